What follows belongs to an exercise in optimizing a design on an open flow for small area, a short achievable clock period and few clock cycles; a production flow would make more cautious choices.
At most, simulation tests tie the RTL to the original design; equivalence was not proved.
The runs stand in the order in which they began. Some may have run side by side, so a run need not build on the results above it, and the first need not be the original design.
Some runs may be left out. An edit can pass the tests and still lose a function that they never use.
Only the layout flow was run in run 5; the RTL was not checked for function there.

`design/flow/design.v`:
```
`timescale 1ns / 1ps
module checkfr_fsm(
    input [31:0] num_in,
    input clk, rst, r_i,
    output res,
    output reg r_o
    );
    reg [4:0] lst;
    reg [4:0] iter;
    reg res_rg;
    reg [1:0] state;
    reg [31:0] num;
    always@(posedge clk)
    begin
        if(rst)
            state <= 2'b00;
        else
        case(state)
        2'b00: if(r_i)
            begin
                lst <= 5'b11111;
                iter <= 0;
                res_rg <= 0;
                num <= num_in;
                state <= 2'b01;
            end
        2'b01:
            begin
                for(iter = 0; iter <= 22; iter = iter + 1)
                begin
                    if (lst == 5'b11111 && num[iter])
                        lst = iter;
                    else
                        lst = lst;
                end
                state <= 2'b10;
            end
        2'b10:
            begin
                if (num[30:23] > 7'b1111111)
                begin
                   res_rg = num[31] || ((22-(num[30:23]-7'b1111111)) >= lst) && (lst!=5'b11111);
                end
                else
                begin
                    res_rg = 1;
                end
                state <= 2'b00;
            end
        default:
            state <= 2'b00;
        endcase
    end
    always@(posedge clk)
    begin
        if(rst)
            r_o <= 0;
        else if(state == 2'b10)
            r_o <= 1;
        else
            r_o <= 0;
    end
    assign res = res_rg;
endmodule
`timescale 1ns / 1ps
module sum_fsm(
    input clk, rst, r_i,
    input [31:0] a, b,
    output [31:0] res,
    output reg r_o
    );
    reg [3:0] state;
    reg [31:0] mx;
    reg [31:0] mn;
    reg [24:0] mant;
    reg [22:0] mant_res;
    reg [8:0] exp;
    reg [4:0] carry;
    reg [4:0] iter;
    reg [31:0] res_reg;
    always@(posedge clk)
    begin
        if(rst)
            state <= 3'b000;
        else
        case(state)
            3'b000:
            begin
                state <= 3'b001;
                mx <= 0;
                mn <= 0;
                mant_res <= 0;
                mant <= 0;
                exp <= 0;
                carry <= 0;
                iter <= 0;
                res_reg <= 0;
            end
            3'b001: if(r_i)
            begin
                mx = (a[30:23] > b[30:23]) ? a : (((a[30:23] == b[30:23])) ? (a[22:0] > b[22:0] ? a : b) : b );
                mn = (a == mx) ? b : a;
                state <= 3'b010;
            end
            3'b010:
            begin
                mant <= (mx[31]^mn[31]) ? {1'b1, mx[22:0]} - ({1'b1, mn[22:0]} >> (mx[30:23]-mn[30:23])): {1'b1, mx[22:0]}+({1'b1, mn[22:0]} >> (mx[30:23]-mn[30:23]));
                state <= 3'b011;
            end
            3'b011:
            begin
                for(iter = 0; iter <= 24; iter = iter + 1)
                begin
                    if(mant[iter])
                        carry = iter;
                    else
                        carry = carry;
                end
                state <= 3'b100;
            end
            3'b100:
            begin
                mant_res <= mant[24] ? (mant >> 1) : (mant << (23-carry)); 
                state <= 3'b101;
            end
            3'b101:
            begin
                exp <= mx[30:23]+carry-5'b10111;
                state <= 3'b110;
            end
            3'b110:
            begin
                res_reg <= mx[31] ? {1'b1, exp[7:0], mant_res} : {1'b0, exp[7:0], mant_res};
                state <= 3'b111;
            end
            3'b111:
                state <= 3'b000;
            default:
                state <= 3'b000;
        endcase
    end
    always@(posedge clk)
    begin
        if(rst)
            r_o <= 0;
        else
        case(state)
            3'b000: r_o <= 0;
            3'b111: r_o <= 1;
        endcase
    end
    assign res = res_reg;
endmodule
`timescale 1ns / 1ps
module del_fsm(
    input [31:0] n, x,
    input clk, rst, r_i,
    output [31:0] res,
    output reg r_o
    );
    reg [24:0] divisible;
    reg [24:0] divider;
    reg [7:0] divs_exp;
    reg [7:0] divd_exp;
    reg divd_fb;
    reg divs_fb;
    reg [4:0] state;
    reg [4:0] iter;
    reg [23:0] mant_res;
    reg [24:0] reminder;
    reg [4:0] carry;
    reg [4:0] carry_sh;
    reg [8:0] exp;
    reg [31:0] res_reg;
    always@(posedge clk)
    begin
        if(rst)
            state <= 5'b00000;
        else
        case(state)
            5'b00000:
            begin
                divisible <= 0;
                divider <= 0;
                divs_exp <= 0;
                divd_exp <= 0;
                divd_fb <= 0;
                divs_fb <= 0;
                iter <= 0;
                mant_res <= 0;
                reminder <= 0;
                carry <= 0;
                res_reg <= 0;
                state <= 5'b00001;
            end
            5'b00001: if(r_i)
            begin
                divisible <= {1'b1, n[22:0]};
                divider <= {1'b1, x[22:0]};
                divs_exp <= n[30:23];
                divd_exp <= x[30:23];
                divd_fb <= n[31];
                divs_fb <= x[31];
                state <= 5'b00010;
            end
            5'b00010:
            begin
                if(divisible >= divider)
                begin
                    divisible <= divisible-divider;
                    mant_res <= mant_res +1'b1;
                    state <= 5'b00010;
                end
                else
                begin
                    reminder <= divisible;
                    state <= 5'b00011;
                end
            end
            5'b00011:
            begin
                reminder <= reminder << 1;
                state <= 5'b00100;
            end
            5'b00100:
            begin
                if(!mant_res[23])
                    state <= 5'b00101;
                else
                    state <= 5'b01010;  
            end
            5'b00101:
            begin
                if(reminder < divider)
                begin
                    mant_res <= mant_res << 1;
                    reminder <= reminder << 1;
                    state <= 5'b01001;
                end
                else
                    state <= 5'b00110;
            end
            5'b00110:
            begin
                mant_res <= (mant_res << 1) + 1'b1;
                state <= 5'b00111;
            end
            5'b00111:
            begin
                reminder <= reminder - divider;
                state <= 5'b01000;
            end
            5'b01000:
            begin
                reminder <= reminder << 1;
                state <= 5'b01001;
            end
            5'b01001:
            begin
                if(iter < 22)
                begin
                    iter <= iter + 1;
                    state <= 5'b00100;
                end
                else
                begin
                    state <= 5'b01010;
                    iter <= 0;
                end
            end
            5'b01010:  
            begin
                if(iter <= 23)
                    state <= 5'b01011;
                else
                    state <= 5'b01100;
            end
            5'b01011:
            begin
                if(mant_res[iter])
                begin
                    carry <= iter;
                    state <= 5'b01101;
                end
                else
                    state <= 5'b01101;
            end
            5'b01101:
            begin
                iter <= iter + 1;
                state <= 5'b01010;
            end
            5'b01100:
            begin
                carry_sh <= 23 - carry;
                state <= 5'b01110;
            end
            5'b01110:
            begin
                mant_res <= mant_res << carry_sh;
                state <= 5'b01111;
            end
            5'b01111:
            begin
                exp <= {1'b0,divs_exp}+7'b1111111-{1'b0,divd_exp};
                state <= 5'b10000;
            end
            5'b10000:
            begin
                res_reg <= {divs_fb^divd_fb, exp[7:0]-5'b10111+carry, mant_res[22:0]};
                state <= 5'b10001;
            end
            5'b10001:
            begin
                state <= 5'b00000;
            end
            default:
                state <= 5'b00000;
        endcase
    end
    always@(posedge clk)
    begin
        if(rst)
            r_o <= 0;
        else if(state == 5'b10001)
            r_o <= 1;
        else
            r_o <= 0;
    end    
    assign res = res_reg;
endmodule
`timescale 1ns / 1ps
module pow2_fsm(
    input [31:0] x,  
    input clk,
    input rst,
    input r_i,
    output [31:0] res,
    output err,
    output reg r_o
    );
    reg [8:0] exp_in;
    reg [22:0] mant_in;
    reg fb;
    reg [8:0] exp;
    reg [47:0] mant;
    reg [22:0] mant_res;
    reg [2:0] state;
    reg [31:0] res_reg;
    reg over;
    always@(posedge clk)
    begin
        if(rst)
            state <= 3'b000;
        else
        case(state)
        3'b000: if(r_i)
        begin
            exp_in <= x[30:23];
            mant_in <= x[22:0];
            fb <= x[31];
            exp <= 0;
            mant <= 0;
            mant_res <= 0;
            over <= 0;
            res_reg <= 0;
            state <= 3'b001;
        end
        3'b001:
        begin
            mant <= {1'b1,mant_in}*{1'b1,mant_in};
            state <= 3'b010;
        end
        3'b010:
        begin
            mant_res <= mant[47] ? mant[46:24] : mant[45:23];  
            state <= 3'b011;
        end
        3'b011:
        begin
            exp <= {1'b0,exp_in}+{1'b0,exp_in}-9'b001111111+mant[47];
            state <= 3'b100;
        end
        3'b100:
        begin
            res_reg = {1'b0, exp[7:0], mant_res};
            over = exp_in[7] ? {exp_in, mant_in} > res_reg[30:0] : {exp_in, mant_in} < res_reg[30:0];
            state <= 3'b101;
        end
        3'b101:
        begin
            state <= 3'b000;
        end
        default:
            state <= 3'b000;
        endcase
    end
    always@(posedge clk)
    begin
        if(rst)
            r_o <= 0;
        else if(state == 3'b101)
            r_o <= 1;
        else
            r_o <= 0;
    end
    assign res = res_reg;
    assign err = over;
endmodule
`timescale 1ns / 1ps
module fsm(
    input [15:0] dataIn,
    input R_I,
    input reset,
    input clk,
    output reg r_o,
    output reg [1:0] err,
    output [31:0] dataOut,
    output ready
    );
    reg [3:0] state;
    reg [31:0] reg_x;
    reg [31:0] reg_n;
    reg [31:0] counter;
    reg [31:0] step1;
    reg [31:0] step2;
    reg fr_i;
    reg fr_flag;
    wire fr_o;
    wire fr_res;
    reg incr_i;
    reg incr_flag;
    wire incr_o;
    wire [31:0] inc_res;
    reg sm_ri;
    reg sm_flag;
    wire sm_ro;
    wire [31:0] sm_res;
    reg dl_ri;
    reg dl_flag;
    wire dl_ro;
    wire [31:0] dl_res;
    reg pw_ri;
    reg pw_flag;
    wire pw_ro;
    wire pw_err;
    wire [31:0] pw_res;
    always@(posedge clk)
    begin
        if(reset)
        begin
            state <= 0;
            fr_i <= 0;
            incr_i <= 0;
            sm_ri <= 0;
            dl_ri <= 0;
            pw_ri <= 0;
        end
        else
        begin
            case(state)
                4'b0000:
                begin
                    reg_x <= 0;
                    reg_n <= 0;
                    counter <= 0;
                    err <= 0;
                    state <= 4'b0001;
                    fr_i <= 0;
                    fr_flag <= 1;
                    incr_i <= 0;
                    incr_flag <= 1;
                    sm_ri <= 0;
                    sm_flag <= 1;
                    dl_ri <= 0;
                    dl_flag <= 1;
                    pw_ri <= 0;
                    pw_flag <= 1;
                end
                4'b0001: if(R_I)
                begin
                    reg_x[31:16] <= dataIn;
                    state <= 4'b0010;
                end
                4'b0010: if(R_I)
                begin
                    reg_x[15:0] <= dataIn;
                    if ({reg_x[31:16], dataIn} == 0)
                    begin 
                        err <= 2'b11;
                        state <= 4'b1110;
                    end
                    else
                        state <= 4'b0011;    
                end
                4'b0011: if(R_I)
                begin
                    reg_n[31:16] <= dataIn;
                    state <= 4'b0100;
                end
                4'b0100: if(R_I)
                begin
                    reg_n[15:0] <= dataIn;
                    state <= 4'b1100;
                end
                4'b1100:  
                begin
                    if(fr_o)
                    begin
                        if(fr_res)
                        begin
                            err <= 2'b10;
                            reg_x <= 0;
                            fr_flag <= 1;
                            state <= 4'b1110;
                        end
                        else
                        begin
                            fr_flag <= 1;
                            state <= 4'b1101;
                        end
                    end
                    else
                    begin
                        if(fr_flag)
                        begin
                            fr_i <= 1;
                            fr_flag <= 0;
                        end
                        else
                            fr_i <= 0;
                   end
                end
                4'b1101:
                begin
                    state <= 4'b0101;
                end
                4'b0101:  
                begin
                    if(incr_o)
                    begin
                        counter <= inc_res;
                        if (inc_res[30:23]>reg_n[30:23] ? 1 : (inc_res[30:23]==reg_n[30:23] ? inc_res[22:0]>=reg_n[22:0] : 0))
                        begin
                            state <= 4'b0000;
                            incr_flag <= 1;
                        end
                        else
                        begin
                            incr_flag <= 1;
                            state <= 4'b0110;
                        end
                    end
                    else
                    begin
                        if(incr_flag)
                        begin
                            incr_i <= 1;
                            incr_flag <= 0;
                        end
                        else
                            incr_i <= 0;
                    end    
                end
                4'b0110:  
                begin
                    if(pw_ro)
                    begin
                        if (pw_err)
                        begin
                            err <= 2'b01;
                            reg_x <= 0;
                            state <= 4'b1110;
                            pw_flag <= 1;
                        end
                        else
                        begin
                            pw_flag <= 1;
                            step1 <= pw_res;
                            state <= 4'b0111;
                        end
                    end
                    else
                    begin
                        if(pw_flag)
                        begin
                            pw_ri <= 1;
                            pw_flag <= 0;
                        end
                        else
                            pw_ri <= 0;
                    end
                end
                4'b0111:  
                begin
                    if(dl_ro)
                    begin
                        dl_flag <= 1;
                        step2 <= dl_res;
                        state <= 4'b1000;
                    end
                    else
                    begin
                        if(dl_flag)
                        begin
                            dl_ri <= 1;
                            dl_flag <= 0;
                        end
                        else
                            dl_ri <= 0;
                   end
                end
                4'b1000:  
                begin
                    if(sm_ro)
                    begin
                        sm_flag <= 1;
                        reg_x <= sm_res;
                        state <= 4'b1110;
                    end
                    else
                    begin
                        if(sm_flag)
                        begin
                            sm_ri <= 1;
                            sm_flag <= 0;
                        end
                        else
                            sm_ri <= 0;
                    end
                end
                4'b1110:  
                begin
                    if(err==0)
                        state <= 4'b0101;
                    else
                        state <= 4'b0000;
                end
            endcase 
        end
    end
    always@(posedge clk)
    begin
        if(reset)
            r_o <= 0;
        else
        case(state)
            4'b0000: r_o <= 0;
            4'b0101: r_o <= 0;
            4'b1110: r_o <= 1;
            4'b1101: r_o <= 1;
        endcase
    end
    assign dataOut = reg_x;
    assign ready = (state == 4'b0001) || (state == 4'b0010) ||
                   (state == 4'b0011) || (state == 4'b0100);
    checkfr_fsm FR(
        .clk(clk),
        .rst(reset),
        .r_i(fr_i),
        .num_in(reg_n),
        .res(fr_res),
        .r_o(fr_o)
    );
    sum_fsm INCR(
        .clk(clk),
        .rst(reset),
        .r_i(incr_i),
        .r_o(incr_o),
        .a(counter),
        .b(32'b00111111100000000000000000000000),
        .res(inc_res)
    );
    sum_fsm SM(
        .clk(clk),
        .rst(reset),
        .r_i(sm_ri),
        .r_o(sm_ro),
        .a(step1),
        .b(step2),
        .res(sm_res)
    );
    pow2_fsm PW(
        .clk(clk),
        .rst(reset),
        .r_i(pw_ri),
        .r_o(pw_ro),
        .x(reg_x),
        .err(pw_err),
        .res(pw_res)
    );
    del_fsm DL(
        .clk(clk),
        .rst(reset),
        .r_i(dl_ri),
        .r_o(dl_ro),
        .n(reg_n),
        .x(reg_x),
        .res(dl_res)
    );
endmodule
```
`design/flow/run.sh`:
```
#!/bin/bash
# synth_recipe.tcl (not shown) runs the flow's synth.tcl, then flattens the netlist and writes it again
# the make line also repeats each setting of config.mk as NAME=value (left out here)
make -C /OpenROAD-flow-scripts/flow DESIGN_CONFIG=/design/flow/config.mk WORK_HOME=/design/flow/orfs CLKGATE_MAP_FILE= SYNTH_SCRIPT=/design/flow/synth_recipe.tcl finish
```
`design/flow/config.mk`:
```
export PLATFORM = sky130hd
export DESIGN_NAME = fsm
export DESIGN_NICKNAME = fsm
export VERILOG_FILES = /design/flow/design.v
export SDC_FILE = /design/flow/constraint.sdc
export NUM_CORES = 4
export LEC_CHECK = 0
export CAP_MARGIN = 20
export CORE_MARGIN = 2
export CORE_UTILIZATION = 40
export SLEW_MARGIN = 20
```
`design/flow/constraint.sdc`:
```
create_clock -name core_clock -period 10.0 [get_ports {clk}]
set_input_delay 2.0000 -clock core_clock [delete_from_list [all_inputs] [get_ports {clk}]]
set_output_delay 2.0000 -clock core_clock [all_outputs]
set_load 0.01 [all_outputs]
```
==> reports/metrics.yaml, run 1 <==
status: "no timing/DRC/antenna violations"
finClkSkew_ns: 0.0389
cp_max_fo: 17
dieArea_um2: 168000
synthCells: 6424
grt_pass1_wl_um: 282000
grt_pass1_vias: 47800
grt_max_degree: 95
slew_headroom_pct: 29.6
worstSkewPairLatency_ns: 0.73
yosysUniqueCellTypes: 101
fmax_mhz: 107
clkTransAtPathRegs_ns: 0.06
final-seq-area_um2: 24900
routed_via_density: 5.53
most-common-layout-cells: "edfxtp_1 (808), inv_1 (793), nor2_1 (532), nand2_1 (461), ha_1 (455)"
drive_gt1_share_pct: 6.70
cts_tree: "yes"
clock_path_buffers: 3
dpl_cell_area_um2: 68900
port_buffers: 54
drt-initial-drc-count: 4598
areaGrowthSynthToFinish_pct: 9.76
postCtsHoldBufs: 0
tightest_slew_ns: 1.06
antenna_found_initial: 20
synth_edf_count: 808
hpwl_um: 140000
drc: 0
core_um2: 164000
drtPass1Iterations: 8
async_flop_share_pct: 0
ctsRootBufferMaster: "clkbuf_16"
h-tree-depth: 3
cts-buffers-inserted: 97
fin_tns_setup_ns: 0
wl_um: 182000
hp-class: "flop to flop"
fillCellCount: 15500
slew_violations: 0
syn_area_um2: 66000
timing.hold.ws_ns: 0.408
multi_input_area_um2: 37000
endpoint_kind: "flop"
vias: 47900
synthFlopType: "edfxtp_1"
seq_area_frac_synth_pct: 37.7
num_rows: 149
die_width_um: 410
antenna_left: 0
gr-total-overflow: 0
gp_congestion: 0.920
syn-num-nets: 7333
pre_cts_slack_ns: 0.834
wl_per_cell_um: 21.0
rsz0062_at_grt: "no"
stdcell_area_um2: 72400
cts_resized: 0
cts_sinks: 839
worst_slack_ns: 0.681
grtUsageTotal_pct: 21.6
nets: 7291
period_needed_ns: 9.32
hold_viol_final: 0
setup_viol_count_final: 0
start_util_pct: 40.1
critPathKind: "flop to flop"
syn_area_per_cell_um2: 10.3
final_common_cell: "edfxtp_1"
drv_cap: 0
cp-start-kind: "flop"
post_cts_buffers: 0
finalCritPeriodShare_pct: 93.2
ys_ff_latch: 839
required_ns: 10.44
die_h_um: 410
crit_arrival_ns: 9.76
pin_count: 55
ys_warn_count: 5
routing by layer:
layer / share of wire, % / track usage [%]
met1: 43 / 29.3
met2: 47 / 34.9
met3: 7.4 / 3.82
met4: 3.1 / 7.00
met5: 0.042 / 0
cell type report:
class                   count  area share, %
flip-flops and latches    839           34.4
well taps                2189           3.78
multi-input cells        4483           51.1
clock inverters            60           1.11
diodes                      6         0.0207
repair buffers            156           1.82
clock buffers             124           3.60
inverters                 805           4.17
cell usage after synthesis (all sizes together) (50+ instances only):
library cell	number	area share, %
mux4	59	2.0
nand3	129	0.98
a22oi	60	0.68
nand4	53	0.53
nand2b	68	0.64
and3	220	2.1
xnor2	152	2.0
nand2	462	2.6
o21ai	261	2.0
ha	457	8.7
mux2i	157	2.4
clkbuf	254	1.5
o21a	50	0.57
and2	187	1.8
nor2b	60	0.57
fa	433	13
nor3	124	0.96
edfxtp	808	37
a211oi	63	0.72
xor2	89	1.2
inv	797	4.5
a21o	66	0.75
a21oi	271	2.1
nor2	534	3.0
final timing paths:
check,slack (ns),depth (start not counted),to,from
worst max register to register,0.68,25,PW.mant[37],PW.mant_in[9]
worst max-delay path,0.68,25,PW.mant[37],PW.mant_in[9]
worst min register to register,0.41,0,step2[2],DL.res_reg[2]
worst min-delay path,0.41,0,step2[2],DL.res_reg[2]
cell families (layout without fill, tap and decap cells):
group           after synthesis  in the layout  synth area share [%]
mux                         240            240                  4.84
flops                       839            839                  37.7
simple gates               1992           1992                  14.8
buf+inv                    1102           1145                  6.41
other cells                   1              7               0.00568
xor+xnor                    241            241                  3.21
compound gates             1119           1119                  11.2
fa+ha+maj                   890            890                  21.8
metrics by stage:
stage,util [%],cells
4_1_cts,44.0,8653
3_5_place_dp,41.9,8469
2_1_floorplan,-,6424
3_3_place_gp,41.9,8468
5_1_grt,44.0,8657
6_report,44.1,8662
worst max-delay path: stages (launching register included):
cell	delay (ns)
edfxtp_1	0.89
clkinv_1	0.74
nor2_1	0.41
ha_1	0.30
xnor2_1	0.23
fa_1	0.45
fa_1	0.50
fa_1	0.56
inv_1	0.05
fa_1	0.39
fa_1	0.57
inv_1	0.06
fa_1	0.37
ha_1	0.33
a2111oi_0	0.42
o21ai_0	0.17
a22oi_1	0.36
a21oi_1	0.34
o2111ai_1	0.43
a21oi_1	0.16
or3b_2	0.51
a21o_1	0.21
a21o_1	0.20
a21oi_1	0.17
xnor2_1	0.13
nor2_1	0.06
Testbench counts, summed over its fixed seeds: cycles 273,764.
Power of run 1 is not shown: the default activity estimate is doubtful for this run.
==> inputs of run 2 (changes only) <==
==> design/flow/design.v (replaced) <==
`timescale 1ns / 1ps
module checkfr_fsm(
    input  [31:0] num_in,
    output        res,
    output        inf,
    output [24:0] inc
    );
    wire [7:0]  e = num_in[30:23];
    wire [22:0] m = num_in[22:0];
    wire        in_rng = (e[7:5] == 3'b100) && (e[4:0] <= 5'd23);    
    wire [4:0]  t = 5'd23 - e[4:0];                                    
    genvar i;
    generate
        for (i = 0; i < 25; i = i + 1) begin : g_inc
            assign inc[i] = (t == i);
        end
    endgenerate
    wire [22:0] fmask;
    generate
        for (i = 0; i < 23; i = i + 1) begin : g_mask
            assign fmask[i] = (e >= 8'd150) || ({1'b0, e} + i <= 9'd149);
        end
    endgenerate
    assign res = num_in[31] || (e <= 8'd127) || ((m & fmask) != 23'd0);
    assign inf = !in_rng;
endmodule
`timescale 1ns / 1ps
module sum_align(
    input  [31:0] a, b,
    output        mx_s,
    output [7:0]  mx_e,
    output [22:0] mx_m,
    output        sub,
    output [23:0] sh
    );
    wire       a_gt = a[30:0] > b[30:0];
    wire [31:0] mx = a_gt ? a : b;
    wire [31:0] mn = a_gt ? b : a;
    wire [7:0]  d  = mx[30:23] - mn[30:23];
    assign sh   = (d >= 8'd24) ? 24'd0 : ({1'b1, mn[22:0]} >> d[4:0]);
    assign mx_s = mx[31];
    assign mx_e = mx[30:23];
    assign mx_m = mx[22:0];
    assign sub  = a[31] ^ b[31];
endmodule
module sum_add(
    input  [22:0] mx_m,
    input  [23:0] sh,
    input         sub,
    output [24:0] mant
    );
    assign mant = sub ? ({1'b0, 1'b1, mx_m} - {1'b0, sh}) : ({1'b0, 1'b1, mx_m} + {1'b0, sh});
endmodule
module sum_norm(
    input  [24:0] mant,
    input  [7:0]  mx_e,
    output [30:0] res
    );
    reg [4:0] carry;
    integer i;
    always @(*) begin
        carry = 5'd0;
        for (i = 0; i <= 24; i = i + 1)
            if (mant[i]) carry = i;
    end
    wire [24:0] shl = mant << (5'd23 - carry);
    wire [22:0] m_res = mant[24] ? mant[23:1] : shl[22:0];
    wire [7:0]  e_res = mx_e + {3'b000, carry} - 8'd23;
    assign res = {e_res, m_res};
endmodule
`timescale 1ns / 1ps
module del_fsm(
    input  [24:0] r,
    input  [23:0] d,
    output [24:0] r_nx,
    output [1:0]  q
    );
    wire [25:0] t1 = {1'b0, r} - {2'b00, d};
    wire        b1 = !t1[25];
    wire [24:0] r1 = {(b1 ? t1[23:0] : r[23:0]), 1'b0};
    wire [25:0] t2 = {1'b0, r1} - {2'b00, d};
    wire        b2 = !t2[25];
    assign r_nx = {(b2 ? t2[23:0] : r1[23:0]), 1'b0};
    assign q = {b1, b2};
endmodule
`timescale 1ns / 1ps
module pow2_fsm(
    input  [23:0] m,
    input  [24:0] acc,
    input  [1:0]  pair,
    input         last,
    output [24:0] acc_nx
    );
    wire [25:0] s = {1'b0, acc} + (pair[0] ? {2'b00, m} : 26'd0)
                                + (pair[1] ? {1'b0, m, 1'b0} : 26'd0);
    assign acc_nx = last ? s[25:1] : {1'b0, s[25:2]};
endmodule
`timescale 1ns / 1ps
module fsm(
    input [15:0] dataIn,
    input R_I,
    input reset,
    input clk,
    output reg r_o,
    output reg [1:0] err,
    output [31:0] dataOut,
    output ready
    );
    localparam [3:0] W1 = 4'd0, W2 = 4'd1, W3 = 4'd2, W4 = 4'd3,
                     CHK = 4'd4, MD = 4'd5, S1 = 4'd6, S2 = 4'd7, S3 = 4'd8;
    reg [3:0]  state;
    reg        rdy;
    reg [31:0] reg_x;
    reg [31:0] reg_n;
    reg [24:0] cnt;         
    reg        last;        
    reg [3:0]  it;
    reg [24:0] acc;         
    reg [24:0] rem;         
    reg [23:0] quo;
    reg [7:0]  mx_e;
    reg        mx_s;
    reg        sub;
    wire take = rdy & R_I;
    wire        fr_err, fr_inf;
    wire [24:0] fr_inc;
    checkfr_fsm FR(.num_in(reg_n), .res(fr_err), .inf(fr_inf), .inc(fr_inc));
    wire [24:0] tgt = {1'b1, reg_n[22:0], 1'b0};
    wire [23:0] xm = {1'b1, reg_x[22:0]};
    wire [1:0]  pair = xm[{it[3:0], 1'b0} +: 2];
    wire [24:0] acc_nx;
    pow2_fsm PW(.m(xm), .acc(acc), .pair(pair), .last(it == 4'd11), .acc_nx(acc_nx));
    wire [24:0] rem_nx;
    wire [1:0]  qb;
    del_fsm DL(.r(rem), .d(xm), .r_nx(rem_nx), .q(qb));
    wire [7:0]  xe   = reg_x[30:23];
    wire [7:0]  sq_e = {xe[6:0], 1'b0} + 8'd129 + {7'd0, acc[24]};
    wire [22:0] sq_m = acc[24] ? acc[23:1] : acc[22:0];
    wire [30:0] sq   = {sq_e, sq_m};
    wire        over = xe[7] ? (reg_x[30:0] > sq) : (reg_x[30:0] < sq);
    wire [7:0]  qt_e = reg_n[30:23] - xe + 8'd127 - {7'd0, !quo[23]};
    wire [22:0] qt_m = quo[23] ? quo[22:0] : {quo[21:0], 1'b0};
    wire [31:0] qt   = {reg_n[31] ^ reg_x[31], qt_e, qt_m};
    wire        al_s, al_sub;
    wire [7:0]  al_e;
    wire [22:0] al_m;
    wire [23:0] al_sh;
    sum_align SA(.a({1'b0, sq}), .b(qt), .mx_s(al_s), .mx_e(al_e), .mx_m(al_m),
                 .sub(al_sub), .sh(al_sh));
    wire [24:0] mant;
    sum_add SD(.mx_m(acc[22:0]), .sh(rem[23:0]), .sub(sub), .mant(mant));
    wire [30:0] nres;
    sum_norm SN(.mant(rem), .mx_e(mx_e), .res(nres));
    always @(posedge clk) begin
        if (reset) begin
            state <= W1;
            rdy <= 1'b1;
            r_o <= 1'b0;
        end else begin
            r_o <= 1'b0;
            case (state)
                W1: if (take) begin
                    reg_x[31:16] <= dataIn;
                    state <= W2;
                end
                W2: if (take) begin
                    reg_x[15:0] <= dataIn;
                    if ({reg_x[31:16], dataIn} == 32'd0) begin
                        err <= 2'b11;
                        r_o <= 1'b1;
                        state <= W1;
                    end else
                        state <= W3;
                end
                W3: if (take) begin
                    reg_n[31:16] <= dataIn;
                    state <= W4;
                end
                W4: if (take) begin
                    reg_n[15:0] <= dataIn;
                    rdy <= 1'b0;
                    state <= CHK;
                end
                CHK: begin
                    r_o <= 1'b1;
                    if (fr_err) begin
                        err <= 2'b10;
                        reg_x <= 32'd0;
                        rdy <= 1'b1;
                        state <= W1;
                    end else begin
                        err <= 2'b00;
                        cnt <= fr_inc;
                        acc <= 25'd0;
                        rem <= {1'b0, 1'b1, reg_n[22:0]};
                        it <= 4'd0;
                        state <= MD;
                    end
                end
                MD: begin
                    acc <= acc_nx;
                    rem <= rem_nx;
                    quo <= {quo[21:0], qb};
                    it <= it + 4'd1;
                    if (it == 4'd0) cnt <= cnt + fr_inc;
                    if (it == 4'd1) last <= !fr_inf && (cnt == tgt);
                    if (it == 4'd11) state <= S1;
                end
                S1: begin
                    if (over) begin
                        err <= 2'b01;
                        reg_x <= 32'd0;
                        r_o <= 1'b1;
                        rdy <= 1'b1;
                        state <= W1;
                    end else begin
                        acc[22:0] <= al_m;
                        rem[23:0] <= al_sh;
                        mx_e <= al_e;
                        mx_s <= al_s;
                        sub <= al_sub;
                        state <= S2;
                    end
                end
                S2: begin
                    rem <= mant;
                    state <= S3;
                end
                S3: begin
                    reg_x <= {mx_s, nres};
                    r_o <= 1'b1;
                    acc <= 25'd0;
                    rem <= {1'b0, 1'b1, reg_n[22:0]};
                    it <= 4'd0;
                    if (last) begin
                        rdy <= 1'b1;
                        state <= W1;
                    end else
                        state <= MD;
                end
                default: begin
                    state <= W1;
                    rdy <= 1'b1;
                end
            endcase
        end
    end
    assign dataOut = reg_x;
    assign ready = rdy;
endmodule
==> run 2 against run 1 <==
Effect of this change: design area shrank 64%; fmax grew 1.5%; still clean on timing, DRC and antenna; sequential share of layout area shrank 13 points; utilization shrank 0.054 points; critical endpoint is now rem[7]; clock skew shrank 0.024 ns.
==> reports/metrics.yaml, run 2 <==
critPathKind: "flop to flop"
synth_common_cells: "nand2_1 (299), nor2_1 (237), a21oi_1 (236), ha_1 (231), inv_1 (231)"
hpwl_um: 73600
cts-buffers-inserted: 17
timing.hold.ws_ns: 0.488
clkTransAtPathRegs_ns: 0.08
top_regs: "reg_n (32), reg_x (32)"
pin_count: 55
grt_pass1_wl_um: 143000
grtUsageTotal_pct: 30.2
final_common_cell: "nand2_1"
ctsRootBufferMaster: "clkbuf_16"
nets: 3172
die_h_um: 249
routed_via_density: 6.35
synth.most_common_cell: "nand2_1"
yosysUniqueCellTypes: 97
syn_area_per_cell_um2: 8.19
post_cts_buffers: 0
finalCritPeriodShare_pct: 91.8
drive_gt1_share_pct: 6.78
ys_top_cells_by_area: "edfxtp_1 (23%), ha_1 (12%), xnor2_1 (5.1%), a21oi_1 (4.9%), mux2i_1 (4.8%)"
vias: 23300
port_buffers: 54
postCtsHoldBufs: 0
slew_headroom_pct: 27.6
num_rows: 89
min_path_cells: 0
crit_arrival_ns: 9.41
wl_per_cell_um: 26.1
synthCells: 2919
cts_tree: "yes"
grt_max_degree: 66
yosysTopAreaCell: "edfxtp_1"
gr-total-overflow: 0
synth_top_area_share_pct: 22.6
final_cell_count_no_fill: 3678
clock_path_buffers: 2
syn-num-nets: 3199
synthFlopType: "edfxtp_1"
drtPass1Iterations: 8
syn_area_um2: 23900
fmax_mhz: 109
period_needed_ns: 9.18
wl_um: 96100
r2r_cells: 24
ys_warn_count: 2
cts_resized: 0
slew_violations: 0
h-tree-depth: 4
diodes: 0
hp-class: "flop to flop"
hold_viol_final: 0
cp-start-kind: "flop"
grt_pass1_vias: 22600
die_width_um: 249
synth_edf_count: 180
areaGrowthSynthToFinish_pct: 8.59
drc: 0
drv_cap: 0
dieArea_um2: 61800
fillCellCount: 5934
drt-initial-drc-count: 2658
core_um2: 59000
endpoint_kind: "flop"
most-common-layout-cells: "nand2_1 (298), a21oi_1 (236), nor2_1 (235), inv_1 (231), ha_1 (231)"
cts_sinks: 186
dpl_cell_area_um2: 25300
dp.cells: 3646
start_util_pct: 40.5
seq_area_frac_synth_pct: 23.1
antenna_found_initial: 2
stdcell_area_um2: 26000
antenna_left: 0
finClkSkew_ns: 0.0149
tightest_slew_ns: 1.08
rsz0062_at_grt: "no"
setup_viol_count_final: 0
ys_ff_latch: 186
gp_congestion: 1.09
async_flop_share_pct: 0
worstSkewPairLatency_ns: 0.50
required_ns: 10.23
cp_max_fo: 30
fin_tns_setup_ns: 0
status: "no timing/DRC/antenna violations"
-- run 2: critical path, cell delays in order, from the launching register on --
cell	delay [ns]
edfxtp_1	0.99
clkinv_1	0.73
ha_1	0.51
inv_1	0.04
ha_1	0.28
ha_1	0.39
xnor2_1	0.43
ha_1	0.33
nand4_1	0.22
nor4_1	0.78
nand3_1	0.49
nor4_4	0.57
a21o_1	0.19
mux2i_2	0.26
ha_1	0.27
nor3_1	0.08
a221oi_1	0.28
and3_1	0.74
buf_4	0.31
mux2i_1	0.26
nand2_1	0.08
o2111ai_1	0.15
o31ai_1	0.10
a21oi_1	0.26
o221ai_1	0.16
-- run 2: routing by layer --
metal	track usage (%)	vias up	wire (um)
met5	0	-	13
li1	-	10600	-
met2	49.3	1188	44100
met3	6.26	241	8530
met1	38.4	11300	38800
met4	13.2	2	4660
-- run 2: cells by family (layout without fill, tap and decap cells) --
group | count (synthesis) | in the layout | share of synthesized area [%]
fa+ha+maj | 266 | 266 | 14.8
xor+xnor | 200 | 200 | 7.51
compound gates | 852 | 852 | 22.9
flops | 186 | 186 | 23.1
buf+inv | 388 | 374 | 6.20
simple gates | 843 | 843 | 16.2
mux | 184 | 184 | 9.27
-- run 2: cell type report --
| cell class | instances | area (um^2) | area share, % |
|---|---|---|---|
| Timing Repair Buffer | 103 | 923 | 3.56 |
| Tap cell | 773 | 967 | 3.72 |
| Clock buffer | 19 | 433 | 1.67 |
| Multi-Input combinational cell | 2345 | 17000 | 65.4 |
| Sequential cell | 186 | 5530 | 21.3 |
| Clock inverter | 13 | 240 | 0.925 |
| Inverter | 239 | 897 | 3.45 |
-- run 2: per-stage QoR --
stage | setup WS [ns] | utilization [%]
floorplan | 2.32 | -
global placement | 0.911 | 42.8
detailed placement | 0.926 | 42.8
CTS | 0.911 | 44.0
global route | 0.333 | 44.0
finish | 0.820 | 44.0
-- run 2: worst paths after layout --
kind                                 from  slack, ns      end
worst min-delay path              quo[14]       0.49  quo[16]
worst min register to register    quo[14]       0.49  quo[16]
worst max-delay path            reg_n[26]       0.82   rem[7]
worst max register to register  reg_n[26]       0.82   rem[7]
Testbench counts for the RTL of run 2, summed over its fixed seeds: cycles 23,218.
Power of run 2 is not shown: the default activity estimate is doubtful for this run.
==> inputs of run 3 (changes only) <==
--- a/design/flow/design.v
+++ b/design/flow/design.v
@@ -8,39 +8,38 @@
     wire [7:0]  e = num_in[30:23];
     wire [22:0] m = num_in[22:0];
-    wire        in_rng = (e[7:5] == 3'b100) && (e[4:0] <= 5'd23);    
-    wire [4:0]  t = 5'd23 - e[4:0];                                    
+    wire [4:0]  u = e[4:0];
+    wire        ge150 = e[7] & ((e[6:5] != 2'b00) | (u >= 5'd22));
+    wire [22:0] fmask;
     genvar i;
     generate
+        for (i = 0; i < 23; i = i + 1) begin : g_mask
+            if (i <= 21) begin : g_lo
+                assign fmask[i] = ge150 | (u <= 5'd21 - i);
+            end else begin : g_hi
+                assign fmask[i] = ge150;
+            end
+        end
         for (i = 0; i < 25; i = i + 1) begin : g_inc
-            assign inc[i] = (t == i);
+            assign inc[i] = (u == 5'd23 - i);
         end
     endgenerate
-    wire [22:0] fmask;
-    generate
-        for (i = 0; i < 23; i = i + 1) begin : g_mask
-            assign fmask[i] = (e >= 8'd150) || ({1'b0, e} + i <= 9'd149);
-        end
-    endgenerate
-    assign res = num_in[31] || (e <= 8'd127) || ((m & fmask) != 23'd0);
-    assign inf = !in_rng;
+    assign res = num_in[31] | !e[7] | ((m & fmask) != 23'd0);
+    assign inf = !(e[7:5] == 3'b100 && u <= 5'd23);
 endmodule
 `timescale 1ns / 1ps
 module sum_align(
-    input  [31:0] a, b,
-    output        mx_s,
-    output [7:0]  mx_e,
+    input  [22:0] am, bm,
+    input         e_gt, e_eq,
+    input  [7:0]  ad,
+    output        a_gt,
     output [22:0] mx_m,
-    output        sub,
     output [23:0] sh
     );
-    wire       a_gt = a[30:0] > b[30:0];
-    wire [31:0] mx = a_gt ? a : b;
-    wire [31:0] mn = a_gt ? b : a;
-    wire [7:0]  d  = mx[30:23] - mn[30:23];
-    assign sh   = (d >= 8'd24) ? 24'd0 : ({1'b1, mn[22:0]} >> d[4:0]);
-    assign mx_s = mx[31];
-    assign mx_e = mx[30:23];
-    assign mx_m = mx[22:0];
-    assign sub  = a[31] ^ b[31];
+    wire        m_gt = am > bm;
+    assign a_gt = e_gt | (e_eq & m_gt);
+    wire [22:0] mn_e = e_gt ? bm : am;       
+    wire [23:0] shd  = (ad >= 8'd24) ? 24'd0 : ({1'b1, mn_e} >> ad[4:0]);
+    assign sh   = e_eq ? {1'b1, (m_gt ? bm : am)} : shd;
+    assign mx_m = a_gt ? am : bm;
 endmodule
 module sum_add(
@@ -119,5 +118,8 @@
     reg [24:0] rem;         
     reg [23:0] quo;
-    reg [7:0]  mx_e;
+    reg [7:0]  mx_e;        
+    reg [7:0]  sqe;         
+    reg [7:0]  ad;          
+    reg        e_gt, e_eq;  
     reg        mx_s;
     reg        sub;
@@ -135,17 +137,19 @@
     del_fsm DL(.r(rem), .d(xm), .r_nx(rem_nx), .q(qb));
     wire [7:0]  xe   = reg_x[30:23];
-    wire [7:0]  sq_e = {xe[6:0], 1'b0} + 8'd129 + {7'd0, acc[24]};
+    wire        f24  = xm >= 24'hB504F4;           
+    wire [7:0]  sq_e = {xe[6:0], 1'b0} + 8'd129 + {7'd0, f24};
+    wire [7:0]  qt_e = reg_n[30:23] - xe + 8'd127 - {7'd0, !quo[1]};
+    wire [8:0]  dsq  = {1'b0, sq_e} - {1'b0, qt_e};
+    wire [8:0]  dqt  = {1'b0, qt_e} - {1'b0, sq_e};
+    wire        qs   = reg_n[31] ^ reg_x[31];
     wire [22:0] sq_m = acc[24] ? acc[23:1] : acc[22:0];
-    wire [30:0] sq   = {sq_e, sq_m};
+    wire [30:0] sq   = {sqe, sq_m};
     wire        over = xe[7] ? (reg_x[30:0] > sq) : (reg_x[30:0] < sq);
-    wire [7:0]  qt_e = reg_n[30:23] - xe + 8'd127 - {7'd0, !quo[23]};
     wire [22:0] qt_m = quo[23] ? quo[22:0] : {quo[21:0], 1'b0};
-    wire [31:0] qt   = {reg_n[31] ^ reg_x[31], qt_e, qt_m};
-    wire        al_s, al_sub;
-    wire [7:0]  al_e;
+    wire        al_agt;
     wire [22:0] al_m;
     wire [23:0] al_sh;
-    sum_align SA(.a({1'b0, sq}), .b(qt), .mx_s(al_s), .mx_e(al_e), .mx_m(al_m),
-                 .sub(al_sub), .sh(al_sh));
+    sum_align SA(.am(sq_m), .bm(qt_m), .e_gt(e_gt), .e_eq(e_eq), .ad(ad),
+                 .a_gt(al_agt), .mx_m(al_m), .sh(al_sh));
     wire [24:0] mant;
     sum_add SD(.mx_m(acc[22:0]), .sh(rem[23:0]), .sub(sub), .mant(mant));
@@ -204,5 +208,13 @@
                     it <= it + 4'd1;
                     if (it == 4'd0) cnt <= cnt + fr_inc;
-                    if (it == 4'd1) last <= !fr_inf && (cnt == tgt);
+                    if (it == 4'd1) begin
+                        last <= !fr_inf && (cnt == tgt);
+                        sqe  <= sq_e;
+                        e_gt <= dqt[8];
+                        e_eq <= (dsq == 9'd0);
+                        ad   <= dsq[8] ? dqt[7:0] : dsq[7:0];
+                        mx_e <= dsq[8] ? qt_e : sq_e;
+                        sub  <= qs;
+                    end
                     if (it == 4'd11) state <= S1;
                 end
@@ -217,7 +229,5 @@
                         acc[22:0] <= al_m;
                         rem[23:0] <= al_sh;
-                        mx_e <= al_e;
-                        mx_s <= al_s;
-                        sub <= al_sub;
+                        mx_s <= al_agt ? 1'b0 : sub;
                         state <= S2;
                     end
==> run 3 against run 2 <==
Effect of this change: utilization barely moved; fmax is 27% higher; still clean; cell count fell by 3.6%; non-clock buffer count fell by 21; critical endpoint is now rem[6]; critical path depth fell by 2; worst hold slack worse by 0.017 ns; flip-flop and latch count grew 18; sequential share of layout area rose by 2.1 points.
==> reports/metrics.yaml, run 3 <==
antenna_left: 0
core_um2: 59000
diodes: 0
timing.hold.ws_ns: 0.471
grtUsageTotal_pct: 30.8
synth_top_area_share_pct: 24.9
synth.most_common_cell: "inv_1"
synth_compound_area_share_pct: 22.1
die_h_um: 248
drtPass1Iterations: 12
gr-total-overflow: 0
synthCells: 2784
finClkSkew_ns: 0.0243
num_rows: 89
synth.mux.area_fraction_pct: 10.5
synth_edf_count: 198
seq_area_frac_synth_pct: 25.4
port_buffers: 54
cp-start-kind: "flop"
path_buf_inv: 3
cp_max_fo: 24
hp-class: "flop to flop"
drc: 0
h-tree-depth: 1
drt-initial-drc-count: 2689
drv_cap: 0
synthFlopType: "edfxtp_1"
cp_slowest_stage_delay_ns: 0.75
yosysUniqueCellTypes: 92
synth_common_cells: "inv_1 (248), nand2_1 (235), ha_1 (223), nor2_1 (223), a21oi_1 (207)"
routed_via_density: 6.42
synthAdderAreaFrac_pct: 14.4
crit_chain: "inv_1 -> ha_1 -> nand4_1 -> or2_1 -> a211oi_1 -> o311a_1 -> o21a_4 -> nor2_8 -> inv_2 -> a21oi_1 -> ha_1 -> nor2b_1 -> o31ai_1 -> nand3b_1 -> a41o_1 -> a41oi_1 -> o21ai_0 -> o211a_1 -> and4_1 -> nor2_4 -> inv_2 -> a311o_1"
grt_pass1_wl_um: 145000
postCtsHoldBufs: 0
slew_violations: 0
rsz0062_at_grt: "no"
cts_resized: 0
ys_top_cells_by_area: "edfxtp_1 (25%), ha_1 (12%), mux2i_1 (4.4%), a21oi_1 (4.3%), inv_1 (3.9%)"
synthXorXnorAreaFrac_pct: 6.19
drive_gt1_share_pct: 7.79
clock_path_buffers: 3
fin_tns_setup_ns: 0
async_flop_share_pct: 0
post_cts_buffers: 0
ys_warn_count: 2
areaGrowthSynthToFinish_pct: 8.74
final_cell_count_no_fill: 3547
endpoint_kind: "flop"
synth_top_family_by_area: "compound AO/OA/AOI/OAI gates"
nets: 3030
grt_max_degree: 47
setup_viol_count_final: 0
vias: 22800
syn-num-nets: 3058
dp.cells: 3500
crit_arrival_ns: 7.53
ys_ff_latch: 204
dieArea_um2: 61700
top_regs: "reg_n (32), reg_x (32)"
ctsRootBufferMaster: "clkbuf_16"
syn_area_um2: 23900
syn_area_per_cell_um2: 8.59
yosysTopAreaCell: "edfxtp_1"
finalCritPeriodShare_pct: 72.0
start_util_pct: 40.5
cts_sinks: 204
cts_tree: "yes"
synth-simple-area-share_pct: 14.9
die_width_um: 248
hpwl_um: 77000
worstSkewPairLatency_ns: 0.59
most-common-layout-cells: "inv_1 (248), nand2_1 (235), ha_1 (223), nor2_1 (221), a21oi_1 (203)"
gp_congestion: 1.00
pin_count: 55
grt_pass1_vias: 21600
status: "no timing/DRC/antenna violations"
cts-buffers-inserted: 27
clkTransAtPathRegs_ns: 0.07
period_needed_ns: 7.20
wl_per_cell_um: 27.7
antenna_found_initial: 6
tightest_slew_ns: 1.17
slew_headroom_pct: 22.0
required_ns: 10.33
fmax_mhz: 139
final_common_cell: "inv_1"
fin_util_pct: 44.0
critPathKind: "flop to flop"
wl_um: 98400
hold_viol_final: 0
crit_family: "compound AO/OA/AOI/OAI gates"
critPathSlowestCell: "edfxtp_1"
-- run 3: layout make-up --
class	count	area, um^2
Clock buffer	34	702
Multi-Input combinational cell	2186	16400
Inverter	255	957
Sequential cell	204	6070
Timing Repair Buffer	82	751
Fill cell	5874	33000
Tap cell	773	967
Clock inverter	13	150
-- run 3: through the flow --
stage	area, um^2	worst slack, ns
finish	26000	2.80
detailed placement	25100	2.96
floorplan	23900	4.29
global placement	25100	3.08
CTS	26000	2.93
global route	26000	2.50
-- run 3: kinds of logic (layout without fill, tap and decap cells) --
family          Yosys count  after routing
flops                   204            204
buf+inv                 394            384
fa+ha+maj               255            255
xor+xnor                169            169
simple gates            753            753
mux                     201            201
compound gates          808            808
-- run 3: final timing paths --
path / depth (start not counted) / slack (ns) / startpoint / end
worst max-delay path: 22 / 2.80 / reg_x[17] / rem[6]
worst min register to register: 0 / 0.47 / quo[3] / quo[5]
worst max register to register: 22 / 2.80 / reg_x[17] / rem[6]
worst min-delay path: 0 / 0.47 / quo[3] / quo[5]
-- run 3: per-layer routing --
layer	wire, um	vias up	GRT usage, %
met4	4570	6	11.9
met1	41600	11100	42.2
met2	43500	1249	48.1
met5	44	-	0
li1	-	10200	-
met3	8640	217	5.41
Testbench counts for the RTL of run 3, summed over its fixed seeds: cycles 23,218.
Power of run 3 is not shown: the default activity estimate is doubtful for this run.
==> inputs of run 4 (changes only) <==
--- a/design/flow/config.mk
+++ b/design/flow/config.mk
@@ -9,3 +9,4 @@
 export CORE_MARGIN = 2
 export CORE_UTILIZATION = 40
+export SETUP_SLACK_MARGIN = 5
 export SLEW_MARGIN = 20
==> run 4 against run 3 <==
Effect of this change: still clean on timing, DRC and antenna; synthesized area is the same; cell count is 3.6% higher; fmax is 29% higher; register-to-register slack improved by 1.6 ns; clock skew is 0.0054 ns higher; flip-flop and latch count unchanged; synthesized cell count stayed put; utilization increased by 3.3 points.
==> reports/metrics.yaml, run 4 <==
most-common-layout-cells: "inv_1 (244), nand2_1 (235), nor2_1 (217), ha_1 (202), edfxtp_1 (198)"
tightest_slew_ns: 1.26
pin_count: 55
fin_tns_setup_ns: 0
drc: 0
cts_tree: "yes"
fmax_mhz: 179
start_util_pct: 40.5
hpwl_um: 77800
antenna_left: 0
critPathKind: "flop to flop"
core_um2: 59000
fillCellCount: 5656
dieArea_um2: 61700
h-tree-depth: 1
clkTransAtPathRegs_ns: 0.08
slew_violations: 0
drv_cap: 0
async_flop_share_pct: 0
ctsRootBufferMaster: "clkbuf_16"
cts-buffers-inserted: 29
final_common_cell: "inv_1"
synth_top_area_share_pct: 24.9
vias: 23600
finClkSkew_ns: 0.0298
ys_warn_count: 2
grt_pass1_vias: 22300
yosysUniqueCellTypes: 92
syn-num-nets: 3058
num_rows: 89
port_buffers: 54
gr-total-overflow: 0
synthCells: 2784
grtUsageTotal_pct: 32.0
top_regs: "reg_n (32), reg_x (32)"
path_buf_inv: 6
routed_via_density: 6.42
cp_max_fo: 11
ys_top_cells_by_area: "edfxtp_1 (25%), ha_1 (12%), mux2i_1 (4.4%), a21oi_1 (4.3%), inv_1 (3.9%)"
gp_congestion: 1.02
grt_pass1_wl_um: 150000
areaGrowthSynthToFinish_pct: 16.9
cp-start-kind: "flop"
wl_um: 104000
antenna_found_initial: 4
hold_viol_final: 0
die_h_um: 248
drive_gt1_share_pct: 15.0
hp-class: "flop to flop"
ys_ff_latch: 204
critPathSlowestCell: "edfxtp_1"
synthFlopType: "edfxtp_1"
crit_family: "compound AO/OA/AOI/OAI gates"
period_needed_ns: 5.58
grt_max_degree: 49
wl_per_cell_um: 28.3
cp_common_cell: "buf_12"
finalCritPeriodShare_pct: 55.8
rsz0062_at_grt: "yes"
required_ns: 10.33
worstSkewPairLatency_ns: 0.61
cp_slowest_stage_delay_ns: 0.47
seq_area_frac_synth_pct: 25.4
status: "no timing/DRC/antenna violations"
clock_path_buffers: 3
drt-initial-drc-count: 2971
syn_area_um2: 23900
setup_viol_count_final: 0
synth.most_common_cell: "inv_1"
syn_area_per_cell_um2: 8.59
crit_arrival_ns: 5.91
endpoint_kind: "flop"
drtPass1Iterations: 6
nets: 3150
die_width_um: 248
slew_headroom_pct: 15.8
cts_sinks: 204
synth_common_cells: "inv_1 (248), nand2_1 (235), ha_1 (223), nor2_1 (223), a21oi_1 (207)"
synth_edf_count: 198
yosysTopAreaCell: "edfxtp_1"
## run 4: cell counts after synthesis
No cell type changed its count.
## run 4: final cells by class
class / count / area [um^2] / area share [%]
diodes: 2 / 5.00 / 0.0179
clock buffers: 32 / 737 / 2.64
repair buffers: 196 / 1750 / 6.27
multi-input cells: 2188 / 17100 / 61.2
clock inverters: 22 / 313 / 1.12
inverters: 255 / 976 / 3.49
well taps: 773 / 967 / 3.46
flip-flops and latches: 204 / 6070 / 21.7
repair inverters: 2 / 17.5 / 0.0627
## run 4: cell families after synthesis
group	Yosys count	synth area share [%]
compound gates	808	22.1
buf+inv	394	6.56
mux	201	10.5
fa+ha+maj	255	14.4
xor+xnor	169	6.19
simple gates	753	14.9
flops	204	25.4
## run 4: timing repair
item / 4_1_cts / 5_1_grt
resized for setup: 80 / 65
setup endpoints to repair: 65 / 79
gates cloned: 5 / 2
pin swaps: 50 / 34
hold buffers: 0 / 0
setup buffers: 88 / 22
## run 4: metrics by stage
stage	instance area, um^2	hold WS [ns]	util (%)	instances	setup slack (ns)
floorplan	24000	0.440	-	2784	4.73
global route	27900	0.486	47.3	3672	4.33
CTS	27400	0.463	46.5	3648	4.33
global placement	25200	0.451	42.7	3501	3.74
detailed placement	25200	0.455	42.7	3501	3.51
finish	27900	0.472	47.3	3674	4.42
## run 4: path summary, 6_finish.rpt
kind | start | endpoint | slack (ns) | depth (start not counted)
max | reg_x[18] | rem[21] | 4.42 | 25
min | quo[19] | quo[21] | 0.47 | 0
max reg2reg | reg_x[18] | rem[21] | 4.42 | 25
min reg2reg | quo[19] | quo[21] | 0.47 | 0
## run 4: layer usage
metal / GRT usage, % / vias to the layer above / wire [um]
met5: 0 / - / 14
met4: 15.8 / 2 / 5950
met3: 6.26 / 297 / 10300
met2: 49.2 / 1420 / 45400
met1: 42.9 / 11400 / 42300
li1: - / 10400 / -
Power of run 4 is not shown: the default activity estimate is doubtful for this run.
==> inputs of run 5 (changes only) <==
--- a/design/flow/design.v
+++ b/design/flow/design.v
@@ -43,11 +43,11 @@
     assign mx_m = a_gt ? am : bm;
 endmodule
-module sum_add(
-    input  [22:0] mx_m,
-    input  [23:0] sh,
+module sum_fsm(
+    input  [24:0] a,
+    input  [23:0] b,
     input         sub,
-    output [24:0] mant
-    );
-    assign mant = sub ? ({1'b0, 1'b1, mx_m} - {1'b0, sh}) : ({1'b0, 1'b1, mx_m} + {1'b0, sh});
+    output [25:0] s
+    );
+    assign s = {1'b0, a} + ({2'b00, b} ^ {26{sub}}) + {25'd0, sub};
 endmodule
 module sum_norm(
@@ -72,14 +72,17 @@
     input  [24:0] r,
     input  [23:0] d,
+    input  [25:0] t2,         
     output [24:0] r_nx,
     output [1:0]  q
     );
-    wire [25:0] t1 = {1'b0, r} - {2'b00, d};
-    wire        b1 = !t1[25];
-    wire [24:0] r1 = {(b1 ? t1[23:0] : r[23:0]), 1'b0};
-    wire [25:0] t2 = {1'b0, r1} - {2'b00, d};
-    wire        b2 = !t2[25];
-    assign r_nx = {(b2 ? t2[23:0] : r1[23:0]), 1'b0};
-    assign q = {b1, b2};
+    wire [26:0] r2 = {1'b0, r, 1'b0};
+    wire [26:0] t1 = r2 - {3'b000, d};
+    wire [26:0] t3 = r2 - {3'b000, d} - {2'b00, d, 1'b0};
+    wire        n1 = t1[26];
+    wire        n2 = t2[25];
+    wire        n3 = t3[26];
+    assign q = !n3 ? 2'd3 : !n2 ? 2'd2 : !n1 ? 2'd1 : 2'd0;
+    wire [23:0] sel = !n3 ? t3[23:0] : !n2 ? {t2[22:0], 1'b0} : !n1 ? t1[23:0] : r2[23:0];
+    assign r_nx = {sel, 1'b0};
 endmodule
 `timescale 1ns / 1ps
@@ -125,4 +128,5 @@
     reg        sub;
     wire take = rdy & R_I;
+    wire md = (state == MD);
     wire        fr_err, fr_inf;
     wire [24:0] fr_inc;
@@ -133,14 +137,14 @@
     wire [24:0] acc_nx;
     pow2_fsm PW(.m(xm), .acc(acc), .pair(pair), .last(it == 4'd11), .acc_nx(acc_nx));
+    wire [25:0] as_s;
+    sum_fsm SD(.a(rem), .b(md ? xm : acc[23:0]), .sub(md | sub), .s(as_s));
     wire [24:0] rem_nx;
     wire [1:0]  qb;
-    del_fsm DL(.r(rem), .d(xm), .r_nx(rem_nx), .q(qb));
+    del_fsm DL(.r(rem), .d(xm), .t2(as_s), .r_nx(rem_nx), .q(qb));
     wire [7:0]  xe   = reg_x[30:23];
     wire        f24  = xm >= 24'hB504F4;           
     wire [7:0]  sq_e = {xe[6:0], 1'b0} + 8'd129 + {7'd0, f24};
-    wire [7:0]  qt_e = reg_n[30:23] - xe + 8'd127 - {7'd0, !quo[1]};
-    wire [8:0]  dsq  = {1'b0, sq_e} - {1'b0, qt_e};
-    wire [8:0]  dqt  = {1'b0, qt_e} - {1'b0, sq_e};
-    wire        qs   = reg_n[31] ^ reg_x[31];
+    wire [8:0]  dsq  = {1'b0, sqe} - {1'b0, mx_e};
+    wire [8:0]  dqt  = {1'b0, mx_e} - {1'b0, sqe};
     wire [22:0] sq_m = acc[24] ? acc[23:1] : acc[22:0];
     wire [30:0] sq   = {sqe, sq_m};
@@ -152,6 +156,4 @@
     sum_align SA(.am(sq_m), .bm(qt_m), .e_gt(e_gt), .e_eq(e_eq), .ad(ad),
                  .a_gt(al_agt), .mx_m(al_m), .sh(al_sh));
-    wire [24:0] mant;
-    sum_add SD(.mx_m(acc[22:0]), .sh(rem[23:0]), .sub(sub), .mant(mant));
     wire [30:0] nres;
     sum_norm SN(.mant(rem), .mx_e(mx_e), .res(nres));
@@ -207,15 +209,24 @@
                     quo <= {quo[21:0], qb};
                     it <= it + 4'd1;
-                    if (it == 4'd0) cnt <= cnt + fr_inc;
-                    if (it == 4'd1) begin
-                        last <= !fr_inf && (cnt == tgt);
-                        sqe  <= sq_e;
-                        e_gt <= dqt[8];
-                        e_eq <= (dsq == 9'd0);
-                        ad   <= dsq[8] ? dqt[7:0] : dsq[7:0];
-                        mx_e <= dsq[8] ? qt_e : sq_e;
-                        sub  <= qs;
-                    end
-                    if (it == 4'd11) state <= S1;
+                    case (it)
+                        4'd0: begin
+                            cnt  <= cnt + fr_inc;
+                            sqe  <= sq_e;
+                            mx_e <= reg_n[30:23] - xe + 8'd126;
+                            sub  <= reg_n[31] ^ reg_x[31];
+                        end
+                        4'd1: begin
+                            last <= !fr_inf && (cnt == tgt);
+                            mx_e <= mx_e + {7'd0, quo[1]};
+                        end
+                        4'd2: begin
+                            e_gt <= dqt[8];
+                            e_eq <= (dsq == 9'd0);
+                            ad   <= dsq[8] ? dqt[7:0] : dsq[7:0];
+                            mx_e <= dsq[8] ? mx_e : sqe;
+                        end
+                        4'd11: state <= S1;
+                        default: ;
+                    endcase
                 end
                 S1: begin
@@ -227,6 +238,6 @@
                         state <= W1;
                     end else begin
-                        acc[22:0] <= al_m;
-                        rem[23:0] <= al_sh;
+                        rem <= {2'b01, al_m};
+                        acc[23:0] <= al_sh;
                         mx_s <= al_agt ? 1'b0 : sub;
                         state <= S2;
@@ -234,5 +245,5 @@
                 end
                 S2: begin
-                    rem <= mant;
+                    rem <= as_s[24:0];
                     state <= S3;
                 end
==> design/flow/flow/run.sh (new file) <==
#!/bin/bash
# Standard ORFS layout, with timing repair aimed below the design's period.
set -euo pipefail
MARGIN=$(cat flow/margin.txt)
sed "s/^make -C/make SETUP_SLACK_MARGIN=$MARGIN -C/" standard.sh > standard_margin.sh
bash standard_margin.sh > make.log 2>&1
==> design/flow/flow/margin.txt (new file) <==
6.5
==> design/flow/standard.sh (new file) <==
#!/bin/bash
# synth_recipe.tcl (not shown) runs the flow's synth.tcl, then flattens the netlist and writes it again
# the make line also repeats each setting of config.mk as NAME=value (left out here)
make -C /OpenROAD-flow-scripts/flow DESIGN_CONFIG=/design/flow/config.mk WORK_HOME=/design/flow/orfs CLKGATE_MAP_FILE= SYNTH_SCRIPT=/design/flow/synth_recipe.tcl "${@:-finish}"
--- a/design/flow/config.mk
+++ b/design/flow/config.mk
@@ -9,4 +9,3 @@
 export CORE_MARGIN = 2
 export CORE_UTILIZATION = 40
-export SETUP_SLACK_MARGIN = 5
 export SLEW_MARGIN = 20
removed: design/flow/run.sh
==> run 5 against run 4 <==
Effect of this change: clock skew decreased by 0.017 ns; first-iteration DRC count grew 7.4%; cell count is 8.8% higher; register-to-register slack better by 0.47 ns; global-route usage is 2.1 points higher; critical endpoint unchanged; largest cell class unchanged.
==> reports/metrics.yaml, run 5 <==
areaGrowthSynthToFinish_pct: 28.6
cp-start-kind: "flop"
rsz0062_at_grt: "yes"
synth_edf_count: 198
vias: 26000
fin_tns_setup_ns: 0
dp.cells: 3687
drt-initial-drc-count: 3192
ys_ff_latch: 204
setup_viol_count_final: 0
required_ns: 10.27
slew_violations: 0
nets: 3466
final_cell_count_no_fill: 3998
top_regs: "reg_n (32), reg_x (32)"
ys_warn_count: 2
start_util_pct: 40.7
drive_gt1_share_pct: 24.5
synth_common_cells: "nand2_1 (330), o21ai_0 (250), nor2_1 (228), ha_1 (220), inv_1 (211)"
antenna_left: 0
grt_pass1_vias: 24700
worstSkewPairLatency_ns: 0.59
fmax_mhz: 196
synthCells: 2952
path_buf_inv: 3
drv_cap: 0
tightest_slew_ns: 1.13
worst_slack_ns: 4.89
cts_tree: "yes"
critPathSlowestCell: "edfxtp_1"
most-common-layout-cells: "nand2_1 (311), o21ai_0 (205), nor2_1 (204), buf_4 (203), edfxtp_1 (198)"
drtPass1Iterations: 6
routed_via_density: 6.50
dieArea_um2: 63600
die_h_um: 252
syn_area_per_cell_um2: 8.34
gr-total-overflow: 0
die_width_um: 252
syn-num-nets: 3223
grt_max_degree: 73
grt_pass1_wl_um: 162000
h-tree-depth: 1
ys_top_cells_by_area: "edfxtp_1 (24%), ha_1 (11%), o21ai_0 (5.1%), mux2i_1 (5.0%), nand2_1 (5.0%)"
drc: 0
ctsRootBufferMaster: "clkbuf_16"
pre_cts_slack_ns: 3.88
fillCellCount: 5542
core_um2: 60600
yosysUniqueCellTypes: 107
antenna_found_initial: 4
finClkSkew_ns: 0.0130
synthFlopType: "edfxtp_1"
finalCritPeriodShare_pct: 51.1
critPathKind: "flop to flop"
synth_top_area_share_pct: 24.1
wl_um: 113000
postCtsHoldBufs: 0
cp_slowest_stage_delay_ns: 0.50
slew_headroom_pct: 24.5
seq_area_frac_synth_pct: 24.6
endpoint_kind: "flop"
pin_count: 55
cts_sinks: 204
crit_chain: "inv_2 -> ha_4 -> nand2b_4 -> a21oi_2 -> o311a_4 -> buf_4 -> nor3_2 -> o21bai_1 -> xor2_1 -> ha_2 -> a21oi_4 -> o22ai_4 -> or4_4 -> o211ai_2 -> and2b_1 -> o21ai_4 -> mux2_4 -> buf_12 -> nand2_8 -> o211ai_1"
hold_viol_final: 0
grtUsageTotal_pct: 34.1
async_flop_share_pct: 0
syn_area_um2: 24600
num_rows: 90
clkTransAtPathRegs_ns: 0.06
cts-buffers-inserted: 27
period_needed_ns: 5.11
yosysTopAreaCell: "edfxtp_1"
crit_arrival_ns: 5.37
wl_per_cell_um: 28.3
port_buffers: 54
hp-class: "flop to flop"
crit_family: "compound AO/OA/AOI/OAI gates"
clock_path_buffers: 3
cp_max_fo: 8
synth.most_common_cell: "nand2_1"
status: "no timing/DRC/antenna violations"
final_common_cell: "nand2_1"
gp_congestion: 1.06
hpwl_um: 81100
fin_util_pct: 52.3
-- run 5: cell families after synthesis --
| logic type | count (synthesis) | share of synthesized area, % |
|---|---|---|
| AOI/OAI and AO/OA | 910 | 24.2 |
| xor gates and xnor gates | 184 | 6.54 |
| adders and majority gates | 252 | 13.8 |
| buffers and inverters | 357 | 5.95 |
| DFF | 204 | 24.6 |
| muxes | 183 | 8.94 |
| and+or+nand+nor | 862 | 15.9 |
-- run 5: worst register-to-register path, stage by stage (launching register included) --
cell and delay, ns:
edfxtp_1 0.50, inv_2 0.13, ha_4 0.22, nand2b_4 0.08, a21oi_2 0.08, o311a_4 0.39, buf_4 0.14, nor3_2 0.25
o21bai_1 0.19, xor2_1 0.28, ha_2 0.38, a21oi_4 0.21, o22ai_4 0.09, or4_4 0.48, o211ai_2 0.09, and2b_1 0.22
o21ai_4 0.22, mux2_4 0.39, buf_12 0.16, nand2_8 0.10, o211ai_1 0.15
-- run 5: metal layers --
metal  up-vias  wire [um]  GRT usage (%)
li1      11400          -              -
met1     12700      44000           43.6
met2      1524      49600           54.4
met3       384      12000           7.16
met4         0       7560           17.3
met5         -          0              0
-- run 5: final cells by class --
class | count | area (um^2) | area share [%]
inverters | 216 | 852 | 2.69
clock inverters | 16 | 180 | 0.569
diodes | 2 | 5.00 | 0.0158
repair inverters | 1 | 3.75 | 0.0119
clock buffers | 32 | 694 | 2.19
well taps | 782 | 978 | 3.09
flip-flops and latches | 204 | 6070 | 19.2
repair buffers | 347 | 3420 | 10.8
multi-input cells | 2398 | 19500 | 61.5
-- run 5: final timing paths --
path / start / endpoint / slack, ns / cells past startpoint
worst max-delay path: reg_x[1] / rem[21] / 4.89 / 20
worst min-delay path: quo[17] / quo[19] / 0.52 / 0
worst max register to register: reg_x[1] / rem[21] / 4.89 / 20
worst min register to register: quo[17] / quo[19] / 0.52 / 0
-- run 5: what timing repair did --
action	in CTS	in global routing
buffers inserted	186	58
gates resized for setup	407	224
pin swaps	75	86
setup endpoints to repair	282	214
gates cloned	17	0
-- run 5: stage by stage --
stage | hold WS, ns | instance area (um^2)
2_1_floorplan | 0.440 | 25100
3_3_place_gp | 0.463 | 26200
3_5_place_dp | 0.471 | 26200
4_1_cts | 0.498 | 30200
5_1_grt | 0.535 | 31700
6_report | 0.524 | 31700
Power of run 5 is not shown: the default activity estimate is doubtful for this run.
==> inputs of run 6 (changes only) <==
--- a/design/flow/design.v
+++ b/design/flow/design.v
@@ -51,21 +51,4 @@
     assign s = {1'b0, a} + ({2'b00, b} ^ {26{sub}}) + {25'd0, sub};
 endmodule
-module sum_norm(
-    input  [24:0] mant,
-    input  [7:0]  mx_e,
-    output [30:0] res
-    );
-    reg [4:0] carry;
-    integer i;
-    always @(*) begin
-        carry = 5'd0;
-        for (i = 0; i <= 24; i = i + 1)
-            if (mant[i]) carry = i;
-    end
-    wire [24:0] shl = mant << (5'd23 - carry);
-    wire [22:0] m_res = mant[24] ? mant[23:1] : shl[22:0];
-    wire [7:0]  e_res = mx_e + {3'b000, carry} - 8'd23;
-    assign res = {e_res, m_res};
-endmodule
 `timescale 1ns / 1ps
 module del_fsm(
@@ -78,5 +61,10 @@
     wire [26:0] r2 = {1'b0, r, 1'b0};
     wire [26:0] t1 = r2 - {3'b000, d};
-    wire [26:0] t3 = r2 - {3'b000, d} - {2'b00, d, 1'b0};
+    wire [26:0] a  = {3'b000, d};
+    wire [26:0] b  = {2'b00, d, 1'b0};
+    wire [26:0] c  = ~r2;
+    wire [26:0] cs = a ^ b ^ c;
+    wire [26:0] cc = {((a & b) | (a & c) | (b & c)), 1'b0};
+    wire [26:0] t3 = ~(cs + cc);
     wire        n1 = t1[26];
     wire        n2 = t2[25];
@@ -90,11 +78,18 @@
     input  [23:0] m,
     input  [24:0] acc,
-    input  [1:0]  pair,
+    input  [2:0]  tri_b,
     input         last,
     output [24:0] acc_nx
     );
-    wire [25:0] s = {1'b0, acc} + (pair[0] ? {2'b00, m} : 26'd0)
-                                + (pair[1] ? {1'b0, m, 1'b0} : 26'd0);
-    assign acc_nx = last ? s[25:1] : {1'b0, s[25:2]};
+    wire [26:0] a  = {2'b00, acc};
+    wire [26:0] p0 = tri_b[0] ? {3'b000, m} : 27'd0;
+    wire [26:0] p1 = tri_b[1] ? {2'b00, m, 1'b0} : 27'd0;
+    wire [26:0] p2 = tri_b[2] ? {1'b0, m, 2'b00} : 27'd0;
+    wire [26:0] s1 = a ^ p0 ^ p1;
+    wire [26:0] c1 = {((a & p0) | (a & p1) | (p0 & p1)), 1'b0};
+    wire [26:0] s2 = s1 ^ c1 ^ p2;
+    wire [26:0] c2 = {((s1 & c1) | (s1 & p2) | (c1 & p2)), 1'b0};
+    wire [26:0] s  = s2 + c2;
+    assign acc_nx = last ? s[26:2] : {1'b0, s[26:3]};
 endmodule
 `timescale 1ns / 1ps
@@ -109,7 +104,7 @@
     output ready
     );
-    localparam [3:0] W1 = 4'd0, W2 = 4'd1, W3 = 4'd2, W4 = 4'd3,
-                     CHK = 4'd4, MD = 4'd5, S1 = 4'd6, S2 = 4'd7, S3 = 4'd8;
-    reg [3:0]  state;
+    localparam [2:0] W1 = 3'd0, W2 = 3'd1, W3 = 3'd2, W4 = 3'd3,
+                     MD = 3'd4, S1 = 3'd5, S2 = 3'd6, NORM = 3'd7;
+    reg [2:0]  state;
     reg        rdy;
     reg [31:0] reg_x;
@@ -117,5 +112,5 @@
     reg [24:0] cnt;         
     reg        last;        
-    reg [3:0]  it;
+    reg [4:0]  it;
     reg [24:0] acc;         
     reg [24:0] rem;         
@@ -131,10 +126,11 @@
     wire        fr_err, fr_inf;
     wire [24:0] fr_inc;
-    checkfr_fsm FR(.num_in(reg_n), .res(fr_err), .inf(fr_inf), .inc(fr_inc));
+    checkfr_fsm FR(.num_in({reg_n[31:16], dataIn}), .res(fr_err), .inf(), .inc());
+    checkfr_fsm FC(.num_in(reg_n), .res(), .inf(fr_inf), .inc(fr_inc));
     wire [24:0] tgt = {1'b1, reg_n[22:0], 1'b0};
     wire [23:0] xm = {1'b1, reg_x[22:0]};
-    wire [1:0]  pair = xm[{it[3:0], 1'b0} +: 2];
+    wire [2:0]  tri_b = (it[2:0] == 3'd7) ? xm[23:21] : xm[{2'b00, it[2:0]} * 5'd3 +: 3];
     wire [24:0] acc_nx;
-    pow2_fsm PW(.m(xm), .acc(acc), .pair(pair), .last(it == 4'd11), .acc_nx(acc_nx));
+    pow2_fsm PW(.m(xm), .acc(acc), .tri_b(tri_b), .last(it[2:0] == 3'd7), .acc_nx(acc_nx));
     wire [25:0] as_s;
     sum_fsm SD(.a(rem), .b(md ? xm : acc[23:0]), .sub(md | sub), .s(as_s));
@@ -150,4 +146,5 @@
     wire [30:0] sq   = {sqe, sq_m};
     wire        over = xe[7] ? (reg_x[30:0] > sq) : (reg_x[30:0] < sq);
+    wire        sqdom = e_gt & (ad >= 8'd24);
     wire [22:0] qt_m = quo[23] ? quo[22:0] : {quo[21:0], 1'b0};
     wire        al_agt;
@@ -156,6 +153,19 @@
     sum_align SA(.am(sq_m), .bm(qt_m), .e_gt(e_gt), .e_eq(e_eq), .ad(ad),
                  .a_gt(al_agt), .mx_m(al_m), .sh(al_sh));
-    wire [30:0] nres;
-    sum_norm SN(.mant(rem), .mx_e(mx_e), .res(nres));
+    wire [24:0] mant = as_s[24:0];
+    wire [7:0]  e_up = mx_e + 8'd1;
+    task automatic finish_elem;
+        begin
+            r_o <= 1'b1;
+            acc <= 25'd0;
+            rem <= {1'b0, 1'b1, reg_n[22:0]};
+            it <= 5'd0;
+            if (last) begin
+                rdy <= 1'b1;
+                state <= W1;
+            end else
+                state <= MD;
+        end
+    endtask
     always @(posedge clk) begin
         if (reset) begin
@@ -185,29 +195,25 @@
                 W4: if (take) begin
                     reg_n[15:0] <= dataIn;
-                    rdy <= 1'b0;
-                    state <= CHK;
-                end
-                CHK: begin
                     r_o <= 1'b1;
                     if (fr_err) begin
                         err <= 2'b10;
                         reg_x <= 32'd0;
-                        rdy <= 1'b1;
                         state <= W1;
                     end else begin
                         err <= 2'b00;
+                        rdy <= 1'b0;
+                        acc <= 25'd0;
+                        rem <= {1'b0, 1'b1, reg_n[22:16], dataIn};
+                        it <= 5'd0;
                         cnt <= fr_inc;
-                        acc <= 25'd0;
-                        rem <= {1'b0, 1'b1, reg_n[22:0]};
-                        it <= 4'd0;
                         state <= MD;
                     end
                 end
                 MD: begin
-                    acc <= acc_nx;
+                    if (it[3:0] <= 4'd7) acc <= acc_nx;
                     rem <= rem_nx;
                     quo <= {quo[21:0], qb};
-                    it <= it + 4'd1;
-                    case (it)
+                    it <= it + 5'd1;
+                    case (it[3:0])
                         4'd0: begin
                             cnt  <= cnt + fr_inc;
@@ -217,6 +223,6 @@
                         end
                         4'd1: begin
+                            mx_e <= mx_e + {7'd0, quo[1]};
                             last <= !fr_inf && (cnt == tgt);
-                            mx_e <= mx_e + {7'd0, quo[1]};
                         end
                         4'd2: begin
@@ -226,4 +232,16 @@
                             mx_e <= dsq[8] ? mx_e : sqe;
                         end
+                        4'd8: begin
+                            if (over) begin
+                                err <= 2'b01;
+                                reg_x <= 32'd0;
+                                r_o <= 1'b1;
+                                rdy <= 1'b1;
+                                state <= W1;
+                            end else if (sqdom) begin
+                                reg_x <= {1'b0, sq};
+                                finish_elem;
+                            end
+                        end
                         4'd11: state <= S1;
                         default: ;
@@ -231,32 +249,31 @@
                 end
                 S1: begin
-                    if (over) begin
-                        err <= 2'b01;
-                        reg_x <= 32'd0;
-                        r_o <= 1'b1;
-                        rdy <= 1'b1;
-                        state <= W1;
+                    rem <= {2'b01, al_m};
+                    acc[23:0] <= al_sh;
+                    mx_s <= al_agt ? 1'b0 : sub;
+                    state <= S2;
+                end
+                S2: begin
+                    if (mant[24]) begin
+                        reg_x <= {mx_s, e_up, mant[23:1]};
+                        finish_elem;
+                    end else if (mant[23]) begin
+                        reg_x <= {mx_s, mx_e, mant[22:0]};
+                        finish_elem;
                     end else begin
-                        rem <= {2'b01, al_m};
-                        acc[23:0] <= al_sh;
-                        mx_s <= al_agt ? 1'b0 : sub;
-                        state <= S2;
+                        rem <= mant;
+                        it <= 5'd0;
+                        state <= NORM;
                     end
                 end
-                S2: begin
-                    rem <= as_s[24:0];
-                    state <= S3;
-                end
-                S3: begin
-                    reg_x <= {mx_s, nres};
-                    r_o <= 1'b1;
-                    acc <= 25'd0;
-                    rem <= {1'b0, 1'b1, reg_n[22:0]};
-                    it <= 4'd0;
-                    if (last) begin
-                        rdy <= 1'b1;
-                        state <= W1;
-                    end else
-                        state <= MD;
+                NORM: begin
+                    if (rem[23] || it == 5'd23) begin
+                        reg_x <= {mx_s, mx_e, rem[22:0]};
+                        finish_elem;
+                    end else begin
+                        rem <= {rem[23:0], 1'b0};
+                        mx_e <= mx_e - 8'd1;
+                        it <= it + 5'd1;
+                    end
                 end
                 default: begin
==> design/flow/run.sh (new file) <==
#!/bin/bash
# synth_recipe.tcl (not shown) runs the flow's synth.tcl, then flattens the netlist and writes it again
# the make line also repeats each setting of config.mk as NAME=value (left out here)
make -C /OpenROAD-flow-scripts/flow DESIGN_CONFIG=/design/flow/config.mk WORK_HOME=/design/flow/orfs CLKGATE_MAP_FILE= SYNTH_SCRIPT=/design/flow/synth_recipe.tcl finish
--- a/design/flow/config.mk
+++ b/design/flow/config.mk
@@ -9,3 +9,4 @@
 export CORE_MARGIN = 2
 export CORE_UTILIZATION = 40
+export SETUP_SLACK_MARGIN = 5
 export SLEW_MARGIN = 20
removed: design/flow/flow/run.sh
removed: design/flow/flow/margin.txt
removed: design/flow/standard.sh
==> run 6 against run 5 <==
Effect of this change: still clean; flip-flop and latch count unchanged; die area grew 2.4%; setup slack got worse by 0.51 ns; critical endpoint is now acc[22].
==> reports/metrics.yaml, run 6 <==
wl_per_cell_um: 27.4
ys_ff_latch: 204
synth_top_area_share_pct: 23.7
required_ns: 10.33
drive_gt1_share_pct: 13.3
synth.most_common_cell: "nor2_1"
critPathKind: "flop to flop"
syn_area_per_cell_um2: 8.51
yosysUniqueCellTypes: 80
dieArea_um2: 65100
synth_edf_count: 199
cts_sinks: 204
cp_max_fo: 5
setup.worst_path.end: "acc[22]"
drc: 0
seq_area_frac_synth_pct: 24.1
cts_tree: "yes"
final_common_cell: "nor2_1"
drv_cap: 0
start_util_pct: 40.2
synth_compound_area_share_pct: 23.9
synthXorXnorAreaFrac_pct: 6.63
ctsRootBufferMaster: "clkbuf_16"
synth-simple-area-share_pct: 14.6
grt_pass1_vias: 23900
period_needed_ns: 5.61
pin_count: 55
synth_common_cells: "nor2_1 (289), a21oi_1 (247), ha_1 (240), nand2_1 (222), inv_1 (214)"
finClkSkew_ns: 0.0286
antenna_left: 0
cp-start-kind: "flop"
areaGrowthSynthToFinish_pct: 16.5
hold_viol_final: 0
drt-initial-drc-count: 3260
synth.mux.area_fraction_pct: 7.00
multi_input_area_um2: 18500
num_rows: 92
syn-num-nets: 3298
slew_violations: 0
nets: 3385
most-common-layout-cells: "nor2_1 (277), a21oi_1 (232), ha_1 (230), nand2_1 (218), inv_1 (210)"
drtPass1Iterations: 12
clock_path_buffers: 3
die_h_um: 255
clkTransAtPathRegs_ns: 0.06
final-seq-area_um2: 6080
grt_pass1_wl_um: 155000
synth_top_family_by_area: "compound AO/OA/AOI/OAI gates"
finalCritPeriodShare_pct: 56.1
h-tree-depth: 1
slew_headroom_pct: 26.0
rsz0062_at_grt: "yes"
rrSetupSlack_ns: 4.39
antenna_found_initial: 3
status: "no timing/DRC/antenna violations"
wl_um: 107000
ys_top_cells_by_area: "edfxtp_1 (24%), ha_1 (12%), fa_1 (6.0%), a21oi_1 (4.9%), nor2_1 (4.3%)"
grtUsageTotal_pct: 32.0
fillCellCount: 6026
top_regs: "reg_n (32), reg_x (32)"
r2r_end: "acc[22]"
gp_congestion: 1.02
core_um2: 62700
regToRegStartpoint: "reg_x[21]"
die_width_um: 255
async_flop_share_pct: 0
synthFlopType: "edfxtp_1"
worstSkewPairLatency_ns: 0.59
syn_area_um2: 25200
cp-startpoint: "reg_x[21]"
routed_via_density: 6.39
cts-buffers-inserted: 27
fmax_mhz: 178
vias: 25000
synthAdderAreaFrac_pct: 17.9
r2r_cells: 21
ys_warn_count: 1
tightest_slew_ns: 1.11
gr-total-overflow: 0
crit_arrival_ns: 5.95
grt_max_degree: 49
hpwl_um: 79200
endpoint_kind: "flop"
yosysTopAreaCell: "edfxtp_1"
fin_tns_setup_ns: 0
synthCells: 2963
hp-class: "flop to flop"
setup_viol_count_final: 0
port_buffers: 54
run 6: area by class of cell:
class                      count  area share [%]
antenna                        2          0.0170
timing repair buffer         213            6.58
sequential                   204            20.7
tap                          846            3.60
clock inverter                15           0.852
clock buffer                  33            2.48
multi-input combinational   2386            62.9
inverter                     218            2.82
run 6: kinds of logic after synthesis:
group | Yosys count
AOI/OAI and AO/OA | 925
xor gates and xnor gates | 191
adders and majority gates | 316
buffers and inverters | 376
DFF | 204
muxes | 146
and+or+nand+nor | 805
run 6: repair_timing:
action	CTS	global route
endpoints found under the setup margin	196	105
resized for setup	74	75
buffers inserted	51	48
pin swaps	32	56
gates cloned	5	3
hold buffers	0	0
run 6: per-layer routing:
metal,part of all wire (%),vias up,wire length (um),track usage [%]
li1,-,11100,-,-
met1,39,12100,42200,40.8
met2,44,1482,47300,50.9
met3,11,352,11400,8.05
met4,5.7,2,6080,14.7
met5,0.13,-,137,1.65
run 6: worst min-delay path by stage:
stage	from	slack (ns)	cells past startpoint	end
6_report	quo[19]	0.47	0	quo[21]
2_1_floorplan	quo[0]	0.44	0	quo[2]
3_5_place_dp	quo[10]	0.46	0	quo[12]
3_3_place_gp	quo[4]	0.46	0	quo[6]
5_1_grt	quo[17]	0.48	0	quo[19]
4_1_cts	quo[19]	0.47	0	quo[21]
run 6: critical path, stage by stage, from the launching register on:
cell	delay, ns
edfxtp_1	0.53
mux4_2	0.51
mux2i_1	0.18
nor2_2	0.08
a21oi_4	0.23
nor2_2	0.08
fa_1	0.54
fa_1	0.43
ha_2	0.20
fa_2	0.35
a21o_1	0.19
a21o_1	0.20
a21oi_4	0.17
o21bai_4	0.10
a2111oi_4	0.28
buf_4	0.20
o31a_1	0.27
nand2b_1	0.11
a21oi_2	0.18
xor2_2	0.21
a221oi_2	0.08
a22o_1	0.24
run 6: metrics by stage:
stage | hold WS, ns | setup WS, ns | std cells | cell area (um^2) | utilization (%)
CTS | 0.469 | 4.49 | 3864 | 28700 | 45.7
global route | 0.480 | 4.23 | 3915 | 29400 | 46.8
detailed placement | 0.460 | 3.70 | 3760 | 26900 | 42.8
global placement | 0.456 | 3.76 | 3760 | 26900 | 42.8
finish | 0.469 | 4.39 | 3917 | 29400 | 46.8
floorplan | 0.440 | 4.89 | 2963 | 25500 | -
Testbench counts for the RTL of run 6, summed over its fixed seeds: cycles 17,123.
Power of run 6 is not shown: the default activity estimate is doubtful for this run.
==> inputs of run 7 (changes only) <==
--- a/design/flow/config.mk
+++ b/design/flow/config.mk
@@ -6,4 +6,5 @@
 export NUM_CORES = 4
 export LEC_CHECK = 0
+export ABC_AREA = 1
 export CAP_MARGIN = 20
 export CORE_MARGIN = 2
==> run 7 against run 6 <==
Effect of this change: still clean on timing, DRC and antenna; register-to-register slack gained 0.69 ns; worst hold slack lost 0.016 ns; die area grew 8.3%; cell count grew 30%; design area grew 3.8%; routed wire length grew 10%; synthesized area grew 8.5%; critical path depth grew 1.
==> reports/metrics.yaml, run 7 <==
status: "no timing/DRC/antenna violations"
ctsRootBufferMaster: "clkbuf_16"
grt_max_degree: 58
drv_cap: 0
fin_tns_setup_ns: 0
vias: 29800
hpwl_um: 92700
final_common_cell: "nand2_1"
grt_pass1_vias: 27200
syn_area_um2: 27400
fillCellCount: 7122
synth_top_area_share_pct: 21.8
final_cell_count_no_fill: 5077
grt_pass1_wl_um: 172000
synthFlopType: "edfxtp_1"
synthCells: 4151
wl_per_cell_um: 23.3
async_flop_share_pct: 0
endpoint_kind: "flop"
min_path_cells: 0
r2r_end: "acc[14]"
dp.cells: 4967
drtPass1Iterations: 8
die_h_um: 266
finalCritPeriodShare_pct: 49.3
setup_viol_count_final: 0
top_regs: "reg_n (32), reg_x (32)"
pin_count: 55
cp-start-kind: "flop"
drive_gt1_share_pct: 6.42
regToRegStartpoint: "reg_x[16]"
fmax_mhz: 203
drt-initial-drc-count: 3781
slew_violations: 0
port_buffers: 54
r2r_cells: 22
cp_max_fo: 4
gp_congestion: 1.02
cts_sinks: 204
clock_path_buffers: 3
die_width_um: 266
dieArea_um2: 70500
wl_met1_um: 50200
cp_common_cell: "a21oi_1"
slew_headroom_pct: 30.7
min_to: "quo[22]"
most-common-layout-cells: "nand2_1 (1,077), inv_1 (506), nor2_1 (410), nand3_1 (305), o21ai_0 (282)"
period_needed_ns: 4.93
drc: 0
rsz0062_at_grt: "yes"
ys_ff_latch: 204
clkTransAtPathRegs_ns: 0.06
crit_chain: "clkinvlp_4 -> a21oi_1 -> o21ai_0 -> nand3_1 -> nand3_1 -> nand2_4 -> buf_12 -> clkinvlp_4 -> buf_4 -> nor2_1 -> fa_1 -> fa_1 -> ha_1 -> nand2_1 -> inv_1 -> a21oi_1 -> nand2_2 -> a21oi_1 -> xor2_1 -> o211ai_1 -> o211ai_1 -> nand2_1"
hold_viol_final: 0
synth_common_cells: "nand2_1 (1,083), inv_1 (524), nor2_1 (421), nand3_1 (309), o21ai_0 (296)"
stdcell_area_um2: 30500
cp_slowest_stage_delay_ns: 0.57
critPathKind: "flop to flop"
ys_top_cells_by_area: "edfxtp_1 (22%), nand2_1 (15%), ha_1 (11%), inv_1 (7.2%), nor2_1 (5.8%)"
min_from: "quo[20]"
top_layer: "met4"
routed_via_density: 5.87
timing.hold.ws_ns: 0.453
wl_um: 118000
seq_area_frac_synth_pct: 22.2
start_util_pct: 40.6
yosysTopAreaCell: "edfxtp_1"
syn_area_per_cell_um2: 6.59
gr-total-overflow: 0
worstSkewPairLatency_ns: 0.57
synth_edf_count: 199
areaGrowthSynthToFinish_pct: 11.5
cts_tree: "yes"
dpl_cell_area_um2: 28700
antenna_found_initial: 2
antenna_left: 0
rrSetupSlack_ns: 5.07
tightest_slew_ns: 1.03
ys_warn_count: 1
postCtsHoldBufs: 0
h-tree-depth: 1
nets: 4520
syn-num-nets: 4486
met2WireLength_um: 49400
synth.most_common_cell: "nand2_1"
core_um2: 67400
required_ns: 10.31
yosysUniqueCellTypes: 56
finClkSkew_ns: 0.0275
grtUsageTotal_pct: 32.5
num_rows: 95
critPathSlowestCell: "edfxtp_1"
crit_arrival_ns: 5.24
cts-buffers-inserted: 24
met3_length_um: 13100
hp-class: "flop to flop"
run 7: cell types whose count changed after synthesis, moves of 40 or more:
cell / delta
a211oi_1: -40
a21o_1: -66
inv_1: +310
mux2_2: -43
mux2i_1: -79
nand2_1: +861
nand3_1: +255
nand4_1: +64
nor2_1: +132
o21ai_0: +98
run 7: metal layers:
| metal | GRT usage (%) | vias up |
|---|---|---|
| li1 | - | 14000 |
| met2 | 48.2 | 1662 |
| met3 | 6.19 | 239 |
| met1 | 45.9 | 13900 |
| met4 | 13.9 | 0 |
| met5 | 0 | - |
run 7: critical path: cells and delay by family, from the launching register on:
family	cells	cell delay (ns)
compound gates	6	0.88
buf+inv	5	0.72
simple gates	7	0.85
fa+ha+maj	3	1.30
xor+xnor	1	0.32
flops	1	0.57
run 7: how the worst max path moves through the flow:
stage | from | endpoint | depth (start not counted)
2_1_floorplan | dataIn[0] | cnt[0] | 8
3_3_place_gp | state[1] | reg_x[4] | 17
3_5_place_dp | state[1] | reg_x[5] | 17
4_1_cts | reg_x[8] | acc[17] | 23
5_1_grt | it[0] | acc[17] | 26
6_report | reg_x[16] | acc[14] | 22
run 7: what timing repair did:
| action | in CTS | in global routing |
|---|---|---|
| gates resized for setup | 33 | 82 |
| pin swaps | 1 | 11 |
| cloned | 2 | 1 |
| endpoints found under the setup margin | 147 | 114 |
| buffers inserted | 28 | 34 |
run 7: cell type report:
| class | instances | area [um^2] | area share (%) |
|---|---|---|---|
| multi-input combinational | 3265 | 19100 | 62.6 |
| clock buffer | 30 | 643 | 2.11 |
| timing repair inverter | 3 | 20.0 | 0.0656 |
| clock inverter | 14 | 168 | 0.550 |
| tap | 873 | 1090 | 3.58 |
| sequential | 204 | 6080 | 19.9 |
| inverter | 537 | 2080 | 6.82 |
| antenna | 1 | 2.50 | 0.00820 |
| timing repair buffer | 150 | 1340 | 4.38 |
run 7: metrics by stage:
stage / worst slack (ns) / utilization, %
6_report: 5.07 / 45.3
5_1_grt: 4.90 / 45.3
4_1_cts: 5.08 / 44.3
3_5_place_dp: 3.69 / 42.6
3_3_place_gp: 3.79 / 42.6
2_1_floorplan: 5.18 / -
run 7: kinds of logic after synthesis:
family	share of synthesized area (%)
buf+inv	9.66
fa+ha+maj	16.5
xor+xnor	3.68
compound gates	16.1
simple gates	31.6
mux	0.146
flops	22.2
Power of run 7 is not shown: the default activity estimate is doubtful for this run.
==> inputs of run 8 (changes only) <==
--- a/design/flow/design.v
+++ b/design/flow/design.v
@@ -104,24 +104,30 @@
     output ready
     );
-    localparam [2:0] W1 = 3'd0, W2 = 3'd1, W3 = 3'd2, W4 = 3'd3,
-                     MD = 3'd4, S1 = 3'd5, S2 = 3'd6, NORM = 3'd7;
-    reg [2:0]  state;
+    localparam [3:0] W1 = 4'd0, W2 = 4'd1, W3 = 4'd2, W4 = 4'd3, MD = 4'd4,
+                     S1 = 4'd5, S2 = 4'd6, NORM = 4'd7, ERRN = 4'd8;
+    reg [3:0]  state;
     reg        rdy;
-    reg [31:0] reg_x;
+    reg [31:0] reg_x;       
     reg [31:0] reg_n;
     reg [24:0] cnt;         
     reg        last;        
     reg [4:0]  it;
+    reg        first;       
+    reg [2:0]  tri_r;       
     reg [24:0] acc;         
     reg [24:0] rem;         
     reg [23:0] quo;
+    reg        asub;        
+    reg        bmd;         
     reg [7:0]  mx_e;        
     reg [7:0]  sqe;         
     reg [7:0]  ad;          
     reg        e_gt, e_eq;  
+    reg        ovr;         
+    reg        amb;         
+    reg        ovf;         
     reg        mx_s;
     reg        sub;
     wire take = rdy & R_I;
-    wire md = (state == MD);
     wire        fr_err, fr_inf;
     wire [24:0] fr_inc;
@@ -130,9 +136,21 @@
     wire [24:0] tgt = {1'b1, reg_n[22:0], 1'b0};
     wire [23:0] xm = {1'b1, reg_x[22:0]};
-    wire [2:0]  tri_b = (it[2:0] == 3'd7) ? xm[23:21] : xm[{2'b00, it[2:0]} * 5'd3 +: 3];
+    wire [2:0]  tri_b = first ? xm[2:0] : tri_r;
+    reg  [2:0]  tri_nx;
+    always @(*) begin
+        case (it[2:0])
+            3'd0: tri_nx = xm[5:3];
+            3'd1: tri_nx = xm[8:6];
+            3'd2: tri_nx = xm[11:9];
+            3'd3: tri_nx = xm[14:12];
+            3'd4: tri_nx = xm[17:15];
+            3'd5: tri_nx = xm[20:18];
+            default: tri_nx = xm[23:21];
+        endcase
+    end
     wire [24:0] acc_nx;
     pow2_fsm PW(.m(xm), .acc(acc), .tri_b(tri_b), .last(it[2:0] == 3'd7), .acc_nx(acc_nx));
     wire [25:0] as_s;
-    sum_fsm SD(.a(rem), .b(md ? xm : acc[23:0]), .sub(md | sub), .s(as_s));
+    sum_fsm SD(.a(rem), .b({reg_x[23] | bmd, reg_x[22:0]}), .sub(asub), .s(as_s));
     wire [24:0] rem_nx;
     wire [1:0]  qb;
@@ -155,10 +173,17 @@
     wire [24:0] mant = as_s[24:0];
     wire [7:0]  e_up = mx_e + 8'd1;
-    task automatic finish_elem;
+    task automatic next_elem;
         begin
-            r_o <= 1'b1;
             acc <= 25'd0;
             rem <= {1'b0, 1'b1, reg_n[22:0]};
             it <= 5'd0;
+            first <= 1'b1;
+            asub <= 1'b1;
+            bmd <= 1'b1;
+        end
+    endtask
+    task automatic present;
+        begin
+            r_o <= 1'b1;
             if (last) begin
                 rdy <= 1'b1;
@@ -195,18 +220,23 @@
                 W4: if (take) begin
                     reg_n[15:0] <= dataIn;
+                    rdy <= 1'b0;
+                    err <= 2'b00;
+                    cnt <= fr_inc;
+                    last <= 1'b0;
+                    acc <= 25'd0;
+                    rem <= {1'b0, 1'b1, reg_n[22:16], dataIn};
+                    it <= 5'd0;
+                    first <= 1'b1;
+                    asub <= 1'b1;
+                    bmd <= 1'b1;
+                    r_o <= !fr_err;
+                    state <= fr_err ? ERRN : MD;
+                end
+                ERRN: begin
+                    err <= 2'b10;
+                    reg_x <= 32'd0;
                     r_o <= 1'b1;
-                    if (fr_err) begin
-                        err <= 2'b10;
-                        reg_x <= 32'd0;
-                        state <= W1;
-                    end else begin
-                        err <= 2'b00;
-                        rdy <= 1'b0;
-                        acc <= 25'd0;
-                        rem <= {1'b0, 1'b1, reg_n[22:16], dataIn};
-                        it <= 5'd0;
-                        cnt <= fr_inc;
-                        state <= MD;
-                    end
+                    rdy <= 1'b1;
+                    state <= W1;
                 end
                 MD: begin
@@ -214,4 +244,6 @@
                     rem <= rem_nx;
                     quo <= {quo[21:0], qb};
+                    tri_r <= tri_nx;
+                    first <= 1'b0;
                     it <= it + 5'd1;
                     case (it[3:0])
@@ -225,4 +257,6 @@
                             mx_e <= mx_e + {7'd0, quo[1]};
                             last <= !fr_inf && (cnt == tgt);
+                            amb  <= (xe == sqe);
+                            ovr  <= xe[7] ? (xe > sqe) : (xe < sqe);
                         end
                         4'd2: begin
@@ -233,5 +267,6 @@
                         end
                         4'd8: begin
-                            if (over) begin
+                            ovf <= over;
+                            if (ovr) begin
                                 err <= 2'b01;
                                 reg_x <= 32'd0;
@@ -239,7 +274,8 @@
                                 rdy <= 1'b1;
                                 state <= W1;
-                            end else if (sqdom) begin
+                            end else if (!amb && sqdom) begin
                                 reg_x <= {1'b0, sq};
-                                finish_elem;
+                                next_elem;
+                                present;
                             end
                         end
@@ -249,30 +285,37 @@
                 end
                 S1: begin
-                    rem <= {2'b01, al_m};
-                    acc[23:0] <= al_sh;
-                    mx_s <= al_agt ? 1'b0 : sub;
-                    state <= S2;
+                    if (amb && ovf) begin
+                        err <= 2'b01;
+                        reg_x <= 32'd0;
+                        r_o <= 1'b1;
+                        rdy <= 1'b1;
+                        state <= W1;
+                    end else if (amb && sqdom) begin
+                        reg_x <= {1'b0, sq};
+                        next_elem;
+                        present;
+                    end else begin
+                        rem <= {2'b01, al_m};
+                        reg_x[23:0] <= al_sh;
+                        mx_s <= al_agt ? 1'b0 : sub;
+                        asub <= sub;
+                        bmd <= 1'b0;
+                        state <= S2;
+                    end
                 end
                 S2: begin
-                    if (mant[24]) begin
-                        reg_x <= {mx_s, e_up, mant[23:1]};
-                        finish_elem;
-                    end else if (mant[23]) begin
-                        reg_x <= {mx_s, mx_e, mant[22:0]};
-                        finish_elem;
-                    end else begin
-                        rem <= mant;
-                        it <= 5'd0;
+                    reg_x <= {mx_s, (mant[24] ? e_up : mx_e), (mant[24] ? mant[23:1] : mant[22:0])};
+                    next_elem;
+                    if (mant[24] || mant[23])
+                        present;
+                    else
                         state <= NORM;
-                    end
                 end
                 NORM: begin
-                    if (rem[23] || it == 5'd23) begin
-                        reg_x <= {mx_s, mx_e, rem[22:0]};
-                        finish_elem;
-                    end else begin
-                        rem <= {rem[23:0], 1'b0};
-                        mx_e <= mx_e - 8'd1;
-                        it <= it + 5'd1;
+                    reg_x[30:0] <= {reg_x[30:23] - 8'd1, reg_x[21:0], 1'b0};
+                    it <= it + 5'd1;
+                    if (reg_x[22] || it == 5'd22) begin
+                        it <= 5'd0;
+                        present;
                     end
                 end
--- a/design/flow/config.mk
+++ b/design/flow/config.mk
@@ -6,5 +6,4 @@
 export NUM_CORES = 4
 export LEC_CHECK = 0
-export ABC_AREA = 1
 export CAP_MARGIN = 20
 export CORE_MARGIN = 2
==> run 8 against run 7 <==
Effect of this change: global-route usage fell by 2.7 points; sequential share of layout area rose by 2.8 points; utilization barely moved; clock skew fell by 0.0074 ns; clock-buffer cell count rose by 5; critical path type unchanged; critical endpoint is now rem[5]; largest cell class unchanged.
==> reports/metrics.yaml, run 8 <==
top_regs: "reg_n (32), reg_x (32)"
syn_area_um2: 25100
ys_warn_count: 1
num_rows: 91
ys_ff_latch: 214
hold_viol_final: 0
critPathSlowestCell: "mux2i_1"
grt_max_degree: 41
ctsRootBufferMaster: "clkbuf_16"
wl_um: 98500
min_from: "quo[19]"
cp_slowest_stage_delay_ns: 0.69
async_flop_share_pct: 0
clock_path_buffers: 3
period_needed_ns: 4.87
synthFlopType: "edfxtp_1"
gp_congestion: 1.04
gr-total-overflow: 0
ys_top_cells_by_area: "edfxtp_1 (25%), ha_1 (12%), fa_1 (6.1%), mux2i_1 (4.5%), a21oi_1 (4.4%)"
cts_sinks: 214
slew_violations: 0
fin_tns_setup_ns: 0
antenna_left: 0
core_um2: 61800
synth.most_common_cell: "nor2_1"
synthCells: 2888
hpwl_um: 75700
fmax_mhz: 205
critPathKind: "flop to flop"
rsz0062_at_grt: "yes"
tightest_slew_ns: 1.11
yosysTopAreaCell: "edfxtp_1"
h-tree-depth: 1
endpoint_kind: "flop"
slew_headroom_pct: 25.9
drtPass1Iterations: 10
final_common_cell: "nor2_1"
crit_arrival_ns: 5.19
pin_count: 55
setup_viol_count_final: 0
status: "no timing/DRC/antenna violations"
cp-start-kind: "flop"
most-common-layout-cells: "nor2_1 (280), ha_1 (241), a21oi_1 (218), nand2_1 (216), edfxtp_1 (208)"
syn_area_per_cell_um2: 8.69
hp-class: "flop to flop"
cts-buffers-inserted: 29
drc: 0
areaGrowthSynthToFinish_pct: 11.4
grtUsageTotal_pct: 29.8
start_util_pct: 40.6
drt-initial-drc-count: 3234
required_ns: 10.32
drive_gt1_share_pct: 8.54
synth_top_area_share_pct: 24.9
die_width_um: 254
cp_common_cell: "nand4_1"
synth_common_cells: "nor2_1 (284), ha_1 (244), a21oi_1 (223), nand2_1 (217), inv_1 (209)"
grt_pass1_vias: 22600
grt_pass1_wl_um: 145000
antenna_found_initial: 1
finalCritPeriodShare_pct: 48.7
nets: 3256
synth_edf_count: 208
finClkSkew_ns: 0.0200
routed_via_density: 6.35
regToRegStartpoint: "quo[23]"
dieArea_um2: 64800
clkTransAtPathRegs_ns: 0.07
seq_area_frac_synth_pct: 25.4
syn-num-nets: 3227
wl_per_cell_um: 26.1
yosysUniqueCellTypes: 85
port_buffers: 54
drv_cap: 0
crit_chain: "buf_4 -> mux2i_1 -> ha_1 -> nand4_1 -> nor4_4 -> nand4_1 -> o21a_1 -> a31oi_2 -> buf_4 -> o21ba_4 -> mux2i_1 -> a222oi_1 -> nand4_1"
diodes: 0
cts_tree: "yes"
die_h_um: 254
cp-startpoint: "quo[23]"
worstSkewPairLatency_ns: 0.60
fillCellCount: 6090
cp_max_fo: 25
vias: 24000
run 8: layer usage:
| metal | track usage, % | part of all wire, % |
|---|---|---|
| met5 | 0 | 0 |
| met3 | 5.01 | 9.8 |
| met4 | 12.6 | 4.9 |
| met2 | 46.2 | 44 |
| met1 | 40.8 | 42 |
run 8: metrics by stage:
step | std cells | setup slack, ns | util [%] | hold WS [ns] | instance area (um^2)
global placement | 3694 | 4.09 | 43.0 | 0.461 | 26600
global route | 3775 | 4.96 | 45.2 | 0.492 | 28000
detailed placement | 3694 | 4.18 | 43.0 | 0.462 | 26600
finish | 3775 | 5.13 | 45.2 | 0.484 | 28000
CTS | 3755 | 5.01 | 44.7 | 0.462 | 27700
floorplan | 2888 | 5.02 | - | 0.440 | 25100
run 8: logic make-up after synthesis:
kind of cell	synth area share, %
AO/OA/AOI/OAI	22.3
AND/OR/NAND/NOR	14.5
buffers and inverters	5.41
adder cells (fa/ha/maj)	18.2
flip-flops	25.4
XOR/XNOR	6.60
multiplexers	7.57
run 8: layout make-up:
type | instances | area, um^2 | area share (%)
Clock buffer | 35 | 748 | 2.67
Clock inverter | 17 | 180 | 0.644
Inverter | 211 | 796 | 2.84
Multi-Input combinational cell | 2328 | 17700 | 63.2
Sequential cell | 214 | 6370 | 22.8
Tap cell | 837 | 1050 | 3.74
Timing Repair Buffer | 133 | 1160 | 4.16
run 8: final timing paths:
| check | to | slack (ns) | cells after the start |
|---|---|---|---|
| worst min register to register | quo[21] | 0.48 | 0 |
| worst max-delay path | rem[5] | 5.13 | 13 |
| worst min-delay path | quo[21] | 0.48 | 0 |
| worst max register to register | rem[5] | 5.13 | 13 |
run 8: timing repair:
| item | 4_1_cts | 5_1_grt |
|---|---|---|
| buffers inserted | 8 | 18 |
| pin swaps | 4 | 9 |
| cloned | 1 | 2 |
| endpoints found under the setup margin | 38 | 33 |
| gates resized for setup | 17 | 33 |
| hold buffers | 0 | 0 |
run 8: critical path, delay by kind of cell (launching register included):
kind            cells  cell delay (ns)
compound gates      4             1.39
simple gates        4             1.02
mux                 2             0.93
buf+inv             2             0.67
flops               1             0.32
fa+ha+maj           1             0.22
Testbench counts for the RTL of run 8, summed over its fixed seeds: cycles 17,148.
Power of run 8 is not shown: the default activity estimate is doubtful for this run.
==> inputs of run 9 (changes only) <==
--- a/design/flow/config.mk
+++ b/design/flow/config.mk
@@ -6,4 +6,5 @@
 export NUM_CORES = 4
 export LEC_CHECK = 0
+export ABC_AREA = 1
 export CAP_MARGIN = 20
 export CORE_MARGIN = 2
==> run 9 against run 8 <==
Effect of this change: critical path depth grew 1; synthesized area grew 9.1%; clock skew grew 0.031 ns; utilization shrank 1.1 points; fmax grew 2.4%; critical path type unchanged; critical endpoint is now rem[9].
==> reports/metrics.yaml, run 9 <==
status: "no timing/DRC/antenna violations"
critPathKind: "flop to flop"
ctsRootBufferMaster: "clkbuf_16"
stdcell_area_um2: 29800
die_h_um: 266
dp.cells: 4870
h-tree-depth: 1
seq_area_frac_synth_pct: 23.3
finalCritPeriodShare_pct: 47.6
die_width_um: 266
hp-class: "flop to flop"
cts_sinks: 214
fmax_mhz: 210
routed_via_density: 5.78
dieArea_um2: 70500
endpoint_kind: "flop"
hpwl_um: 89000
yosysUniqueCellTypes: 72
syn_area_um2: 27400
core_um2: 67500
synth_top_area_share_pct: 22.8
top_regs: "reg_n (32), reg_x (32)"
drt-initial-drc-count: 3522
yosysTopAreaCell: "edfxtp_1"
met1_usage_pct: 43.9
cts-buffers-inserted: 28
busiest_layer: "met2"
synth_common_cells: "nand2_1 (1,032), inv_1 (520), nor2_1 (383), nand3_1 (338), a21oi_1 (259)"
drc: 0
num_rows: 95
areaGrowthSynthToFinish_pct: 8.83
pin_count: 55
grt_pass1_wl_um: 168000
crit_arrival_ns: 5.09
slew_headroom_pct: 13.9
tightest_slew_ns: 1.27
wl_um: 113000
most-common-layout-cells: "nand2_1 (1,031), inv_1 (518), nor2_1 (380), nand3_1 (338), a21oi_1 (255)"
hold_viol_final: 0
grtUsageTotal_pct: 31.6
cp_max_fo: 26
gr-usage-met3_pct: 5.76
antenna_left: 0
final_cell_count_no_fill: 4927
antenna_found_initial: 3
setup_viol_count_final: 0
final_common_cell: "nand2_1"
grt_pass1_vias: 26600
fillCellCount: 7163
gp_congestion: 1.05
worst_slack_ns: 5.24
synthFlopType: "edfxtp_1"
syn-num-nets: 4355
grt_max_degree: 44
drtPass1Iterations: 7
fin_tns_setup_ns: 0
start_util_pct: 40.5
synth.most_common_cell: "nand2_1"
syn_area_per_cell_um2: 6.82
pre_cts_slack_ns: 4.86
clock_path_buffers: 3
ys_top_cells_by_area: "edfxtp_1 (23%), nand2_1 (14%), ha_1 (11%), inv_1 (7.1%), nand3_1 (6.2%)"
gr-total-overflow: 0
async_flop_share_pct: 0
rsz0062_at_grt: "no"
ys_warn_count: 1
cts_tree: "yes"
synthCells: 4016
required_ns: 10.33
slew_violations: 0
ys_ff_latch: 214
period_needed_ns: 4.76
clkTransAtPathRegs_ns: 0.06
worstSkewPairLatency_ns: 0.62
met2_usage_pct: 48.8
dpl_cell_area_um2: 28700
vias: 28500
port_buffers: 54
finClkSkew_ns: 0.0506
drv_cap: 0
wl_per_cell_um: 22.9
nets: 4368
synth_edf_count: 208
cp-start-kind: "flop"
drive_gt1_share_pct: 5.43
## run 9: changes by cell type after synthesis, sizes merged, moves of 53 or more
cell	change
a21o	-53
o21ai	+71
nor2	+117
xnor2	-65
inv	+334
mux2i	-112
nand2	+835
nand3	+289
clkbuf	-62
## run 9: metrics by stage
stage / hold slack, ns / util (%)
5_1_grt: 0.478 / 44.1
4_1_cts: 0.455 / 44.1
3_3_place_gp: 0.440 / 42.5
2_1_floorplan: 0.426 / -
3_5_place_dp: 0.432 / 42.5
6_report: 0.458 / 44.1
## run 9: path summary, 6_finish.rpt
path             start     end  slack, ns  depth (start not counted)
max          reg_x[16]  rem[9]       5.24                         14
min             quo[4]  quo[6]       0.46                          0
max reg2reg  reg_x[16]  rem[9]       5.24                         14
min reg2reg     quo[4]  quo[6]       0.46                          0
## run 9: repair_timing
action                                  4_1_cts  5_1_grt
endpoints found under the setup margin       14       33
setup buffers                                 1        0
cloned                                        1        0
hold buffers                                  0        0
resized for setup                             5        5
## run 9: cell type report
type	instances	area [um^2]	area share [%]
diodes	3	7.51	0.0252
flip-flops and latches	214	6370	21.4
multi-input cells	3141	18400	61.7
inverters	547	2070	6.96
repair inverters	1	7.51	0.0252
well taps	873	1090	3.67
clock inverters	20	287	0.962
repair buffers	96	856	2.87
clock buffers	32	716	2.40
## run 9: worst max-delay path, cell delays in order (launching register included)
cell and delay [ns]:
edfxtp_1 0.88, inv_1 0.53, fa_1 0.65, inv_1 0.04
ha_1 0.33, a21oi_1 0.22, o21ai_0 0.13, a21oi_1 0.19
nand3_2 0.18, nand2_1 0.12, nand3_2 0.44, o21ai_0 0.40
inv_1 0.15, a21oi_1 0.18, nor2_1 0.05
## run 9: logic make-up after synthesis
| logic type | after synthesis | share of synthesized area [%] |
|---|---|---|
| flops | 214 | 23.3 |
| fa+ha+maj | 320 | 16.7 |
| xor+xnor | 114 | 3.65 |
| buf+inv | 661 | 9.81 |
| compound gates | 713 | 15.0 |
| simple gates | 1992 | 31.5 |
| mux | 2 | 0.0731 |
## run 9: layer usage
metal  wire (um)  vias to the layer above
met5           0                        -
met4        4900                        0
met3       10800                      237
met2       48800                     1503
met1       48400                    13300
li1            -                    13400
Power of run 9 is not shown: the default activity estimate is doubtful for this run.
==> inputs of run 10 (changes only) <==
--- a/design/flow/design.v
+++ b/design/flow/design.v
@@ -30,6 +30,7 @@
 module sum_align(
     input  [22:0] am, bm,
+    input  [23:0] q,
     input         e_gt, e_eq,
-    input  [7:0]  ad,
+    input  [4:0]  sa,
     output        a_gt,
     output [22:0] mx_m,
@@ -38,6 +39,6 @@
     wire        m_gt = am > bm;
     assign a_gt = e_gt | (e_eq & m_gt);
-    wire [22:0] mn_e = e_gt ? bm : am;       
-    wire [23:0] shd  = (ad >= 8'd24) ? 24'd0 : ({1'b1, mn_e} >> ad[4:0]);
+    wire [23:0] mn  = e_gt ? q : {1'b1, am};
+    wire [23:0] shd = mn >> sa;
     assign sh   = e_eq ? {1'b1, (m_gt ? bm : am)} : shd;
     assign mx_m = a_gt ? am : bm;
@@ -77,19 +78,39 @@
 module pow2_fsm(
     input  [23:0] m,
-    input  [24:0] acc,
-    input  [2:0]  tri_b,
-    input         last,
-    output [24:0] acc_nx
+    input  [23:0] s, c,
+    input         cin,
+    input  [7:0]  sx,
+    output [23:0] s_nx, c_nx,
+    output        cout,
+    output        l7
     );
-    wire [26:0] a  = {2'b00, acc};
-    wire [26:0] p0 = tri_b[0] ? {3'b000, m} : 27'd0;
-    wire [26:0] p1 = tri_b[1] ? {2'b00, m, 1'b0} : 27'd0;
-    wire [26:0] p2 = tri_b[2] ? {1'b0, m, 2'b00} : 27'd0;
-    wire [26:0] s1 = a ^ p0 ^ p1;
-    wire [26:0] c1 = {((a & p0) | (a & p1) | (p0 & p1)), 1'b0};
-    wire [26:0] s2 = s1 ^ c1 ^ p2;
-    wire [26:0] c2 = {((s1 & c1) | (s1 & p2) | (c1 & p2)), 1'b0};
-    wire [26:0] s  = s2 + c2;
-    assign acc_nx = last ? s[26:2] : {1'b0, s[26:3]};
+    function [63:0] csa;    
+        input [31:0] a, b, d;
+        begin
+            csa = {a ^ b ^ d, ((a & b) | (a & d) | (b & d)) << 1};
+        end
+    endfunction
+    wire [31:0] p0 = sx[0] ? {8'd0, m}       : 32'd0;
+    wire [31:0] p1 = sx[1] ? {7'd0, m, 1'b0} : 32'd0;
+    wire [31:0] p2 = sx[2] ? {6'd0, m, 2'd0} : 32'd0;
+    wire [31:0] p3 = sx[3] ? {5'd0, m, 3'd0} : 32'd0;
+    wire [31:0] p4 = sx[4] ? {4'd0, m, 4'd0} : 32'd0;
+    wire [31:0] p5 = sx[5] ? {3'd0, m, 5'd0} : 32'd0;
+    wire [31:0] p6 = sx[6] ? {2'd0, m, 6'd0} : 32'd0;
+    wire [31:0] p7 = sx[7] ? {1'd0, m, 7'd0} : 32'd0;
+    wire [31:0] p1c = p1 | {31'd0, cin};
+    wire [63:0] a1 = csa({8'd0, s}, {8'd0, c}, p0);
+    wire [63:0] b1 = csa(p1c, p2, p3);
+    wire [63:0] c1 = csa(p4, p5, p6);
+    wire [63:0] a2 = csa(a1[63:32], a1[31:0], b1[63:32]);
+    wire [63:0] b2 = csa(b1[31:0], c1[63:32], c1[31:0]);
+    wire [63:0] a3 = csa(a2[63:32], a2[31:0], b2[63:32]);
+    wire [63:0] a4 = csa(a3[63:32], a3[31:0], b2[31:0]);
+    wire [63:0] a5 = csa(a4[63:32], a4[31:0], p7);
+    wire [8:0] lo = {1'b0, a5[39:32]} + {1'b0, a5[7:0]};
+    assign cout = lo[8];
+    assign l7   = lo[7];
+    assign s_nx = a5[63:40];
+    assign c_nx = a5[31:8];
 endmodule
 `timescale 1ns / 1ps
@@ -114,6 +135,12 @@
     reg [4:0]  it;
     reg        first;       
-    reg [2:0]  tri_r;       
-    reg [24:0] acc;         
+    reg [7:0]  sx_r;        
+    reg [23:0] acs, acc_c;  
+    reg        acin;        
+    reg        l23;         
+    reg        q0r;         
+    reg        sqd;         
+    reg [3:0]  stopm1;      
+    reg [4:0]  sa;          
     reg [24:0] rem;         
     reg [23:0] quo;
@@ -136,19 +163,11 @@
     wire [24:0] tgt = {1'b1, reg_n[22:0], 1'b0};
     wire [23:0] xm = {1'b1, reg_x[22:0]};
-    wire [2:0]  tri_b = first ? xm[2:0] : tri_r;
-    reg  [2:0]  tri_nx;
-    always @(*) begin
-        case (it[2:0])
-            3'd0: tri_nx = xm[5:3];
-            3'd1: tri_nx = xm[8:6];
-            3'd2: tri_nx = xm[11:9];
-            3'd3: tri_nx = xm[14:12];
-            3'd4: tri_nx = xm[17:15];
-            3'd5: tri_nx = xm[20:18];
-            default: tri_nx = xm[23:21];
-        endcase
-    end
-    wire [24:0] acc_nx;
-    pow2_fsm PW(.m(xm), .acc(acc), .tri_b(tri_b), .last(it[2:0] == 3'd7), .acc_nx(acc_nx));
+    wire [7:0]  sx = first ? xm[7:0] : sx_r;
+    wire [7:0]  sx_nx = it[0] ? xm[23:16] : xm[15:8];
+    wire [23:0] acs_nx, acc_c_nx;
+    wire        acin_nx, l7;
+    pow2_fsm PW(.m(xm), .s(acs), .c(acc_c), .cin(acin), .sx(sx),
+                .s_nx(acs_nx), .c_nx(acc_c_nx), .cout(acin_nx), .l7(l7));
+    wire [23:0] sqsum = acs + acc_c + {23'd0, acin};    
     wire [25:0] as_s;
     sum_fsm SD(.a(rem), .b({reg_x[23] | bmd, reg_x[22:0]}), .sub(asub), .s(as_s));
@@ -159,21 +178,32 @@
     wire        f24  = xm >= 24'hB504F4;           
     wire [7:0]  sq_e = {xe[6:0], 1'b0} + 8'd129 + {7'd0, f24};
+    wire        amb_c = (xe == sq_e);
+    wire        ovr_c = !amb_c && (xe[7] ? (xe > sq_e) : (xe < sq_e));
     wire [8:0]  dsq  = {1'b0, sqe} - {1'b0, mx_e};
     wire [8:0]  dqt  = {1'b0, mx_e} - {1'b0, sqe};
-    wire [22:0] sq_m = acc[24] ? acc[23:1] : acc[22:0];
+    wire [22:0] sq_m = acs[22:0];
     wire [30:0] sq   = {sqe, sq_m};
+    wire [22:0] sqf_m = sqsum[23] ? sqsum[22:0] : {sqsum[21:0], l23};
     wire        over = xe[7] ? (reg_x[30:0] > sq) : (reg_x[30:0] < sq);
-    wire        sqdom = e_gt & (ad >= 8'd24);
-    wire [22:0] qt_m = quo[23] ? quo[22:0] : {quo[21:0], 1'b0};
+    wire [22:0] qt_m = q0r ? quo[22:0] : {quo[21:0], 1'b0};
     wire        al_agt;
     wire [22:0] al_m;
     wire [23:0] al_sh;
-    sum_align SA(.am(sq_m), .bm(qt_m), .e_gt(e_gt), .e_eq(e_eq), .ad(ad),
+    sum_align SA(.am(sq_m), .bm(qt_m), .q(quo), .e_gt(e_gt), .e_eq(e_eq), .sa(sa),
                  .a_gt(al_agt), .mx_m(al_m), .sh(al_sh));
+    wire [4:0]  need  = 5'd24 - ad[4:0] + {4'd0, !q0r};
+    wire [3:0]  kdiv  = need[4:1] + {3'd0, need[0]};
+    wire [3:0]  kmin  = 4'd5;
+    wire        part  = e_gt && !e_eq && (ad < 8'd24);
+    wire [3:0]  stop  = !part ? 4'd12 : (kdiv > kmin) ? kdiv : kmin;
+    wire [4:0]  sa_q  = ad[4:0] + {stop, 1'b0} - 5'd24 - {4'd0, !q0r};
     wire [24:0] mant = as_s[24:0];
     wire [7:0]  e_up = mx_e + 8'd1;
     task automatic next_elem;
         begin
-            acc <= 25'd0;
+            acs <= 24'd0;
+            acc_c <= 24'd0;
+            acin <= 1'b0;
+            quo <= 24'd0;
             rem <= {1'b0, 1'b1, reg_n[22:0]};
             it <= 5'd0;
@@ -224,5 +254,8 @@
                     cnt <= fr_inc;
                     last <= 1'b0;
-                    acc <= 25'd0;
+                    acs <= 24'd0;
+                    acc_c <= 24'd0;
+                    acin <= 1'b0;
+                    quo <= 24'd0;
                     rem <= {1'b0, 1'b1, reg_n[22:16], dataIn};
                     it <= 5'd0;
@@ -241,22 +274,28 @@
                 end
                 MD: begin
-                    if (it[3:0] <= 4'd7) acc <= acc_nx;
+                    if (it[3:0] <= 4'd2) begin
+                        acs <= acs_nx;
+                        acc_c <= acc_c_nx;
+                        acin <= acin_nx;
+                    end
+                    if (it[3:0] == 4'd2) l23 <= l7;
                     rem <= rem_nx;
                     quo <= {quo[21:0], qb};
-                    tri_r <= tri_nx;
+                    sx_r <= sx_nx;
                     first <= 1'b0;
                     it <= it + 5'd1;
+                    ovf <= over;
                     case (it[3:0])
                         4'd0: begin
                             cnt  <= cnt + fr_inc;
                             sqe  <= sq_e;
+                            amb  <= amb_c;
                             mx_e <= reg_n[30:23] - xe + 8'd126;
                             sub  <= reg_n[31] ^ reg_x[31];
                         end
                         4'd1: begin
+                            q0r  <= quo[1];
                             mx_e <= mx_e + {7'd0, quo[1]};
                             last <= !fr_inf && (cnt == tgt);
-                            amb  <= (xe == sqe);
-                            ovr  <= xe[7] ? (xe > sqe) : (xe < sqe);
                         end
                         4'd2: begin
@@ -266,21 +305,24 @@
                             mx_e <= dsq[8] ? mx_e : sqe;
                         end
-                        4'd8: begin
-                            ovf <= over;
-                            if (ovr) begin
-                                err <= 2'b01;
-                                reg_x <= 32'd0;
-                                r_o <= 1'b1;
-                                rdy <= 1'b1;
-                                state <= W1;
-                            end else if (!amb && sqdom) begin
-                                reg_x <= {1'b0, sq};
-                                next_elem;
-                                present;
-                            end
+                        4'd3: begin
+                            acs[22:0] <= sqf_m;
+                            sqd    <= e_gt & (ad >= 8'd24);
+                            stopm1 <= stop - 4'd1;
+                            sa     <= part ? sa_q : (ad >= 8'd24) ? 5'd24 : ad[4:0];
                         end
-                        4'd11: state <= S1;
                         default: ;
                     endcase
+                    if (it[3:0] == 4'd0 && ovr_c) begin
+                        err <= 2'b01;
+                        reg_x <= 32'd0;
+                        r_o <= 1'b1;
+                        rdy <= 1'b1;
+                        state <= W1;
+                    end else if (it[3:0] == 4'd3 && !amb && e_gt && (ad >= 8'd24)) begin
+                        reg_x <= {1'b0, sqe, sqf_m};
+                        next_elem;
+                        present;
+                    end else if (it[3:0] == stopm1 && it[3:0] >= 4'd4)
+                        state <= S1;
                 end
                 S1: begin
@@ -291,5 +333,5 @@
                         rdy <= 1'b1;
                         state <= W1;
-                    end else if (amb && sqdom) begin
+                    end else if (amb && sqd) begin
                         reg_x <= {1'b0, sq};
                         next_elem;
==> run 10 against run 9 <==
Effect of this change: synthesized cell count is 20% higher; fmax decreased by 1.6%; setup slack worse by 0.079 ns; first-iteration DRC count rose by 18%; critical path depth increased by 3; via count rose by 19%; global-route usage down 0.64 points.
==> reports/metrics.yaml, run 10 <==
grt_max_degree: 71
top_regs: "reg_n (32), reg_x (32)"
slew_violations: 0
clkTransAtPathRegs_ns: 0.06
synth_top_family_by_area: "simple AND/OR/NAND/NOR gates"
cts_sinks: 254
port_buffers: 54
most-common-layout-cells: "nand2_1 (1,253), inv_1 (650), nor2_1 (527), nand3_1 (370), ha_1 (279)"
die_width_um: 296
nets: 5388
met2WireLength_um: 59300
period_needed_ns: 4.84
synth.mux.area_fraction_pct: 0.0294
clock_path_buffers: 3
synthXorXnorAreaFrac_pct: 3.39
finalCritPeriodShare_pct: 48.4
hp-class: "flop to flop"
synthFlopType: "edfxtp_1"
dieArea_um2: 87500
seq_area_frac_synth_pct: 22.2
h-tree-depth: 2
pin_count: 55
ctsRootBufferMaster: "clkbuf_16"
ys_ff_latch: 254
slew_headroom_pct: 25.7
antenna_found_initial: 0
wl_um: 138000
start_util_pct: 40.2
drtPass1Iterations: 6
synth-simple-area-share_pct: 30.1
areaGrowthSynthToFinish_pct: 10.7
core_um2: 84700
critPathKind: "flop to flop"
hpwl_um: 110000
setup_viol_count_final: 0
min_path_cells: 1
antenna_left: 0
postCtsHoldBufs: 0
drc: 0
wl_per_cell_um: 22.9
async_flop_share_pct: 0
synthCells: 4820
cts_tree: "yes"
grt_pass1_vias: 31500
fmax_mhz: 207
grtUsageTotal_pct: 30.9
status: "no timing/DRC/antenna violations"
cp-start-kind: "flop"
yosysTopAreaCell: "edfxtp_1"
wl_met1_um: 57900
synth.most_common_cell: "nand2_1"
tightest_slew_ns: 1.11
final_common_cell: "nand2_1"
synth_edf_count: 248
endpoint_kind: "flop"
syn_area_per_cell_um2: 7.07
required_ns: 10.32
num_rows: 107
gr-total-overflow: 0
cts-buffers-inserted: 37
ys_warn_count: 2
routed_via_density: 5.61
drv_cap: 0
syn-num-nets: 5334
synthAdderAreaFrac_pct: 22.9
cp_max_fo: 5
rsz0062_at_grt: "no"
synth_top_area_share_pct: 21.9
yosysUniqueCellTypes: 60
top_layer: "met4"
gp_congestion: 0.987
ys_top_cells_by_area: "edfxtp_1 (22%), nand2_1 (14%), fa_1 (13%), ha_1 (10%), inv_1 (7.3%)"
vias: 33900
crit_arrival_ns: 5.15
hold_viol_final: 0
fin_tns_setup_ns: 0
drt-initial-drc-count: 4170
worstSkewPairLatency_ns: 0.58
synth_compound_area_share_pct: 11.5
drive_gt1_share_pct: 6.39
die_h_um: 296
grt_pass1_wl_um: 201000
r2r_cells: 17
synth_common_cells: "nand2_1 (1,253), inv_1 (667), nor2_1 (531), nand3_1 (370), ha_1 (279)"
syn_area_um2: 34100
met3_length_um: 14300
finClkSkew_ns: 0.0259
fillCellCount: 8864
==> run 10: cell types whose count changed after synthesis, sizes merged, moves of 37 or more <==
cell,delta
nor2,+148
inv,+144
edfxtp,+40
fa,+140
clkbuf,+37
o211ai,+42
nand2,+225
==> run 10: layer usage <==
metal	vias to the layer above	GRT usage [%]
met3	265	6.26
li1	15800	-
met1	16200	42.8
met2	1671	46.8
met4	0	13.2
met5	-	0
==> run 10: metrics by stage <==
stage | area (um^2) | instances | hold slack [ns] | util [%] | worst slack [ns]
final | 37700 | 6048 | 0.540 | 44.5 | 5.16
after global routing | 37700 | 6045 | 0.567 | 44.5 | 4.99
after CTS | 37300 | 5994 | 0.541 | 44.0 | 5.00
after detailed placement | 35600 | 5899 | 0.526 | 42.0 | 4.02
after global placement | 35600 | 5899 | 0.525 | 42.0 | 4.23
after floorplan | 34100 | 4820 | 0.493 | - | 5.04
==> run 10: logic make-up after synthesis <==
family | count (synthesis)
flops | 254
compound gates | 692
mux | 1
simple gates | 2400
buf+inv | 846
fa+ha+maj | 495
xor+xnor | 132
==> run 10: critical path, cell delays in order, from the launching register on <==
cell        delay [ns]
edfxtp_1          0.45
buf_4             0.19
buf_4             0.14
a21oi_4           0.23
clkinvlp_4        0.18
nor2_1            0.14
fa_1              0.45
fa_1              0.53
inv_1             0.05
fa_1              0.46
fa_1              0.54
inv_1             0.04
ha_1              0.28
ha_1              0.30
a21oi_1           0.13
o21ai_0           0.14
a211oi_1          0.24
nor3_1            0.07
==> run 10: area by class of cell <==
class / instances / area, um^2 / share of cell area (%)
multi-input cells: 3723 / 23300 / 61.8
repair inverters: 3 / 22.5 / 0.0597
inverters: 692 / 2690 / 7.12
well taps: 1144 / 1430 / 3.79
clock inverters: 19 / 313 / 0.829
diodes: 3 / 7.51 / 0.0199
repair buffers: 163 / 1370 / 3.64
flip-flops and latches: 254 / 7570 / 20.1
clock buffers: 47 / 1010 / 2.69
==> run 10: path summary, 6_finish.rpt <==
| check | startpoint | end | slack [ns] |
|---|---|---|---|
| worst max-delay path | first | acin | 5.16 |
| worst min-delay path | mx_s | reg_x[31] | 0.54 |
| worst max register to register | first | acin | 5.16 |
| worst min register to register | mx_s | reg_x[31] | 0.54 |
==> run 10: what timing repair did <==
action / 4_1_cts / 5_1_grt
hold endpoints to repair: 0 / 0
setup buffers: 26 / 47
pin swaps: 0 / 3
setup endpoints to repair: 110 / 120
gates cloned: 3 / 3
gates resized for setup: 37 / 16
Testbench counts for the RTL of run 10, summed over its fixed seeds: cycles 9,732.
Power of run 10 is not shown: the default activity estimate is doubtful for this run.
==> inputs of run 11 (changes only) <==
==> design/flow/flow/run.sh (new file) <==
#!/bin/bash
# Standard ORFS layout, with timing repair aimed below the design's period.
set -euo pipefail
MARGIN=$(cat flow/margin.txt)
sed "s/^make -C/make SETUP_SLACK_MARGIN=$MARGIN -C/" standard.sh > standard_margin.sh
bash standard_margin.sh > make.log 2>&1
==> design/flow/flow/margin.txt (new file) <==
6
==> design/flow/standard.sh (new file) <==
#!/bin/bash
# synth_recipe.tcl (not shown) runs the flow's synth.tcl, then flattens the netlist and writes it again
# the make line also repeats each setting of config.mk as NAME=value (left out here)
make -C /OpenROAD-flow-scripts/flow DESIGN_CONFIG=/design/flow/config.mk WORK_HOME=/design/flow/orfs CLKGATE_MAP_FILE= SYNTH_SCRIPT=/design/flow/synth_recipe.tcl "${@:-finish}"
--- a/design/flow/config.mk
+++ b/design/flow/config.mk
@@ -10,4 +10,3 @@
 export CORE_MARGIN = 2
 export CORE_UTILIZATION = 40
-export SETUP_SLACK_MARGIN = 5
 export SLEW_MARGIN = 20
removed: design/flow/run.sh
==> run 11 against run 10 <==
Effect of this change: still clean; critical path depth fell by 1; fmax increased by 5.2%; non-clock buffer count is 103 higher; first-iteration DRC count is 4.4% higher; flip-flop and latch count unchanged; synthesized cell count unchanged; die area did not move; routed wire length up 6.2%; clock skew increased by 0.019 ns; via count up 3.5%; utilization rose by 3.6 points.
==> reports/metrics.yaml, run 11 <==
drv_cap: 0
core_um2: 84700
ys_warn_count: 2
period_needed_ns: 4.60
grt_pass1_wl_um: 209000
drt-initial-drc-count: 4355
crit_family: "adder cells"
cts_sinks: 254
drive_gt1_share_pct: 14.6
cp_max_fo: 3
dieArea_um2: 87500
die_h_um: 296
crit_arrival_ns: 4.92
synth_edf_count: 248
postCtsHoldBufs: 0
cts-buffers-inserted: 35
rsz0062_at_grt: "yes"
finalCritPeriodShare_pct: 46.0
r2r_cells: 16
syn_area_um2: 34100
drc: 0
synth_top_area_share_pct: 21.9
wl_per_cell_um: 23.9
ctsRootBufferMaster: "clkbuf_16"
synth-simple-area-share_pct: 30.1
start_util_pct: 40.2
final-seq-area_um2: 7570
port_buffers: 54
antenna_left: 0
grt_pass1_vias: 32900
slew_violations: 0
pre_cts_slack_ns: 4.10
fin_tns_setup_ns: 0
synth_top_family_by_area: "simple AND/OR/NAND/NOR gates"
crit_chain: "buf_6 -> buf_6 -> a21oi_4 -> clkinvlp_4 -> buf_12 -> nor2_4 -> fa_1 -> inv_2 -> fa_1 -> fa_1 -> fa_1 -> fa_2 -> inv_2 -> ha_4 -> a211oi_2 -> nor3_1"
clock_path_buffers: 3
fillCellCount: 8472
synth_compound_area_share_pct: 11.5
slew_headroom_pct: 28.7
cts_tree: "yes"
num_rows: 107
syn_area_per_cell_um2: 7.07
pin_count: 55
path_buf_inv: 6
min_from: "sub"
cp_common_cell: "fa_1"
synthAdderAreaFrac_pct: 22.9
critPathSlowestCell: "fa_2"
status: "no timing/DRC/antenna violations"
die_width_um: 296
gp_congestion: 1.04
grt_max_degree: 72
worst_slack_ns: 5.40
vias: 35100
finClkSkew_ns: 0.0447
wl_um: 147000
most-common-layout-cells: "nand2_1 (1,210), inv_1 (603), nor2_1 (435), nand3_1 (344), ha_1 (263)"
hpwl_um: 110000
gr-total-overflow: 0
cp-start-kind: "flop"
required_ns: 10.32
synthCells: 4820
yosysUniqueCellTypes: 60
h-tree-depth: 2
hp-class: "flop to flop"
tightest_slew_ns: 1.07
min_path_cells: 2
timing.hold.ws_ns: 0.532
synthXorXnorAreaFrac_pct: 3.39
fmax_mhz: 217
clkTransAtPathRegs_ns: 0.07
cp-startpoint: "first"
final_common_cell: "nand2_1"
synth_common_cells: "nand2_1 (1,253), inv_1 (667), nor2_1 (531), nand3_1 (370), ha_1 (279)"
worstSkewPairLatency_ns: 0.60
routed_via_density: 5.71
async_flop_share_pct: 0
critPathKind: "flop to flop"
endpoint_kind: "flop"
areaGrowthSynthToFinish_pct: 19.7
cp_slowest_stage_delay_ns: 0.57
synth.most_common_cell: "nand2_1"
synth.mux.area_fraction_pct: 0.0294
synthFlopType: "edfxtp_1"
drtPass1Iterations: 8
grtUsageTotal_pct: 32.3
syn-num-nets: 5334
multi_input_area_um2: 25000
top_regs: "reg_n (32), reg_x (32)"
yosysTopAreaCell: "edfxtp_1"
nets: 5497
seq_area_frac_synth_pct: 22.2
ys_top_cells_by_area: "edfxtp_1 (22%), nand2_1 (14%), fa_1 (13%), ha_1 (10%), inv_1 (7.3%)"
ys_ff_latch: 254
setup_viol_count_final: 0
cp.depth: 16
regToRegStartpoint: "first"
hold_viol_final: 0
antenna_found_initial: 3
## run 11: logic make-up after synthesis
logic type      Yosys count
compound gates          692
buf+inv                 846
mux                       1
simple gates           2400
flops                   254
xor+xnor                132
fa+ha+maj               495
## run 11: worst paths after layout
path / to / slack (ns)
setup / recovery: acin / 5.40
hold / removal: asub / 0.53
setup reg to reg: acin / 5.40
hold reg to reg: asub / 0.53
## run 11: worst min-delay path: cells and delay by family, from the launching register on
family	cells	cell delay, ns
buffers and inverters	1	0.06
and+or+nand+nor	1	0.06
DFF	1	0.32
## run 11: layout make-up
class	instances	area share, %
Timing Repair Buffer	266	6.76
Clock inverter	21	0.512
Sequential cell	254	18.6
Tap cell	1144	3.51
Antenna cell	2	0.0123
Multi-Input combinational cell	3724	61.2
Timing Repair inverter	10	0.414
Clock buffer	42	2.24
Inverter	692	6.77
## run 11: metrics by stage
step | std cells | instance area (um^2) | utilization, %
after floorplan | 4820 | 34300 | -
after global placement | 5888 | 35600 | 42.0
after detailed placement | 5888 | 35600 | 42.0
after CTS | 6075 | 38500 | 45.4
after global routing | 6153 | 40800 | 48.1
final | 6155 | 40800 | 48.1
## run 11: per-layer routing
| metal | global-route usage [%] | vias up | part of all wire, % |
|---|---|---|---|
| li1 | - | 16100 | - |
| met1 | 43.3 | 16700 | 40 |
| met2 | 48.4 | 1994 | 42 |
| met3 | 7.82 | 413 | 12 |
| met4 | 16.7 | 4 | 6.2 |
| met5 | 0 | - | 0.016 |
## run 11: what timing repair did
action / CTS / global route
buffers inserted: 110 / 64
endpoints found under the setup margin: 292 / 247
resized for setup: 221 / 376
pin swaps: 73 / 213
gates cloned: 14 / 12
Power of run 11 is not shown: the default activity estimate is doubtful for this run.
==> inputs of run 12 (changes only) <==
--- a/design/flow/design.v
+++ b/design/flow/design.v
@@ -79,9 +79,8 @@
     input  [23:0] m,
     input  [23:0] s, c,
-    input         cin,
+    input         pc,
     input  [7:0]  sx,
     output [23:0] s_nx, c_nx,
-    output        cout,
-    output        l7
+    output [7:0]  ls, lc
     );
     function [63:0] csa;    
@@ -99,7 +98,7 @@
     wire [31:0] p6 = sx[6] ? {2'd0, m, 6'd0} : 32'd0;
     wire [31:0] p7 = sx[7] ? {1'd0, m, 7'd0} : 32'd0;
-    wire [31:0] p1c = p1 | {31'd0, cin};
+    wire [31:0] p7c = p7 | {31'd0, pc};
     wire [63:0] a1 = csa({8'd0, s}, {8'd0, c}, p0);
-    wire [63:0] b1 = csa(p1c, p2, p3);
+    wire [63:0] b1 = csa(p1, p2, p3);
     wire [63:0] c1 = csa(p4, p5, p6);
     wire [63:0] a2 = csa(a1[63:32], a1[31:0], b1[63:32]);
@@ -107,10 +106,9 @@
     wire [63:0] a3 = csa(a2[63:32], a2[31:0], b2[63:32]);
     wire [63:0] a4 = csa(a3[63:32], a3[31:0], b2[31:0]);
-    wire [63:0] a5 = csa(a4[63:32], a4[31:0], p7);
-    wire [8:0] lo = {1'b0, a5[39:32]} + {1'b0, a5[7:0]};
-    assign cout = lo[8];
-    assign l7   = lo[7];
+    wire [63:0] a5 = csa(a4[63:32], a4[31:0], p7c);
     assign s_nx = a5[63:40];
     assign c_nx = a5[31:8];
+    assign ls   = a5[39:32];
+    assign lc   = a5[7:0];
 endmodule
 `timescale 1ns / 1ps
@@ -134,12 +132,12 @@
     reg        last;        
     reg [4:0]  it;
-    reg        first;       
+    reg [3:0]  oh;          
+    reg        go_s1;       
+    reg [3:0]  stopm2;
     reg [7:0]  sx_r;        
     reg [23:0] acs, acc_c;  
-    reg        acin;        
-    reg        l23;         
+    reg [7:0]  a_ls, a_lc;  
     reg        q0r;         
     reg        sqd;         
-    reg [3:0]  stopm1;      
     reg [4:0]  sa;          
     reg [24:0] rem;         
@@ -163,11 +161,13 @@
     wire [24:0] tgt = {1'b1, reg_n[22:0], 1'b0};
     wire [23:0] xm = {1'b1, reg_x[22:0]};
-    wire [7:0]  sx = first ? xm[7:0] : sx_r;
-    wire [7:0]  sx_nx = it[0] ? xm[23:16] : xm[15:8];
+    wire [7:0]  sx = oh[0] ? xm[7:0] : sx_r;
+    wire [7:0]  sx_nx = oh[1] ? xm[23:16] : xm[15:8];
     wire [23:0] acs_nx, acc_c_nx;
-    wire        acin_nx, l7;
-    pow2_fsm PW(.m(xm), .s(acs), .c(acc_c), .cin(acin), .sx(sx),
-                .s_nx(acs_nx), .c_nx(acc_c_nx), .cout(acin_nx), .l7(l7));
-    wire [23:0] sqsum = acs + acc_c + {23'd0, acin};    
+    wire [7:0]  ls_nx, lc_nx;
+    wire [8:0]  alo  = {1'b0, a_ls} + {1'b0, a_lc};
+    wire        l23  = alo[7];                          
+    pow2_fsm PW(.m(xm), .s(acs), .c(acc_c), .pc(alo[8]), .sx(sx),
+                .s_nx(acs_nx), .c_nx(acc_c_nx), .ls(ls_nx), .lc(lc_nx));
+    wire [23:0] sqsum = acs + acc_c + {23'd0, alo[8]};   
     wire [25:0] as_s;
     sum_fsm SD(.a(rem), .b({reg_x[23] | bmd, reg_x[22:0]}), .sub(asub), .s(as_s));
@@ -204,23 +204,109 @@
             acs <= 24'd0;
             acc_c <= 24'd0;
-            acin <= 1'b0;
+            a_ls <= 8'd0;
+            a_lc <= 8'd0;
             quo <= 24'd0;
             rem <= {1'b0, 1'b1, reg_n[22:0]};
             it <= 5'd0;
-            first <= 1'b1;
+            oh <= 4'b0001;
+            go_s1 <= 1'b0;
             asub <= 1'b1;
             bmd <= 1'b1;
         end
     endtask
-    task automatic present;
-        begin
-            r_o <= 1'b1;
-            if (last) begin
-                rdy <= 1'b1;
-                state <= W1;
-            end else
-                state <= MD;
-        end
-    endtask
+    reg [3:0] state_d;
+    reg       rdy_d, r_o_d;
+    always @(*) begin
+        state_d = state;
+        rdy_d = rdy;
+            r_o_d = 1'b0;
+            case (state)
+                W1: if (take) begin
+                    state_d = W2;
+                end
+                W2: if (take) begin
+                    if ({reg_x[31:16], dataIn} == 32'd0) begin
+                        r_o_d = 1'b1;
+                        state_d = W1;
+                    end else
+                        state_d = W3;
+                end
+                W3: if (take) begin
+                    state_d = W4;
+                end
+                W4: if (take) begin
+                    rdy_d = 1'b0;
+                    r_o_d = !fr_err;
+                    state_d = fr_err ? ERRN : MD;
+                end
+                ERRN: begin
+                    r_o_d = 1'b1;
+                    rdy_d = 1'b1;
+                    state_d = W1;
+                end
+                MD: begin
+                    if (oh[1] && ovr) begin
+                        r_o_d = 1'b1;
+                        rdy_d = 1'b1;
+                        state_d = W1;
+                    end else if (oh[3] && !amb && e_gt && (ad >= 8'd24)) begin
+                        r_o_d = 1'b1;
+                        if (last) begin
+                            rdy_d = 1'b1;
+                            state_d = W1;
+                        end else begin
+                            state_d = MD;
+                        end
+                    end else if (go_s1) begin
+                        state_d = S1;
+                    end
+                end
+                S1: begin
+                    if (amb && ovf) begin
+                        r_o_d = 1'b1;
+                        rdy_d = 1'b1;
+                        state_d = W1;
+                    end else if (amb && sqd) begin
+                        r_o_d = 1'b1;
+                        if (last) begin
+                            rdy_d = 1'b1;
+                            state_d = W1;
+                        end else begin
+                            state_d = MD;
+                        end
+                    end else begin
+                        state_d = S2;
+                    end
+                end
+                S2: begin
+                    if (mant[24] || mant[23]) begin
+                        r_o_d = 1'b1;
+                        if (last) begin
+                            rdy_d = 1'b1;
+                            state_d = W1;
+                        end else begin
+                            state_d = MD;
+                        end
+                    end else begin
+                        state_d = NORM;
+                    end
+                end
+                NORM: begin
+                    if (reg_x[22] || it == 5'd22) begin
+                        r_o_d = 1'b1;
+                        if (last) begin
+                            rdy_d = 1'b1;
+                            state_d = W1;
+                        end else begin
+                            state_d = MD;
+                        end
+                    end
+                end
+                default: begin
+                    state_d = W1;
+                    rdy_d = 1'b1;
+                end
+            endcase
+    end
     always @(posedge clk) begin
         if (reset) begin
@@ -229,26 +315,23 @@
             r_o <= 1'b0;
         end else begin
-            r_o <= 1'b0;
+            state <= state_d;
+            rdy <= rdy_d;
+            r_o <= r_o_d;
+        end
+    end
+    always @(posedge clk) begin
             case (state)
-                W1: if (take) begin
+                W1: begin
                     reg_x[31:16] <= dataIn;
-                    state <= W2;
                 end
-                W2: if (take) begin
+                W2: begin
                     reg_x[15:0] <= dataIn;
-                    if ({reg_x[31:16], dataIn} == 32'd0) begin
-                        err <= 2'b11;
-                        r_o <= 1'b1;
-                        state <= W1;
-                    end else
-                        state <= W3;
+                    err <= 2'b11;
                 end
-                W3: if (take) begin
+                W3: begin
                     reg_n[31:16] <= dataIn;
-                    state <= W4;
                 end
-                W4: if (take) begin
+                W4: begin
                     reg_n[15:0] <= dataIn;
-                    rdy <= 1'b0;
                     err <= 2'b00;
                     cnt <= fr_inc;
@@ -256,48 +339,47 @@
                     acs <= 24'd0;
                     acc_c <= 24'd0;
-                    acin <= 1'b0;
+                    a_ls <= 8'd0;
+                    a_lc <= 8'd0;
                     quo <= 24'd0;
                     rem <= {1'b0, 1'b1, reg_n[22:16], dataIn};
                     it <= 5'd0;
-                    first <= 1'b1;
+                    oh <= 4'b0001;
+            go_s1 <= 1'b0;
                     asub <= 1'b1;
                     bmd <= 1'b1;
-                    r_o <= !fr_err;
-                    state <= fr_err ? ERRN : MD;
                 end
                 ERRN: begin
                     err <= 2'b10;
                     reg_x <= 32'd0;
-                    r_o <= 1'b1;
-                    rdy <= 1'b1;
-                    state <= W1;
                 end
                 MD: begin
-                    if (it[3:0] <= 4'd2) begin
+                    if (oh[0] | oh[1] | oh[2]) begin
                         acs <= acs_nx;
                         acc_c <= acc_c_nx;
-                        acin <= acin_nx;
+                        a_ls <= ls_nx;
+                        a_lc <= lc_nx;
                     end
-                    if (it[3:0] == 4'd2) l23 <= l7;
                     rem <= rem_nx;
                     quo <= {quo[21:0], qb};
                     sx_r <= sx_nx;
-                    first <= 1'b0;
+                    oh <= {oh[2:0], 1'b0};
+                    go_s1 <= oh[3] ? (stop == 4'd5) : (!(oh[0] | oh[1] | oh[2]) && it[3:0] == stopm2);
                     it <= it + 5'd1;
                     ovf <= over;
-                    case (it[3:0])
-                        4'd0: begin
+                    begin
+                        if (oh[0]) begin
                             cnt  <= cnt + fr_inc;
                             sqe  <= sq_e;
                             amb  <= amb_c;
+                            ovr  <= ovr_c;
                             mx_e <= reg_n[30:23] - xe + 8'd126;
                             sub  <= reg_n[31] ^ reg_x[31];
                         end
-                        4'd1: begin
+                        if (oh[1]) begin
                             q0r  <= quo[1];
                             mx_e <= mx_e + {7'd0, quo[1]};
                             last <= !fr_inf && (cnt == tgt);
                         end
-                        4'd2: begin
+                        if (oh[2]) begin
                             e_gt <= dqt[8];
                             e_eq <= (dsq == 9'd0);
@@ -305,24 +387,19 @@
                             mx_e <= dsq[8] ? mx_e : sqe;
                         end
-                        4'd3: begin
+                        if (oh[3]) begin
                             acs[22:0] <= sqf_m;
                             sqd    <= e_gt & (ad >= 8'd24);
-                            stopm1 <= stop - 4'd1;
+                            stopm2 <= stop - 4'd2;
                             sa     <= part ? sa_q : (ad >= 8'd24) ? 5'd24 : ad[4:0];
                         end
-                        default: ;
-                    endcase
-                    if (it[3:0] == 4'd0 && ovr_c) begin
+                    end
+                    if (oh[1] && ovr) begin
                         err <= 2'b01;
                         reg_x <= 32'd0;
-                        r_o <= 1'b1;
-                        rdy <= 1'b1;
-                        state <= W1;
-                    end else if (it[3:0] == 4'd3 && !amb && e_gt && (ad >= 8'd24)) begin
+                    end else if (oh[3] && !amb && e_gt && (ad >= 8'd24)) begin
                         reg_x <= {1'b0, sqe, sqf_m};
                         next_elem;
-                        present;
-                    end else if (it[3:0] == stopm1 && it[3:0] >= 4'd4)
-                        state <= S1;
+                    end else if (go_s1) begin
+                    end
                 end
                 S1: begin
@@ -330,11 +407,7 @@
                         err <= 2'b01;
                         reg_x <= 32'd0;
-                        r_o <= 1'b1;
-                        rdy <= 1'b1;
-                        state <= W1;
                     end else if (amb && sqd) begin
                         reg_x <= {1'b0, sq};
                         next_elem;
-                        present;
                     end else begin
                         rem <= {2'b01, al_m};
@@ -343,5 +416,4 @@
                         asub <= sub;
                         bmd <= 1'b0;
-                        state <= S2;
                     end
                 end
@@ -349,8 +421,7 @@
                     reg_x <= {mx_s, (mant[24] ? e_up : mx_e), (mant[24] ? mant[23:1] : mant[22:0])};
                     next_elem;
-                    if (mant[24] || mant[23])
-                        present;
-                    else
-                        state <= NORM;
+                    if (mant[24] || mant[23]) begin
+                    end else begin
+                    end
                 end
                 NORM: begin
@@ -359,13 +430,9 @@
                     if (reg_x[22] || it == 5'd22) begin
                         it <= 5'd0;
-                        present;
                     end
                 end
                 default: begin
-                    state <= W1;
-                    rdy <= 1'b1;
                 end
             endcase
-        end
     end
     assign dataOut = reg_x;
==> design/flow/run.sh (new file) <==
#!/bin/bash
# synth_recipe.tcl (not shown) runs the flow's synth.tcl, then flattens the netlist and writes it again
# the make line also repeats each setting of config.mk as NAME=value (left out here)
make -C /OpenROAD-flow-scripts/flow DESIGN_CONFIG=/design/flow/config.mk WORK_HOME=/design/flow/orfs CLKGATE_MAP_FILE= SYNTH_SCRIPT=/design/flow/synth_recipe.tcl finish
--- a/design/flow/config.mk
+++ b/design/flow/config.mk
@@ -10,3 +10,4 @@
 export CORE_MARGIN = 2
 export CORE_UTILIZATION = 40
+export SETUP_SLACK_MARGIN = 5
 export SLEW_MARGIN = 20
removed: design/flow/flow/run.sh
removed: design/flow/flow/margin.txt
removed: design/flow/standard.sh
==> run 12 against run 11 <==
Effect of this change: highest routed layer is now met4; register-to-register slack got worse by 0.29 ns; largest cell class unchanged; clock skew is 0.010 ns lower; sequential share of layout area grew 2.7 points; non-clock buffer count fell by 152; first-iteration DRC count down 3.7%; still clean on timing, DRC and antenna; clock-buffer cell count rose by 4; worst hold slack worse by 0.024 ns; synthesized area grew 3.1%; design area fell by 6.2%; setup slack lost 0.29 ns; critical path type unchanged.
==> reports/metrics.yaml, run 12 <==
status: "no timing/DRC/antenna violations"
slew_violations: 0
synth_common_cells: "nand2_1 (1,248), inv_1 (732), nor2_1 (535), nand3_1 (419), a21oi_1 (309)"
timing.hold.ws_ns: 0.507
worstSkewPairLatency_ns: 0.60
clock_path_buffers: 3
grt_pass1_vias: 32700
critPathSlowestCell: "edfxtp_1"
endpoint_kind: "flop"
ys_top_cells_by_area: "edfxtp_1 (23%), nand2_1 (13%), fa_1 (12%), ha_1 (10%), inv_1 (7.8%)"
pin_count: 55
drtPass1Iterations: 8
finalCritPeriodShare_pct: 48.9
areaGrowthSynthToFinish_pct: 8.93
drc: 0
gp_congestion: 1.01
clkTransAtPathRegs_ns: 0.06
fmax_mhz: 204
wl_per_cell_um: 23.4
yosysUniqueCellTypes: 67
slew_headroom_pct: 16.2
synth.most_common_cell: "nand2_1"
crit_arrival_ns: 5.31
drive_gt1_share_pct: 4.44
grt_max_degree: 74
synthCells: 5001
ys_ff_latch: 273
ctsRootBufferMaster: "clkbuf_16"
crit_chain: "clkinvlp_4 -> ha_1 -> o21ai_0 -> a21oi_1 -> o21bai_1 -> nand2_1 -> nand3_1 -> nand2_1 -> nand3_1 -> ha_1 -> nand3_1 -> nor2_1 -> xor2_1 -> inv_1 -> ha_1 -> nand4_1 -> inv_1 -> nand2_1 -> o211ai_1 -> o22ai_1 -> a21oi_1"
seq_area_frac_synth_pct: 23.2
synth_top_area_share_pct: 22.8
hold_viol_final: 0
critPathKind: "flop to flop"
num_rows: 108
fin_tns_setup_ns: 0
antenna_found_initial: 0
rsz0062_at_grt: "yes"
cts_tree: "yes"
period_needed_ns: 4.89
grt_pass1_wl_um: 211000
synth_edf_count: 267
syn_area_um2: 35100
port_buffers: 54
gr-total-overflow: 0
die_width_um: 300
tightest_slew_ns: 1.25
cp-start-kind: "flop"
final_common_cell: "nand2_1"
drv_cap: 0
finClkSkew_ns: 0.0344
drt-initial-drc-count: 4193
most-common-layout-cells: "nand2_1 (1,248), inv_1 (727), nor2_1 (532), nand3_1 (419), a21oi_1 (306)"
cp_max_fo: 12
postCtsHoldBufs: 0
required_ns: 10.42
cp_slowest_stage_delay_ns: 0.73
synthFlopType: "edfxtp_1"
vias: 35100
hp-class: "flop to flop"
yosysTopAreaCell: "edfxtp_1"
async_flop_share_pct: 0
syn_area_per_cell_um2: 7.02
setup_viol_count_final: 0
antenna_left: 0
h-tree-depth: 2
syn-num-nets: 5518
wl_um: 144000
hpwl_um: 113000
nets: 5509
dieArea_um2: 90200
start_util_pct: 40.4
grtUsageTotal_pct: 31.4
die_h_um: 300
crit_family: "simple AND/OR/NAND/NOR gates"
routed_via_density: 5.68
cts_sinks: 273
core_um2: 86900
ys_warn_count: 2
top_regs: "reg_n (32), reg_x (32)"
path_buf_inv: 3
cts-buffers-inserted: 40
-- run 12: cell types whose count changed after synthesis, moves of 12 or more --
cell,change
inv_1,+65
nand3_1,+49
a21oi_1,+47
nor3_1,+32
o211ai_1,-31
edfxtp_1,+19
a211oi_1,-15
clkbuf_1,+14
nand3b_1,-14
clkinv_1,+13
nand4_1,+12
-- run 12: final cells by class --
class / instances / area [um^2]
Tap cell: 1155 / 1450
Inverter: 765 / 2930
Multi-Input combinational cell: 3794 / 23400
Timing Repair Buffer: 114 / 1010
Antenna cell: 2 / 5.00
Fill cell: 9044 / 48600
Sequential cell: 273 / 8140
Timing Repair inverter: 4 / 27.5
Clock buffer: 46 / 1020
Clock inverter: 28 / 269
-- run 12: repair_timing --
item                       CTS  global route
resized for setup           25            14
setup endpoints to repair   50            33
cloned                       3             1
pin swaps                    0             1
setup buffers                7            23
-- run 12: logic make-up (layout without fill, tap and decap cells) --
kind of cell               count (synthesis)  count (layout)  share of synthesized area (%)
AOI/OAI and AO/OA                        715             715                           11.3
xor gates and xnor gates                 121             121                           3.02
adders and majority gates                498             498                           22.4
buffers and inverters                    934             957                           10.4
DFF                                      273             273                           23.2
muxes                                      1               1                         0.0285
other                                      0               2                              0
and+or+nand+nor                         2459            2459                           29.7
-- run 12: worst paths after layout --
| check | start | to | slack, ns | cells past startpoint |
|---|---|---|---|---|
| min reg2reg | state[0] | state[0] | 0.51 | 2 |
| min | state[0] | state[0] | 0.51 | 2 |
| max | reg_x[9] | ovr | 5.11 | 21 |
| max reg2reg | reg_x[9] | ovr | 5.11 | 21 |
-- run 12: routing by layer --
| metal | GRT usage [%] | share of wire, % | vias to the layer above |
|---|---|---|---|
| met4 | 14.5 | 5.4 | 0 |
| met3 | 7.65 | 11 | 362 |
| li1 | - | - | 16300 |
| met5 | 0 | 0 | - |
| met1 | 42.5 | 41 | 16700 |
| met2 | 47.2 | 43 | 1808 |
-- run 12: stage by stage --
stage / cell area, um^2 / utilization (%) / worst slack [ns] / instances
after floorplan: 35100 / - / 5.16 / 5001
final: 38300 / 44.0 / 5.11 / 6181
after global routing: 38300 / 44.0 / 4.97 / 6179
after global placement: 36600 / 42.1 / 4.62 / 6071
after detailed placement: 36600 / 42.1 / 4.45 / 6071
after CTS: 38000 / 43.8 / 5.03 / 6155
-- run 12: tightest hold or removal path: cells and delay by family, from the launching register on --
family | cells | cell delay (ns)
AOI/OAI and AO/OA | 1 | 0.05
and+or+nand+nor | 1 | 0.07
DFF | 1 | 0.33
Testbench counts for the RTL of run 12, summed over its fixed seeds: cycles 9,959.
Power of run 12 is not shown: the default activity estimate is doubtful for this run.
==> inputs of run 13 (changes only) <==
--- a/design/flow/config.mk
+++ b/design/flow/config.mk
@@ -9,5 +9,5 @@
 export CAP_MARGIN = 20
 export CORE_MARGIN = 2
-export CORE_UTILIZATION = 40
+export CORE_UTILIZATION = 60
 export SETUP_SLACK_MARGIN = 5
 export SLEW_MARGIN = 20
==> run 13 against run 12 <==
Effect of this change: clock-buffer cell count increased by 1; setup slack got worse by 0.012 ns; critical path depth shrank 5; largest cell class unchanged; flip-flop and latch count unchanged; worst hold slack improved by 0.0067 ns; die area down 33%; sequential share of layout area grew 0.32 points; still clean; fmax down 0.25%; design area is 1.5% lower; utilization rose by 21 points; first-iteration DRC count up 19%; non-clock buffer count decreased by 3.
==> reports/metrics.yaml, run 13 <==
busiest_layer: "met2"
met2_usage_pct: 65.1
critPathKind: "flop to flop"
routed_via_density: 6.16
setup_viol_count_final: 0
nets: 5502
ys_warn_count: 2
cts-buffers-inserted: 36
synth.most_common_cell: "nand2_1"
r2r_end: "rem[21]"
slew_headroom_pct: 15.6
r2r_cells: 16
fmax_mhz: 204
met1_usage_pct: 57.3
rrSetupSlack_ns: 5.10
cp_max_fo: 33
hold_viol_final: 0
period_needed_ns: 4.90
final_common_cell: "nand2_1"
port_buffers: 54
fin_tns_setup_ns: 0
synthCells: 5001
syn_area_um2: 35100
num_rows: 88
yosysUniqueCellTypes: 67
most-common-layout-cells: "nand2_1 (1,247), inv_1 (722), nor2_1 (533), nand3_1 (419), a21oi_1 (305)"
gr-usage-met3_pct: 12.9
finClkSkew_ns: 0.0379
grtUsageTotal_pct: 44.1
status: "no timing/DRC/antenna violations"
grt_pass1_vias: 32600
core_um2: 57800
h-tree-depth: 2
hp-class: "flop to flop"
postCtsHoldBufs: 0
cp-startpoint: "reg_x[10]"
regToRegStartpoint: "reg_x[10]"
pin_count: 55
antenna_found_initial: 4
cts_tree: "yes"
syn-num-nets: 5518
synth_edf_count: 267
vias: 35600
required_ns: 10.29
crit_arrival_ns: 5.20
ctsRootBufferMaster: "clkbuf_16"
die_width_um: 246
wl_um: 135000
cts_sinks: 273
diodes: 0
clock_path_buffers: 3
wl_per_cell_um: 23.4
yosysTopAreaCell: "edfxtp_1"
syn_area_per_cell_um2: 7.02
setup.worst_path.end: "rem[21]"
drive_gt1_share_pct: 4.45
gp_congestion: 1.07
seq_area_frac_synth_pct: 23.2
drt-initial-drc-count: 4970
ys_ff_latch: 273
synthFlopType: "edfxtp_1"
die_h_um: 246
fillCellCount: 5370
async_flop_share_pct: 0
dieArea_um2: 60500
areaGrowthSynthToFinish_pct: 7.30
antenna_left: 0
endpoint_kind: "flop"
grt_max_degree: 74
clkTransAtPathRegs_ns: 0.06
synth_common_cells: "nand2_1 (1,248), inv_1 (732), nor2_1 (535), nand3_1 (419), a21oi_1 (309)"
worstSkewPairLatency_ns: 0.58
rsz0062_at_grt: "no"
finalCritPeriodShare_pct: 49.0
synth_top_area_share_pct: 22.8
hpwl_um: 105000
top_regs: "reg_n (32), reg_x (32)"
tightest_slew_ns: 1.25
cp-start-kind: "flop"
gr-total-overflow: 0
ys_top_cells_by_area: "edfxtp_1 (23%), nand2_1 (13%), fa_1 (12%), ha_1 (10%), inv_1 (7.8%)"
grt_pass1_wl_um: 198000
start_util_pct: 60.8
slew_violations: 0
drc: 0
drtPass1Iterations: 9
drv_cap: 0
-- run 13: worst min-delay path by stage --
stage               startpoint        to  slack [ns]  cells after the start
CTS                   state[0]  state[0]        0.51                      2
finish                state[0]  state[0]        0.51                      2
detailed placement    state[0]  state[0]        0.50                      2
floorplan             state[0]  state[0]        0.47                      2
global route          state[0]  state[0]        0.56                      2
global placement      state[2]  state[2]        0.50                      2
-- run 13: routing by layer --
layer / share of wire (%) / vias up
met5: 0.067 / -
met4: 6.8 / 8
met3: 14 / 495
met2: 42 / 2291
met1: 38 / 16500
li1: - / 16300
-- run 13: cell families after synthesis --
| kind of cell | after synthesis | share of synthesized area [%] |
|---|---|---|
| flip-flops | 273 | 23.2 |
| buffers and inverters | 934 | 10.4 |
| adder cells (fa/ha/maj) | 498 | 22.4 |
| AND/OR/NAND/NOR | 2459 | 29.7 |
| multiplexers | 1 | 0.0285 |
| XOR/XNOR | 121 | 3.02 |
| AO/OA/AOI/OAI | 715 | 11.3 |
-- run 13: what timing repair did --
item | CTS | global route
setup buffers | 9 | 25
endpoints found under the setup margin | 42 | 52
cloned | 4 | 0
gates resized for setup | 24 | 19
-- run 13: stage by stage --
stage	instance area [um^2]	utilization (%)	std cells	setup slack (ns)	hold slack, ns
2_1_floorplan	35100	-	5001	5.16	0.466
3_3_place_gp	36000	62.3	5674	4.72	0.504
3_5_place_dp	36000	62.3	5674	4.63	0.500
4_1_cts	37400	64.7	5751	5.00	0.510
5_1_grt	37700	65.2	5776	4.98	0.558
6_report	37700	65.2	5776	5.10	0.514
-- run 13: area by class of cell --
| class | instances | area, um^2 | area share (%) |
|---|---|---|---|
| Clock inverter | 17 | 225 | 0.598 |
| Inverter | 765 | 2950 | 7.82 |
| Multi-Input combinational cell | 3794 | 23400 | 62.1 |
| Timing Repair Buffer | 111 | 981 | 2.60 |
| Timing Repair inverter | 4 | 30.0 | 0.0797 |
| Tap cell | 765 | 957 | 2.54 |
| Sequential cell | 273 | 8140 | 21.6 |
| Clock buffer | 47 | 1000 | 2.66 |
-- run 13: worst max-delay path, cell delays in order, from the launching register on --
cell and delay, ns:
edfxtp_1 0.73, clkinvlp_4 0.59, fa_1 0.69, inv_1 0.05
ha_1 0.35, nand2_1 0.09, inv_1 0.10, nand2_1 0.08
nor3_1 0.50, nand4_1 0.16, nand2_1 0.10, buf_4 0.33
inv_2 0.27, nand3_1 0.18, nand3_1 0.16, nand2_1 0.12
nand3_1 0.09
Power of run 13 is not shown: the default activity estimate is doubtful for this run.
==> inputs of run 14 (changes only) <==
--- a/design/flow/design.v
+++ b/design/flow/design.v
@@ -135,5 +135,4 @@
     reg        go_s1;       
     reg [3:0]  stopm2;
-    reg [7:0]  sx_r;        
     reg [23:0] acs, acc_c;  
     reg [7:0]  a_ls, a_lc;  
@@ -146,5 +145,4 @@
     reg        bmd;         
     reg [7:0]  mx_e;        
-    reg [7:0]  sqe;         
     reg [7:0]  ad;          
     reg        e_gt, e_eq;  
@@ -161,11 +159,10 @@
     wire [24:0] tgt = {1'b1, reg_n[22:0], 1'b0};
     wire [23:0] xm = {1'b1, reg_x[22:0]};
-    wire [7:0]  sx = oh[0] ? xm[7:0] : sx_r;
-    wire [7:0]  sx_nx = oh[1] ? xm[23:16] : xm[15:8];
+    wire [7:0]  sx = ({8{oh[0]}} & xm[7:0]) | ({8{oh[1]}} & xm[15:8]) | ({8{oh[2]}} & xm[23:16]);
     wire [23:0] acs_nx, acc_c_nx;
     wire [7:0]  ls_nx, lc_nx;
     wire [8:0]  alo  = {1'b0, a_ls} + {1'b0, a_lc};
     wire        l23  = alo[7];                          
-    pow2_fsm PW(.m(xm), .s(acs), .c(acc_c), .pc(alo[8]), .sx(sx),
+    pow2_fsm PW(.m(xm), .s(acs & {24{!oh[0]}}), .c(acc_c & {24{!oh[0]}}), .pc(alo[8] & !oh[0]), .sx(sx),
                 .s_nx(acs_nx), .c_nx(acc_c_nx), .ls(ls_nx), .lc(lc_nx));
     wire [23:0] sqsum = acs + acc_c + {23'd0, alo[8]};   
@@ -178,4 +175,5 @@
     wire        f24  = xm >= 24'hB504F4;           
     wire [7:0]  sq_e = {xe[6:0], 1'b0} + 8'd129 + {7'd0, f24};
+    wire [7:0]  sqe  = sq_e;
     wire        amb_c = (xe == sq_e);
     wire        ovr_c = !amb_c && (xe[7] ? (xe > sq_e) : (xe < sq_e));
@@ -202,8 +200,4 @@
     task automatic next_elem;
         begin
-            acs <= 24'd0;
-            acc_c <= 24'd0;
-            a_ls <= 8'd0;
-            a_lc <= 8'd0;
             quo <= 24'd0;
             rem <= {1'b0, 1'b1, reg_n[22:0]};
@@ -246,5 +240,5 @@
                 end
                 MD: begin
-                    if (oh[1] && ovr) begin
+                    if (oh[0] && ovr_c) begin
                         r_o_d = 1'b1;
                         rdy_d = 1'b1;
@@ -267,12 +261,4 @@
                         rdy_d = 1'b1;
                         state_d = W1;
-                    end else if (amb && sqd) begin
-                        r_o_d = 1'b1;
-                        if (last) begin
-                            rdy_d = 1'b1;
-                            state_d = W1;
-                        end else begin
-                            state_d = MD;
-                        end
                     end else begin
                         state_d = S2;
@@ -337,8 +323,4 @@
                     cnt <= fr_inc;
                     last <= 1'b0;
-                    acs <= 24'd0;
-                    acc_c <= 24'd0;
-                    a_ls <= 8'd0;
-                    a_lc <= 8'd0;
                     quo <= 24'd0;
                     rem <= {1'b0, 1'b1, reg_n[22:16], dataIn};
@@ -362,5 +344,4 @@
                     rem <= rem_nx;
                     quo <= {quo[21:0], qb};
-                    sx_r <= sx_nx;
                     oh <= {oh[2:0], 1'b0};
                     go_s1 <= oh[3] ? (stop == 4'd5) : (!(oh[0] | oh[1] | oh[2]) && it[3:0] == stopm2);
@@ -370,5 +351,4 @@
                         if (oh[0]) begin
                             cnt  <= cnt + fr_inc;
-                            sqe  <= sq_e;
                             amb  <= amb_c;
                             ovr  <= ovr_c;
@@ -394,5 +374,5 @@
                         end
                     end
-                    if (oh[1] && ovr) begin
+                    if (oh[0] && ovr_c) begin
                         err <= 2'b01;
                         reg_x <= 32'd0;
@@ -407,7 +387,4 @@
                         err <= 2'b01;
                         reg_x <= 32'd0;
-                    end else if (amb && sqd) begin
-                        reg_x <= {1'b0, sq};
-                        next_elem;
                     end else begin
                         rem <= {2'b01, al_m};
--- a/design/flow/config.mk
+++ b/design/flow/config.mk
@@ -9,5 +9,5 @@
 export CAP_MARGIN = 20
 export CORE_MARGIN = 2
-export CORE_UTILIZATION = 60
+export CORE_UTILIZATION = 40
 export SETUP_SLACK_MARGIN = 5
 export SLEW_MARGIN = 20
==> run 14 against run 13 <==
Effect of this change: via count down 11%; worst hold slack better by 0.0054 ns; die area up 38%; clock-buffer cell count down 8; flip-flop and latch count down 24; utilization down 21 points; register-to-register slack better by 0.02 ns; routed wire length down 5.2%.
==> reports/metrics.yaml, run 14 <==
status: "no timing/DRC/antenna violations"
ctsRootBufferMaster: "clkbuf_16"
gp_congestion: 1.03
fmax_mhz: 205
setup_viol_count_final: 0
tightest_slew_ns: 1.13
required_ns: 10.29
cp-startpoint: "reg_x[22]"
finalCritPeriodShare_pct: 48.8
syn-num-nets: 5048
min_path_cells: 2
r2r_cells: 15
nets: 5058
gr-total-overflow: 0
crit_arrival_ns: 5.17
port_buffers: 54
timing.hold.ws_ns: 0.520
yosysTopAreaCell: "edfxtp_1"
synth.most_common_cell: "nand2_1"
cts-buffers-inserted: 35
syn_area_per_cell_um2: 7.15
drt-initial-drc-count: 3935
top_regs: "reg_n (32), reg_x (32)"
ys_warn_count: 2
hold_viol_final: 0
core_um2: 80500
endpoint_kind: "flop"
cts_sinks: 249
seq_area_frac_synth_pct: 22.8
most-common-layout-cells: "nand2_1 (1,199), inv_1 (746), nor2_1 (338), o21ai_0 (293), a21oi_1 (267)"
critPathKind: "flop to flop"
cts_tree: "yes"
cp_max_fo: 25
hp-class: "flop to flop"
fin_tns_setup_ns: 0
routed_via_density: 5.59
synthCells: 4551
wl_um: 128000
vias: 31600
drv_cap: 0
grt_max_degree: 46
syn_area_um2: 32500
grt_pass1_wl_um: 190000
synth_edf_count: 243
die_h_um: 289
start_util_pct: 40.4
slew_headroom_pct: 24.2
areaGrowthSynthToFinish_pct: 9.57
postCtsHoldBufs: 0
period_needed_ns: 4.88
drive_gt1_share_pct: 5.41
antenna_left: 0
drc: 0
ys_top_cells_by_area: "edfxtp_1 (22%), nand2_1 (14%), fa_1 (13%), ha_1 (10%), inv_1 (8.7%)"
drtPass1Iterations: 8
worstSkewPairLatency_ns: 0.57
yosysUniqueCellTypes: 65
min_from: "state[2]"
regToRegStartpoint: "reg_x[22]"
pin_count: 55
grtUsageTotal_pct: 30.4
num_rows: 104
wl_per_cell_um: 22.7
synthFlopType: "edfxtp_1"
finClkSkew_ns: 0.0196
final_common_cell: "nand2_1"
clkTransAtPathRegs_ns: 0.06
rsz0062_at_grt: "no"
hpwl_um: 102000
h-tree-depth: 2
synth_common_cells: "nand2_1 (1,201), inv_1 (751), nor2_1 (343), o21ai_0 (298), a21oi_1 (267)"
dieArea_um2: 83600
slew_violations: 0
async_flop_share_pct: 0
synth_top_area_share_pct: 22.4
cp-start-kind: "flop"
antenna_found_initial: 4
grt_pass1_vias: 29700
ys_ff_latch: 249
clock_path_buffers: 3
die_width_um: 289
-- run 14: stage by stage --
stage / area (um^2) / instances / setup WS (ns) / util (%)
floorplan: 32500 / 4551 / 5.30 / -
global placement: 34100 / 5552 / 4.10 / 42.3
detailed placement: 34100 / 5553 / 4.07 / 42.3
CTS: 35400 / 5629 / 5.02 / 44.0
global route: 35600 / 5648 / 5.01 / 44.3
finish: 35700 / 5650 / 5.12 / 44.3
-- run 14: final timing paths --
kind | endpoint | slack, ns
max reg2reg | acs[12] | 5.12
min reg2reg | state[2] | 0.52
min | state[2] | 0.52
max | acs[12] | 5.12
-- run 14: cell type report --
class,count,area (um^2)
fillers,8415,44900
multi-input cells,3381,21700
flip-flops and latches,249,7420
inverters,767,2910
well taps,1060,1330
repair buffers,127,1130
clock buffers,39,912
clock inverters,25,297
diodes,2,5.00
-- run 14: repair_timing --
item / CTS / global route
setup endpoints to repair: 153 / 158
pin swaps: 0 / 2
resized for setup: 7 / 19
setup buffers: 12 / 18
cloned: 0 / 0
-- run 14: routing by layer --
layer	part of all wire (%)	global-route usage, %
met1	44	43.5
met2	42	44.9
met3	10	6.24
met4	4.2	11.7
met5	0.010	0
-- run 14: worst max-delay path, cell delays in order (launching register included) --
cell      delay [ns]
edfxtp_1        0.32
buf_4           0.38
inv_1           0.33
o221ai_2        0.31
buf_6           0.29
nand2_1         0.13
inv_1           0.09
fa_1            0.43
fa_1            0.51
inv_1           0.05
fa_1            0.47
inv_1           0.05
fa_1            0.52
fa_1            0.50
nor2_1          0.11
a31oi_1         0.05
-- run 14: kinds of logic after synthesis --
group,count (synthesis),synth area share (%)
simple gates,2021,26.4
mux,5,0.154
xor+xnor,131,3.53
compound gates,746,12.8
fa+ha+maj,478,23.3
buf+inv,921,11.0
flops,249,22.8
Testbench counts for the RTL of run 14, summed over its fixed seeds: cycles 9,732.
Power of run 14 is not shown: the default activity estimate is doubtful for this run.
==> inputs of run 15 (changes only) <==
--- a/design/flow/design.v
+++ b/design/flow/design.v
@@ -176,6 +176,7 @@
     wire [7:0]  sq_e = {xe[6:0], 1'b0} + 8'd129 + {7'd0, f24};
     wire [7:0]  sqe  = sq_e;
-    wire        amb_c = (xe == sq_e);
-    wire        ovr_c = !amb_c && (xe[7] ? (xe > sq_e) : (xe < sq_e));
+    wire        amb_c = (xe == 8'd127 && !f24) || (xe == 8'd126 && f24);
+    wire        ovr_c = (xe >= 8'd192) || (xe == 8'd191 && f24) || (xe <= 8'd62) ||
+                        (xe == 8'd63 && !f24) || (xe == 8'd127 && f24);
     wire [8:0]  dsq  = {1'b0, sqe} - {1'b0, mx_e};
     wire [8:0]  dqt  = {1'b0, mx_e} - {1'b0, sqe};
==> run 15 against run 14 <==
Effect of this change: utilization decreased by 0.62 points; via count decreased by 1.1%; clock-buffer cell count increased by 6; sequential share of layout area increased by 0.33 points; cell count decreased by 1.7%; register-to-register slack got worse by 0.03 ns; design area decreased by 1.6%; global-route usage about the same; first-iteration DRC count decreased by 4.8%; highest routed layer unchanged.
==> reports/metrics.yaml, run 15 <==
antenna_left: 0
synth_top_area_share_pct: 22.5
num_rows: 104
cp_common_cell: "nand2_1"
worst_slack_ns: 5.09
cts_sinks: 249
antenna_found_initial: 4
port_buffers: 54
cp-start-kind: "flop"
most-common-layout-cells: "nand2_1 (1,172), inv_1 (714), nor2_1 (324), o21ai_0 (287), ha_1 (268)"
tightest_slew_ns: 1.01
timing.hold.ws_ns: 0.508
finalCritPeriodShare_pct: 49.1
synth.most_common_cell: "nand2_1"
grt_pass1_wl_um: 189000
setup_viol_count_final: 0
synth_edf_count: 243
path_buf_inv: 3
cp_max_fo: 27
h-tree-depth: 2
clkTransAtPathRegs_ns: 0.06
period_needed_ns: 4.91
yosysUniqueCellTypes: 66
final-seq-area_um2: 7420
worstSkewPairLatency_ns: 0.60
vias: 31300
wl_um: 127000
postCtsHoldBufs: 0
hpwl_um: 99600
ctsRootBufferMaster: "clkbuf_16"
critPathSlowestCell: "edfxtp_1"
pre_cts_slack_ns: 4.73
core_um2: 80400
crit_arrival_ns: 5.34
hp-class: "flop to flop"
finClkSkew_ns: 0.0448
nets: 4973
wl_per_cell_um: 22.9
yosysTopAreaCell: "edfxtp_1"
drc: 0
drv_cap: 0
die_width_um: 289
drive_gt1_share_pct: 4.58
syn_area_per_cell_um2: 7.24
synth_common_cells: "nand2_1 (1,172), inv_1 (716), nor2_1 (327), o21ai_0 (288), ha_1 (268)"
cts_tree: "yes"
busiest_layer: "met2"
async_flop_share_pct: 0
met1_usage_pct: 44.0
drt-initial-drc-count: 3745
stdcell_area_um2: 35100
grt_max_degree: 50
gp_congestion: 0.999
fin_tns_setup_ns: 0
fillCellCount: 8521
fmax_mhz: 204
syn_area_um2: 32400
gr-usage-met3_pct: 4.57
hold_viol_final: 0
endpoint_kind: "flop"
gr-total-overflow: 0
cts-buffers-inserted: 35
die_h_um: 289
crit_family: "simple AND/OR/NAND/NOR gates"
ys_top_cells_by_area: "edfxtp_1 (23%), nand2_1 (14%), fa_1 (13%), ha_1 (10%), inv_1 (8.3%)"
dpl_cell_area_um2: 33900
synthFlopType: "edfxtp_1"
slew_headroom_pct: 32.7
routed_via_density: 5.63
clock_path_buffers: 3
grtUsageTotal_pct: 30.4
drtPass1Iterations: 6
ys_warn_count: 2
syn-num-nets: 4975
grt_pass1_vias: 29500
ys_ff_latch: 249
cp_slowest_stage_delay_ns: 1.01
synthCells: 4473
final_common_cell: "nand2_1"
slew_violations: 0
rsz0062_at_grt: "yes"
required_ns: 10.43
crit_chain: "inv_1 -> fa_1 -> inv_1 -> ha_1 -> nand2_1 -> nor2_1 -> nand3_1 -> nand3_1 -> nand4_1 -> nand2_2 -> inv_2 -> a21oi_1 -> nand2_1 -> nand2_1 -> nand2_1 -> nand3_1"
start_util_pct: 40.3
top_regs: "reg_n (32), reg_x (32)"
rrSetupSlack_ns: 5.09
status: "no timing/DRC/antenna violations"
met2_usage_pct: 45.0
multi_input_area_um2: 21500
critPathKind: "flop to flop"
seq_area_frac_synth_pct: 22.9
dieArea_um2: 83300
areaGrowthSynthToFinish_pct: 8.32
pin_count: 55
-- run 15: what timing repair did --
item / in CTS / in global routing
cloned: 0 / 0
gates resized for setup: 1 / 0
endpoints found under the setup margin: 39 / 30
setup buffers: 6 / 13
-- run 15: worst paths after layout --
check / from / endpoint / cells after the start
worst max-delay path: reg_x[4] / rem[20] / 16
worst min-delay path: state[2] / state[2] / 2
worst max register to register: reg_x[4] / rem[20] / 16
worst min register to register: state[2] / state[2] / 2
-- run 15: logic make-up after synthesis --
logic type                 after synthesis  synth area share (%)
AOI/OAI and AO/OA                      715                  12.3
xor gates and xnor gates               156                  4.22
adders and majority gates              483                  23.6
buffers and inverters                  894                  10.9
DFF                                    249                  22.9
muxes                                   12                 0.371
and+or+nand+nor                       1964                  25.7
-- run 15: metrics by stage --
| stage | std cells | util, % |
|---|---|---|
| after floorplan | 4473 | - |
| after global placement | 5475 | 42.1 |
| after CTS | 5540 | 43.5 |
| final | 5554 | 43.6 |
| after global routing | 5553 | 43.6 |
| after detailed placement | 5475 | 42.1 |
-- run 15: layout make-up --
class / count / area share (%)
antenna: 1 / 0.00713
clock buffer: 45 / 2.60
clock inverter: 14 / 0.385
inverter: 739 / 7.94
multi-input combinational: 3330 / 61.3
sequential: 249 / 21.1
tap: 1060 / 3.78
timing repair buffer: 116 / 2.87
-- run 15: tightest hold or removal path, stage by stage (launching register included) --
cell	delay [ns]
dfxtp_1	0.33
nand2_1	0.07
a21oi_1	0.06
-- run 15: metal layers --
layer / vias to the layer above / share of wire (%)
met5: - / 0.021
met4: 4 / 4.7
met3: 248 / 9.6
met2: 1544 / 42
met1: 15000 / 44
li1: 14500 / -
Testbench counts for the RTL of run 15, summed over its fixed seeds: cycles 9,732.
Power of run 15 is not shown: the default activity estimate is doubtful for this run.
==> inputs of run 16 (changes only) <==
--- a/design/flow/design.v
+++ b/design/flow/design.v
@@ -124,5 +124,5 @@
     );
     localparam [3:0] W1 = 4'd0, W2 = 4'd1, W3 = 4'd2, W4 = 4'd3, MD = 4'd4,
-                     S1 = 4'd5, S2 = 4'd6, NORM = 4'd7, ERRN = 4'd8;
+                     S1 = 4'd5, S2 = 4'd6, NORM = 4'd7, ERRN = 4'd8, XL = 4'd9;
     reg [3:0]  state;
     reg        rdy;
@@ -144,4 +144,6 @@
     reg        asub;        
     reg        bmd;         
+    reg [31:0] xb;          
+    reg [1:0]  pf;          
     reg [7:0]  mx_e;        
     reg [7:0]  ad;          
@@ -212,7 +214,26 @@
     reg [3:0] state_d;
     reg       rdy_d, r_o_d;
+    wire       busy = (state == MD) || (state == S1) || (state == S2) || (state == NORM);
+    wire       xbz  = (xb == 32'd0);
+    reg [1:0]  pf_d;
+    task automatic job_end;
+        begin
+            if (pf_d != 2'd0) begin
+                state_d = XL;
+                rdy_d = (pf == 2'd2) ? !xbz : (pf_d == 2'd1);
+            end else begin
+                state_d = W1;
+                rdy_d = 1'b1;
+            end
+        end
+    endtask
     always @(*) begin
         state_d = state;
         rdy_d = rdy;
+        pf_d = pf;
+        if (busy && take) begin
+            pf_d = pf + 2'd1;
+            if (pf == 2'd1) rdy_d = 1'b0;
+        end
             r_o_d = 1'b0;
             case (state)
@@ -231,5 +252,5 @@
                 end
                 W4: if (take) begin
-                    rdy_d = 1'b0;
+                    rdy_d = !fr_err;
                     r_o_d = !fr_err;
                     state_d = fr_err ? ERRN : MD;
@@ -243,11 +264,9 @@
                     if (oh[0] && ovr_c) begin
                         r_o_d = 1'b1;
-                        rdy_d = 1'b1;
-                        state_d = W1;
+                        job_end;
                     end else if (oh[3] && !amb && e_gt && (ad >= 8'd24)) begin
                         r_o_d = 1'b1;
                         if (last) begin
-                            rdy_d = 1'b1;
-                            state_d = W1;
+                            job_end;
                         end else begin
                             state_d = MD;
@@ -260,6 +279,5 @@
                     if (amb && ovf) begin
                         r_o_d = 1'b1;
-                        rdy_d = 1'b1;
-                        state_d = W1;
+                        job_end;
                     end else begin
                         state_d = S2;
@@ -270,6 +288,5 @@
                         r_o_d = 1'b1;
                         if (last) begin
-                            rdy_d = 1'b1;
-                            state_d = W1;
+                            job_end;
                         end else begin
                             state_d = MD;
@@ -283,9 +300,31 @@
                         r_o_d = 1'b1;
                         if (last) begin
+                            job_end;
+                        end else begin
+                            state_d = MD;
+                        end
+                    end
+                end
+                XL: begin
+                    pf_d = 2'd0;
+                    if (pf == 2'd2) begin
+                        if (xbz) begin
+                            r_o_d = 1'b1;
                             rdy_d = 1'b1;
                             state_d = W1;
                         end else begin
-                            state_d = MD;
+                            rdy_d = 1'b1;
+                            state_d = take ? W4 : W3;
                         end
+                    end else begin
+                        rdy_d = 1'b1;
+                        if (take) begin
+                            if ({xb[31:16], dataIn} == 32'd0) begin
+                                r_o_d = 1'b1;
+                                state_d = W1;
+                            end else
+                                state_d = W3;
+                        end else
+                            state_d = W2;
                     end
                 end
@@ -301,11 +340,17 @@
             rdy <= 1'b1;
             r_o <= 1'b0;
+            pf <= 2'd0;
         end else begin
             state <= state_d;
             rdy <= rdy_d;
             r_o <= r_o_d;
+            pf <= pf_d;
         end
     end
     always @(posedge clk) begin
+            if (busy && take) begin
+                if (pf == 2'd0) xb[31:16] <= dataIn;
+                else xb[15:0] <= dataIn;
+            end
             case (state)
                 W1: begin
@@ -336,4 +381,10 @@
                     reg_x <= 32'd0;
                 end
+                XL: begin
+                    reg_x[31:16] <= xb[31:16];
+                    reg_x[15:0] <= (pf == 2'd2) ? xb[15:0] : dataIn;
+                    reg_n[31:16] <= dataIn;
+                    err <= 2'b11;
+                end
                 MD: begin
                     if (oh[0] | oh[1] | oh[2]) begin
==> run 16 against run 15 <==
Effect of this change: design area increased by 9.0%; clock skew increased by 0.0048 ns; clock-buffer cell count increased by 3; critical path depth decreased by 1; highest routed layer unchanged; non-clock buffer count increased by 20; setup slack improved by 0.14 ns; utilization increased by 0.44 points; worst hold slack improved by 0.017 ns; fmax increased by 3.0%; first-iteration DRC count increased by 22%; global-route usage increased by 0.39 points; sequential share of layout area increased by 0.88 points.
==> reports/metrics.yaml, run 16 <==
grt_pass1_wl_um: 207000
period_needed_ns: 4.76
finClkSkew_ns: 0.0496
syn-num-nets: 5390
final_common_cell: "nand2_1"
synth_top_area_share_pct: 23.6
required_ns: 10.31
cp_slowest_stage_delay_ns: 0.62
regToRegStartpoint: "reg_x[5]"
endpoint_kind: "flop"
cts_tree: "yes"
most-common-layout-cells: "nand2_1 (1,271), inv_1 (782), nor2_1 (384), nand3_1 (312), o21ai_0 (277)"
tightest_slew_ns: 1.09
hp-class: "flop to flop"
cts_sinks: 283
ys_warn_count: 2
r2r_cells: 15
yosysTopAreaCell: "edfxtp_1"
async_flop_share_pct: 0
cts-buffers-inserted: 42
path_buf_inv: 5
cp-start-kind: "flop"
synthFlopType: "edfxtp_1"
top_regs: "reg_n (32), reg_x (32), xb (32)"
synth.most_common_cell: "nand2_1"
core_um2: 86800
ctsRootBufferMaster: "clkbuf_16"
areaGrowthSynthToFinish_pct: 9.28
min_to: "state[2]"
crit_arrival_ns: 5.07
rsz0062_at_grt: "no"
cp.depth: 15
start_util_pct: 40.3
port_buffers: 54
cp_max_fo: 24
status: "no timing/DRC/antenna violations"
cp_common_cell: "fa_1"
fmax_mhz: 210
num_rows: 108
synth_edf_count: 275
grt_pass1_vias: 32200
dieArea_um2: 89900
critPathKind: "flop to flop"
die_h_um: 300
drt-initial-drc-count: 4562
finalCritPeriodShare_pct: 47.6
slew_violations: 0
drive_gt1_share_pct: 5.12
min_path_cells: 2
r2r_end: "acs[13]"
grt_max_degree: 53
routed_via_density: 5.66
crit_chain: "buf_4 -> nand2_1 -> o221ai_2 -> buf_4 -> nand2_1 -> inv_1 -> fa_1 -> fa_1 -> inv_1 -> fa_1 -> inv_1 -> fa_1 -> fa_1 -> nor2_1 -> a31oi_1"
drc: 0
h-tree-depth: 2
gp_congestion: 1.07
vias: 34400
clkTransAtPathRegs_ns: 0.06
multi_input_area_um2: 22800
wl_per_cell_um: 23.2
yosysUniqueCellTypes: 69
syn_area_um2: 35000
fillCellCount: 9022
clock_path_buffers: 3
ys_top_cells_by_area: "edfxtp_1 (24%), nand2_1 (14%), fa_1 (12%), ha_1 (9.7%), inv_1 (8.4%)"
pin_count: 55
min_from: "state[2]"
wl_um: 141000
hold_viol_final: 0
antenna_found_initial: 2
seq_area_frac_synth_pct: 24.1
fin_tns_setup_ns: 0
crit_family: "adder cells"
synth_common_cells: "nand2_1 (1,273), inv_1 (786), nor2_1 (388), nand3_1 (312), o21ai_0 (280)"
drtPass1Iterations: 8
setup_viol_count_final: 0
postCtsHoldBufs: 0
worstSkewPairLatency_ns: 0.63
gr-total-overflow: 0
rrSetupSlack_ns: 5.24
ys_ff_latch: 283
nets: 5393
grtUsageTotal_pct: 30.8
slew_headroom_pct: 26.8
drv_cap: 0
syn_area_per_cell_um2: 7.16
final-seq-area_um2: 8420
synthCells: 4884
die_width_um: 300
critPathSlowestCell: "edfxtp_1"
hpwl_um: 109000
antenna_left: 0
==> run 16: cell types whose count changed in the layout (fill, tap and decap cells not counted), sizes merged, moves of 9 or more <==
cell / before / now
nand3: 246 / 314
nand4: 75 / 64
buf: 62 / 82
o22ai: 9 / 25
edfxtp: 243 / 275
a21oi: 252 / 277
o21ai: 315 / 296
inv: 732 / 802
mux2i: 12 / 3
nor2: 333 / 396
nand2: 1187 / 1297
nand3b: 17 / 31
==> run 16: cells by family after synthesis <==
kind of cell | Yosys count | synth area share (%)
buf+inv | 987 | 11.1
xor+xnor | 150 | 3.75
mux | 3 | 0.0858
fa+ha+maj | 487 | 22.0
compound gates | 770 | 12.5
simple gates | 2204 | 26.5
flops | 283 | 24.1
==> run 16: area by class of cell <==
class / count / share of cell area, %
flip-flops and latches: 283 / 22.0
repair buffers: 136 / 3.08
clock inverters: 27 / 0.726
inverters: 810 / 8.03
multi-input cells: 3614 / 59.6
well taps: 1155 / 3.78
diodes: 2 / 0.0131
clock buffers: 48 / 2.81
==> run 16: repair_timing <==
item | 4_1_cts | 5_1_grt
setup endpoints to repair | 52 | 60
buffers inserted | 15 | 16
resized for setup | 4 | 10
==> run 16: metrics by stage <==
step | hold WS (ns) | util [%] | worst slack, ns | cell area (um^2) | std cells
6_report | 0.525 | 44.1 | 5.24 | 38200 | 6075
5_1_grt | 0.570 | 44.1 | 5.01 | 38200 | 6073
4_1_cts | 0.528 | 43.9 | 5.02 | 38100 | 6057
3_5_place_dp | 0.519 | 42.2 | 4.49 | 36600 | 5967
3_3_place_gp | 0.514 | 42.2 | 4.61 | 36600 | 5967
2_1_floorplan | 0.472 | - | 5.29 | 35000 | 4884
==> run 16: how the worst max path moves through the flow <==
| stage | from | to | slack (ns) |
|---|---|---|---|
| 5_1_grt | reg_x[9] | mx_e[2] | 5.01 |
| 6_report | reg_x[5] | acs[13] | 5.24 |
| 4_1_cts | oh[0] | acs[6] | 5.02 |
| 3_5_place_dp | oh[1] | acs[14] | 4.49 |
| 2_1_floorplan | reg_x[17] | acs[10] | 5.29 |
| 3_3_place_gp | oh[1] | acs[6] | 4.61 |
==> run 16: per-layer routing <==
layer	global-route usage [%]	share of wire [%]	wire length [um]	vias up
met1	43.7	42	59300	16200
met3	6.42	11	15900	341
met5	0	0.0085	12	-
li1	-	-	-	15900
met4	14.6	5.5	7780	2
met2	44.6	41	57900	1994
==> run 16: tightest hold or removal path, stage by stage (launching register included) <==
cell	delay, ns
dfxtp_1	0.34
nand2_1	0.08
a21oi_1	0.06
Testbench counts for the RTL of run 16, summed over its fixed seeds: cycles 9,115.
Power of run 16 is not shown: the default activity estimate is doubtful for this run.
==> inputs of run 17 (changes only) <==
--- a/design/flow/design.v
+++ b/design/flow/design.v
@@ -124,5 +124,5 @@
     );
     localparam [3:0] W1 = 4'd0, W2 = 4'd1, W3 = 4'd2, W4 = 4'd3, MD = 4'd4,
-                     S1 = 4'd5, S2 = 4'd6, NORM = 4'd7, ERRN = 4'd8, XL = 4'd9;
+                     S1 = 4'd5, S2 = 4'd6, NORM = 4'd7, ERRN = 4'd8;
     reg [3:0]  state;
     reg        rdy;
@@ -138,4 +138,6 @@
     reg [7:0]  a_ls, a_lc;  
     reg        q0r;         
+    reg [7:0]  sqe;         
+    reg [7:0]  sx_r;        
     reg        sqd;         
     reg [4:0]  sa;          
@@ -144,6 +146,4 @@
     reg        asub;        
     reg        bmd;         
-    reg [31:0] xb;          
-    reg [1:0]  pf;          
     reg [7:0]  mx_e;        
     reg [7:0]  ad;          
@@ -161,5 +161,5 @@
     wire [24:0] tgt = {1'b1, reg_n[22:0], 1'b0};
     wire [23:0] xm = {1'b1, reg_x[22:0]};
-    wire [7:0]  sx = ({8{oh[0]}} & xm[7:0]) | ({8{oh[1]}} & xm[15:8]) | ({8{oh[2]}} & xm[23:16]);
+    wire [7:0]  sx = sx_r;
     wire [23:0] acs_nx, acc_c_nx;
     wire [7:0]  ls_nx, lc_nx;
@@ -170,5 +170,5 @@
     wire [23:0] sqsum = acs + acc_c + {23'd0, alo[8]};   
     wire [25:0] as_s;
-    sum_fsm SD(.a(rem), .b({reg_x[23] | bmd, reg_x[22:0]}), .sub(asub), .s(as_s));
+    sum_fsm SD(.a(bmd ? rem : {1'b0, acc_c}), .b({reg_x[23] | bmd, reg_x[22:0]}), .sub(asub), .s(as_s));
     wire [24:0] rem_nx;
     wire [1:0]  qb;
@@ -177,5 +177,4 @@
     wire        f24  = xm >= 24'hB504F4;           
     wire [7:0]  sq_e = {xe[6:0], 1'b0} + 8'd129 + {7'd0, f24};
-    wire [7:0]  sqe  = sq_e;
     wire        amb_c = (xe == 8'd127 && !f24) || (xe == 8'd126 && f24);
     wire        ovr_c = (xe >= 8'd192) || (xe == 8'd191 && f24) || (xe <= 8'd62) ||
@@ -214,26 +213,7 @@
     reg [3:0] state_d;
     reg       rdy_d, r_o_d;
-    wire       busy = (state == MD) || (state == S1) || (state == S2) || (state == NORM);
-    wire       xbz  = (xb == 32'd0);
-    reg [1:0]  pf_d;
-    task automatic job_end;
-        begin
-            if (pf_d != 2'd0) begin
-                state_d = XL;
-                rdy_d = (pf == 2'd2) ? !xbz : (pf_d == 2'd1);
-            end else begin
-                state_d = W1;
-                rdy_d = 1'b1;
-            end
-        end
-    endtask
     always @(*) begin
         state_d = state;
         rdy_d = rdy;
-        pf_d = pf;
-        if (busy && take) begin
-            pf_d = pf + 2'd1;
-            if (pf == 2'd1) rdy_d = 1'b0;
-        end
             r_o_d = 1'b0;
             case (state)
@@ -252,5 +232,5 @@
                 end
                 W4: if (take) begin
-                    rdy_d = !fr_err;
+                    rdy_d = 1'b0;
                     r_o_d = !fr_err;
                     state_d = fr_err ? ERRN : MD;
@@ -264,9 +244,11 @@
                     if (oh[0] && ovr_c) begin
                         r_o_d = 1'b1;
-                        job_end;
+                        rdy_d = 1'b1;
+                        state_d = W1;
                     end else if (oh[3] && !amb && e_gt && (ad >= 8'd24)) begin
                         r_o_d = 1'b1;
                         if (last) begin
-                            job_end;
+                            rdy_d = 1'b1;
+                            state_d = W1;
                         end else begin
                             state_d = MD;
@@ -279,5 +261,6 @@
                     if (amb && ovf) begin
                         r_o_d = 1'b1;
-                        job_end;
+                        rdy_d = 1'b1;
+                        state_d = W1;
                     end else begin
                         state_d = S2;
@@ -288,5 +271,6 @@
                         r_o_d = 1'b1;
                         if (last) begin
-                            job_end;
+                            rdy_d = 1'b1;
+                            state_d = W1;
                         end else begin
                             state_d = MD;
@@ -300,31 +284,9 @@
                         r_o_d = 1'b1;
                         if (last) begin
-                            job_end;
-                        end else begin
-                            state_d = MD;
-                        end
-                    end
-                end
-                XL: begin
-                    pf_d = 2'd0;
-                    if (pf == 2'd2) begin
-                        if (xbz) begin
-                            r_o_d = 1'b1;
                             rdy_d = 1'b1;
                             state_d = W1;
                         end else begin
-                            rdy_d = 1'b1;
-                            state_d = take ? W4 : W3;
+                            state_d = MD;
                         end
-                    end else begin
-                        rdy_d = 1'b1;
-                        if (take) begin
-                            if ({xb[31:16], dataIn} == 32'd0) begin
-                                r_o_d = 1'b1;
-                                state_d = W1;
-                            end else
-                                state_d = W3;
-                        end else
-                            state_d = W2;
                     end
                 end
@@ -340,17 +302,11 @@
             rdy <= 1'b1;
             r_o <= 1'b0;
-            pf <= 2'd0;
         end else begin
             state <= state_d;
             rdy <= rdy_d;
             r_o <= r_o_d;
-            pf <= pf_d;
         end
     end
     always @(posedge clk) begin
-            if (busy && take) begin
-                if (pf == 2'd0) xb[31:16] <= dataIn;
-                else xb[15:0] <= dataIn;
-            end
             case (state)
                 W1: begin
@@ -359,4 +315,5 @@
                 W2: begin
                     reg_x[15:0] <= dataIn;
+                    sx_r <= dataIn[7:0];
                     err <= 2'b11;
                 end
@@ -381,10 +338,4 @@
                     reg_x <= 32'd0;
                 end
-                XL: begin
-                    reg_x[31:16] <= xb[31:16];
-                    reg_x[15:0] <= (pf == 2'd2) ? xb[15:0] : dataIn;
-                    reg_n[31:16] <= dataIn;
-                    err <= 2'b11;
-                end
                 MD: begin
                     if (oh[0] | oh[1] | oh[2]) begin
@@ -396,4 +347,5 @@
                     rem <= rem_nx;
                     quo <= {quo[21:0], qb};
+                    sx_r <= oh[0] ? xm[15:8] : xm[23:16];
                     oh <= {oh[2:0], 1'b0};
                     go_s1 <= oh[3] ? (stop == 4'd5) : (!(oh[0] | oh[1] | oh[2]) && it[3:0] == stopm2);
@@ -404,4 +356,5 @@
                             cnt  <= cnt + fr_inc;
                             amb  <= amb_c;
+                            sqe  <= sq_e;
                             ovr  <= ovr_c;
                             mx_e <= reg_n[30:23] - xe + 8'd126;
@@ -431,4 +384,5 @@
                     end else if (oh[3] && !amb && e_gt && (ad >= 8'd24)) begin
                         reg_x <= {1'b0, sqe, sqf_m};
+                        sx_r <= sqf_m[7:0];
                         next_elem;
                     end else if (go_s1) begin
@@ -440,5 +394,5 @@
                         reg_x <= 32'd0;
                     end else begin
-                        rem <= {2'b01, al_m};
+                        acc_c <= {1'b1, al_m};
                         reg_x[23:0] <= al_sh;
                         mx_s <= al_agt ? 1'b0 : sub;
@@ -449,4 +403,5 @@
                 S2: begin
                     reg_x <= {mx_s, (mant[24] ? e_up : mx_e), (mant[24] ? mant[23:1] : mant[22:0])};
+                    sx_r <= mant[24] ? mant[8:1] : mant[7:0];
                     next_elem;
                     if (mant[24] || mant[23]) begin
@@ -456,4 +411,5 @@
                 NORM: begin
                     reg_x[30:0] <= {reg_x[30:23] - 8'd1, reg_x[21:0], 1'b0};
+                    sx_r <= {reg_x[6:0], 1'b0};
                     it <= it + 5'd1;
                     if (reg_x[22] || it == 5'd22) begin
==> run 17 against run 16 <==
Effect of this change: non-clock buffer count decreased by 33; synthesized area decreased by 3.4%; global-route usage decreased by 0.87 points; sequential share of layout area fell by 0.43 points; highest routed layer is now met4; design area down 4.3%; worst hold slack improved by 0.012 ns; cell count decreased by 3.3%; critical endpoint is now rem[14]; flip-flop and latch count shrank 18; routed wire length shrank 7.7%; critical path depth stayed put.
==> reports/metrics.yaml, run 17 <==
synth_top_area_share_pct: 23.0
yosysTopAreaCell: "edfxtp_1"
setup_viol_count_final: 0
syn_area_per_cell_um2: 7.13
hold_viol_final: 0
drive_gt1_share_pct: 4.46
start_util_pct: 40.4
final_cell_count_no_fill: 5872
drv_cap: 0
ys_top_cells_by_area: "edfxtp_1 (23%), nand2_1 (14%), fa_1 (13%), ha_1 (10%), inv_1 (9.3%)"
syn_area_um2: 33800
top_regs: "reg_n (32), reg_x (32)"
vias: 32400
cp_max_fo: 30
synthFlopType: "edfxtp_1"
fillCellCount: 8782
slew_headroom_pct: 26.9
grt_pass1_vias: 30600
drc: 0
period_needed_ns: 4.78
gp_congestion: 1.01
ys_warn_count: 2
most-common-layout-cells: "nand2_1 (1,240), inv_1 (833), nor2_1 (357), o21ai_0 (299), ha_1 (269)"
cts_sinks: 265
grt_max_degree: 64
cp-start-kind: "flop"
final_common_cell: "nand2_1"
hpwl_um: 103000
pre_cts_slack_ns: 5.29
cts_tree: "yes"
clock_path_buffers: 3
seq_area_frac_synth_pct: 23.4
fin_tns_setup_ns: 0
ctsRootBufferMaster: "clkbuf_16"
stdcell_area_um2: 36600
hp-class: "flop to flop"
cts-buffers-inserted: 37
clkTransAtPathRegs_ns: 0.07
wl_per_cell_um: 22.2
tightest_slew_ns: 1.09
rsz0062_at_grt: "yes"
ys_ff_latch: 265
yosysUniqueCellTypes: 65
synth_common_cells: "nand2_1 (1,240), inv_1 (833), nor2_1 (359), o21ai_0 (300), ha_1 (269)"
finalCritPeriodShare_pct: 47.8
synth_edf_count: 259
fmax_mhz: 209
port_buffers: 54
areaGrowthSynthToFinish_pct: 8.29
slew_violations: 0
die_width_um: 295
async_flop_share_pct: 0
worst_slack_ns: 5.22
dieArea_um2: 86800
finClkSkew_ns: 0.0349
drt-initial-drc-count: 4069
h-tree-depth: 2
synth.most_common_cell: "nand2_1"
status: "no timing/DRC/antenna violations"
critPathKind: "flop to flop"
gr-total-overflow: 0
num_rows: 106
routed_via_density: 5.52
antenna_left: 0
die_h_um: 295
endpoint_kind: "flop"
worstSkewPairLatency_ns: 0.58
crit_arrival_ns: 5.11
syn-num-nets: 5240
required_ns: 10.32
grt_pass1_wl_um: 195000
nets: 5212
synthCells: 4737
pin_count: 55
antenna_found_initial: 2
core_um2: 83700
dpl_cell_area_um2: 35300
drtPass1Iterations: 8
wl_um: 130000
dp.cells: 5799
grtUsageTotal_pct: 29.9
[run 17: area by class of cell]
class	count	area, um^2	share of cell area, %
diodes	2	5.00	0.0137
clock buffers	41	941	2.57
clock inverters	25	325	0.889
inverters	858	3230	8.82
multi-input cells	3444	21900	59.8
flip-flops and latches	265	7900	21.6
well taps	1134	1420	3.88
repair buffers	103	908	2.48
[run 17: per-stage QoR]
stage	hold slack, ns	util [%]
floorplan	0.486	-
global placement	0.515	42.2
detailed placement	0.515	42.2
CTS	0.526	43.7
global route	0.561	43.7
finish	0.537	43.7
[run 17: cell families after synthesis]
logic type      share of synthesized area (%)
compound gates                           12.3
simple gates                             25.6
fa+ha+maj                                22.7
buf+inv                                  12.0
xor+xnor                                 3.76
flops                                    23.4
mux                                     0.267
[run 17: path summary, 6_finish.rpt]
kind,depth (start not counted),startpoint,slack (ns),end
max reg2reg,15,reg_x[14],5.22,rem[14]
min reg2reg,2,state[2],0.54,state[2]
min,2,state[2],0.54,state[2]
max,15,reg_x[14],5.22,rem[14]
[run 17: what timing repair did]
action,in CTS,in global routing
hold buffers,0,0
setup buffers,0,5
gates resized for setup,0,2
setup endpoints to repair,0,38
[run 17: worst max-delay path, cell delays in order (launching register included)]
cell	delay, ns
edfxtp_1	1.01
inv_1	0.45
fa_1	0.64
inv_1	0.04
ha_1	0.35
nand2_1	0.14
nor3_2	0.22
nand4_1	0.13
nand3_2	0.16
nand2_1	0.08
nand2_2	0.41
inv_2	0.39
a21oi_1	0.22
nand2_1	0.08
nand2_1	0.07
o211ai_1	0.08
[run 17: routing by layer]
metal	GRT usage, %	share of wire [%]	vias up
met5	0	0	-
met4	11.4	4.4	0
met3	5.07	10	302
met2	45.1	42	1695
met1	42.6	43	15300
li1	-	-	15100
Testbench counts for the RTL of run 17, summed over its fixed seeds: cycles 9,732.
Power of run 17 is not shown: the default activity estimate is doubtful for this run.
==> inputs of run 18 (changes only) <==
--- a/design/flow/design.v
+++ b/design/flow/design.v
@@ -124,5 +124,5 @@
     );
     localparam [3:0] W1 = 4'd0, W2 = 4'd1, W3 = 4'd2, W4 = 4'd3, MD = 4'd4,
-                     S1 = 4'd5, S2 = 4'd6, NORM = 4'd7, ERRN = 4'd8;
+                     S1 = 4'd5, S2 = 4'd6, NORM = 4'd7, ERRN = 4'd8, XL = 4'd9;
     reg [3:0]  state;
     reg        rdy;
@@ -146,4 +146,6 @@
     reg        asub;        
     reg        bmd;         
+    reg [31:0] xb;          
+    reg [1:0]  pf;          
     reg [7:0]  mx_e;        
     reg [7:0]  ad;          
@@ -213,7 +215,26 @@
     reg [3:0] state_d;
     reg       rdy_d, r_o_d;
+    wire       busy = (state == MD) || (state == S1) || (state == S2) || (state == NORM);
+    wire       xbz  = (xb == 32'd0);
+    reg [1:0]  pf_d;
+    task automatic job_end;
+        begin
+            if (pf_d != 2'd0) begin
+                state_d = XL;
+                rdy_d = (pf == 2'd2) ? !xbz : (pf_d == 2'd1);
+            end else begin
+                state_d = W1;
+                rdy_d = 1'b1;
+            end
+        end
+    endtask
     always @(*) begin
         state_d = state;
         rdy_d = rdy;
+        pf_d = pf;
+        if (busy && take) begin
+            pf_d = pf + 2'd1;
+            if (pf == 2'd1) rdy_d = 1'b0;
+        end
             r_o_d = 1'b0;
             case (state)
@@ -232,5 +253,5 @@
                 end
                 W4: if (take) begin
-                    rdy_d = 1'b0;
+                    rdy_d = !fr_err;
                     r_o_d = !fr_err;
                     state_d = fr_err ? ERRN : MD;
@@ -244,11 +265,9 @@
                     if (oh[0] && ovr_c) begin
                         r_o_d = 1'b1;
-                        rdy_d = 1'b1;
-                        state_d = W1;
+                        job_end;
                     end else if (oh[3] && !amb && e_gt && (ad >= 8'd24)) begin
                         r_o_d = 1'b1;
                         if (last) begin
-                            rdy_d = 1'b1;
-                            state_d = W1;
+                            job_end;
                         end else begin
                             state_d = MD;
@@ -261,6 +280,5 @@
                     if (amb && ovf) begin
                         r_o_d = 1'b1;
-                        rdy_d = 1'b1;
-                        state_d = W1;
+                        job_end;
                     end else begin
                         state_d = S2;
@@ -271,6 +289,5 @@
                         r_o_d = 1'b1;
                         if (last) begin
-                            rdy_d = 1'b1;
-                            state_d = W1;
+                            job_end;
                         end else begin
                             state_d = MD;
@@ -284,9 +301,31 @@
                         r_o_d = 1'b1;
                         if (last) begin
+                            job_end;
+                        end else begin
+                            state_d = MD;
+                        end
+                    end
+                end
+                XL: begin
+                    pf_d = 2'd0;
+                    if (pf == 2'd2) begin
+                        if (xbz) begin
+                            r_o_d = 1'b1;
                             rdy_d = 1'b1;
                             state_d = W1;
                         end else begin
-                            state_d = MD;
+                            rdy_d = 1'b1;
+                            state_d = take ? W4 : W3;
                         end
+                    end else begin
+                        rdy_d = 1'b1;
+                        if (take) begin
+                            if ({xb[31:16], dataIn} == 32'd0) begin
+                                r_o_d = 1'b1;
+                                state_d = W1;
+                            end else
+                                state_d = W3;
+                        end else
+                            state_d = W2;
                     end
                 end
@@ -302,11 +341,17 @@
             rdy <= 1'b1;
             r_o <= 1'b0;
+            pf <= 2'd0;
         end else begin
             state <= state_d;
             rdy <= rdy_d;
             r_o <= r_o_d;
+            pf <= pf_d;
         end
     end
     always @(posedge clk) begin
+            if (busy && take) begin
+                if (pf == 2'd0) xb[31:16] <= dataIn;
+                else xb[15:0] <= dataIn;
+            end
             case (state)
                 W1: begin
@@ -338,4 +383,11 @@
                     reg_x <= 32'd0;
                 end
+                XL: begin
+                    reg_x[31:16] <= xb[31:16];
+                    reg_x[15:0] <= (pf == 2'd2) ? xb[15:0] : dataIn;
+                    sx_r <= (pf == 2'd2) ? xb[7:0] : dataIn[7:0];
+                    reg_n[31:16] <= dataIn;
+                    err <= 2'b11;
+                end
                 MD: begin
                     if (oh[0] | oh[1] | oh[2]) begin
==> run 18 against run 17 <==
Effect of this change: still clean on timing, DRC and antenna; routed wire length increased by 12%; clock-buffer cell count increased by 11; global-route usage increased by 0.88 points; fmax decreased by 1.2%; utilization decreased by 0.14 points; non-clock buffer count increased by 5; critical endpoint is now rem[16].
==> reports/metrics.yaml, run 18 <==
wl_um: 146000
grtUsageTotal_pct: 30.8
cts-buffers-inserted: 41
synthCells: 5032
port_buffers: 54
gp_congestion: 0.982
fin_tns_setup_ns: 0
ys_warn_count: 2
hold_viol_final: 0
tightest_slew_ns: 1.25
areaGrowthSynthToFinish_pct: 8.05
syn_area_um2: 36300
hpwl_um: 114000
ctsRootBufferMaster: "clkbuf_16"
slew_violations: 0
async_flop_share_pct: 0
grt_pass1_vias: 33500
crit_family: "simple AND/OR/NAND/NOR gates"
worstSkewPairLatency_ns: 0.60
ys_ff_latch: 299
final_common_cell: "nand2_1"
h-tree-depth: 2
path_buf_inv: 3
syn_area_per_cell_um2: 7.21
critPathKind: "flop to flop"
timing.hold.ws_ns: 0.533
cp-start-kind: "flop"
r2r_end: "rem[16]"
endpoint_kind: "flop"
cts_tree: "yes"
die_width_um: 305
fmax_mhz: 207
synth_edf_count: 291
finalCritPeriodShare_pct: 48.4
r2r_cells: 15
status: "no timing/DRC/antenna violations"
pin_count: 55
clock_path_buffers: 3
regToRegStartpoint: "reg_x[17]"
seq_area_frac_synth_pct: 24.5
min_to: "asub"
period_needed_ns: 4.84
crit_arrival_ns: 5.20
drive_gt1_share_pct: 5.22
yosysTopAreaCell: "edfxtp_1"
gr-total-overflow: 0
synthFlopType: "edfxtp_1"
vias: 35100
core_um2: 89900
ys_top_cells_by_area: "edfxtp_1 (24%), nand2_1 (14%), fa_1 (12%), ha_1 (9.4%), inv_1 (8.9%)"
drv_cap: 0
grt_pass1_wl_um: 216000
wl_per_cell_um: 23.4
drtPass1Iterations: 7
rsz0062_at_grt: "no"
nets: 5510
hp-class: "flop to flop"
min_path_cells: 2
min_from: "sub"
critPathSlowestCell: "edfxtp_1"
crit_chain: "inv_1 -> ha_1 -> nand2_1 -> nor2_2 -> inv_2 -> nor4_2 -> nand2_1 -> nand3b_2 -> inv_2 -> nand2_1 -> nand2_1 -> nand2_1 -> nand3_1 -> nand3_1 -> nand2_1"
die_h_um: 305
most-common-layout-cells: "nand2_1 (1,319), inv_1 (856), nor2_1 (352), nand3_1 (321), edfxtp_1 (291)"
num_rows: 110
top_regs: "reg_n (32), reg_x (32), xb (32)"
antenna_left: 0
synth.most_common_cell: "nand2_1"
start_util_pct: 40.3
syn-num-nets: 5538
slew_headroom_pct: 16.4
setup_viol_count_final: 0
cp_common_cell: "nand2_1"
rrSetupSlack_ns: 5.16
finClkSkew_ns: 0.0188
yosysUniqueCellTypes: 68
required_ns: 10.36
antenna_found_initial: 7
grt_max_degree: 53
dieArea_um2: 93100
clkTransAtPathRegs_ns: 0.06
routed_via_density: 5.65
cts_sinks: 299
cp_slowest_stage_delay_ns: 0.98
drc: 0
synth_top_area_share_pct: 24.1
synth_common_cells: "nand2_1 (1,319), inv_1 (856), nor2_1 (354), nand3_1 (321), edfxtp_1 (291)"
drt-initial-drc-count: 4022
cp_max_fo: 31
==> run 18: cell types whose count changed after synthesis, moves of 22 or more <==
cell,delta
inv_1,+23
edfxtp_1,+32
nand3_1,+59
a21oi_1,+27
nand2_1,+79
nor3_1,+22
==> run 18: tightest hold or removal path: cells and delay by family, from the launching register on <==
family / cells / cell delay [ns]
buffers and inverters: 1 / 0.05
DFF: 1 / 0.32
and+or+nand+nor: 1 / 0.06
==> run 18: how the worst max path moves through the flow <==
stage,startpoint,to,depth (start not counted)
final,reg_x[17],rem[16],15
after global placement,reg_x[18],rem[12],16
after detailed placement,reg_x[17],rem[16],15
after CTS,reg_x[18],rem[7],16
after global routing,reg_x[17],rem[16],15
after floorplan,q0r,sa[4],22
==> run 18: through the flow <==
stage                     instance area [um^2]  utilization, %  std cells  setup slack (ns)
after global placement                   37700            42.0       6132              5.28
after global routing                     39200            43.6       6213              5.08
after floorplan                          36300               -       5032              5.83
after CTS                                39100            43.5       6209              5.32
final                                    39200            43.6       6219              5.16
after detailed placement                 37800            42.0       6133              5.32
==> run 18: cell type report <==
class	count	area (um^2)
Antenna cell	6	15.0
Clock buffer	52	1110
Clock inverter	24	244
Fill cell	9361	50700
Inverter	884	3340
Multi-Input combinational cell	3670	23100
Sequential cell	299	8900
Tap cell	1176	1470
Timing Repair Buffer	108	973
==> run 18: cell families after synthesis <==
group,after synthesis,share of synthesized area [%]
flip-flops,299,24.5
XOR/XNOR,144,3.48
AND/OR/NAND/NOR,2266,27.0
buffers and inverters,1063,11.7
adder cells (fa/ha/maj),487,21.3
AO/OA/AOI/OAI,770,11.9
multiplexers,3,0.0828
==> run 18: timing repair <==
item                                   CTS  global route
gates resized for setup                  0             0
setup endpoints to repair                0             2
setup buffers                            0             3
endpoints found under the hold margin    0             0
hold buffers                             0             0
==> run 18: routing by layer <==
layer / GRT usage [%] / vias to the layer above / routed length, um
met1: 39.8 / 16900 / 58400
met3: 4.99 / 396 / 12300
met5: 0 / - / 0
li1: - / 16200 / -
met2: 50.1 / 1685 / 66600
met4: 15.1 / 0 / 8360
Testbench counts for the RTL of run 18, summed over its fixed seeds: cycles 9,115.
Power of run 18 is not shown: the default activity estimate is doubtful for this run.
==> inputs of run 19 (changes only) <==
--- a/design/flow/design.v
+++ b/design/flow/design.v
@@ -79,8 +79,9 @@
     input  [23:0] m,
     input  [23:0] s, c,
-    input         pc,
+    input         cin,
     input  [7:0]  sx,
     output [23:0] s_nx, c_nx,
-    output [7:0]  ls, lc
+    output        cout,
+    output        l7
     );
     function [63:0] csa;    
@@ -98,7 +99,7 @@
     wire [31:0] p6 = sx[6] ? {2'd0, m, 6'd0} : 32'd0;
     wire [31:0] p7 = sx[7] ? {1'd0, m, 7'd0} : 32'd0;
-    wire [31:0] p7c = p7 | {31'd0, pc};
+    wire [31:0] p1c = p1 | {31'd0, cin};
     wire [63:0] a1 = csa({8'd0, s}, {8'd0, c}, p0);
-    wire [63:0] b1 = csa(p1, p2, p3);
+    wire [63:0] b1 = csa(p1c, p2, p3);
     wire [63:0] c1 = csa(p4, p5, p6);
     wire [63:0] a2 = csa(a1[63:32], a1[31:0], b1[63:32]);
@@ -106,9 +107,10 @@
     wire [63:0] a3 = csa(a2[63:32], a2[31:0], b2[63:32]);
     wire [63:0] a4 = csa(a3[63:32], a3[31:0], b2[31:0]);
-    wire [63:0] a5 = csa(a4[63:32], a4[31:0], p7c);
+    wire [63:0] a5 = csa(a4[63:32], a4[31:0], p7);
+    wire [8:0] lo = {1'b0, a5[39:32]} + {1'b0, a5[7:0]};
+    assign cout = lo[8];
+    assign l7   = lo[7];
     assign s_nx = a5[63:40];
     assign c_nx = a5[31:8];
-    assign ls   = a5[39:32];
-    assign lc   = a5[7:0];
 endmodule
 `timescale 1ns / 1ps
@@ -136,8 +138,7 @@
     reg [3:0]  stopm2;
     reg [23:0] acs, acc_c;  
-    reg [7:0]  a_ls, a_lc;  
+    reg        acin;        
+    reg        l23;         
     reg        q0r;         
-    reg [7:0]  sqe;         
-    reg [7:0]  sx_r;        
     reg        sqd;         
     reg [4:0]  sa;          
@@ -163,14 +164,12 @@
     wire [24:0] tgt = {1'b1, reg_n[22:0], 1'b0};
     wire [23:0] xm = {1'b1, reg_x[22:0]};
-    wire [7:0]  sx = sx_r;
+    wire [7:0]  sx = ({8{oh[0]}} & xm[7:0]) | ({8{oh[1]}} & xm[15:8]) | ({8{oh[2]}} & xm[23:16]);
     wire [23:0] acs_nx, acc_c_nx;
-    wire [7:0]  ls_nx, lc_nx;
-    wire [8:0]  alo  = {1'b0, a_ls} + {1'b0, a_lc};
-    wire        l23  = alo[7];                          
-    pow2_fsm PW(.m(xm), .s(acs & {24{!oh[0]}}), .c(acc_c & {24{!oh[0]}}), .pc(alo[8] & !oh[0]), .sx(sx),
-                .s_nx(acs_nx), .c_nx(acc_c_nx), .ls(ls_nx), .lc(lc_nx));
-    wire [23:0] sqsum = acs + acc_c + {23'd0, alo[8]};   
+    wire        acin_nx, l7;
+    pow2_fsm PW(.m(xm), .s(acs & {24{!oh[0]}}), .c(acc_c & {24{!oh[0]}}), .cin(acin & !oh[0]), .sx(sx),
+                .s_nx(acs_nx), .c_nx(acc_c_nx), .cout(acin_nx), .l7(l7));
+    wire [23:0] sqsum = acs + acc_c + {23'd0, acin};     
     wire [25:0] as_s;
-    sum_fsm SD(.a(bmd ? rem : {1'b0, acc_c}), .b({reg_x[23] | bmd, reg_x[22:0]}), .sub(asub), .s(as_s));
+    sum_fsm SD(.a(rem), .b({reg_x[23] | bmd, reg_x[22:0]}), .sub(asub), .s(as_s));
     wire [24:0] rem_nx;
     wire [1:0]  qb;
@@ -179,4 +178,5 @@
     wire        f24  = xm >= 24'hB504F4;           
     wire [7:0]  sq_e = {xe[6:0], 1'b0} + 8'd129 + {7'd0, f24};
+    wire [7:0]  sqe  = sq_e;
     wire        amb_c = (xe == 8'd127 && !f24) || (xe == 8'd126 && f24);
     wire        ovr_c = (xe >= 8'd192) || (xe == 8'd191 && f24) || (xe <= 8'd62) ||
@@ -360,5 +360,4 @@
                 W2: begin
                     reg_x[15:0] <= dataIn;
-                    sx_r <= dataIn[7:0];
                     err <= 2'b11;
                 end
@@ -386,5 +385,4 @@
                     reg_x[31:16] <= xb[31:16];
                     reg_x[15:0] <= (pf == 2'd2) ? xb[15:0] : dataIn;
-                    sx_r <= (pf == 2'd2) ? xb[7:0] : dataIn[7:0];
                     reg_n[31:16] <= dataIn;
                     err <= 2'b11;
@@ -394,10 +392,8 @@
                         acs <= acs_nx;
                         acc_c <= acc_c_nx;
-                        a_ls <= ls_nx;
-                        a_lc <= lc_nx;
+                        acin <= acin_nx;
                     end
                     rem <= rem_nx;
                     quo <= {quo[21:0], qb};
-                    sx_r <= oh[0] ? xm[15:8] : xm[23:16];
                     oh <= {oh[2:0], 1'b0};
                     go_s1 <= oh[3] ? (stop == 4'd5) : (!(oh[0] | oh[1] | oh[2]) && it[3:0] == stopm2);
@@ -408,5 +404,4 @@
                             cnt  <= cnt + fr_inc;
                             amb  <= amb_c;
-                            sqe  <= sq_e;
                             ovr  <= ovr_c;
                             mx_e <= reg_n[30:23] - xe + 8'd126;
@@ -419,4 +414,5 @@
                         end
                         if (oh[2]) begin
+                            l23  <= l7;
                             e_gt <= dqt[8];
                             e_eq <= (dsq == 9'd0);
@@ -436,5 +432,4 @@
                     end else if (oh[3] && !amb && e_gt && (ad >= 8'd24)) begin
                         reg_x <= {1'b0, sqe, sqf_m};
-                        sx_r <= sqf_m[7:0];
                         next_elem;
                     end else if (go_s1) begin
@@ -446,5 +441,5 @@
                         reg_x <= 32'd0;
                     end else begin
-                        acc_c <= {1'b1, al_m};
+                        rem <= {2'b01, al_m};
                         reg_x[23:0] <= al_sh;
                         mx_s <= al_agt ? 1'b0 : sub;
@@ -455,5 +450,4 @@
                 S2: begin
                     reg_x <= {mx_s, (mant[24] ? e_up : mx_e), (mant[24] ? mant[23:1] : mant[22:0])};
-                    sx_r <= mant[24] ? mant[8:1] : mant[7:0];
                     next_elem;
                     if (mant[24] || mant[23]) begin
@@ -463,5 +457,4 @@
                 NORM: begin
                     reg_x[30:0] <= {reg_x[30:23] - 8'd1, reg_x[21:0], 1'b0};
-                    sx_r <= {reg_x[6:0], 1'b0};
                     it <= it + 5'd1;
                     if (reg_x[22] || it == 5'd22) begin
==> run 19 against run 18 <==
Effect of this change: synthesized cell count is 4.4% lower; still clean on timing, DRC and antenna; cell count decreased by 3.4%; critical endpoint is now ovf; flip-flop and latch count decreased by 25; synthesized area fell by 5.3%; routed wire length shrank 7.4%; sequential share of layout area fell by 1.1 points; first-iteration DRC count up 14%; critical path depth increased by 10; design area decreased by 3.7%; largest cell class unchanged; die area decreased by 5.3%; setup slack worse by 0.014 ns; via count is 4.2% lower.
==> reports/metrics.yaml, run 19 <==
status: "no timing/DRC/antenna violations"
pin_count: 55
rsz0062_at_grt: "no"
fin_util_pct: 44.3
final_common_cell: "nand2_1"
gp_congestion: 1.05
hp-class: "flop to flop"
cp_common_cell: "nand2_1"
h-tree-depth: 2
worstSkewPairLatency_ns: 0.61
drv_cap: 0
syn_area_per_cell_um2: 7.14
gr-total-overflow: 0
r2r_end: "ovf"
top_regs: "reg_n (32), reg_x (32), xb (32)"
crit_arrival_ns: 5.20
fillCellCount: 8846
multi_input_area_um2: 22500
hold_viol_final: 0
dpl_cell_area_um2: 35900
most-common-layout-cells: "nand2_1 (1,279), inv_1 (756), nor2_1 (422), nand3_1 (330), ha_1 (269)"
num_rows: 107
synth.most_common_cell: "nand2_1"
antenna_found_initial: 1
start_util_pct: 40.3
tightest_slew_ns: 1.10
synth_edf_count: 266
antenna_left: 0
synth_common_cells: "nand2_1 (1,281), inv_1 (768), nor2_1 (427), nand3_1 (330), ha_1 (270)"
synth_top_area_share_pct: 23.3
vias: 33600
min_from: "sub"
slew_violations: 0
ys_top_cells_by_area: "edfxtp_1 (23%), nand2_1 (14%), fa_1 (13%), ha_1 (9.8%), inv_1 (8.4%)"
grt_max_degree: 59
ys_ff_latch: 274
areaGrowthSynthToFinish_pct: 9.92
wl_per_cell_um: 22.5
diodes: 0
slew_headroom_pct: 26.5
synthFlopType: "edfxtp_1"
cts_sinks: 274
endpoint_kind: "flop"
pre_cts_slack_ns: 4.24
wl_um: 135000
finalCritPeriodShare_pct: 48.6
drive_gt1_share_pct: 5.49
yosysUniqueCellTypes: 65
drt-initial-drc-count: 4591
core_um2: 85100
synthCells: 4810
critPathSlowestCell: "nor2_1"
drtPass1Iterations: 6
routed_via_density: 5.60
die_width_um: 297
cp_max_fo: 12
fin_tns_setup_ns: 0
syn_area_um2: 34300
ctsRootBufferMaster: "clkbuf_16"
drc: 0
yosysTopAreaCell: "edfxtp_1"
clock_path_buffers: 3
final-seq-area_um2: 8150
hpwl_um: 104000
async_flop_share_pct: 0
fmax_mhz: 206
r2r_cells: 25
syn-num-nets: 5314
min_path_cells: 2
seq_area_frac_synth_pct: 23.7
cts-buffers-inserted: 39
clkTransAtPathRegs_ns: 0.06
cp_slowest_stage_delay_ns: 0.56
min_to: "asub"
cp-start-kind: "flop"
period_needed_ns: 4.86
ys_warn_count: 2
die_h_um: 297
grt_pass1_vias: 31000
rrSetupSlack_ns: 5.14
nets: 5337
required_ns: 10.35
grt_pass1_wl_um: 198000
regToRegStartpoint: "reg_x[13]"
setup_viol_count_final: 0
stdcell_area_um2: 37700
postCtsHoldBufs: 0
dieArea_um2: 88200
finClkSkew_ns: 0.0300
port_buffers: 54
cts_tree: "yes"
grtUsageTotal_pct: 29.6
worst_slack_ns: 5.14
critPathKind: "flop to flop"
==> run 19: how the worst max path moves through the flow <==
stage | from | end | slack (ns) | cells after the start
global placement | oh[1] | acin | 4.33 | 18
CTS | oh[0] | acin | 5.02 | 19
detailed placement | oh[1] | acin | 4.24 | 18
finish | reg_x[13] | ovf | 5.14 | 25
global route | reg_x[13] | e_eq | 4.97 | 24
floorplan | reg_x[18] | acin | 5.04 | 19
==> run 19: stage by stage <==
stage	instances	hold WS [ns]
after global routing	6007	0.540
after global placement	5888	0.515
final	6007	0.529
after detailed placement	5889	0.517
after floorplan	4810	0.491
after CTS	5982	0.526
==> run 19: cells by family after synthesis <==
family	Yosys count	synth area share, %
AND/OR/NAND/NOR	2280	28.1
XOR/XNOR	139	3.55
buffers and inverters	952	10.9
adder cells (fa/ha/maj)	485	22.4
AO/OA/AOI/OAI	677	11.2
flip-flops	274	23.7
multiplexers	3	0.0875
==> run 19: final cells by class <==
| class | count | area share, % |
|---|---|---|
| clock inverter | 23 | 0.743 |
| clock buffer | 48 | 2.76 |
| sequential | 274 | 21.6 |
| multi-input combinational | 3584 | 59.7 |
| inverter | 789 | 8.02 |
| tap | 1144 | 3.79 |
| timing repair buffer | 145 | 3.40 |
==> run 19: critical path, delay by kind of cell (launching register included) <==
family                   cells  cell delay, ns
AND/OR/NAND/NOR             13            2.47
buffers and inverters        7            0.91
adder cells (fa/ha/maj)      3            0.63
flip-flops                   1            0.36
XOR/XNOR                     1            0.16
AO/OA/AOI/OAI                1            0.09
==> run 19: metal layers <==
metal	part of all wire, %	track usage, %	vias to the layer above
met5	0.0096	0	-
met4	4.6	11.5	2
met3	11	5.59	254
met2	42	43.7	1826
met1	43	42.7	15900
li1	-	-	15600
==> run 19: timing repair <==
item,in CTS,in global routing
cloned,0,1
endpoints found under the setup margin,52,27
setup buffers,22,23
resized for setup,9,20
pin swaps,0,1
Testbench counts for the RTL of run 19, summed over its fixed seeds: cycles 9,115.
Power of run 19 is not shown: the default activity estimate is doubtful for this run.
==> inputs of run 20 (changes only) <==
==> design/flow/design.v: back to that of run 16 <==
--- a/design/flow/config.mk
+++ b/design/flow/config.mk
@@ -10,4 +10,4 @@
 export CORE_MARGIN = 2
 export CORE_UTILIZATION = 40
-export SETUP_SLACK_MARGIN = 5
+export SETUP_SLACK_MARGIN = 4.5
 export SLEW_MARGIN = 20
==> run 20 against run 19 <==
Effect of this change: still clean; first-iteration DRC count is 4.9% lower; design area is 0.77% higher; clock-buffer cell count stayed put; non-clock buffer count is 31 lower; flip-flop and latch count is 9 higher; global-route usage is 1.1 points higher; die area is 1.9% higher; via count is 2.2% higher; highest routed layer unchanged.
==> reports/metrics.yaml, run 20 <==
clock_path_buffers: 3
slew_headroom_pct: 19.4
dieArea_um2: 89900
crit_arrival_ns: 5.66
stdcell_area_um2: 38000
path_buf_inv: 3
endpoint_kind: "flop"
nets: 5371
routed_via_density: 5.68
drive_gt1_share_pct: 4.58
postCtsHoldBufs: 0
cts-buffers-inserted: 42
cp_max_fo: 24
most-common-layout-cells: "nand2_1 (1,273), inv_1 (786), nor2_1 (384), nand3_1 (312), o21ai_0 (278)"
ys_warn_count: 2
hold_viol_final: 0
hpwl_um: 109000
final_common_cell: "nand2_1"
grt_pass1_wl_um: 207000
synth_edf_count: 275
slew_violations: 0
cts_tree: "yes"
synthFlopType: "edfxtp_1"
finClkSkew_ns: 0.0484
cp_slowest_stage_delay_ns: 0.83
drc: 0
start_util_pct: 40.3
period_needed_ns: 5.36
syn-num-nets: 5390
die_width_um: 300
dpl_cell_area_um2: 36600
ys_ff_latch: 283
worstSkewPairLatency_ns: 0.63
crit_chain: "inv_1 -> o221ai_2 -> buf_4 -> nand2_1 -> fa_1 -> fa_1 -> fa_1 -> inv_1 -> fa_1 -> fa_1 -> nor2_1 -> a31oi_1"
rsz0062_at_grt: "no"
finalCritPeriodShare_pct: 53.6
port_buffers: 54
critPathKind: "flop to flop"
tightest_slew_ns: 1.21
cp-start-kind: "flop"
fillCellCount: 9034
pin_count: 55
grt_max_degree: 53
grt_pass1_vias: 32200
areaGrowthSynthToFinish_pct: 8.67
syn_area_um2: 35000
cts_sinks: 283
synth_top_area_share_pct: 23.6
h-tree-depth: 2
antenna_left: 0
clkTransAtPathRegs_ns: 0.06
top_regs: "reg_n (32), reg_x (32), xb (32)"
wl_um: 141000
vias: 34400
antenna_found_initial: 4
syn_area_per_cell_um2: 7.16
synth.most_common_cell: "nand2_1"
yosysUniqueCellTypes: 69
status: "no timing/DRC/antenna violations"
num_rows: 108
gp_congestion: 1.07
yosysTopAreaCell: "edfxtp_1"
drt-initial-drc-count: 4367
async_flop_share_pct: 0
required_ns: 10.31
critPathSlowestCell: "edfxtp_1"
synth_common_cells: "nand2_1 (1,273), inv_1 (786), nor2_1 (388), nand3_1 (312), o21ai_0 (280)"
wl_per_cell_um: 23.3
core_um2: 86800
gr-total-overflow: 0
setup_viol_count_final: 0
fmax_mhz: 187
hp-class: "flop to flop"
ys_top_cells_by_area: "edfxtp_1 (24%), nand2_1 (14%), fa_1 (12%), ha_1 (9.7%), inv_1 (8.4%)"
drtPass1Iterations: 6
fin_tns_setup_ns: 0
synthCells: 4884
seq_area_frac_synth_pct: 24.1
grtUsageTotal_pct: 30.7
cp_common_cell: "fa_1"
ctsRootBufferMaster: "clkbuf_16"
drv_cap: 0
die_h_um: 300
crit_family: "adder cells"
[run 20: cell types whose count changed in the layout (fill, tap and decap cells not counted), moves of 9 or more]
cell,change
inv_1,+30
xnor2_1,+21
o21ai_0,+40
nand3_1,-18
or2_2,-11
buf_4,-22
xor2_1,-9
o22ai_1,+14
o21ai_1,-12
a21oi_1,+44
clkinvlp_4,-11
edfxtp_1,+9
nor2_1,-38
[run 20: worst paths after layout]
check             cells after the start  slack (ns)  startpoint       end
hold reg to reg                       2        0.52    state[2]  state[2]
setup reg to reg                     12        4.64   reg_x[17]   acs[13]
setup / recovery                     12        4.64   reg_x[17]   acs[13]
hold / removal                        2        0.52    state[2]  state[2]
[run 20: cells by family after synthesis]
kind of cell    share of synthesized area (%)
simple gates                             26.5
flops                                    24.1
xor+xnor                                 3.75
compound gates                           12.5
mux                                    0.0858
buf+inv                                  11.1
fa+ha+maj                                22.0
[run 20: metal layers]
layer	routed length, um	GRT usage [%]	share of wire (%)	vias up
met5	35	0	0.025	-
met3	15800	6.53	11	355
li1	-	-	-	15800
met4	8100	14.9	5.8	6
met2	57400	44.3	41	1970
met1	59400	43.6	42	16200
[run 20: what timing repair did]
action	in CTS	in global routing
endpoints found under the setup margin	4	8
gates resized for setup	1	0
buffers inserted	0	9
[run 20: worst reg2reg max path: cells and delay by family, from the launching register on]
family	cells	cell delay, ns
compound gates	2	0.39
fa+ha+maj	5	2.58
buf+inv	3	0.99
flops	1	0.83
simple gates	2	0.30
[run 20: area by class of cell]
class,instances,area [um^2],share of cell area [%]
Inverter,810,3050,8.02
Tap cell,1155,1450,3.80
Clock inverter,27,278,0.730
Multi-Input combinational cell,3614,22800,59.9
Timing Repair Buffer,114,991,2.61
Clock buffer,48,1070,2.82
Sequential cell,283,8420,22.1
Antenna cell,1,2.50,0.00658
[run 20: per-stage QoR]
stage	hold WS [ns]	worst slack, ns	instances	util [%]
floorplan	0.472	5.29	4884	-
global placement	0.514	4.61	5967	42.2
detailed placement	0.519	4.49	5967	42.2
CTS	0.528	4.70	6042	43.8
global route	0.570	4.51	6051	43.8
finish	0.525	4.64	6052	43.8
Testbench counts for the RTL of run 20, summed over its fixed seeds: cycles 9,115.
Power of run 20 is not shown: the default activity estimate is doubtful for this run.
==> inputs of run 21 (changes only) <==
==> design/flow/flow/run.sh (new file) <==
#!/bin/bash
# Standard ORFS layout, with timing repair aimed below the design's period.
set -euo pipefail
MARGIN=$(cat flow/margin.txt)
sed "s/^make -C/make SETUP_SLACK_MARGIN=$MARGIN -C/" standard.sh > standard_margin.sh
bash standard_margin.sh > make.log 2>&1
==> design/flow/flow/margin.txt (new file) <==
5.5
==> design/flow/standard.sh (new file) <==
#!/bin/bash
# synth_recipe.tcl (not shown) runs the flow's synth.tcl, then flattens the netlist and writes it again
# the make line also repeats each setting of config.mk as NAME=value (left out here)
make -C /OpenROAD-flow-scripts/flow DESIGN_CONFIG=/design/flow/config.mk WORK_HOME=/design/flow/orfs CLKGATE_MAP_FILE= SYNTH_SCRIPT=/design/flow/synth_recipe.tcl "${@:-finish}"
--- a/design/flow/config.mk
+++ b/design/flow/config.mk
@@ -10,4 +10,3 @@
 export CORE_MARGIN = 2
 export CORE_UTILIZATION = 40
-export SETUP_SLACK_MARGIN = 4.5
 export SLEW_MARGIN = 20
removed: design/flow/run.sh
==> run 21 against run 20 <==
Effect of this change: global-route usage fell by 0.36 points; fmax rose by 20%; design area rose by 2.3%; synthesized area did not move; non-clock buffer count rose by 59; via count rose by 0.98%; first-iteration DRC count rose by 1.9%; synthesized cell count did not move; clock skew fell by 0.010 ns; clock-buffer cell count rose by 4; worst hold slack got worse by 0.00051 ns; critical path type unchanged; largest cell class unchanged.
==> reports/metrics.yaml, run 21 <==
ys_ff_latch: 283
critPathSlowestCell: "o21ai_0"
min_path_cells: 2
h-tree-depth: 2
nets: 5428
yosysUniqueCellTypes: 69
ys_warn_count: 2
dieArea_um2: 89900
worstSkewPairLatency_ns: 0.61
areaGrowthSynthToFinish_pct: 11.2
fin_util_pct: 44.9
clock_path_buffers: 3
crit_family: "simple AND/OR/NAND/NOR gates"
busiest_layer: "met2"
cp_slowest_stage_delay_ns: 0.72
drc: 0
grt_pass1_vias: 32100
pin_count: 55
hold_viol_final: 0
drt-initial-drc-count: 4452
drtPass1Iterations: 6
drv_cap: 0
gr-total-overflow: 0
core_um2: 86800
fin_tns_setup_ns: 0
wl_per_cell_um: 23.1
dp.cells: 5965
synthCells: 4884
cts-buffers-inserted: 40
pre_cts_slack_ns: 4.45
die_width_um: 300
min_from: "state[2]"
cp-start-kind: "flop"
final_common_cell: "nand2_1"
cts_tree: "yes"
ctsRootBufferMaster: "clkbuf_16"
grtUsageTotal_pct: 30.4
syn-num-nets: 5390
syn_area_per_cell_um2: 7.16
met2_usage_pct: 44.0
start_util_pct: 40.3
gr-usage-met3_pct: 5.69
crit_chain: "ha_1 -> nand4_1 -> o21ai_0 -> a21o_1 -> inv_1 -> fa_1 -> inv_1 -> nand3_1 -> nand2_1 -> nand2_1 -> nand2_2 -> nand3_1 -> nand2_1 -> nand2_1 -> nand4_1 -> nand2_4 -> o21ai_0 -> nand3_1 -> nand3_1"
top_regs: "reg_n (32), reg_x (32), xb (32)"
status: "no timing/DRC/antenna violations"
slew_violations: 0
drive_gt1_share_pct: 6.06
syn_area_um2: 35000
tightest_slew_ns: 0.961
cts_sinks: 283
routed_via_density: 5.68
grt_max_degree: 59
met1_usage_pct: 43.4
grt_pass1_wl_um: 204000
required_ns: 10.44
slew_headroom_pct: 35.9
worst_slack_ns: 5.52
path_buf_inv: 2
seq_area_frac_synth_pct: 24.1
die_h_um: 300
ys_top_cells_by_area: "edfxtp_1 (24%), nand2_1 (14%), fa_1 (12%), ha_1 (9.7%), inv_1 (8.4%)"
antenna_left: 0
num_rows: 108
rrSetupSlack_ns: 5.52
port_buffers: 54
crit_arrival_ns: 4.92
synth.most_common_cell: "nand2_1"
clkTransAtPathRegs_ns: 0.06
r2r_end: "reg_x[12]"
antenna_found_initial: 2
async_flop_share_pct: 0
synth_common_cells: "nand2_1 (1,273), inv_1 (786), nor2_1 (388), nand3_1 (312), o21ai_0 (280)"
final_cell_count_no_fill: 6110
rsz0062_at_grt: "yes"
gp_congestion: 1.05
yosysTopAreaCell: "edfxtp_1"
min_to: "state[2]"
synth_edf_count: 275
synth_top_area_share_pct: 23.6
vias: 34700
hp-class: "flop to flop"
r2r_cells: 19
hpwl_um: 107000
setup_viol_count_final: 0
regToRegStartpoint: "a_ls[6]"
most-common-layout-cells: "nand2_1 (1,271), inv_1 (772), nor2_1 (383), nand3_1 (311), edfxtp_1 (275)"
cp_max_fo: 25
fmax_mhz: 223
critPathKind: "flop to flop"
wl_um: 141000
period_needed_ns: 4.48
finClkSkew_ns: 0.0381
finalCritPeriodShare_pct: 44.8
synthFlopType: "edfxtp_1"
endpoint_kind: "flop"
[run 21: cell counts after synthesis]
No cell type changed its count.
[run 21: area by class of cell]
cell class	count	area (um^2)
Tap cell	1155	1450
Antenna cell	1	2.50
Timing Repair Buffer	173	1730
Clock inverter	22	284
Clock buffer	52	1050
Sequential cell	283	8420
Fill cell	8914	47800
Multi-Input combinational cell	3614	22900
Inverter	810	3110
[run 21: logic make-up after synthesis]
family | Yosys count | synth area share, %
buf+inv | 987 | 11.1
mux | 3 | 0.0858
fa+ha+maj | 487 | 22.0
flops | 283 | 24.1
simple gates | 2204 | 26.5
compound gates | 770 | 12.5
xor+xnor | 150 | 3.75
[run 21: worst max-delay path by stage]
stage	cells past startpoint	slack [ns]	from	endpoint
after floorplan	13	5.51	reg_x[18]	acs[2]
after global placement	14	4.53	oh[1]	acs[6]
after detailed placement	14	4.45	oh[1]	acs[7]
after CTS	14	5.49	reg_x[13]	acs[7]
after global routing	14	5.41	oh[2]	acs[10]
final	19	5.52	a_ls[6]	reg_x[12]
[run 21: through the flow]
step	cell area, um^2	hold slack, ns
after floorplan	35000	0.472
after global placement	36600	0.514
after detailed placement	36600	0.507
after CTS	38300	0.516
after global routing	38900	0.542
final	38900	0.524
[run 21: what timing repair did]
action	CTS	global route
endpoints found under the setup margin	162	58
hold buffers	0	0
gates cloned	0	7
setup buffers	36	27
pin swaps	0	25
resized for setup	29	51
[run 21: worst min-delay path, delay by kind of cell (launching register included)]
kind | cells | cell delay, ns
AO/OA/AOI/OAI | 1 | 0.06
AND/OR/NAND/NOR | 1 | 0.07
flip-flops | 1 | 0.34
[run 21: routing by layer]
| layer | routed length, um | share of wire, % |
|---|---|---|
| met5 | 0 | 0 |
| met4 | 8170 | 5.8 |
| met3 | 16000 | 11 |
| met2 | 58200 | 41 |
| met1 | 58600 | 42 |
Power of run 21 is not shown: the default activity estimate is doubtful for this run.
==> inputs of run 22 (changes only) <==
==> design/flow/flow/margin.txt (replaced) <==
5.25
==> run 22 against run 21 <==
Effect of this change: cell count is 0.52% lower; critical endpoint is now acs[7]; clock skew is 0.0047 ns higher; design area is 1.5% lower; critical path depth is 7 lower; die area stayed put; sequential share of layout area is 0.33 points higher; still clean; flip-flop and latch count stayed put.
==> reports/metrics.yaml, run 22 <==
final_common_cell: "nand2_1"
crit_chain: "inv_1 -> o221ai_2 -> buf_4 -> nand2_1 -> fa_1 -> fa_1 -> fa_1 -> inv_1 -> fa_1 -> fa_1 -> nor2_1 -> a31oi_1"
nets: 5398
pre_cts_slack_ns: 4.49
fin_util_pct: 44.2
gp_congestion: 1.07
rrSetupSlack_ns: 5.42
finClkSkew_ns: 0.0428
synthCells: 4884
port_buffers: 54
rsz0062_at_grt: "no"
die_width_um: 300
cts_sinks: 283
hold_viol_final: 0
required_ns: 10.32
async_flop_share_pct: 0
tightest_slew_ns: 1.06
die_h_um: 300
grtUsageTotal_pct: 30.8
ys_top_cells_by_area: "edfxtp_1 (24%), nand2_1 (14%), fa_1 (12%), ha_1 (9.7%), inv_1 (8.4%)"
dieArea_um2: 89900
routed_via_density: 5.67
top_regs: "reg_n (32), reg_x (32), xb (32)"
most-common-layout-cells: "nand2_1 (1,270), inv_1 (780), nor2_1 (384), nand3_1 (312), o21ai_0 (277)"
clkTransAtPathRegs_ns: 0.06
endpoint_kind: "flop"
start_util_pct: 40.3
yosysTopAreaCell: "edfxtp_1"
critPathSlowestCell: "fa_1"
cts-buffers-inserted: 42
hp-class: "flop to flop"
slew_headroom_pct: 28.8
timing.hold.ws_ns: 0.526
fillCellCount: 9006
ys_warn_count: 2
drt-initial-drc-count: 4493
drive_gt1_share_pct: 5.30
hpwl_um: 109000
synth.most_common_cell: "nand2_1"
cp_slowest_stage_delay_ns: 0.56
wl_per_cell_um: 23.2
ys_ff_latch: 283
h-tree-depth: 2
drtPass1Iterations: 6
fmax_mhz: 218
pin_count: 55
cp-start-kind: "flop"
syn-num-nets: 5390
diodes: 0
synth_edf_count: 275
cp_common_cell: "fa_1"
drv_cap: 0
status: "no timing/DRC/antenna violations"
synth_top_area_share_pct: 23.6
grt_pass1_wl_um: 207000
vias: 34500
wl_um: 141000
cts_tree: "yes"
syn_area_per_cell_um2: 7.16
num_rows: 108
cp_max_fo: 24
syn_area_um2: 35000
worstSkewPairLatency_ns: 0.62
core_um2: 86800
drc: 0
setup_viol_count_final: 0
ctsRootBufferMaster: "clkbuf_16"
gr-total-overflow: 0
seq_area_frac_synth_pct: 24.1
yosysUniqueCellTypes: 69
antenna_left: 0
crit_arrival_ns: 4.90
worst_slack_ns: 5.42
areaGrowthSynthToFinish_pct: 9.53
synthFlopType: "edfxtp_1"
fin_tns_setup_ns: 0
synth_common_cells: "nand2_1 (1,273), inv_1 (786), nor2_1 (388), nand3_1 (312), o21ai_0 (280)"
antenna_found_initial: 4
slew_violations: 0
grt_max_degree: 53
finalCritPeriodShare_pct: 45.8
grt_pass1_vias: 32300
clock_path_buffers: 3
period_needed_ns: 4.58
critPathKind: "flop to flop"
==> run 22: changes by cell type in the layout (fill, tap and decap cells not counted), sizes merged <==
cell and delta:
clkinvlp -7, diode -1, clkinv +8, buf -25, clkbuf -11, inv +5, bufinv -1
==> run 22: what timing repair did <==
action / CTS / global route
pin swaps: 0 / 1
setup buffers: 24 / 12
gates resized for setup: 7 / 19
endpoints found under the setup margin: 75 / 65
cloned: 0 / 0
hold buffers: 0 / 0
==> run 22: per-stage QoR <==
step                      cell area (um^2)  instances
after CTS                            38200       6066
after floorplan                      35000       4884
after global routing                 38300       6078
after detailed placement             36600       5967
after global placement               36600       5967
final                                38300       6078
==> run 22: per-layer routing <==
metal	GRT usage [%]	routed length (um)	share of wire, %
met1	43.5	59600	42
met3	6.80	15700	11
met2	44.2	57500	41
met5	0	40	0.028
met4	15.7	8230	5.8
==> run 22: final timing paths <==
check                  from  endpoint  cells past startpoint
setup / recovery  reg_x[10]    acs[7]                     12
hold / removal     state[2]  state[2]                      2
setup reg to reg  reg_x[10]    acs[7]                     12
hold reg to reg    state[2]  state[2]                      2
==> run 22: cells by family (layout without fill, tap and decap cells) <==
kind of cell    count (synthesis)  count (layout)  share of synthesized area [%]
compound gates                770             770                           12.5
xor+xnor                      150             150                           3.75
fa+ha+maj                     487             487                           22.0
buf+inv                       987            1026                           11.1
flops                         283             283                           24.1
mux                             3               3                         0.0858
simple gates                 2204            2204                           26.5
==> run 22: critical path, delay by kind of cell, from the launching register on <==
| kind | cells | cell delay [ns] |
|---|---|---|
| AO/OA/AOI/OAI | 2 | 0.32 |
| flip-flops | 1 | 0.40 |
| AND/OR/NAND/NOR | 2 | 0.25 |
| buffers and inverters | 3 | 0.72 |
| adder cells (fa/ha/maj) | 5 | 2.58 |
==> run 22: cell type report <==
class / instances / area, um^2 / share of cell area [%]
multi-input cells: 3614 / 22800 / 59.5
flip-flops and latches: 283 / 8420 / 22.0
inverters: 810 / 3080 / 8.04
well taps: 1155 / 1450 / 3.77
repair buffers: 141 / 1240 / 3.24
clock buffers: 48 / 1070 / 2.80
clock inverters: 27 / 278 / 0.725
Power of run 22 is not shown: the default activity estimate is doubtful for this run.
==> inputs of run 23 (changes only) <==
==> design/flow/design.v: back to that of run 19 <==
==> run 23 against run 22 <==
Effect of this change: die area decreased by 1.9%; non-clock buffer count increased by 24; clock-buffer cell count decreased by 6; global-route usage decreased by 1.2 points; flip-flop and latch count decreased by 9; utilization increased by 0.62 points; fmax decreased by 1.7%; design area decreased by 0.48%.
==> reports/metrics.yaml, run 23 <==
status: "no timing/DRC/antenna violations"
h-tree-depth: 2
cp_common_cell: "fa_1"
start_util_pct: 40.3
grt_pass1_wl_um: 199000
syn_area_per_cell_um2: 7.14
postCtsHoldBufs: 0
fmax_mhz: 215
drive_gt1_share_pct: 6.04
hpwl_um: 103000
seq_area_frac_synth_pct: 23.7
required_ns: 10.31
fillCellCount: 8791
critPathSlowestCell: "fa_1"
ys_ff_latch: 274
ys_warn_count: 2
most-common-layout-cells: "nand2_1 (1,275), inv_1 (754), nor2_1 (421), nand3_1 (329), ha_1 (269)"
synth_top_area_share_pct: 23.3
cp-start-kind: "flop"
ys_top_cells_by_area: "edfxtp_1 (23%), nand2_1 (14%), fa_1 (13%), ha_1 (9.8%), inv_1 (8.4%)"
cts_sinks: 274
port_buffers: 54
synth.most_common_cell: "nand2_1"
ctsRootBufferMaster: "clkbuf_16"
cts_tree: "yes"
grt_max_degree: 59
cts-buffers-inserted: 38
drt-initial-drc-count: 4484
hp-class: "flop to flop"
worstSkewPairLatency_ns: 0.60
synthCells: 4810
setup_viol_count_final: 0
clkTransAtPathRegs_ns: 0.06
clock_path_buffers: 3
hold_viol_final: 0
finClkSkew_ns: 0.0380
top_regs: "reg_n (32), reg_x (32), xb (32)"
endpoint_kind: "flop"
syn_area_um2: 34300
crit_chain: "buf_8 -> clkinvlp_4 -> o221ai_4 -> buf_4 -> clkbuf_16 -> nand2_1 -> inv_1 -> fa_1 -> fa_1 -> inv_1 -> fa_1 -> inv_1 -> fa_1 -> fa_1 -> nor2_1 -> a31oi_1"
pin_count: 55
syn-num-nets: 5314
nets: 5357
vias: 33800
gr-total-overflow: 0
die_width_um: 297
yosysTopAreaCell: "edfxtp_1"
die_h_um: 297
num_rows: 107
gp_congestion: 1.02
async_flop_share_pct: 0
crit_arrival_ns: 4.97
grtUsageTotal_pct: 29.6
areaGrowthSynthToFinish_pct: 11.1
finalCritPeriodShare_pct: 46.6
routed_via_density: 5.60
fin_tns_setup_ns: 0
final_common_cell: "nand2_1"
antenna_left: 0
dieArea_um2: 88200
slew_violations: 0
drc: 0
drtPass1Iterations: 6
critPathKind: "flop to flop"
cp_slowest_stage_delay_ns: 0.53
drv_cap: 0
rsz0062_at_grt: "no"
synth_common_cells: "nand2_1 (1,281), inv_1 (768), nor2_1 (427), nand3_1 (330), ha_1 (270)"
slew_headroom_pct: 26.3
synth_edf_count: 266
period_needed_ns: 4.66
wl_um: 136000
cp_max_fo: 12
diodes: 0
core_um2: 85100
grt_pass1_vias: 31300
yosysUniqueCellTypes: 65
synthFlopType: "edfxtp_1"
tightest_slew_ns: 1.10
wl_per_cell_um: 22.6
antenna_found_initial: 1
## run 23: worst paths after layout
kind | startpoint | to | slack (ns) | cells after the start
max reg2reg | reg_x[14] | acs[4] | 5.34 | 16
max | reg_x[14] | acs[4] | 5.34 | 16
min reg2reg | state[2] | state[2] | 0.54 | 2
min | state[2] | state[2] | 0.54 | 2
## run 23: worst max-delay path: cells and delay by family, from the launching register on
| family | cells | cell delay (ns) |
|---|---|---|
| flip-flops | 1 | 0.36 |
| adder cells (fa/ha/maj) | 5 | 2.51 |
| buffers and inverters | 7 | 1.02 |
| AND/OR/NAND/NOR | 2 | 0.16 |
| AO/OA/AOI/OAI | 2 | 0.33 |
## run 23: cells by family (layout without fill, tap and decap cells)
logic type / count (synthesis) / after routing / synth area share [%]
compound gates: 677 / 677 / 11.2
xor+xnor: 139 / 139 / 3.55
fa+ha+maj: 485 / 485 / 22.4
buf+inv: 952 / 1025 / 10.9
flops: 274 / 274 / 23.7
mux: 3 / 3 / 0.0875
simple gates: 2280 / 2280 / 28.1
## run 23: routing by layer
metal	GRT usage [%]	share of wire (%)	wire, um
met5	0	0	0
met4	12.1	5.1	6900
met3	5.23	11	14700
met2	44.1	42	57300
met1	42.4	42	57700
## run 23: repair_timing
| action | CTS | global route |
|---|---|---|
| cloned | 1 | 9 |
| setup endpoints to repair | 85 | 82 |
| gates resized for setup | 29 | 48 |
| buffers inserted | 28 | 25 |
| pin swaps | 1 | 10 |
## run 23: stage by stage
step | hold slack (ns) | area [um^2] | utilization [%] | instances | setup slack [ns]
after floorplan | 0.491 | 34400 | - | 4810 | 5.28
after global placement | 0.505 | 36000 | 42.2 | 5893 | 4.26
after detailed placement | 0.513 | 36000 | 42.2 | 5893 | 4.15
after CTS | 0.540 | 37500 | 44.1 | 5992 | 5.25
after global routing | 0.581 | 38100 | 44.8 | 6027 | 5.22
final | 0.543 | 38100 | 44.8 | 6027 | 5.34
## run 23: cell type report
cell class                 count  area (um^2)  share of cell area, %
clock buffer                  42          966                   2.53
multi-input combinational   3584        22600                   59.3
timing repair buffer         165         1690                   4.44
timing repair inverter         1         5.00                 0.0131
clock inverter                28          243                  0.636
inverter                     789         3040                   7.96
sequential                   274         8150                   21.4
tap                         1144         1430                   3.75
Testbench counts for the RTL of run 23, summed over its fixed seeds: cycles 9,115.
Power of run 23 is not shown: the default activity estimate is doubtful for this run.
==> inputs of run 24 (changes only) <==
==> design/flow/design.v: back to that of run 14 <==
==> run 24 against run 23 <==
Effect of this change: highest routed layer is now met5; still clean; clock-buffer cell count shrank 3; non-clock buffer count down 35; setup slack lost 0.041 ns; first-iteration DRC count decreased by 15%; worst hold slack worse by 0.020 ns; synthesized area is 5.2% lower.
==> reports/metrics.yaml, run 24 <==
status: "no timing/DRC/antenna violations"
fin_tns_setup_ns: 0
endpoint_kind: "flop"
ys_top_cells_by_area: "edfxtp_1 (22%), nand2_1 (14%), fa_1 (13%), ha_1 (10%), inv_1 (8.7%)"
synth_top_area_share_pct: 22.4
syn_area_um2: 32500
cts_sinks: 249
yosysTopAreaCell: "edfxtp_1"
required_ns: 10.30
r2r_end: "reg_x[14]"
finalCritPeriodShare_pct: 47.0
h-tree-depth: 2
fmax_mhz: 213
start_util_pct: 40.4
synthFlopType: "edfxtp_1"
ctsRootBufferMaster: "clkbuf_16"
worstSkewPairLatency_ns: 0.57
setup_viol_count_final: 0
drt-initial-drc-count: 3822
wl_per_cell_um: 22.9
rsz0062_at_grt: "yes"
setup.worst_path.end: "reg_x[14]"
antenna_found_initial: 3
yosysUniqueCellTypes: 65
dieArea_um2: 83600
rrSetupSlack_ns: 5.30
diodes: 0
pin_count: 55
synth.most_common_cell: "nand2_1"
num_rows: 104
tightest_slew_ns: 1.07
routed_via_density: 5.61
cp-start-kind: "flop"
slew_violations: 0
crit_arrival_ns: 5.00
drtPass1Iterations: 6
seq_area_frac_synth_pct: 22.8
hp-class: "flop to flop"
vias: 31700
nets: 5063
syn_area_per_cell_um2: 7.15
drc: 0
slew_headroom_pct: 27.7
die_width_um: 289
areaGrowthSynthToFinish_pct: 9.91
antenna_left: 0
synthCells: 4551
clkTransAtPathRegs_ns: 0.06
synth_common_cells: "nand2_1 (1,201), inv_1 (751), nor2_1 (343), o21ai_0 (298), a21oi_1 (267)"
ys_warn_count: 2
gp_congestion: 1.03
grtUsageTotal_pct: 30.5
grt_pass1_wl_um: 190000
most-common-layout-cells: "nand2_1 (1,198), inv_1 (744), nor2_1 (337), o21ai_0 (288), a21oi_1 (267)"
top_regs: "reg_n (32), reg_x (32)"
final_common_cell: "nand2_1"
drv_cap: 0
r2r_cells: 16
fillCellCount: 8428
syn-num-nets: 5048
finClkSkew_ns: 0.0241
gr-total-overflow: 0
port_buffers: 54
cts_tree: "yes"
ys_ff_latch: 249
cp-startpoint: "q0r"
wl_um: 130000
cp_max_fo: 45
grt_max_degree: 46
grt_pass1_vias: 29800
hpwl_um: 102000
fin_util_pct: 44.4
cts-buffers-inserted: 35
drive_gt1_share_pct: 5.62
core_um2: 80500
period_needed_ns: 4.70
hold_viol_final: 0
async_flop_share_pct: 0
clock_path_buffers: 3
synth_edf_count: 243
die_h_um: 289
regToRegStartpoint: "q0r"
critPathKind: "flop to flop"
## run 24: what timing repair did
item                       4_1_cts  5_1_grt
resized for setup               21       29
setup endpoints to repair      193      159
pin swaps                        2        1
hold buffers                     0        0
buffers inserted                25        8
cloned                           0        2
## run 24: worst min-delay path by stage
stage | start | depth (start not counted) | slack, ns | to
after floorplan | state[2] | 2 | 0.48 | state[2]
after global routing | state[1] | 2 | 0.54 | state[1]
after detailed placement | state[2] | 2 | 0.51 | state[2]
after global placement | state[2] | 2 | 0.51 | state[2]
after CTS | state[2] | 2 | 0.52 | state[2]
final | state[2] | 2 | 0.52 | state[2]
## run 24: worst max-delay path, cell delays in order, from the launching register on
cell      delay [ns]
edfxtp_1        0.49
buf_6           0.24
o21ai_0         0.53
inv_1           0.14
ha_1            0.31
nand2_1         0.05
inv_1           0.07
nand3_1         0.14
nor2_1          0.18
nand4_1         0.42
nand2_2         0.41
buf_4           0.35
nor2_1          0.06
o21ai_0         0.41
o21ai_0         0.15
nor2_1          0.29
nand3_1         0.11
## run 24: metal layers
metal	track usage (%)	wire length, um	up-vias
li1	-	-	14800
met1	43.7	57000	15100
met2	44.9	54300	1531
met3	6.11	12400	279
met4	12.1	5840	2
met5	0	13	-
## run 24: cell type report
type	count	area, um^2	share of cell area, %
clock buffers	39	912	2.55
clock inverters	25	297	0.829
inverters	767	2920	8.16
multi-input cells	3383	21700	60.7
flip-flops and latches	249	7420	20.7
well taps	1060	1330	3.71
repair buffers	130	1190	3.33
## run 24: logic make-up (layout without fill, tap and decap cells)
group           Yosys count  after routing  synth area share (%)
simple gates           2021           2023                  26.4
buf+inv                 921            961                  11.0
compound gates          746            746                  12.8
fa+ha+maj               478            478                  23.3
flops                   249            249                  22.8
xor+xnor                131            131                  3.53
mux                       5              5                 0.154
## run 24: metrics by stage
step	hold WS (ns)	worst slack, ns	cells	instance area (um^2)
after floorplan	0.475	5.30	4551	32500
after global placement	0.506	4.10	5552	34100
after detailed placement	0.514	4.07	5553	34100
after CTS	0.523	5.26	5642	35600
after global routing	0.544	5.19	5653	35800
final	0.522	5.30	5653	35800
Testbench counts for the RTL of run 24, summed over its fixed seeds: cycles 9,732.
Power of run 24 is not shown: the default activity estimate is doubtful for this run.

afterwards: timing with drivers on the ports:
No port has a modelled driver above. Below, the same layouts with a new extraction and two added sets of constraints.
Step 1 (the two cells are an assumption about what drives the block):
set clk [get_ports {clk}]
set_driving_cell -lib_cell sky130_fd_sc_hd__clkbuf_16 $clk
set_driving_cell -lib_cell sky130_fd_sc_hd__buf_2 [delete_from_list [all_inputs] $clk]
Step 2 adds t to the input delays and takes it off the output delays; t is the mean of the earliest and latest rising clock arrival at the registers after step 1. Input paths then give back, and output paths get back, about the clock's delay inside the block.
a / b / c = no drivers / after step 1 / after step 2; a / b = the first two.
run | t (ns) | slack for setup (ns) | latest minus earliest clock arrival (ns) | worst slew at a driven data input, ns
run 1 | 0.800 | 0.681 / 0.681 / 0.681 | 0.041 / 0.041 | 0.19
run 2 | 0.564 | 0.820 / 0.820 / 0.820 | 0.015 / 0.015 | 0.04
run 3 | 0.639 | 2.796 / 2.796 / 2.796 | 0.026 / 0.025 | 0.04
run 4 | 0.663 | 4.424 / 4.424 / 4.424 | 0.030 / 0.029 | 0.06
run 5 | 0.641 | 4.894 / 4.894 / 4.894 | 0.013 / 0.013 | 0.04
run 6 | 0.637 | 4.386 / 4.386 / 4.386 | 0.029 / 0.029 | 0.03
run 7 | 0.611 | 5.074 / 5.074 / 4.650 | 0.027 / 0.027 | 0.03
run 8 | 0.653 | 5.130 / 5.130 / 5.068 | 0.020 / 0.020 | 0.06
run 9 | 0.663 | 5.242 / 5.242 / 4.936 | 0.050 / 0.051 | 0.03
run 10 | 0.645 | 5.164 / 5.164 / 4.935 | 0.026 / 0.026 | 0.03
run 11 | 0.647 | 5.401 / 5.401 / 5.401 | 0.047 / 0.047 | 0.03
run 12 | 0.651 | 5.109 / 5.109 / 5.109 | 0.036 / 0.036 | 0.04
run 13 | 0.639 | 5.097 / 5.097 / 5.097 | 0.040 / 0.040 | 0.04
run 14 | 0.626 | 5.119 / 5.119 / 5.119 | 0.020 / 0.020 | 0.03
run 15 | 0.657 | 5.092 / 5.092 / 5.092 | 0.045 / 0.045 | 0.04
run 16 | 0.675 | 5.236 / 5.236 / 5.236 | 0.050 / 0.050 | 0.04
run 17 | 0.630 | 5.217 / 5.217 / 5.217 | 0.036 / 0.036 | 0.04
run 18 | 0.665 | 5.159 / 5.159 / 5.159 | 0.021 / 0.021 | 0.04
run 19 | 0.665 | 5.145 / 5.145 / 5.145 | 0.034 / 0.034 | 0.03
run 20 | 0.676 | 4.643 / 4.643 / 4.643 | 0.048 / 0.049 | 0.04
run 21 | 0.659 | 5.518 / 5.518 / 5.518 | 0.038 / 0.038 | 0.03
run 22 | 0.674 | 5.423 / 5.423 / 5.423 | 0.042 / 0.042 | 0.04
run 23 | 0.647 | 5.342 / 5.342 / 5.342 | 0.038 / 0.038 | 0.03
run 24 | 0.626 | 5.301 / 5.301 / 5.301 | 0.024 / 0.024 | 0.03
After both steps setup and hold are still met in every run listed. For run 7, which loses most, drivers alone change the setup slack by 0.000 ns; drivers and shift together by -0.424 ns.
